Background: an optimization exercise with open tools, aiming at small area and a short achievable clock period. Do not read the settings as production practice.
RTL that was checked went through simulation tests only; none was proved equivalent to the original.
Order is by start time. A run may have started before the one above it ended, and the first run may already hold edits.
Not every run is shown, and edits may drop behaviour that the tests do not exercise.
For runs 1, 3 and 4, only the layout was checked, not whether the RTL still works.

[design/flow/constraint.sdc]
create_clock -name core_clock -period 14.0 [get_ports {clk_i}]
set_input_delay 2.8000 -clock core_clock [delete_from_list [all_inputs] [get_ports {clk_i}]]
set_output_delay 2.8000 -clock core_clock [all_outputs]
set_load 0.01 [all_outputs]
[design/flow/run.sh]
#!/bin/bash
# synth_recipe.tcl (not shown) runs the flow's synth.tcl, then flattens the netlist and writes it again
# the make line also repeats each setting of config.mk as NAME=value (left out here)
make -C /OpenROAD-flow-scripts/flow DESIGN_CONFIG=/design/flow/config.mk WORK_HOME=/design/flow/orfs CLKGATE_MAP_FILE= SYNTH_SCRIPT=/design/flow/synth_recipe.tcl finish
[design/flow/design.v]
module fir(
    input                clk_i,
    input                rst_n_i,
    input  signed [15:0] data_in,                        
    input signed [15:0] coef1,       
    input signed [15:0] coef2,
    input signed [15:0] coef3,
    input signed [15:0] coef4,
    input signed [15:0] coef5,
    input signed [15:0] coef6,
    input signed [15:0] coef7,
    input signed [15:0] coef8,
    input signed [15:0] coef9,
    output signed [15:0] data_o                    
    );
reg signed [15:0] data_shift1;
reg signed [15:0] data_shift2;
reg signed [15:0] data_shift3;
reg signed [15:0] data_shift4;
reg signed [15:0] data_shift5;
reg signed [15:0] data_shift6;
reg signed [15:0] data_shift7;
reg signed [15:0] data_shift8;
reg signed [15:0] data_shift9;
always @(posedge clk_i or negedge rst_n_i) begin
    if(!rst_n_i)begin
        data_shift1 <= 16'd0;
        data_shift2 <= 16'd0;
        data_shift3 <= 16'd0;
        data_shift4 <= 16'd0;
        data_shift5 <= 16'd0;
        data_shift6 <= 16'd0;
        data_shift7 <= 16'd0;
        data_shift8 <= 16'd0;
        data_shift9 <= 16'd0;
    end
    else begin
        data_shift9 <= data_shift8;
        data_shift8 <= data_shift7;
        data_shift7 <= data_shift6;
        data_shift6 <= data_shift5;
        data_shift5 <= data_shift4;
        data_shift4 <= data_shift3;
        data_shift3 <= data_shift2;
        data_shift2 <= data_shift1;
        data_shift1 <= data_in    ;
    end
end
reg signed [31:0] multi_data1;
reg signed [31:0] multi_data2;
reg signed [31:0] multi_data3;
reg signed [31:0] multi_data4;
reg signed [31:0] multi_data5;
reg signed [31:0] multi_data6;
reg signed [31:0] multi_data7;
reg signed [31:0] multi_data8;
reg signed [31:0] multi_data9;
always @(posedge clk_i or negedge rst_n_i) begin
    if(!rst_n_i)begin
        multi_data1 <= 32'd0;
        multi_data2 <= 32'd0;
        multi_data3 <= 32'd0;
        multi_data4 <= 32'd0;
        multi_data5 <= 32'd0;
        multi_data6 <= 32'd0;
        multi_data7 <= 32'd0;
        multi_data8 <= 32'd0;
        multi_data9 <= 32'd0;
    end
    else begin
        multi_data1 <= data_shift1 * coef1 ;
        multi_data2 <= data_shift2 * coef2 ;
        multi_data3 <= data_shift3 * coef3 ;
        multi_data4 <= data_shift4 * coef4 ;
        multi_data5 <= data_shift5 * coef5 ;
        multi_data6 <= data_shift6 * coef6 ;
        multi_data7 <= data_shift7 * coef7 ;
        multi_data8 <= data_shift8 * coef8 ;
        multi_data9 <= data_shift9 * coef9 ;
    end
end
reg signed [40:0] adder_data_one_1;
reg signed [40:0] adder_data_one_2;
reg signed [40:0] adder_data_one_3;
reg signed [40:0] adder_data_one_4;
reg signed [40:0] adder_data_one_5;
reg signed [40:0] adder_data_two_1;
reg signed [40:0] adder_data_two_2;
reg signed [40:0] adder_data_two_3;
reg signed [40:0] adder_data_three_1;
reg signed [40:0] adder_data_three_2;
reg signed [40:0] adder_data_four;
always @(posedge clk_i or negedge rst_n_i) begin
    if(!rst_n_i)begin
        adder_data_one_1   <= 40'd0;
        adder_data_one_2   <= 40'd0;
        adder_data_one_3   <= 40'd0;
        adder_data_one_4   <= 40'd0;
        adder_data_one_5   <= 40'd0;
        adder_data_two_1   <= 40'd0;
        adder_data_two_2   <= 40'd0;
        adder_data_two_3   <= 40'd0;
        adder_data_three_1 <= 40'd0;
        adder_data_three_2 <= 40'd0;
        adder_data_four    <= 40'd0;
    end
    else begin
        adder_data_one_1   <= multi_data1 + multi_data2;
        adder_data_one_2   <= multi_data3 + multi_data4;
        adder_data_one_3   <= multi_data5 + multi_data6;
        adder_data_one_4   <= multi_data7 + multi_data8;
        adder_data_one_5   <= multi_data9;
        adder_data_two_1   <= adder_data_one_1 + adder_data_one_2;
        adder_data_two_2   <= adder_data_one_3 + adder_data_one_4;
        adder_data_two_3   <= adder_data_one_5;
        adder_data_three_1 <= adder_data_two_1 + adder_data_two_2;
        adder_data_three_2 <= adder_data_two_3;
        adder_data_four    <= adder_data_three_1 + adder_data_three_2;
    end
end
assign data_o = adder_data_four>>24;
endmodule
module error_calcu(
    input                clk_i,
    input                rst_n_i,
    input  signed [15:0] data_in,            
    input  signed [15:0] data_ref,           
    output signed [15:0] error_o             
    );
    wire  signed [15:0] error;
    reg signed [15:0] data_shift1;
    reg signed [15:0] data_shift2;
    reg signed [15:0] data_shift3;
    reg signed [15:0] data_shift4;
    reg signed [15:0] data_shift5;
    reg signed [15:0] data_shift6;
    reg signed [15:0] data_shift7;
    reg signed [15:0] data_shift8;
    reg signed [15:0] data_shift9;
    always @(posedge clk_i or negedge rst_n_i) begin
        if(!rst_n_i)begin
            data_shift1 <= 16'd0;
            data_shift2 <= 16'd0;
            data_shift3 <= 16'd0;
            data_shift4 <= 16'd0;
            data_shift5 <= 16'd0;
            data_shift6 <= 16'd0;
            data_shift7 <= 16'd0;
            data_shift8 <= 16'd0;
            data_shift9 <= 16'd0;
        end
        else begin
            data_shift1 <= data_ref   ;
            data_shift2 <= data_shift1;
            data_shift3 <= data_shift2;
            data_shift4 <= data_shift3;
            data_shift5 <= data_shift4;
            data_shift6 <= data_shift5;
            data_shift7 <= data_shift6;
            data_shift8 <= data_shift7;
            data_shift9 <= data_shift8;
        end
    end
assign error = data_shift9 - data_in;
assign error_o = error;
endmodule
module coef_update(                      
    input               clk_i,
    input               rst_n_i,
    input signed [15:0] error_o,           
    input signed [15:0] data_in,         
    output reg signed [15:0] coef1,
    output reg signed [15:0] coef2,
    output reg signed [15:0] coef3,
    output reg signed [15:0] coef4,
    output reg signed [15:0] coef5,
    output reg signed [15:0] coef6,
    output reg signed [15:0] coef7,
    output reg signed [15:0] coef8,
    output reg signed [15:0] coef9
    );
    reg signed [15:0] mu;            
    reg signed [15:0] data_shift1;
    reg signed [15:0] data_shift2;
    reg signed [15:0] data_shift3;
    reg signed [15:0] data_shift4;
    reg signed [15:0] data_shift5;
    reg signed [15:0] data_shift6;
    reg signed [15:0] data_shift7;
    reg signed [15:0] data_shift8;
    reg signed [15:0] data_shift9;
    always @(posedge clk_i or negedge rst_n_i) begin
        if(!rst_n_i)begin            
            data_shift1 <= 16'b0000_0001_0010_1010;            
            data_shift2 <= 16'b0000_0001_0010_1011;            
            data_shift3 <= 16'b0000_0001_0010_1100;            
            data_shift4 <= 16'b0000_0001_0010_1101;            
            data_shift5 <= 16'b0000_0001_0010_1101;            
            data_shift6 <= 16'b0000_0001_0010_1110;            
            data_shift7 <= 16'b0000_0001_0010_1100;            
            data_shift8 <= 16'b0000_0001_0010_1011;            
            data_shift9 <= 16'b0000_0001_0010_1001;            
            mu          <= 16'd383;              
        end
        else begin
            data_shift1 <= data_in   ;
            data_shift2 <= data_shift1;
            data_shift3 <= data_shift2;
            data_shift4 <= data_shift3;
            data_shift5 <= data_shift4;
            data_shift6 <= data_shift5;
            data_shift7 <= data_shift6;
            data_shift8 <= data_shift7;
            data_shift9 <= data_shift8;
        end
    end    
    reg signed [47:0] coef1_reg;
    reg signed [47:0] coef2_reg;
    reg signed [47:0] coef3_reg;
    reg signed [47:0] coef4_reg;
    reg signed [47:0] coef5_reg;
    reg signed [47:0] coef6_reg;
    reg signed [47:0] coef7_reg;
    reg signed [47:0] coef8_reg;
    reg signed [47:0] coef9_reg;
always @(posedge clk_i or negedge rst_n_i) begin
    if(!rst_n_i)begin
        coef1 <= 16'd0;
        coef2 <= 16'd0;
        coef3 <= 16'd0;
        coef4 <= 16'd0;
        coef5 <= 16'd0;
        coef6 <= 16'd0;
        coef7 <= 16'd0;
        coef8 <= 16'd0;
        coef9 <= 16'd0;
        coef1_reg <= 16'd0;
        coef2_reg <= 16'd0;
        coef3_reg <= 16'd0;
        coef4_reg <= 16'd0;
        coef5_reg <= 16'd0;
        coef6_reg <= 16'd0;
        coef7_reg <= 16'd0;
        coef8_reg <= 16'd0;
        coef9_reg <= 16'd0;
    end
    else begin
        coef1_reg <= (mu * error_o * data_shift1)>>2;
        coef2_reg <= (mu * error_o * data_shift2)>>2;
        coef3_reg <= (mu * error_o * data_shift3)>>2;
        coef4_reg <= (mu * error_o * data_shift4)>>2;
        coef5_reg <= (mu * error_o * data_shift5)>>2;
        coef6_reg <= (mu * error_o * data_shift6)>>2;
        coef7_reg <= (mu * error_o * data_shift7)>>2;
        coef8_reg <= (mu * error_o * data_shift8)>>2;
        coef9_reg <= (mu * error_o * data_shift9)>>2;
        coef1 <= coef1 + coef1_reg;
        coef2 <= coef2 + coef2_reg;
        coef3 <= coef3 + coef3_reg;
        coef4 <= coef4 + coef4_reg;
        coef5 <= coef5 + coef5_reg;
        coef6 <= coef6 + coef6_reg;
        coef7 <= coef7 + coef7_reg;
        coef8 <= coef8 + coef8_reg;
        coef9 <= coef9 + coef9_reg;
    end
end
endmodule
module lsm_top(
    (* io_buffer_type = "none" *)input clk_i,
    (* io_buffer_type = "none" *)input rst_n_i,
    (* io_buffer_type = "none" *)input signed [15:0] data_in,         
    (* io_buffer_type = "none" *)input signed [15:0] data_ref,        
    (* io_buffer_type = "none" *)output signed [15:0] error_o,          
    (* io_buffer_type = "none" *)output signed [15:0] data_o          
    );
    wire signed [15:0] coef1;
    wire signed [15:0] coef2;
    wire signed [15:0] coef3;
    wire signed [15:0] coef4;
    wire signed [15:0] coef5;
    wire signed [15:0] coef6;
    wire signed [15:0] coef7;
    wire signed [15:0] coef8;
    wire signed [15:0] coef9;
    fir 
    fir_dut (
      .clk_i (clk_i ),
      .rst_n_i (rst_n_i ),
      .data_in (data_in ),
      .coef1 (coef1 ),
      .coef2 (coef2 ),
      .coef3 (coef3 ),
      .coef4 (coef4 ),
      .coef5 (coef5 ),
      .coef6 (coef6 ),
      .coef7 (coef7 ),
      .coef8 (coef8 ),
      .coef9 (coef9 ),
      .data_o(data_o)
    );
    error_calcu 
    error_calcu_dut (
      .clk_i (clk_i ),
      .rst_n_i (rst_n_i ),
      .data_in (data_in ),
      .data_ref (data_ref ),
      .error_o  ( error_o)
    );
    coef_update 
    coef_update_dut (
      .clk_i (clk_i ),
      .rst_n_i (rst_n_i ),
      .error_o (error_o ),
      .data_in (data_in ),
      .coef1 (coef1 ),
      .coef2 (coef2 ),
      .coef3 (coef3 ),
      .coef4 (coef4 ),
      .coef5 (coef5 ),
      .coef6 (coef6 ),
      .coef7 (coef7 ),
      .coef8 (coef8 ),
      .coef9 (coef9 )
    );
endmodule
[design/flow/config.mk]
export PLATFORM = sky130hd
export DESIGN_NAME = lsm_top
export DESIGN_NICKNAME = lsm_top
export VERILOG_FILES = /design/flow/design.v
export SDC_FILE = /design/flow/constraint.sdc
export NUM_CORES = 4
export LEC_CHECK = 0
export CAP_MARGIN = 20
export CORE_MARGIN = 2
export CORE_UTILIZATION = 40
export PLACE_DENSITY = 0.6
export SLEW_MARGIN = 20
==> results.json, run 1 <==
{
  "cpMaxStageDelayCell": "fa_1",
  "antenna_found_initial": 28,
  "synth_area_mm2": 0.185,
  "endpoint_kind": "flop",
  "chipWidth_um": 684,
  "synthFlopType": "dfrtp_1",
  "avgSynthCellArea_um2": 9.73,
  "ant_nets": 0,
  "largest_register": "fir_dut.adder_data_three_1",
  "max-cap-violations": 0,
  "syn_to_final_growth_pct": 9.02,
  "worst-path-max-fanout": 4,
  "yosysMostFrequentCell": "inv_1",
  "finalCritPeriodShare_pct": 97.2,
  "ys_warn_count": 3,
  "hold_viol": 0,
  "rsz0062_at_grt": "yes",
  "hold_buffers": 0,
  "clock_latency_ns": 0.89,
  "grt_max_degree": 158,
  "synthTopCellsByArea": "fa_1 37%, dfrtp_1 17%, ha_1 12%",
  "routed_wirelength_mm": 486,
  "reg2reg_to": "coef_update_dut.coef2_reg[15]",
  "drive_gt1_share_pct": 5.21,
  "synth_top_area_share_pct": 36.8,
  "dr_wl_met2_mm": 231,
  "reg_top3": "fir_dut.adder_data_three_1 (40), fir_dut.adder_data_two_1 (34), fir_dut.adder_data_two_2 (34)",
  "cts_buffer_depth": 4,
  "synth-edff-count": 0,
  "slew_viol_final": 0,
  "tritoncts": "done",
  "nets": 24400,
  "rows": 249,
  "grt_pass1_vias": 137000,
  "dieArea_mm2": 0.468,
  "viasPerCell": 4.93,
  "crit_required_ns": 14.73,
  "holdPathStages": 0,
  "crit_path_start_kind": "input port",
  "drc_errors": 0,
  "clkSinkCount": 1267,
  "hold_path_class": "flop to flop",
  "cts_buffers": 157,
  "hold_start": "fir_dut.adder_data_two_3[1]",
  "synth.largest_area_cell": "fa_1",
  "post_drt_wl_per_cell_um": 19.1,
  "worstPathArrival_ns": 14.34,
  "grt_util_all_layers_pct": 21.3,
  "reg2reg_depth": 49,
  "clk_pin_slew_worst_paths_ns": 0.06,
  "worstSetupPathType": "input port to flop",
  "wl_met1_mm": 211,
  "critPathMostFrequentCell": "fa_1",
  "synth.top_cells.by_count": "4255 x inv_1, 3397 x fa_1, 2140 x nand2_1, 1765 x ha_1, 1522 x and2_1",
  "cts-root-buf": "clkbuf_16",
  "die-height_um": 684,
  "grt_pass1_wl_mm": 782,
  "max_stage_delay_ns": 0.57,
  "io_pins": 66,
  "status": "finished clean",
  "grt_overflow": 0,
  "coreArea_mm2": 0.460,
  "finalSetupViolCount": 0,
  "dr.pass1.iters": 6,
  "wl_met3_mm": 26.9,
  "hpwl_mm": 380,
  "ys_seq_area_share_pct": 17.2,
  "relSlewSlack_pct": 22.3,
  "fmaxAchievable_ghz": 0.0735,
  "min_to": "fir_dut.adder_data_three_2[1]",
  "reg2reg_slack_ns": 2.38,
  "portBuffers": 65,
  "synth-async-reset-ratio_pct": 100,
  "fin_skew_ns": 0.0663,
  "r2r-start": "error_calcu_dut.data_shift9[0]",
  "dr.max_layer_used": "met5",
  "netlist_instances": 19000,
  "largest_reg_flops": 40,
  "period_minus_slack_ns": 13.61,
  "finalSetupTns_ns": 0,
  "drt_iter0_markers": 7260,
  "initial_core_util_pct": 40.2,
  "tightest_slew_ns": 1.17,
  "vias": 125000,
  "cts-htree-levels": 4,
  "synthDistinctLibCells": 91,
  "gp_congestion": 0.873,
  "ys_seq_elements": 1267
}
layer usage:
metal / track usage [%] / up-vias
li1: - / 57400
met1: 28.4 / 64300
met2: 35.9 / 3080
met3: 2.89 / 685
met4: 6.74 / 2
met5: 0 / -
kinds of logic after synthesis:
family                   Yosys count  synth area share (%)
XOR/XNOR                         989                  4.87
adder cells (fa/ha/maj)         5162                  48.7
AND/OR/NAND/NOR                 5008                  13.4
AO/OA/AOI/OAI                   1683                  5.83
buffers and inverters           4882                  9.92
multiplexers                       9                0.0494
flip-flops                      1267                  17.2
how the worst max path moves through the flow:
stage,startpoint,to,slack [ns],cells past startpoint
floorplan,data_in[2],coef_update_dut.coef3_reg[15],0.02,47
global placement,data_in[1],coef_update_dut.coef3_reg[15],-1.06,47
detailed placement,data_in[1],coef_update_dut.coef3_reg[15],-1.11,47
CTS,data_in[1],coef_update_dut.coef2_reg[15],0.03,48
global route,data_in[5],coef_update_dut.coef4_reg[15],-0.06,47
finish,data_in[5],coef_update_dut.coef2_reg[15],0.39,47
stage by stage:
step	utilization, %	area, µm²	instances	hold WS, ns	setup WS, ns
2_1_floorplan	-	185000	19000	0.331	0.0180
5_1_grt	43.8	202000	25400	0.329	-0.0566
3_5_place_dp	42.6	196000	25200	0.335	-1.11
4_1_cts	43.7	201000	25400	0.322	0.0270
6_report	43.8	202000	25500	0.318	0.386
3_3_place_gp	42.6	196000	25200	0.331	-1.06
cell type report:
type,count,area (µm²)
Multi-Input combinational cell,12900,135000
Timing Repair Buffer,641,5560
Inverter,4256,16000
Clock buffer,195,4270
Antenna cell,11,27.5
Tap cell,6149,7690
Clock inverter,86,1030
Fill cell,44300,259000
Sequential cell,1267,31800
critical path: cells and delay by family:
kind,cells,cell delay (ns)
AOI/OAI and AO/OA,4,0.85
xor gates and xnor gates,13,2.29
adders and majority gates,13,6.00
buffers and inverters,13,1.78
and+or+nand+nor,4,0.57
cell usage in the layout (no fill, tap or decap), drive strengths merged, types with 198 or more instances in the layout:
master	instances
and2	1522
nand2b	256
buf	575
a21o	276
o21ai	302
nor2	385
nor2b	256
a21oi	543
fa	3397
xnor2	772
dfrtp	1226
nand2	2141
ha	1765
inv	4276
xor2	198
what timing repair did:
item	in CTS	in global routing
pin swaps	0	66
gates cloned	0	2
buffers inserted	0	9
endpoints found under the setup margin	7	9
resized for setup	4	53
Power of run 1 is not shown: default switching activity piles up to over one toggle a cycle in this logic, so the estimate is an artifact.
## Run 2: large edit since run 1, in outline
design/flow/design.v: 326 -> 4852 lines; modules unchanged: 0
  fir: edited, 122 -> 2916 lines, shown in part
  full_add: new, 4 lines
  half_add: new, 4 lines
  error_calcu: edited, 44 -> 23 lines
  coef_update: edited, 102 -> 1856 lines, not shown
  lsm_top: edited, 58 -> 49 lines
==> module fir, changes in run 2, first 56 of 3034 lines <==
@@ -1,122 +1,2916 @@
 module fir(
     input                clk_i,
     input                rst_n_i,
-    input  signed [15:0] data_in,                        
-    input signed [15:0] coef1,       
-    input signed [15:0] coef2,
-    input signed [15:0] coef3,
-    input signed [15:0] coef4,
-    input signed [15:0] coef5,
-    input signed [15:0] coef6,
-    input signed [15:0] coef7,
-    input signed [15:0] coef8,
-    input signed [15:0] coef9,
-    output signed [15:0] data_o                    
+    input        [143:0] taps,      
+    input        [143:0] coefs,     
+    input        [9:1]   valid,     
+    output signed [15:0] data_o
     );
-reg signed [15:0] data_shift1;
-reg signed [15:0] data_shift2;
-reg signed [15:0] data_shift3;
-reg signed [15:0] data_shift4;
-reg signed [15:0] data_shift5;
-reg signed [15:0] data_shift6;
-reg signed [15:0] data_shift7;
-reg signed [15:0] data_shift8;
-reg signed [15:0] data_shift9;
-always @(posedge clk_i or negedge rst_n_i) begin
-    if(!rst_n_i)begin
-        data_shift1 <= 16'd0;
-        data_shift2 <= 16'd0;
-        data_shift3 <= 16'd0;
-        data_shift4 <= 16'd0;
-        data_shift5 <= 16'd0;
-        data_shift6 <= 16'd0;
-        data_shift7 <= 16'd0;
-        data_shift8 <= 16'd0;
-        data_shift9 <= 16'd0;
-    end
-    else begin
-        data_shift9 <= data_shift8;
-        data_shift8 <= data_shift7;
-        data_shift7 <= data_shift6;
-        data_shift6 <= data_shift5;
-        data_shift5 <= data_shift4;
-        data_shift4 <= data_shift3;
-        data_shift3 <= data_shift2;
-        data_shift2 <= data_shift1;
-        data_shift1 <= data_in    ;
-    end
-end
-reg signed [31:0] multi_data1;
-reg signed [31:0] multi_data2;
-reg signed [31:0] multi_data3;
==> module full_add as of run 2 <==
module full_add(input a, input b, input ci, output s, output co);
  assign s  = a ^ b ^ ci;
  assign co = (a & b) | (ci & (a ^ b));
endmodule
==> module half_add as of run 2 <==
module half_add(input a, input b, output s, output co);
  assign s  = a ^ b;
  assign co = a & b;
endmodule
==> module error_calcu as of run 2 <==
module error_calcu(
    input                clk_i,
    input                rst_n_i,
    input  signed [15:0] data_in,
    input  signed [15:0] data_ref,
    input                valid9,     
    output signed [15:0] error_o
    );
  reg [15:0] ref1, ref2, ref3, ref4, ref5, ref6, ref7, ref8, ref9;
  always @(posedge clk_i) begin
    ref1 <= data_ref;
    ref2 <= ref1;
    ref3 <= ref2;
    ref4 <= ref3;
    ref5 <= ref4;
    ref6 <= ref5;
    ref7 <= ref6;
    ref8 <= ref7;
    ref9 <= ref8;
  end
  wire [15:0] ref9m = ref9 & {16{valid9}};
  assign error_o = ref9m - data_in;
endmodule
==> module lsm_top as of run 2 <==
module lsm_top(
    (* io_buffer_type = "none" *)input clk_i,
    (* io_buffer_type = "none" *)input rst_n_i,
    (* io_buffer_type = "none" *)input signed [15:0] data_in,
    (* io_buffer_type = "none" *)input signed [15:0] data_ref,
    (* io_buffer_type = "none" *)output signed [15:0] error_o,
    (* io_buffer_type = "none" *)output signed [15:0] data_o
    );
  reg [10:1] valid;
  reg [143:0] taps9;
  reg [15:0]  tap10;
  always @(posedge clk_i or negedge rst_n_i) begin
    if (!rst_n_i) begin
      valid <= 10'd0;
      taps9 <= {16'h0129, 16'h012B, 16'h012C, 16'h012E, 16'h012D, 16'h012D, 16'h012C, 16'h012B, 16'h012A};
    end else begin
      valid <= {valid[9:1], 1'b1};
      taps9 <= {taps9[127:0], data_in};
    end
  end
  always @(posedge clk_i)
    tap10 <= taps9[143:128];
  wire [159:0] taps = {tap10, taps9};
  wire [143:0] coefs;
  error_calcu error_calcu_dut (
    .clk_i   (clk_i),
    .rst_n_i (rst_n_i),
    .data_in (data_in),
    .data_ref(data_ref),
    .valid9  (valid[9]),
    .error_o (error_o)
  );
  coef_update coef_update_dut (
    .clk_i   (clk_i),
    .rst_n_i (rst_n_i),
    .error_o (error_o),
    .taps    (taps),
    .valid   (valid),
    .coefs   (coefs)
  );
  fir fir_dut (
    .clk_i   (clk_i),
    .rst_n_i (rst_n_i),
    .taps    (taps[143:0]),
    .coefs   (coefs),
    .valid   (valid[9:1]),
    .data_o  (data_o)
  );
endmodule
removed: design/flow/run.sh
==> design/flow/flow/run.sh (new file) <==
#!/bin/bash
set -euo pipefail
MARGIN=7.4
sed -e "s/SETUP_SLACK_MARGIN=[0-9.]*/SETUP_SLACK_MARGIN=$MARGIN/" standard.sh > standard_margin.sh
grep -q "SETUP_SLACK_MARGIN=$MARGIN" standard_margin.sh
bash standard_margin.sh > standard.log 2>&1
==> design/flow/standard.sh (new file) <==
#!/bin/bash
# synth_recipe.tcl (not shown) runs the flow's synth.tcl, then flattens the netlist and writes it again
# the make line also repeats each setting of config.mk as NAME=value (left out here)
make -C /OpenROAD-flow-scripts/flow DESIGN_CONFIG=/design/flow/config.mk WORK_HOME=/design/flow/orfs CLKGATE_MAP_FILE= SYNTH_SCRIPT=/design/flow/synth_recipe.tcl "${@:-finish}"
==> design/flow/config.mk (replaced) <==
export PLATFORM = sky130hd
export DESIGN_NAME = lsm_top
export DESIGN_NICKNAME = lsm_top
export VERILOG_FILES = /design/flow/design.v
export SDC_FILE = /design/flow/constraint.sdc
export NUM_CORES = 4
export LEC_CHECK = 0
export ABC_AREA = 1
export CAP_MARGIN = 20
export CORE_MARGIN = 2
export CORE_UTILIZATION = 55
export PLACE_DENSITY = 0.65
export SETUP_SLACK_MARGIN = 5
export SLEW_MARGIN = 20
export SYNTH_HIERARCHICAL = 1
export SYNTH_MINIMUM_KEEP_SIZE = 0
==> run 2 against run 1 <==
Area after synthesis down 44%. Sequential share of layout area down 3.8 points. Die area down 59%. Worst setup slack better by 6.6 ns. Fmax up 94%. First-iteration DRC count up 83%. Wire length down 4.8%. Utilization up 16 points. Largest cell class unchanged.
==> results.json, run 2 <==
{
  "status": "finished clean",
  "coreArea_mm2": 0.187,
  "routed_wirelength_mm": 462,
  "clk_pin_slew_worst_paths_ns": 0.07,
  "wl_met1_mm": 169,
  "slew_viol_final": 0,
  "dpl.cell_count": 12600,
  "syn_to_final_growth_pct": 9.06,
  "clkSinkCount": 587,
  "worstSetupPathType": "input port to output pin",
  "grt_pass1_vias": 88000,
  "final_common_cell": "xor2_1",
  "rsz0062_at_grt": "yes",
  "hold_path_class": "flop to flop",
  "rows": 159,
  "hold-worst-slack_ns": 0.320,
  "worst-path-max-fanout": 3,
  "seq_area_mm2": 0.0135,
  "fmaxAchievable_ghz": 0.142,
  "antenna_found_initial": 24,
  "finalCritPeriodShare_pct": 50.2,
  "grt_max_degree": 104,
  "crit_path_start_kind": "input port",
  "wl_met3_mm": 71.1,
  "dieArea_mm2": 0.191,
  "portBuffers": 65,
  "relSlewSlack_pct": 18.1,
  "avgSynthCellArea_um2": 9.71,
  "ant_nets": 0,
  "drive_gt1_share_pct": 12.7,
  "reg2reg_to": "fir_dut.sa[27]",
  "holdPathStages": 0,
  "largest_reg_flops": 144,
  "finalSetupViolCount": 0,
  "multiInputGateArea_mm2": 0.0849,
  "post_drt_wl_per_cell_um": 35.5,
  "ys_warn_count": 10,
  "hpwl_mm": 356,
  "period_minus_slack_ns": 7.02,
  "dr.pass1.iters": 8,
  "final_util_pct": 60.2,
  "dr.max_layer_used": "met5",
  "vias": 88500,
  "fin_skew_ns": 0.0594,
  "clock_latency_ns": 0.78,
  "initial_core_util_pct": 55.2,
  "reg2reg_slack_ns": 7.40,
  "gp_congestion": 1.14,
  "viasPerCell": 6.79,
  "cts-htree-levels": 3,
  "crit_required_ns": 11.20,
  "layoutNonFillerInstCount": 13000,
  "netlist_instances": 10600,
  "chipWidth_um": 437,
  "nets": 12800,
  "startpoint": "data_in[0]",
  "die-height_um": 437,
  "tritoncts": "done",
  "cts_buffer_depth": 3,
  "cts_buffers": 78,
  "reg_top3": "taps9 (144), fir_dut.sa (34), fir_dut.sb (34)",
  "drt_iter0_markers": 13300,
  "tightest_slew_ns": 1.22,
  "cts-root-buf": "clkbuf_16",
  "worstPathArrival_ns": 4.22,
  "hold_viol": 0,
  "grt_pass1_wl_mm": 650,
  "drc_errors": 0,
  "endpoint_kind": "output pin",
  "crit_end": "error_o[14]",
  "mostFrequentLayoutCells": "1982 x xor2_1, 1820 x fa_1, 1582 x o22ai_1",
  "synth_area_mm2": 0.103,
  "finalSetupTns_ns": 0,
  "max-cap-violations": 0,
  "dr_wl_met2_mm": 185,
  "grt_util_all_layers_pct": 47.5,
  "r2r-start": "taps9[61]",
  "reg2reg_depth": 15,
  "largest_register": "taps9",
  "io_pins": 66,
  "fillers": 16000,
  "grt_overflow": 0
}
## run 2: cell type report
cell class	instances	share of cell area, %
clock buffer	92	1.82
timing repair inverter	4	0.0222
tap	2495	2.77
inverter	862	3.23
multi-input combinational	8443	75.4
antenna	10	0.0222
timing repair buffer	497	4.17
sequential	587	12.0
clock inverter	51	0.608
## run 2: critical path, cell delays in order
cell	delay, ns
buf_8	0.10
ha_4	0.15
fa_2	0.40
inv_2	0.07
nand4_1	0.09
nand2_2	0.15
nand2_2	0.09
nand2_1	0.07
nand2_1	0.06
nand2_2	0.11
buf_6	0.12
## run 2: metal layers
metal	up-vias	global-route usage, %
li1	35000	-
met1	44600	62.8
met4	30	27.5
met3	1647	19.3
met5	-	0.731
met2	7224	65.5
## run 2: through the flow
step | area, µm² | worst slack [ns]
after floorplan | 103000 | 7.33
after global placement | 105000 | 5.95
after detailed placement | 105000 | 6.02
after CTS | 110000 | 6.92
after global routing | 113000 | 6.91
final | 113000 | 6.98
## run 2: worst min path at each step
stage | startpoint | endpoint | slack, ns
2_1_floorplan | error_calcu_dut.ref1[0] | error_calcu_dut.ref2[0] | 0.31
6_report | error_calcu_dut.ref6[6] | error_calcu_dut.ref7[6] | 0.32
3_5_place_dp | error_calcu_dut.ref1[7] | error_calcu_dut.ref2[7] | 0.31
3_3_place_gp | error_calcu_dut.ref2[13] | error_calcu_dut.ref3[13] | 0.31
5_1_grt | error_calcu_dut.ref1[13] | error_calcu_dut.ref2[13] | 0.33
4_1_cts | error_calcu_dut.ref6[6] | error_calcu_dut.ref7[6] | 0.32
## run 2: repair_timing
item | in CTS | in global routing
buffers inserted | 112 | 153
resized for setup | 466 | 369
cloned | 2 | 8
hold buffers | 0 | 0
setup endpoints to repair | 68 | 84
pin swaps | 65 | 108
Power of run 2 is left out for the same reason.
--- run 3: outline of the changes from run 2 ---
design/flow/design.v: 4852 -> 4916 lines; modules unchanged: 2
  error_calcu: edited, 23 -> 23 lines
  err_sub: new, 257 lines
  g_nand2: new, 3 lines
  g_nor2: new, 3 lines
  g_inv: new, 3 lines
  g_aoi21: new, 3 lines
  g_oai21: new, 3 lines
  g_mux2i: new, 3 lines
  coef_regs: new, 10 lines
  lsm_top: edited, 49 -> 4600 lines, shown in part
  removed: fir, coef_update
==> module error_calcu, changes in run 3 <==
@@ -19,5 +19,5 @@
     ref9 <= ref8;
   end
   wire [15:0] ref9m = ref9 & {16{valid9}};
-  assign error_o = ref9m - data_in;
+  err_sub sub (.a(ref9m), .x(data_in), .d(error_o));
 endmodule
==> module err_sub as of run 3 <==
module err_sub(input [15:0] a, input [15:0] x, output [15:0] d);
  wire [15:0] an = ~a;
  wire [15:0] h = a ^ x;
  wire [15:0] hn = ~h;
  wire s1;
  g_nand2 u_s1 (.a(an[0]), .b(x[0]), .y(s1));
  wire s2;
  g_nor2 u_s2 (.a(an[1]), .b(x[1]), .y(s2));
  wire s3;
  g_nand2 u_s3 (.a(an[1]), .b(x[1]), .y(s3));
  wire s4;
  g_nor2 u_s4 (.a(an[2]), .b(x[2]), .y(s4));
  wire s5;
  g_nand2 u_s5 (.a(an[2]), .b(x[2]), .y(s5));
  wire s6;
  g_nor2 u_s6 (.a(an[3]), .b(x[3]), .y(s6));
  wire s7;
  g_nand2 u_s7 (.a(an[3]), .b(x[3]), .y(s7));
  wire s8;
  g_nor2 u_s8 (.a(an[4]), .b(x[4]), .y(s8));
  wire s9;
  g_nand2 u_s9 (.a(an[4]), .b(x[4]), .y(s9));
  wire s10;
  g_nor2 u_s10 (.a(an[5]), .b(x[5]), .y(s10));
  wire s11;
  g_nand2 u_s11 (.a(an[5]), .b(x[5]), .y(s11));
  wire s12;
  g_nor2 u_s12 (.a(an[6]), .b(x[6]), .y(s12));
  wire s13;
  g_nand2 u_s13 (.a(an[6]), .b(x[6]), .y(s13));
  wire s14;
  g_nor2 u_s14 (.a(an[7]), .b(x[7]), .y(s14));
  wire s15;
  g_nand2 u_s15 (.a(an[7]), .b(x[7]), .y(s15));
  wire s16;
  g_nor2 u_s16 (.a(an[8]), .b(x[8]), .y(s16));
  wire s17;
  g_nand2 u_s17 (.a(an[8]), .b(x[8]), .y(s17));
  wire s18;
  g_nor2 u_s18 (.a(an[9]), .b(x[9]), .y(s18));
  wire s19;
  g_nand2 u_s19 (.a(an[9]), .b(x[9]), .y(s19));
  wire s20;
  g_nor2 u_s20 (.a(an[10]), .b(x[10]), .y(s20));
  wire s21;
  g_nand2 u_s21 (.a(an[10]), .b(x[10]), .y(s21));
  wire s22;
  g_nor2 u_s22 (.a(an[11]), .b(x[11]), .y(s22));
  wire s23;
  g_nand2 u_s23 (.a(an[11]), .b(x[11]), .y(s23));
  wire s24;
  g_nor2 u_s24 (.a(an[12]), .b(x[12]), .y(s24));
  wire s25;
  g_nand2 u_s25 (.a(an[12]), .b(x[12]), .y(s25));
  wire s26;
  g_nor2 u_s26 (.a(an[13]), .b(x[13]), .y(s26));
  wire s27;
  g_nand2 u_s27 (.a(an[13]), .b(x[13]), .y(s27));
  wire s28;
  g_nor2 u_s28 (.a(an[14]), .b(x[14]), .y(s28));
  wire s29;
  g_nand2 u_s29 (.a(an[14]), .b(x[14]), .y(s29));
  wire s30;
  g_nor2 u_s30 (.a(an[15]), .b(x[15]), .y(s30));
  wire s31;
  g_nand2 u_s31 (.a(an[15]), .b(x[15]), .y(s31));
  wire s32;
  g_aoi21 u_s32 (.a(s3), .b(s1), .c(s2), .y(s32));
  wire s33;
  g_aoi21 u_s33 (.a(s5), .b(s2), .c(s4), .y(s33));
  wire s34;
  g_nand2 u_s34 (.a(s5), .b(s3), .y(s34));
  wire s35;
  g_aoi21 u_s35 (.a(s7), .b(s4), .c(s6), .y(s35));
  wire s36;
  g_nand2 u_s36 (.a(s7), .b(s5), .y(s36));
  wire s37;
  g_aoi21 u_s37 (.a(s9), .b(s6), .c(s8), .y(s37));
  wire s38;
  g_nand2 u_s38 (.a(s9), .b(s7), .y(s38));
  wire s39;
  g_aoi21 u_s39 (.a(s11), .b(s8), .c(s10), .y(s39));
  wire s40;
  g_nand2 u_s40 (.a(s11), .b(s9), .y(s40));
  wire s41;
  g_aoi21 u_s41 (.a(s13), .b(s10), .c(s12), .y(s41));
  wire s42;
  g_nand2 u_s42 (.a(s13), .b(s11), .y(s42));
  wire s43;
  g_aoi21 u_s43 (.a(s15), .b(s12), .c(s14), .y(s43));
  wire s44;
  g_nand2 u_s44 (.a(s15), .b(s13), .y(s44));
  wire s45;
  g_aoi21 u_s45 (.a(s17), .b(s14), .c(s16), .y(s45));
  wire s46;
  g_nand2 u_s46 (.a(s17), .b(s15), .y(s46));
  wire s47;
  g_aoi21 u_s47 (.a(s19), .b(s16), .c(s18), .y(s47));
  wire s48;
  g_nand2 u_s48 (.a(s19), .b(s17), .y(s48));
  wire s49;
  g_aoi21 u_s49 (.a(s21), .b(s18), .c(s20), .y(s49));
  wire s50;
  g_nand2 u_s50 (.a(s21), .b(s19), .y(s50));
  wire s51;
  g_aoi21 u_s51 (.a(s23), .b(s20), .c(s22), .y(s51));
  wire s52;
  g_nand2 u_s52 (.a(s23), .b(s21), .y(s52));
  wire s53;
  g_aoi21 u_s53 (.a(s25), .b(s22), .c(s24), .y(s53));
  wire s54;
  g_nand2 u_s54 (.a(s25), .b(s23), .y(s54));
  wire s55;
  g_aoi21 u_s55 (.a(s27), .b(s24), .c(s26), .y(s55));
  wire s56;
  g_nand2 u_s56 (.a(s27), .b(s25), .y(s56));
  wire s57;
  g_aoi21 u_s57 (.a(s29), .b(s26), .c(s28), .y(s57));
  wire s58;
  g_nand2 u_s58 (.a(s29), .b(s27), .y(s58));
  wire s59;
  g_aoi21 u_s59 (.a(s31), .b(s28), .c(s30), .y(s59));
  wire s60;
  g_nand2 u_s60 (.a(s31), .b(s29), .y(s60));
  wire s61;
  g_inv u_s61 (.a(s1), .y(s61));
  wire s62;
  g_oai21 u_s62 (.a(s34), .b(s61), .c(s33), .y(s62));
  wire s63;
  g_oai21 u_s63 (.a(s36), .b(s32), .c(s35), .y(s63));
  wire s64;
  g_oai21 u_s64 (.a(s38), .b(s33), .c(s37), .y(s64));
  wire s65;
  g_nor2 u_s65 (.a(s38), .b(s34), .y(s65));
  wire s66;
  g_oai21 u_s66 (.a(s40), .b(s35), .c(s39), .y(s66));
  wire s67;
  g_nor2 u_s67 (.a(s40), .b(s36), .y(s67));
  wire s68;
  g_oai21 u_s68 (.a(s42), .b(s37), .c(s41), .y(s68));
  wire s69;
  g_nor2 u_s69 (.a(s42), .b(s38), .y(s69));
  wire s70;
  g_oai21 u_s70 (.a(s44), .b(s39), .c(s43), .y(s70));
  wire s71;
  g_nor2 u_s71 (.a(s44), .b(s40), .y(s71));
  wire s72;
  g_oai21 u_s72 (.a(s46), .b(s41), .c(s45), .y(s72));
  wire s73;
  g_nor2 u_s73 (.a(s46), .b(s42), .y(s73));
  wire s74;
  g_oai21 u_s74 (.a(s48), .b(s43), .c(s47), .y(s74));
  wire s75;
  g_nor2 u_s75 (.a(s48), .b(s44), .y(s75));
  wire s76;
  g_oai21 u_s76 (.a(s50), .b(s45), .c(s49), .y(s76));
  wire s77;
  g_nor2 u_s77 (.a(s50), .b(s46), .y(s77));
  wire s78;
  g_oai21 u_s78 (.a(s52), .b(s47), .c(s51), .y(s78));
  wire s79;
  g_nor2 u_s79 (.a(s52), .b(s48), .y(s79));
  wire s80;
  g_oai21 u_s80 (.a(s54), .b(s49), .c(s53), .y(s80));
  wire s81;
  g_nor2 u_s81 (.a(s54), .b(s50), .y(s81));
  wire s82;
  g_oai21 u_s82 (.a(s56), .b(s51), .c(s55), .y(s82));
  wire s83;
  g_nor2 u_s83 (.a(s56), .b(s52), .y(s83));
  wire s84;
  g_oai21 u_s84 (.a(s58), .b(s53), .c(s57), .y(s84));
  wire s85;
  g_nor2 u_s85 (.a(s58), .b(s54), .y(s85));
  wire s86;
  g_oai21 u_s86 (.a(s60), .b(s55), .c(s59), .y(s86));
  wire s87;
  g_nor2 u_s87 (.a(s60), .b(s56), .y(s87));
  wire s88;
  g_aoi21 u_s88 (.a(s65), .b(s1), .c(s64), .y(s88));
  wire s89;
  g_inv u_s89 (.a(s32), .y(s89));
  wire s90;
  g_aoi21 u_s90 (.a(s67), .b(s89), .c(s66), .y(s90));
  wire s91;
  g_aoi21 u_s91 (.a(s69), .b(s62), .c(s68), .y(s91));
  wire s92;
  g_aoi21 u_s92 (.a(s71), .b(s63), .c(s70), .y(s92));
  wire s93;
  g_aoi21 u_s93 (.a(s73), .b(s64), .c(s72), .y(s93));
  wire s94;
  g_nand2 u_s94 (.a(s73), .b(s65), .y(s94));
  wire s95;
  g_aoi21 u_s95 (.a(s75), .b(s66), .c(s74), .y(s95));
  wire s96;
  g_nand2 u_s96 (.a(s75), .b(s67), .y(s96));
  wire s97;
  g_aoi21 u_s97 (.a(s77), .b(s68), .c(s76), .y(s97));
  wire s98;
  g_nand2 u_s98 (.a(s77), .b(s69), .y(s98));
  wire s99;
  g_aoi21 u_s99 (.a(s79), .b(s70), .c(s78), .y(s99));
  wire s100;
  g_nand2 u_s100 (.a(s79), .b(s71), .y(s100));
  wire s101;
  g_aoi21 u_s101 (.a(s81), .b(s72), .c(s80), .y(s101));
  wire s102;
  g_nand2 u_s102 (.a(s81), .b(s73), .y(s102));
  wire s103;
  g_aoi21 u_s103 (.a(s83), .b(s74), .c(s82), .y(s103));
  wire s104;
  g_nand2 u_s104 (.a(s83), .b(s75), .y(s104));
  wire s105;
  g_aoi21 u_s105 (.a(s85), .b(s76), .c(s84), .y(s105));
  wire s106;
  g_nand2 u_s106 (.a(s85), .b(s77), .y(s106));
  wire s107;
  g_aoi21 u_s107 (.a(s87), .b(s78), .c(s86), .y(s107));
  wire s108;
  g_nand2 u_s108 (.a(s87), .b(s79), .y(s108));
  wire s109;
  g_oai21 u_s109 (.a(s94), .b(s61), .c(s93), .y(s109));
  wire s110;
  g_oai21 u_s110 (.a(s96), .b(s32), .c(s95), .y(s110));
  wire s111;
  g_inv u_s111 (.a(s62), .y(s111));
  wire s112;
  g_oai21 u_s112 (.a(s98), .b(s111), .c(s97), .y(s112));
  wire s113;
  g_inv u_s113 (.a(s63), .y(s113));
  wire s114;
  g_oai21 u_s114 (.a(s100), .b(s113), .c(s99), .y(s114));
  wire s115;
  g_oai21 u_s115 (.a(s102), .b(s88), .c(s101), .y(s115));
  wire s116;
  g_oai21 u_s116 (.a(s104), .b(s90), .c(s103), .y(s116));
  wire s117;
  g_oai21 u_s117 (.a(s106), .b(s91), .c(s105), .y(s117));
  wire s118;
  g_oai21 u_s118 (.a(s108), .b(s92), .c(s107), .y(s118));
  assign d[0] = h[0];
  g_mux2i u_d1 (.a(h[1]), .b(hn[1]), .s(s1), .y(d[1]));
  g_mux2i u_d2 (.a(hn[2]), .b(h[2]), .s(s32), .y(d[2]));
  g_mux2i u_d3 (.a(h[3]), .b(hn[3]), .s(s62), .y(d[3]));
  g_mux2i u_d4 (.a(h[4]), .b(hn[4]), .s(s63), .y(d[4]));
  g_mux2i u_d5 (.a(hn[5]), .b(h[5]), .s(s88), .y(d[5]));
  g_mux2i u_d6 (.a(hn[6]), .b(h[6]), .s(s90), .y(d[6]));
  g_mux2i u_d7 (.a(hn[7]), .b(h[7]), .s(s91), .y(d[7]));
  g_mux2i u_d8 (.a(hn[8]), .b(h[8]), .s(s92), .y(d[8]));
  g_mux2i u_d9 (.a(h[9]), .b(hn[9]), .s(s109), .y(d[9]));
  g_mux2i u_d10 (.a(h[10]), .b(hn[10]), .s(s110), .y(d[10]));
  g_mux2i u_d11 (.a(h[11]), .b(hn[11]), .s(s112), .y(d[11]));
  g_mux2i u_d12 (.a(h[12]), .b(hn[12]), .s(s114), .y(d[12]));
  g_mux2i u_d13 (.a(h[13]), .b(hn[13]), .s(s115), .y(d[13]));
  g_mux2i u_d14 (.a(h[14]), .b(hn[14]), .s(s116), .y(d[14]));
  g_mux2i u_d15 (.a(h[15]), .b(hn[15]), .s(s117), .y(d[15]));
endmodule
==> module g_nand2 as of run 3 <==
module g_nand2(input a, input b, output y);
  assign y = ~(a & b);
endmodule
==> module g_nor2 as of run 3 <==
module g_nor2(input a, input b, output y);
  assign y = ~(a | b);
endmodule
==> module g_inv as of run 3 <==
module g_inv(input a, output y);
  assign y = ~a;
endmodule
==> module g_aoi21 as of run 3 <==
module g_aoi21(input a, input b, input c, output y);
  assign y = ~((a & b) | c);
endmodule
==> module g_oai21 as of run 3 <==
module g_oai21(input a, input b, input c, output y);
  assign y = ~((a | b) & c);
endmodule
==> module g_mux2i as of run 3 <==
module g_mux2i(input a, input b, input s, output y);
  assign y = ~(s ? b : a);
endmodule
==> module coef_regs as of run 3 <==
module coef_regs(
    input              clk_i,
    input              rst_n_i,
    input      [143:0] next,
    output reg [143:0] coefs
    );
  always @(posedge clk_i or negedge rst_n_i)
    if (!rst_n_i) coefs <= 144'd0;
    else coefs <= next;
endmodule
==> module lsm_top, changes in run 3, first 50 of 4596 lines <==
@@ -21,7 +21,6 @@
   always @(posedge clk_i)
     tap10 <= taps9[143:128];
   wire [159:0] taps = {tap10, taps9};
-  wire [143:0] coefs;
   error_calcu error_calcu_dut (
     .clk_i   (clk_i),
     .rst_n_i (rst_n_i),
@@ -30,20 +29,4572 @@
     .valid9  (valid[9]),
     .error_o (error_o)
   );
-  coef_update coef_update_dut (
-    .clk_i   (clk_i),
-    .rst_n_i (rst_n_i),
-    .error_o (error_o),
-    .taps    (taps),
-    .valid   (valid),
-    .coefs   (coefs)
-  );
-  fir fir_dut (
-    .clk_i   (clk_i),
-    .rst_n_i (rst_n_i),
-    .taps    (taps[143:0]),
-    .coefs   (coefs),
-    .valid   (valid[9:1]),
-    .data_o  (data_o)
+  wire [143:0] coefs;
+  wire [17:0] es = {{2{error_o[15]}}, error_o};
+  wire [17:0] e383 = (es << 8) + (es << 7) - es;
+  wire en_one0 = e383[0] ^ 1'b0;
+  wire en_two0 = (e383[1] & ~e383[0] & ~1'b0) | (~e383[1] & e383[0] & 1'b0);
+  wire en_neg0 = e383[1];
+  wire en_one1 = e383[2] ^ e383[1];
+  wire en_two1 = (e383[3] & ~e383[2] & ~e383[1]) | (~e383[3] & e383[2] & e383[1]);
+  wire en_neg1 = e383[3];
+  wire en_one2 = e383[4] ^ e383[3];
+  wire en_two2 = (e383[5] & ~e383[4] & ~e383[3]) | (~e383[5] & e383[4] & e383[3]);
+  wire en_neg2 = e383[5];
+  wire en_one3 = e383[6] ^ e383[5];
+  wire en_two3 = (e383[7] & ~e383[6] & ~e383[5]) | (~e383[7] & e383[6] & e383[5]);
+  wire en_neg3 = e383[7];
+  wire en_one4 = e383[8] ^ e383[7];
+  wire en_two4 = (e383[9] & ~e383[8] & ~e383[7]) | (~e383[9] & e383[8] & e383[7]);
+  wire en_neg4 = e383[9];
+  wire en_one5 = e383[10] ^ e383[9];
+  wire en_two5 = (e383[11] & ~e383[10] & ~e383[9]) | (~e383[11] & e383[10] & e383[9]);
+  wire en_neg5 = e383[11];
+  wire en_one6 = e383[12] ^ e383[11];
+  wire en_two6 = (e383[13] & ~e383[12] & ~e383[11]) | (~e383[13] & e383[12] & e383[11]);
==> design/flow/flow/run.sh (replaced) <==
#!/bin/bash
set -euo pipefail
MARGIN=7.5
sed -e "s/SETUP_SLACK_MARGIN=[0-9.]*/SETUP_SLACK_MARGIN=$MARGIN/" standard.sh > standard_margin.sh
grep -q "SETUP_SLACK_MARGIN=$MARGIN" standard_margin.sh
bash standard_margin.sh > standard.log 2>&1
==> run 3 against run 2 <==
Global-route usage grew 3.2 points. Fmax grew 3.6%. Worst setup slack better by 0.24 ns. Register-to-register slack worse by 0.16 ns. Sequential share of layout area shrank 0.23 points. Flip-flop and latch count decreased by 14.
==> results.json, run 3 <==
{
  "yosysMostFrequentCell": "xor2_1",
  "synthTopCellsByArea": "fa_1 37%, xor2_1 17%, o22ai_1 11%",
  "nets": 12900,
  "ant_nets": 0,
  "mostFrequentLayoutCells": "1965 x xor2_1, 1716 x o22ai_1, 1687 x fa_1",
  "dr.pass1.iters": 9,
  "clkSinkCount": 573,
  "fillers": 15500,
  "initial_core_util_pct": 55.4,
  "ys_warn_count": 9,
  "status": "finished clean",
  "relSlewSlack_pct": 22.5,
  "drt_iter0_markers": 14500,
  "grt_overflow": 0,
  "cts-root-buf": "clkbuf_16",
  "worstPathArrival_ns": 3.98,
  "rows": 157,
  "routed_wirelength_mm": 478,
  "reg2reg_depth": 22,
  "clock_latency_ns": 0.80,
  "hpwl_mm": 361,
  "die-height_um": 434,
  "synth-edff-count": 0,
  "dieArea_mm2": 0.188,
  "grt_max_degree": 112,
  "crit_required_ns": 11.20,
  "finalCritPeriodShare_pct": 48.4,
  "hold_start": "error_calcu_dut.ref8[5]",
  "crit_path_start_kind": "input port",
  "crit_chain": "buf_12 > nor2_4 > buf_4 > a21oi_4 > o21ai_4 > a21oi_4 > o21ai_2 > inv_1 > nand2_1 > nand2_2 > buf_6",
  "drive_gt1_share_pct": 14.6,
  "synth.top_cells.by_count": "1986 x xor2_1, 1889 x fa_1, 1760 x o22ai_1, 1360 x nand2_1, 700 x inv_1",
  "reg2reg_slack_ns": 7.24,
  "critPathMostFrequentCell": "a21oi_4",
  "final_common_cell": "xor2_1",
  "viasPerCell": 6.91,
  "cts-htree-levels": 3,
  "fmaxAchievable_ghz": 0.148,
  "cts_buffer_depth": 3,
  "synth-async-reset-ratio_pct": 56.5,
  "synth_top_area_share_pct": 37.3,
  "drc_errors": 0,
  "reg_top3": "coef_update_dut.coefs (144), taps9 (144)",
  "r2r-start": "taps9[5]",
  "portBuffers": 65,
  "netlist_instances": 10700,
  "grt_util_all_layers_pct": 50.8,
  "synth_area_mm2": 0.101,
  "synth.largest_area_cell": "fa_1",
  "coreArea_mm2": 0.183,
  "hold_buffers": 0,
  "ys_seq_elements": 573,
  "hold_viol": 0,
  "worstSetupPathType": "input port to output pin",
  "rsz0062_at_grt": "yes",
  "slew_viol_final": 0,
  "grt_pass1_wl_mm": 673,
  "cpMaxStageDelayCell": "o21ai_4",
  "holdPathStages": 0,
  "synthDistinctLibCells": 53,
  "endpoint_kind": "output pin",
  "max_stage_delay_ns": 0.18,
  "hold_path_class": "flop to flop",
  "gp_congestion": 1.13,
  "vias": 91200,
  "synthFlopType": "dfrtp_1",
  "max-cap-violations": 0,
  "fin_skew_ns": 0.0726,
  "antenna_found_initial": 28,
  "period_minus_slack_ns": 6.78,
  "finalSetupViolCount": 0,
  "grt_pass1_vias": 90100,
  "reg2reg_to": "sc",
  "avgSynthCellArea_um2": 9.49,
  "io_pins": 66,
  "multiInputGateArea_mm2": 0.0842,
  "tritoncts": "done",
  "seq_area_mm2": 0.0133,
  "tightest_slew_ns": 1.16,
  "clk_pin_slew_worst_paths_ns": 0.07,
  "worst-path-max-fanout": 4,
  "min_to": "error_calcu_dut.ref9[5]",
  "cts_buffers": 78,
  "finalSetupTns_ns": 0,
  "chipWidth_um": 434,
  "post_drt_wl_per_cell_um": 36.2,
  "syn_to_final_growth_pct": 11.2,
  "ys_seq_area_share_pct": 13.0
}
-- run 3: cell types whose count changed in the layout (fill, tap and decap cells not counted), moves of 24 or more --
cell,before,now
nand2_1,1052,1241
fa_1,1820,1687
buf_4,337,421
nand3_1,157,185
inv_1,741,635
o22ai_1,1582,1716
o22ai_2,181,40
ha_1,359,283
nand2_4,57,89
o21bai_1,43,19
fa_2,60,202
inv_2,34,73
-- run 3: Yosys stat by module, one instance, submodules excluded, excerpt --
module | flops+latches | times used | cells inside | area [µm²]
g_nor2 | 0 | 25 | 1 | 3.75
g_oai21 | 0 | 20 | 1 | 5.00
coef_regs | 144 | 1 | 144 | 3600
g_inv | 0 | 4 | 1 | 3.75
g_mux2i | 0 | 15 | 6 | 22.5
lsm_top | 285 | 1 | 8058 | 54400
-- run 3: final cells by class --
class	instances	share of cell area (%)
inverters	819	3.20
clock buffers	94	1.90
well taps	2464	2.73
flip-flops and latches	573	11.7
clock inverters	52	0.651
repair inverters	15	0.0854
diodes	26	0.0577
multi-input cells	8564	74.6
repair buffers	592	4.98
-- run 3: worst max-delay path by stage --
stage / endpoint / from / slack, ns / depth (start not counted)
after floorplan: error_o[13] / data_in[1] / 7.51 / 8
after global placement: error_o[15] / data_in[4] / 6.06 / 9
after detailed placement: error_o[15] / data_in[4] / 6.07 / 9
after CTS: error_o[15] / data_in[3] / 7.29 / 10
after global routing: sc / taps9[7] / 7.06 / 23
final: error_o[14] / data_in[3] / 7.22 / 11
-- run 3: layer usage --
layer  vias up  GRT usage (%)  share of wire, %
li1      35400              -                 -
met1     45400           63.0                35
met2      8252           68.9                39
met3      2093           25.6                17
met4        34           33.5               9.1
met5         -           2.11              0.19
-- run 3: what timing repair did --
item / 4_1_cts / 5_1_grt
pin swaps: 166 / 177
buffers inserted: 229 / 89
gates cloned: 20 / 4
endpoints found under the setup margin: 56 / 56
gates resized for setup: 815 / 311
-- run 3: logic make-up after synthesis --
family,after synthesis,synth area share [%]
buf+inv,1570,6.52
flops,573,13.0
other cells,1,0.00369
xor+xnor,2001,17.3
compound gates,2268,13.8
fa+ha+maj,2175,40.8
simple gates,2112,8.65
-- run 3: through the flow --
stage          hold WS [ns]  worst slack (ns)  instance area (µm²)  util, %  instances
2_1_floorplan         0.310              7.51               102000        -      10700
3_3_place_gp          0.310              6.06               103000     56.4      12700
3_5_place_dp          0.312              6.07               103000     56.4      12700
4_1_cts               0.313              7.29               111000     60.5      13100
5_1_grt               0.310              7.06               113000     61.5      13200
6_report              0.319              7.22               113000     61.6      13200
-- run 3: critical path: cells and delay by family --
| family | cells | cell delay, ns |
|---|---|---|
| simple gates | 3 | 0.30 |
| compound gates | 4 | 0.42 |
| buf+inv | 4 | 0.45 |
Power of run 3 is left out for the same reason.
==> run 4: changes to the inputs <==
==> design/flow/flow/run.sh (replaced) <==
#!/bin/bash
set -euo pipefail
MARGIN=7.2
sed -e "s/SETUP_SLACK_MARGIN=[0-9.]*/SETUP_SLACK_MARGIN=$MARGIN/" standard.sh > standard_margin.sh
grep -q "SETUP_SLACK_MARGIN=$MARGIN" standard_margin.sh
bash standard_margin.sh > standard.log 2>&1
==> run 4 against run 3 <==
Highest routed layer unchanged. Via count shrank 0.18%. Critical path depth rose by 3. Clock skew is 0.011 ns lower. Worst setup slack got worse by 0.11 ns. Wire length fell by 0.12%. First-iteration DRC count grew 3.1%. Die area is the same.
==> results.json, run 4 <==
{
  "status": "finished clean",
  "reg_top3": "coef_update_dut.coefs (144), taps9 (144)",
  "initial_core_util_pct": 55.4,
  "viasPerCell": 6.95,
  "clkSinkCount": 573,
  "finalSetupViolCount": 0,
  "wl_met3_mm": 79.6,
  "dr.max_layer_used": "met5",
  "yosysMostFrequentCell": "xor2_1",
  "worst-path-max-fanout": 22,
  "synth-edff-count": 0,
  "hpwl_mm": 364,
  "gp_congestion": 1.14,
  "antenna_found_initial": 27,
  "critPathMostFrequentCell": "fa_1",
  "chipWidth_um": 434,
  "crit_path_start_kind": "flop",
  "worstPathArrival_ns": 7.49,
  "ys_seq_area_share_pct": 13.0,
  "coreArea_mm2": 0.183,
  "rows": 157,
  "dr.pass1.iters": 9,
  "syn_to_final_growth_pct": 9.05,
  "rsz0062_at_grt": "yes",
  "endpoint_kind": "flop",
  "final_cell_area_mm2": 0.111,
  "relSlewSlack_pct": 23.9,
  "synth-async-reset-ratio_pct": 56.5,
  "ys_warn_count": 9,
  "nets": 12800,
  "synth.top_cells.by_count": "1986 x xor2_1, 1889 x fa_1, 1760 x o22ai_1, 1360 x nand2_1, 700 x inv_1",
  "clk_pin_slew_worst_paths_ns": 0.07,
  "crit_required_ns": 14.60,
  "synth_top_area_share_pct": 37.3,
  "path_delay_family": "adder cells",
  "avgSynthCellArea_um2": 9.49,
  "finalSetupTns_ns": 0,
  "ys_seq_elements": 573,
  "fin_skew_ns": 0.0618,
  "slew_viol_final": 0,
  "grt_pass1_vias": 88400,
  "io_pins": 66,
  "synthDistinctLibCells": 53,
  "hold_buffers": 0,
  "max_stage_delay_ns": 0.78,
  "worst-path-buf-inv": 1,
  "mostFrequentLayoutCells": "1967 x xor2_1, 1847 x fa_1, 1743 x o22ai_1",
  "die-height_um": 434,
  "cts-root-buf": "clkbuf_16",
  "placed_area_mm2": 0.103,
  "grt_overflow": 0,
  "cts_buffers": 79,
  "clock_latency_ns": 0.79,
  "wl_met1_mm": 169,
  "drt_iter0_markers": 15000,
  "grt_max_degree": 123,
  "max-cap-violations": 0,
  "ant_nets": 0,
  "synthFlopType": "dfrtp_1",
  "hold_path_class": "flop to flop",
  "drc_errors": 0,
  "dr_wl_met2_mm": 187,
  "grt_pass1_wl_mm": 666,
  "cts_buffer_depth": 3,
  "cpMaxStageDelayCell": "xor2_1",
  "tritoncts": "done",
  "post_drt_wl_per_cell_um": 36.5,
  "dieArea_mm2": 0.188,
  "drive_gt1_share_pct": 11.5,
  "fillers": 15600,
  "final_common_cell": "xor2_1",
  "netlist_instances": 10700,
  "fmaxAchievable_ghz": 0.145,
  "period_minus_slack_ns": 6.89,
  "synth_area_mm2": 0.101,
  "synth.largest_area_cell": "fa_1",
  "routed_wirelength_mm": 478,
  "cts-htree-levels": 3,
  "synthTopCellsByArea": "fa_1 37%, xor2_1 17%, o22ai_1 11%",
  "portBuffers": 65,
  "worstSetupPathType": "flop to flop",
  "crit_chain": "buf_4 > nor2_1 > nor2_1 > nand2_1 > xor2_1 > fa_1 > fa_1 > fa_1 > fa_1 > fa_1 > fa_1 > fa_1 > fa_1 > fa_1",
  "grt_util_all_layers_pct": 50.4,
  "finalCritPeriodShare_pct": 49.2,
  "vias": 91000,
  "tightest_slew_ns": 1.14,
  "hold_viol": 0
}
## run 4: cell count changes in the layout (fill, tap and decap cells not counted), sizes merged, moves of 2 or more
cell      change
inv           -5
diode         +2
nor2          -2
clkbuf        +8
buf          -96
clkinvlp      +7
bufinv        -6
bufbuf        -3
nand2         -2
## run 4: cells by family (layout without fill, tap and decap cells)
logic type | Yosys count | after routing | share of synthesized area [%]
xor gates and xnor gates | 2001 | 2001 | 17.3
DFF | 573 | 573 | 13.0
other | 1 | 32 | 0.00369
and+or+nand+nor | 2112 | 2112 | 8.65
adders and majority gates | 2175 | 2175 | 40.8
buffers and inverters | 1570 | 1479 | 6.52
AOI/OAI and AO/OA | 2268 | 2268 | 13.8
## run 4: path summary, 6_finish.rpt
check                                        start                    endpoint  depth (start not counted)  slack [ns]
max                                      taps9[91]                       sb[2]                         14        7.11
min                        error_calcu_dut.ref8[1]     error_calcu_dut.ref9[1]                          0        0.32
max reg2reg                              taps9[91]                       sb[2]                         14        7.11
min reg2reg                error_calcu_dut.ref8[1]     error_calcu_dut.ref9[1]                          0        0.32
max in group asynchronous                  rst_n_i                   taps9[39]                          3        9.72
min in group asynchronous                  rst_n_i  coef_update_dut.coefs[105]                          1        1.97
## run 4: modules after synthesis (local to each module, per instance), a selection
module | cells | times used | cell area, µm²
g_inv | 1 | 4 | 3.75
g_aoi21 | 1 | 25 | 8.76
err_sub | 126 | 1 | 477
coef_regs | 144 | 1 | 3600
g_oai21 | 1 | 20 | 5.00
lsm_top | 8058 | 1 | 54400
g_nand2 | 1 | 35 | 3.75
g_mux2i | 6 | 15 | 22.5
full_add | 1 | 1880 | 20.0
error_calcu | 178 | 1 | 3050
half_add | 1 | 115 | 12.5
## run 4: area by class of cell
type / instances / area [µm²] / share of cell area [%]
clock buffer: 97 / 2130 / 1.93
multi-input combinational: 8560 / 83300 / 75.2
inverter: 819 / 3540 / 3.20
antenna: 28 / 70.1 / 0.0633
tap: 2464 / 3080 / 2.79
timing repair buffer: 501 / 4560 / 4.12
timing repair inverter: 11 / 65.1 / 0.0588
clock inverter: 51 / 716 / 0.647
sequential: 573 / 13200 / 12.0
## run 4: metrics by stage
stage	cells	utilization [%]	worst slack, ns	hold slack (ns)
final	13100	60.4	7.11	0.325
after global routing	13100	60.4	7.08	0.330
after CTS	13000	59.1	7.15	0.321
after detailed placement	12700	56.5	5.95	0.312
after global placement	12700	56.5	5.97	0.310
after floorplan	10700	-	7.45	0.310
## run 4: metal layers
layer  vias to the layer above  track usage (%)
li1                      35200                -
met1                     45400             63.9
met2                      8338             67.6
met3                      2072             25.2
met4                        31             32.0
met5                         -            0.520
## run 4: what timing repair did
item	in CTS	in global routing
resized for setup	445	327
buffers inserted	100	110
endpoints found under the setup margin	55	46
pin swaps	53	81
cloned	6	9
Power of run 4 is left out for the same reason.
==> run 5: changes to the inputs <==
--- a/design/flow/design.v
+++ b/design/flow/design.v
@@ -574,7 +574,68 @@
   full_add uc1_165 (.a(c1_111), .b(c1_142), .ci(c1_143), .s(c1_165), .co(c1_166));
   wire [17:0] c1_ra = {c1_164, c1_162, c1_160, c1_158, c1_156, c1_154, c1_152, c1_150, c1_148, c1_146, c1_145, c1_120, c1_118, c1_116, c1_114, q1_1[0], q1_0[1], e_neg0};
   wire [17:0] c1_rb = {c1_165, c1_163, c1_161, c1_159, c1_157, c1_155, c1_153, c1_151, c1_149, c1_147, 1'b0, c1_121, c1_119, c1_117, c1_115, c1_113, 1'b0, q1_0[0]};
-  wire [17:0] c1_s = c1_ra + c1_rb;
+  wire [17:0] c1_g = c1_ra & c1_rb;
+  wire [17:0] c1_p = c1_ra ^ c1_rb;
+  wire c1_G1 = c1_g[1] | (c1_p[1] & c1_g[0]);
+  wire c1_G2 = c1_g[3] | (c1_p[3] & c1_g[2]);
+  wire c1_P2 = c1_p[3] & c1_p[2];
+  wire c1_G3 = c1_g[5] | (c1_p[5] & c1_g[4]);
+  wire c1_P3 = c1_p[5] & c1_p[4];
+  wire c1_G4 = c1_g[7] | (c1_p[7] & c1_g[6]);
+  wire c1_P4 = c1_p[7] & c1_p[6];
+  wire c1_G5 = c1_g[9] | (c1_p[9] & c1_g[8]);
+  wire c1_P5 = c1_p[9] & c1_p[8];
+  wire c1_G6 = c1_g[11] | (c1_p[11] & c1_g[10]);
+  wire c1_P6 = c1_p[11] & c1_p[10];
+  wire c1_G7 = c1_g[13] | (c1_p[13] & c1_g[12]);
+  wire c1_P7 = c1_p[13] & c1_p[12];
+  wire c1_G8 = c1_g[15] | (c1_p[15] & c1_g[14]);
+  wire c1_P8 = c1_p[15] & c1_p[14];
+  wire c1_G9 = c1_g[17] | (c1_p[17] & c1_g[16]);
+  wire c1_P9 = c1_p[17] & c1_p[16];
+  wire c1_G10 = c1_G2 | (c1_P2 & c1_G1);
+  wire c1_G11 = c1_G4 | (c1_P4 & c1_G3);
+  wire c1_P11 = c1_P4 & c1_P3;
+  wire c1_G12 = c1_G6 | (c1_P6 & c1_G5);
+  wire c1_P12 = c1_P6 & c1_P5;
+  wire c1_G13 = c1_G8 | (c1_P8 & c1_G7);
+  wire c1_P13 = c1_P8 & c1_P7;
+  wire c1_G14 = c1_G11 | (c1_P11 & c1_G10);
+  wire c1_G15 = c1_G13 | (c1_P13 & c1_G12);
+  wire c1_P15 = c1_P13 & c1_P12;
+  wire c1_G16 = c1_G15 | (c1_P15 & c1_G14);
+  wire c1_G17 = c1_G12 | (c1_P12 & c1_G14);
+  wire c1_G18 = c1_G3 | (c1_P3 & c1_G10);
+  wire c1_G19 = c1_G5 | (c1_P5 & c1_G14);
+  wire c1_G20 = c1_G7 | (c1_P7 & c1_G17);
+  wire c1_G21 = c1_G9 | (c1_P9 & c1_G16);
+  wire c1_G22 = c1_g[2] | (c1_p[2] & c1_G1);
+  wire c1_G23 = c1_g[4] | (c1_p[4] & c1_G10);
+  wire c1_G24 = c1_g[6] | (c1_p[6] & c1_G18);
+  wire c1_G25 = c1_g[8] | (c1_p[8] & c1_G14);
+  wire c1_G26 = c1_g[10] | (c1_p[10] & c1_G19);
+  wire c1_G27 = c1_g[12] | (c1_p[12] & c1_G17);
+  wire c1_G28 = c1_g[14] | (c1_p[14] & c1_G20);
+  wire c1_G29 = c1_g[16] | (c1_p[16] & c1_G16);
+  wire [17:0] c1_s;
+  assign c1_s[0] = c1_p[0];
+  assign c1_s[1] = c1_p[1] ^ c1_g[0];
+  assign c1_s[2] = c1_p[2] ^ c1_G1;
+  assign c1_s[3] = c1_p[3] ^ c1_G22;
+  assign c1_s[4] = c1_p[4] ^ c1_G10;
+  assign c1_s[5] = c1_p[5] ^ c1_G23;
+  assign c1_s[6] = c1_p[6] ^ c1_G18;
+  assign c1_s[7] = c1_p[7] ^ c1_G24;
+  assign c1_s[8] = c1_p[8] ^ c1_G14;
+  assign c1_s[9] = c1_p[9] ^ c1_G25;
+  assign c1_s[10] = c1_p[10] ^ c1_G19;
+  assign c1_s[11] = c1_p[11] ^ c1_G26;
+  assign c1_s[12] = c1_p[12] ^ c1_G17;
+  assign c1_s[13] = c1_p[13] ^ c1_G27;
+  assign c1_s[14] = c1_p[14] ^ c1_G20;
+  assign c1_s[15] = c1_p[15] ^ c1_G28;
+  assign c1_s[16] = c1_p[16] ^ c1_G16;
+  assign c1_s[17] = c1_p[17] ^ c1_G29;
   wire [15:0] u2 = taps[47:32];
   wire [17:0] u2_x = {{2{u2[15]}}, u2};
   wire [17:0] q2_0 = (({18{e_one0}} & u2_x[17:0]) | ({18{e_two0}} & {u2_x[16:0], 1'b0})) ^ {18{e_neg0}};
@@ -754,7 +815,68 @@
   full_add uc2_165 (.a(c2_111), .b(c2_142), .ci(c2_143), .s(c2_165), .co(c2_166));
   wire [17:0] c2_ra = {c2_164, c2_162, c2_160, c2_158, c2_156, c2_154, c2_152, c2_150, c2_148, c2_146, c2_145, c2_120, c2_118, c2_116, c2_114, q2_1[0], q2_0[1], e_neg0};
   wire [17:0] c2_rb = {c2_165, c2_163, c2_161, c2_159, c2_157, c2_155, c2_153, c2_151, c2_149, c2_147, 1'b0, c2_121, c2_119, c2_117, c2_115, c2_113, 1'b0, q2_0[0]};
-  wire [17:0] c2_s = c2_ra + c2_rb;
+  wire [17:0] c2_g = c2_ra & c2_rb;
+  wire [17:0] c2_p = c2_ra ^ c2_rb;
+  wire c2_G1 = c2_g[1] | (c2_p[1] & c2_g[0]);
+  wire c2_G2 = c2_g[3] | (c2_p[3] & c2_g[2]);
+  wire c2_P2 = c2_p[3] & c2_p[2];
+  wire c2_G3 = c2_g[5] | (c2_p[5] & c2_g[4]);
+  wire c2_P3 = c2_p[5] & c2_p[4];
+  wire c2_G4 = c2_g[7] | (c2_p[7] & c2_g[6]);
+  wire c2_P4 = c2_p[7] & c2_p[6];
+  wire c2_G5 = c2_g[9] | (c2_p[9] & c2_g[8]);
+  wire c2_P5 = c2_p[9] & c2_p[8];
+  wire c2_G6 = c2_g[11] | (c2_p[11] & c2_g[10]);
+  wire c2_P6 = c2_p[11] & c2_p[10];
+  wire c2_G7 = c2_g[13] | (c2_p[13] & c2_g[12]);
+  wire c2_P7 = c2_p[13] & c2_p[12];
+  wire c2_G8 = c2_g[15] | (c2_p[15] & c2_g[14]);
+  wire c2_P8 = c2_p[15] & c2_p[14];
+  wire c2_G9 = c2_g[17] | (c2_p[17] & c2_g[16]);
+  wire c2_P9 = c2_p[17] & c2_p[16];
+  wire c2_G10 = c2_G2 | (c2_P2 & c2_G1);
+  wire c2_G11 = c2_G4 | (c2_P4 & c2_G3);
+  wire c2_P11 = c2_P4 & c2_P3;
+  wire c2_G12 = c2_G6 | (c2_P6 & c2_G5);
+  wire c2_P12 = c2_P6 & c2_P5;
+  wire c2_G13 = c2_G8 | (c2_P8 & c2_G7);
+  wire c2_P13 = c2_P8 & c2_P7;
+  wire c2_G14 = c2_G11 | (c2_P11 & c2_G10);
+  wire c2_G15 = c2_G13 | (c2_P13 & c2_G12);
+  wire c2_P15 = c2_P13 & c2_P12;
+  wire c2_G16 = c2_G15 | (c2_P15 & c2_G14);
+  wire c2_G17 = c2_G12 | (c2_P12 & c2_G14);
+  wire c2_G18 = c2_G3 | (c2_P3 & c2_G10);
+  wire c2_G19 = c2_G5 | (c2_P5 & c2_G14);
+  wire c2_G20 = c2_G7 | (c2_P7 & c2_G17);
+  wire c2_G21 = c2_G9 | (c2_P9 & c2_G16);
+  wire c2_G22 = c2_g[2] | (c2_p[2] & c2_G1);
+  wire c2_G23 = c2_g[4] | (c2_p[4] & c2_G10);
+  wire c2_G24 = c2_g[6] | (c2_p[6] & c2_G18);
+  wire c2_G25 = c2_g[8] | (c2_p[8] & c2_G14);
+  wire c2_G26 = c2_g[10] | (c2_p[10] & c2_G19);
+  wire c2_G27 = c2_g[12] | (c2_p[12] & c2_G17);
+  wire c2_G28 = c2_g[14] | (c2_p[14] & c2_G20);
+  wire c2_G29 = c2_g[16] | (c2_p[16] & c2_G16);
+  wire [17:0] c2_s;
+  assign c2_s[0] = c2_p[0];
+  assign c2_s[1] = c2_p[1] ^ c2_g[0];
+  assign c2_s[2] = c2_p[2] ^ c2_G1;
+  assign c2_s[3] = c2_p[3] ^ c2_G22;
+  assign c2_s[4] = c2_p[4] ^ c2_G10;
+  assign c2_s[5] = c2_p[5] ^ c2_G23;
+  assign c2_s[6] = c2_p[6] ^ c2_G18;
+  assign c2_s[7] = c2_p[7] ^ c2_G24;
+  assign c2_s[8] = c2_p[8] ^ c2_G14;
+  assign c2_s[9] = c2_p[9] ^ c2_G25;
+  assign c2_s[10] = c2_p[10] ^ c2_G19;
+  assign c2_s[11] = c2_p[11] ^ c2_G26;
+  assign c2_s[12] = c2_p[12] ^ c2_G17;
+  assign c2_s[13] = c2_p[13] ^ c2_G27;
+  assign c2_s[14] = c2_p[14] ^ c2_G20;
+  assign c2_s[15] = c2_p[15] ^ c2_G28;
+  assign c2_s[16] = c2_p[16] ^ c2_G16;
+  assign c2_s[17] = c2_p[17] ^ c2_G29;
   wire [15:0] u3 = taps[63:48];
   wire [17:0] u3_x = {{2{u3[15]}}, u3};
   wire [17:0] q3_0 = (({18{e_one0}} & u3_x[17:0]) | ({18{e_two0}} & {u3_x[16:0], 1'b0})) ^ {18{e_neg0}};
@@ -934,7 +1056,68 @@
   full_add uc3_165 (.a(c3_111), .b(c3_142), .ci(c3_143), .s(c3_165), .co(c3_166));
   wire [17:0] c3_ra = {c3_164, c3_162, c3_160, c3_158, c3_156, c3_154, c3_152, c3_150, c3_148, c3_146, c3_145, c3_120, c3_118, c3_116, c3_114, q3_1[0], q3_0[1], e_neg0};
   wire [17:0] c3_rb = {c3_165, c3_163, c3_161, c3_159, c3_157, c3_155, c3_153, c3_151, c3_149, c3_147, 1'b0, c3_121, c3_119, c3_117, c3_115, c3_113, 1'b0, q3_0[0]};
-  wire [17:0] c3_s = c3_ra + c3_rb;
+  wire [17:0] c3_g = c3_ra & c3_rb;
+  wire [17:0] c3_p = c3_ra ^ c3_rb;
+  wire c3_G1 = c3_g[1] | (c3_p[1] & c3_g[0]);
+  wire c3_G2 = c3_g[3] | (c3_p[3] & c3_g[2]);
+  wire c3_P2 = c3_p[3] & c3_p[2];
+  wire c3_G3 = c3_g[5] | (c3_p[5] & c3_g[4]);
+  wire c3_P3 = c3_p[5] & c3_p[4];
+  wire c3_G4 = c3_g[7] | (c3_p[7] & c3_g[6]);
+  wire c3_P4 = c3_p[7] & c3_p[6];
+  wire c3_G5 = c3_g[9] | (c3_p[9] & c3_g[8]);
+  wire c3_P5 = c3_p[9] & c3_p[8];
+  wire c3_G6 = c3_g[11] | (c3_p[11] & c3_g[10]);
+  wire c3_P6 = c3_p[11] & c3_p[10];
+  wire c3_G7 = c3_g[13] | (c3_p[13] & c3_g[12]);
+  wire c3_P7 = c3_p[13] & c3_p[12];
+  wire c3_G8 = c3_g[15] | (c3_p[15] & c3_g[14]);
+  wire c3_P8 = c3_p[15] & c3_p[14];
+  wire c3_G9 = c3_g[17] | (c3_p[17] & c3_g[16]);
+  wire c3_P9 = c3_p[17] & c3_p[16];
+  wire c3_G10 = c3_G2 | (c3_P2 & c3_G1);
+  wire c3_G11 = c3_G4 | (c3_P4 & c3_G3);
+  wire c3_P11 = c3_P4 & c3_P3;
+  wire c3_G12 = c3_G6 | (c3_P6 & c3_G5);
+  wire c3_P12 = c3_P6 & c3_P5;
+  wire c3_G13 = c3_G8 | (c3_P8 & c3_G7);
+  wire c3_P13 = c3_P8 & c3_P7;
+  wire c3_G14 = c3_G11 | (c3_P11 & c3_G10);
+  wire c3_G15 = c3_G13 | (c3_P13 & c3_G12);
+  wire c3_P15 = c3_P13 & c3_P12;
+  wire c3_G16 = c3_G15 | (c3_P15 & c3_G14);
+  wire c3_G17 = c3_G12 | (c3_P12 & c3_G14);
+  wire c3_G18 = c3_G3 | (c3_P3 & c3_G10);
+  wire c3_G19 = c3_G5 | (c3_P5 & c3_G14);
+  wire c3_G20 = c3_G7 | (c3_P7 & c3_G17);
+  wire c3_G21 = c3_G9 | (c3_P9 & c3_G16);
+  wire c3_G22 = c3_g[2] | (c3_p[2] & c3_G1);
+  wire c3_G23 = c3_g[4] | (c3_p[4] & c3_G10);
+  wire c3_G24 = c3_g[6] | (c3_p[6] & c3_G18);
+  wire c3_G25 = c3_g[8] | (c3_p[8] & c3_G14);
+  wire c3_G26 = c3_g[10] | (c3_p[10] & c3_G19);
+  wire c3_G27 = c3_g[12] | (c3_p[12] & c3_G17);
+  wire c3_G28 = c3_g[14] | (c3_p[14] & c3_G20);
+  wire c3_G29 = c3_g[16] | (c3_p[16] & c3_G16);
+  wire [17:0] c3_s;
+  assign c3_s[0] = c3_p[0];
+  assign c3_s[1] = c3_p[1] ^ c3_g[0];
+  assign c3_s[2] = c3_p[2] ^ c3_G1;
+  assign c3_s[3] = c3_p[3] ^ c3_G22;
+  assign c3_s[4] = c3_p[4] ^ c3_G10;
+  assign c3_s[5] = c3_p[5] ^ c3_G23;
+  assign c3_s[6] = c3_p[6] ^ c3_G18;
+  assign c3_s[7] = c3_p[7] ^ c3_G24;
+  assign c3_s[8] = c3_p[8] ^ c3_G14;
+  assign c3_s[9] = c3_p[9] ^ c3_G25;
+  assign c3_s[10] = c3_p[10] ^ c3_G19;
+  assign c3_s[11] = c3_p[11] ^ c3_G26;
+  assign c3_s[12] = c3_p[12] ^ c3_G17;
+  assign c3_s[13] = c3_p[13] ^ c3_G27;
+  assign c3_s[14] = c3_p[14] ^ c3_G20;
+  assign c3_s[15] = c3_p[15] ^ c3_G28;
+  assign c3_s[16] = c3_p[16] ^ c3_G16;
+  assign c3_s[17] = c3_p[17] ^ c3_G29;
   wire [15:0] u4 = taps[79:64];
   wire [17:0] u4_x = {{2{u4[15]}}, u4};
   wire [17:0] q4_0 = (({18{e_one0}} & u4_x[17:0]) | ({18{e_two0}} & {u4_x[16:0], 1'b0})) ^ {18{e_neg0}};
@@ -1114,7 +1297,68 @@
   full_add uc4_165 (.a(c4_111), .b(c4_142), .ci(c4_143), .s(c4_165), .co(c4_166));
   wire [17:0] c4_ra = {c4_164, c4_162, c4_160, c4_158, c4_156, c4_154, c4_152, c4_150, c4_148, c4_146, c4_145, c4_120, c4_118, c4_116, c4_114, q4_1[0], q4_0[1], e_neg0};
   wire [17:0] c4_rb = {c4_165, c4_163, c4_161, c4_159, c4_157, c4_155, c4_153, c4_151, c4_149, c4_147, 1'b0, c4_121, c4_119, c4_117, c4_115, c4_113, 1'b0, q4_0[0]};
-  wire [17:0] c4_s = c4_ra + c4_rb;
+  wire [17:0] c4_g = c4_ra & c4_rb;
+  wire [17:0] c4_p = c4_ra ^ c4_rb;
+  wire c4_G1 = c4_g[1] | (c4_p[1] & c4_g[0]);
+  wire c4_G2 = c4_g[3] | (c4_p[3] & c4_g[2]);
+  wire c4_P2 = c4_p[3] & c4_p[2];
+  wire c4_G3 = c4_g[5] | (c4_p[5] & c4_g[4]);
+  wire c4_P3 = c4_p[5] & c4_p[4];
+  wire c4_G4 = c4_g[7] | (c4_p[7] & c4_g[6]);
+  wire c4_P4 = c4_p[7] & c4_p[6];
+  wire c4_G5 = c4_g[9] | (c4_p[9] & c4_g[8]);
+  wire c4_P5 = c4_p[9] & c4_p[8];
+  wire c4_G6 = c4_g[11] | (c4_p[11] & c4_g[10]);
+  wire c4_P6 = c4_p[11] & c4_p[10];
+  wire c4_G7 = c4_g[13] | (c4_p[13] & c4_g[12]);
+  wire c4_P7 = c4_p[13] & c4_p[12];
+  wire c4_G8 = c4_g[15] | (c4_p[15] & c4_g[14]);
+  wire c4_P8 = c4_p[15] & c4_p[14];
+  wire c4_G9 = c4_g[17] | (c4_p[17] & c4_g[16]);
+  wire c4_P9 = c4_p[17] & c4_p[16];
+  wire c4_G10 = c4_G2 | (c4_P2 & c4_G1);
+  wire c4_G11 = c4_G4 | (c4_P4 & c4_G3);
+  wire c4_P11 = c4_P4 & c4_P3;
+  wire c4_G12 = c4_G6 | (c4_P6 & c4_G5);
+  wire c4_P12 = c4_P6 & c4_P5;
+  wire c4_G13 = c4_G8 | (c4_P8 & c4_G7);
+  wire c4_P13 = c4_P8 & c4_P7;
+  wire c4_G14 = c4_G11 | (c4_P11 & c4_G10);
+  wire c4_G15 = c4_G13 | (c4_P13 & c4_G12);
+  wire c4_P15 = c4_P13 & c4_P12;
+  wire c4_G16 = c4_G15 | (c4_P15 & c4_G14);
+  wire c4_G17 = c4_G12 | (c4_P12 & c4_G14);
+  wire c4_G18 = c4_G3 | (c4_P3 & c4_G10);
+  wire c4_G19 = c4_G5 | (c4_P5 & c4_G14);
+  wire c4_G20 = c4_G7 | (c4_P7 & c4_G17);
+  wire c4_G21 = c4_G9 | (c4_P9 & c4_G16);
+  wire c4_G22 = c4_g[2] | (c4_p[2] & c4_G1);
+  wire c4_G23 = c4_g[4] | (c4_p[4] & c4_G10);
+  wire c4_G24 = c4_g[6] | (c4_p[6] & c4_G18);
+  wire c4_G25 = c4_g[8] | (c4_p[8] & c4_G14);
+  wire c4_G26 = c4_g[10] | (c4_p[10] & c4_G19);
+  wire c4_G27 = c4_g[12] | (c4_p[12] & c4_G17);
+  wire c4_G28 = c4_g[14] | (c4_p[14] & c4_G20);
+  wire c4_G29 = c4_g[16] | (c4_p[16] & c4_G16);
+  wire [17:0] c4_s;
+  assign c4_s[0] = c4_p[0];
+  assign c4_s[1] = c4_p[1] ^ c4_g[0];
+  assign c4_s[2] = c4_p[2] ^ c4_G1;
+  assign c4_s[3] = c4_p[3] ^ c4_G22;
+  assign c4_s[4] = c4_p[4] ^ c4_G10;
+  assign c4_s[5] = c4_p[5] ^ c4_G23;
+  assign c4_s[6] = c4_p[6] ^ c4_G18;
+  assign c4_s[7] = c4_p[7] ^ c4_G24;
+  assign c4_s[8] = c4_p[8] ^ c4_G14;
+  assign c4_s[9] = c4_p[9] ^ c4_G25;
+  assign c4_s[10] = c4_p[10] ^ c4_G19;
+  assign c4_s[11] = c4_p[11] ^ c4_G26;
+  assign c4_s[12] = c4_p[12] ^ c4_G17;
+  assign c4_s[13] = c4_p[13] ^ c4_G27;
+  assign c4_s[14] = c4_p[14] ^ c4_G20;
+  assign c4_s[15] = c4_p[15] ^ c4_G28;
+  assign c4_s[16] = c4_p[16] ^ c4_G16;
+  assign c4_s[17] = c4_p[17] ^ c4_G29;
   wire [15:0] u5 = taps[95:80];
   wire [17:0] u5_x = {{2{u5[15]}}, u5};
   wire [17:0] q5_0 = (({18{e_one0}} & u5_x[17:0]) | ({18{e_two0}} & {u5_x[16:0], 1'b0})) ^ {18{e_neg0}};
@@ -1294,7 +1538,68 @@
   full_add uc5_165 (.a(c5_111), .b(c5_142), .ci(c5_143), .s(c5_165), .co(c5_166));
   wire [17:0] c5_ra = {c5_164, c5_162, c5_160, c5_158, c5_156, c5_154, c5_152, c5_150, c5_148, c5_146, c5_145, c5_120, c5_118, c5_116, c5_114, q5_1[0], q5_0[1], e_neg0};
   wire [17:0] c5_rb = {c5_165, c5_163, c5_161, c5_159, c5_157, c5_155, c5_153, c5_151, c5_149, c5_147, 1'b0, c5_121, c5_119, c5_117, c5_115, c5_113, 1'b0, q5_0[0]};
-  wire [17:0] c5_s = c5_ra + c5_rb;
+  wire [17:0] c5_g = c5_ra & c5_rb;
+  wire [17:0] c5_p = c5_ra ^ c5_rb;
+  wire c5_G1 = c5_g[1] | (c5_p[1] & c5_g[0]);
+  wire c5_G2 = c5_g[3] | (c5_p[3] & c5_g[2]);
+  wire c5_P2 = c5_p[3] & c5_p[2];
+  wire c5_G3 = c5_g[5] | (c5_p[5] & c5_g[4]);
+  wire c5_P3 = c5_p[5] & c5_p[4];
+  wire c5_G4 = c5_g[7] | (c5_p[7] & c5_g[6]);
+  wire c5_P4 = c5_p[7] & c5_p[6];
+  wire c5_G5 = c5_g[9] | (c5_p[9] & c5_g[8]);
+  wire c5_P5 = c5_p[9] & c5_p[8];
+  wire c5_G6 = c5_g[11] | (c5_p[11] & c5_g[10]);
+  wire c5_P6 = c5_p[11] & c5_p[10];
+  wire c5_G7 = c5_g[13] | (c5_p[13] & c5_g[12]);
+  wire c5_P7 = c5_p[13] & c5_p[12];
+  wire c5_G8 = c5_g[15] | (c5_p[15] & c5_g[14]);
+  wire c5_P8 = c5_p[15] & c5_p[14];
+  wire c5_G9 = c5_g[17] | (c5_p[17] & c5_g[16]);
+  wire c5_P9 = c5_p[17] & c5_p[16];
+  wire c5_G10 = c5_G2 | (c5_P2 & c5_G1);
+  wire c5_G11 = c5_G4 | (c5_P4 & c5_G3);
+  wire c5_P11 = c5_P4 & c5_P3;
+  wire c5_G12 = c5_G6 | (c5_P6 & c5_G5);
+  wire c5_P12 = c5_P6 & c5_P5;
+  wire c5_G13 = c5_G8 | (c5_P8 & c5_G7);
+  wire c5_P13 = c5_P8 & c5_P7;
+  wire c5_G14 = c5_G11 | (c5_P11 & c5_G10);
+  wire c5_G15 = c5_G13 | (c5_P13 & c5_G12);
+  wire c5_P15 = c5_P13 & c5_P12;
+  wire c5_G16 = c5_G15 | (c5_P15 & c5_G14);
+  wire c5_G17 = c5_G12 | (c5_P12 & c5_G14);
+  wire c5_G18 = c5_G3 | (c5_P3 & c5_G10);
+  wire c5_G19 = c5_G5 | (c5_P5 & c5_G14);
+  wire c5_G20 = c5_G7 | (c5_P7 & c5_G17);
+  wire c5_G21 = c5_G9 | (c5_P9 & c5_G16);
+  wire c5_G22 = c5_g[2] | (c5_p[2] & c5_G1);
+  wire c5_G23 = c5_g[4] | (c5_p[4] & c5_G10);
+  wire c5_G24 = c5_g[6] | (c5_p[6] & c5_G18);
+  wire c5_G25 = c5_g[8] | (c5_p[8] & c5_G14);
+  wire c5_G26 = c5_g[10] | (c5_p[10] & c5_G19);
+  wire c5_G27 = c5_g[12] | (c5_p[12] & c5_G17);
+  wire c5_G28 = c5_g[14] | (c5_p[14] & c5_G20);
+  wire c5_G29 = c5_g[16] | (c5_p[16] & c5_G16);
+  wire [17:0] c5_s;
+  assign c5_s[0] = c5_p[0];
+  assign c5_s[1] = c5_p[1] ^ c5_g[0];
+  assign c5_s[2] = c5_p[2] ^ c5_G1;
+  assign c5_s[3] = c5_p[3] ^ c5_G22;
+  assign c5_s[4] = c5_p[4] ^ c5_G10;
+  assign c5_s[5] = c5_p[5] ^ c5_G23;
+  assign c5_s[6] = c5_p[6] ^ c5_G18;
+  assign c5_s[7] = c5_p[7] ^ c5_G24;
+  assign c5_s[8] = c5_p[8] ^ c5_G14;
+  assign c5_s[9] = c5_p[9] ^ c5_G25;
+  assign c5_s[10] = c5_p[10] ^ c5_G19;
+  assign c5_s[11] = c5_p[11] ^ c5_G26;
+  assign c5_s[12] = c5_p[12] ^ c5_G17;
+  assign c5_s[13] = c5_p[13] ^ c5_G27;
+  assign c5_s[14] = c5_p[14] ^ c5_G20;
+  assign c5_s[15] = c5_p[15] ^ c5_G28;
+  assign c5_s[16] = c5_p[16] ^ c5_G16;
+  assign c5_s[17] = c5_p[17] ^ c5_G29;
   wire [15:0] u6 = taps[111:96];
   wire [17:0] u6_x = {{2{u6[15]}}, u6};
   wire [17:0] q6_0 = (({18{e_one0}} & u6_x[17:0]) | ({18{e_two0}} & {u6_x[16:0], 1'b0})) ^ {18{e_neg0}};
@@ -1474,7 +1779,68 @@
   full_add uc6_165 (.a(c6_111), .b(c6_142), .ci(c6_143), .s(c6_165), .co(c6_166));
   wire [17:0] c6_ra = {c6_164, c6_162, c6_160, c6_158, c6_156, c6_154, c6_152, c6_150, c6_148, c6_146, c6_145, c6_120, c6_118, c6_116, c6_114, q6_1[0], q6_0[1], e_neg0};
   wire [17:0] c6_rb = {c6_165, c6_163, c6_161, c6_159, c6_157, c6_155, c6_153, c6_151, c6_149, c6_147, 1'b0, c6_121, c6_119, c6_117, c6_115, c6_113, 1'b0, q6_0[0]};
-  wire [17:0] c6_s = c6_ra + c6_rb;
+  wire [17:0] c6_g = c6_ra & c6_rb;
+  wire [17:0] c6_p = c6_ra ^ c6_rb;
+  wire c6_G1 = c6_g[1] | (c6_p[1] & c6_g[0]);
+  wire c6_G2 = c6_g[3] | (c6_p[3] & c6_g[2]);
+  wire c6_P2 = c6_p[3] & c6_p[2];
+  wire c6_G3 = c6_g[5] | (c6_p[5] & c6_g[4]);
+  wire c6_P3 = c6_p[5] & c6_p[4];
+  wire c6_G4 = c6_g[7] | (c6_p[7] & c6_g[6]);
+  wire c6_P4 = c6_p[7] & c6_p[6];
+  wire c6_G5 = c6_g[9] | (c6_p[9] & c6_g[8]);
+  wire c6_P5 = c6_p[9] & c6_p[8];
+  wire c6_G6 = c6_g[11] | (c6_p[11] & c6_g[10]);
+  wire c6_P6 = c6_p[11] & c6_p[10];
+  wire c6_G7 = c6_g[13] | (c6_p[13] & c6_g[12]);
+  wire c6_P7 = c6_p[13] & c6_p[12];
+  wire c6_G8 = c6_g[15] | (c6_p[15] & c6_g[14]);
+  wire c6_P8 = c6_p[15] & c6_p[14];
+  wire c6_G9 = c6_g[17] | (c6_p[17] & c6_g[16]);
+  wire c6_P9 = c6_p[17] & c6_p[16];
+  wire c6_G10 = c6_G2 | (c6_P2 & c6_G1);
+  wire c6_G11 = c6_G4 | (c6_P4 & c6_G3);
+  wire c6_P11 = c6_P4 & c6_P3;
+  wire c6_G12 = c6_G6 | (c6_P6 & c6_G5);
+  wire c6_P12 = c6_P6 & c6_P5;
+  wire c6_G13 = c6_G8 | (c6_P8 & c6_G7);
+  wire c6_P13 = c6_P8 & c6_P7;
+  wire c6_G14 = c6_G11 | (c6_P11 & c6_G10);
+  wire c6_G15 = c6_G13 | (c6_P13 & c6_G12);
+  wire c6_P15 = c6_P13 & c6_P12;
+  wire c6_G16 = c6_G15 | (c6_P15 & c6_G14);
+  wire c6_G17 = c6_G12 | (c6_P12 & c6_G14);
+  wire c6_G18 = c6_G3 | (c6_P3 & c6_G10);
+  wire c6_G19 = c6_G5 | (c6_P5 & c6_G14);
+  wire c6_G20 = c6_G7 | (c6_P7 & c6_G17);
+  wire c6_G21 = c6_G9 | (c6_P9 & c6_G16);
+  wire c6_G22 = c6_g[2] | (c6_p[2] & c6_G1);
+  wire c6_G23 = c6_g[4] | (c6_p[4] & c6_G10);
+  wire c6_G24 = c6_g[6] | (c6_p[6] & c6_G18);
+  wire c6_G25 = c6_g[8] | (c6_p[8] & c6_G14);
+  wire c6_G26 = c6_g[10] | (c6_p[10] & c6_G19);
+  wire c6_G27 = c6_g[12] | (c6_p[12] & c6_G17);
+  wire c6_G28 = c6_g[14] | (c6_p[14] & c6_G20);
+  wire c6_G29 = c6_g[16] | (c6_p[16] & c6_G16);
+  wire [17:0] c6_s;
+  assign c6_s[0] = c6_p[0];
+  assign c6_s[1] = c6_p[1] ^ c6_g[0];
+  assign c6_s[2] = c6_p[2] ^ c6_G1;
+  assign c6_s[3] = c6_p[3] ^ c6_G22;
+  assign c6_s[4] = c6_p[4] ^ c6_G10;
+  assign c6_s[5] = c6_p[5] ^ c6_G23;
+  assign c6_s[6] = c6_p[6] ^ c6_G18;
+  assign c6_s[7] = c6_p[7] ^ c6_G24;
+  assign c6_s[8] = c6_p[8] ^ c6_G14;
+  assign c6_s[9] = c6_p[9] ^ c6_G25;
+  assign c6_s[10] = c6_p[10] ^ c6_G19;
+  assign c6_s[11] = c6_p[11] ^ c6_G26;
+  assign c6_s[12] = c6_p[12] ^ c6_G17;
+  assign c6_s[13] = c6_p[13] ^ c6_G27;
+  assign c6_s[14] = c6_p[14] ^ c6_G20;
+  assign c6_s[15] = c6_p[15] ^ c6_G28;
+  assign c6_s[16] = c6_p[16] ^ c6_G16;
+  assign c6_s[17] = c6_p[17] ^ c6_G29;
   wire [15:0] u7 = taps[127:112];
   wire [17:0] u7_x = {{2{u7[15]}}, u7};
   wire [17:0] q7_0 = (({18{e_one0}} & u7_x[17:0]) | ({18{e_two0}} & {u7_x[16:0], 1'b0})) ^ {18{e_neg0}};
@@ -1654,7 +2020,68 @@
   full_add uc7_165 (.a(c7_111), .b(c7_142), .ci(c7_143), .s(c7_165), .co(c7_166));
   wire [17:0] c7_ra = {c7_164, c7_162, c7_160, c7_158, c7_156, c7_154, c7_152, c7_150, c7_148, c7_146, c7_145, c7_120, c7_118, c7_116, c7_114, q7_1[0], q7_0[1], e_neg0};
   wire [17:0] c7_rb = {c7_165, c7_163, c7_161, c7_159, c7_157, c7_155, c7_153, c7_151, c7_149, c7_147, 1'b0, c7_121, c7_119, c7_117, c7_115, c7_113, 1'b0, q7_0[0]};
-  wire [17:0] c7_s = c7_ra + c7_rb;
+  wire [17:0] c7_g = c7_ra & c7_rb;
+  wire [17:0] c7_p = c7_ra ^ c7_rb;
+  wire c7_G1 = c7_g[1] | (c7_p[1] & c7_g[0]);
+  wire c7_G2 = c7_g[3] | (c7_p[3] & c7_g[2]);
+  wire c7_P2 = c7_p[3] & c7_p[2];
+  wire c7_G3 = c7_g[5] | (c7_p[5] & c7_g[4]);
+  wire c7_P3 = c7_p[5] & c7_p[4];
+  wire c7_G4 = c7_g[7] | (c7_p[7] & c7_g[6]);
+  wire c7_P4 = c7_p[7] & c7_p[6];
+  wire c7_G5 = c7_g[9] | (c7_p[9] & c7_g[8]);
+  wire c7_P5 = c7_p[9] & c7_p[8];
+  wire c7_G6 = c7_g[11] | (c7_p[11] & c7_g[10]);
+  wire c7_P6 = c7_p[11] & c7_p[10];
+  wire c7_G7 = c7_g[13] | (c7_p[13] & c7_g[12]);
+  wire c7_P7 = c7_p[13] & c7_p[12];
+  wire c7_G8 = c7_g[15] | (c7_p[15] & c7_g[14]);
+  wire c7_P8 = c7_p[15] & c7_p[14];
+  wire c7_G9 = c7_g[17] | (c7_p[17] & c7_g[16]);
+  wire c7_P9 = c7_p[17] & c7_p[16];
+  wire c7_G10 = c7_G2 | (c7_P2 & c7_G1);
+  wire c7_G11 = c7_G4 | (c7_P4 & c7_G3);
+  wire c7_P11 = c7_P4 & c7_P3;
+  wire c7_G12 = c7_G6 | (c7_P6 & c7_G5);
+  wire c7_P12 = c7_P6 & c7_P5;
+  wire c7_G13 = c7_G8 | (c7_P8 & c7_G7);
+  wire c7_P13 = c7_P8 & c7_P7;
+  wire c7_G14 = c7_G11 | (c7_P11 & c7_G10);
+  wire c7_G15 = c7_G13 | (c7_P13 & c7_G12);
+  wire c7_P15 = c7_P13 & c7_P12;
+  wire c7_G16 = c7_G15 | (c7_P15 & c7_G14);
+  wire c7_G17 = c7_G12 | (c7_P12 & c7_G14);
+  wire c7_G18 = c7_G3 | (c7_P3 & c7_G10);
+  wire c7_G19 = c7_G5 | (c7_P5 & c7_G14);
+  wire c7_G20 = c7_G7 | (c7_P7 & c7_G17);
+  wire c7_G21 = c7_G9 | (c7_P9 & c7_G16);
+  wire c7_G22 = c7_g[2] | (c7_p[2] & c7_G1);
+  wire c7_G23 = c7_g[4] | (c7_p[4] & c7_G10);
+  wire c7_G24 = c7_g[6] | (c7_p[6] & c7_G18);
+  wire c7_G25 = c7_g[8] | (c7_p[8] & c7_G14);
+  wire c7_G26 = c7_g[10] | (c7_p[10] & c7_G19);
+  wire c7_G27 = c7_g[12] | (c7_p[12] & c7_G17);
+  wire c7_G28 = c7_g[14] | (c7_p[14] & c7_G20);
+  wire c7_G29 = c7_g[16] | (c7_p[16] & c7_G16);
+  wire [17:0] c7_s;
+  assign c7_s[0] = c7_p[0];
+  assign c7_s[1] = c7_p[1] ^ c7_g[0];
+  assign c7_s[2] = c7_p[2] ^ c7_G1;
+  assign c7_s[3] = c7_p[3] ^ c7_G22;
+  assign c7_s[4] = c7_p[4] ^ c7_G10;
+  assign c7_s[5] = c7_p[5] ^ c7_G23;
+  assign c7_s[6] = c7_p[6] ^ c7_G18;
+  assign c7_s[7] = c7_p[7] ^ c7_G24;
+  assign c7_s[8] = c7_p[8] ^ c7_G14;
+  assign c7_s[9] = c7_p[9] ^ c7_G25;
+  assign c7_s[10] = c7_p[10] ^ c7_G19;
+  assign c7_s[11] = c7_p[11] ^ c7_G26;
+  assign c7_s[12] = c7_p[12] ^ c7_G17;
+  assign c7_s[13] = c7_p[13] ^ c7_G27;
+  assign c7_s[14] = c7_p[14] ^ c7_G20;
+  assign c7_s[15] = c7_p[15] ^ c7_G28;
+  assign c7_s[16] = c7_p[16] ^ c7_G16;
+  assign c7_s[17] = c7_p[17] ^ c7_G29;
   wire [15:0] u8 = taps[143:128];
   wire [17:0] u8_x = {{2{u8[15]}}, u8};
   wire [17:0] q8_0 = (({18{e_one0}} & u8_x[17:0]) | ({18{e_two0}} & {u8_x[16:0], 1'b0})) ^ {18{e_neg0}};
@@ -1834,7 +2261,68 @@
   full_add uc8_165 (.a(c8_111), .b(c8_142), .ci(c8_143), .s(c8_165), .co(c8_166));
   wire [17:0] c8_ra = {c8_164, c8_162, c8_160, c8_158, c8_156, c8_154, c8_152, c8_150, c8_148, c8_146, c8_145, c8_120, c8_118, c8_116, c8_114, q8_1[0], q8_0[1], e_neg0};
   wire [17:0] c8_rb = {c8_165, c8_163, c8_161, c8_159, c8_157, c8_155, c8_153, c8_151, c8_149, c8_147, 1'b0, c8_121, c8_119, c8_117, c8_115, c8_113, 1'b0, q8_0[0]};
-  wire [17:0] c8_s = c8_ra + c8_rb;
+  wire [17:0] c8_g = c8_ra & c8_rb;
+  wire [17:0] c8_p = c8_ra ^ c8_rb;
+  wire c8_G1 = c8_g[1] | (c8_p[1] & c8_g[0]);
+  wire c8_G2 = c8_g[3] | (c8_p[3] & c8_g[2]);
+  wire c8_P2 = c8_p[3] & c8_p[2];
+  wire c8_G3 = c8_g[5] | (c8_p[5] & c8_g[4]);
+  wire c8_P3 = c8_p[5] & c8_p[4];
+  wire c8_G4 = c8_g[7] | (c8_p[7] & c8_g[6]);
+  wire c8_P4 = c8_p[7] & c8_p[6];
+  wire c8_G5 = c8_g[9] | (c8_p[9] & c8_g[8]);
+  wire c8_P5 = c8_p[9] & c8_p[8];
+  wire c8_G6 = c8_g[11] | (c8_p[11] & c8_g[10]);
+  wire c8_P6 = c8_p[11] & c8_p[10];
+  wire c8_G7 = c8_g[13] | (c8_p[13] & c8_g[12]);
+  wire c8_P7 = c8_p[13] & c8_p[12];
+  wire c8_G8 = c8_g[15] | (c8_p[15] & c8_g[14]);
+  wire c8_P8 = c8_p[15] & c8_p[14];
+  wire c8_G9 = c8_g[17] | (c8_p[17] & c8_g[16]);
+  wire c8_P9 = c8_p[17] & c8_p[16];
+  wire c8_G10 = c8_G2 | (c8_P2 & c8_G1);
+  wire c8_G11 = c8_G4 | (c8_P4 & c8_G3);
+  wire c8_P11 = c8_P4 & c8_P3;
+  wire c8_G12 = c8_G6 | (c8_P6 & c8_G5);
+  wire c8_P12 = c8_P6 & c8_P5;
+  wire c8_G13 = c8_G8 | (c8_P8 & c8_G7);
+  wire c8_P13 = c8_P8 & c8_P7;
+  wire c8_G14 = c8_G11 | (c8_P11 & c8_G10);
+  wire c8_G15 = c8_G13 | (c8_P13 & c8_G12);
+  wire c8_P15 = c8_P13 & c8_P12;
+  wire c8_G16 = c8_G15 | (c8_P15 & c8_G14);
+  wire c8_G17 = c8_G12 | (c8_P12 & c8_G14);
+  wire c8_G18 = c8_G3 | (c8_P3 & c8_G10);
+  wire c8_G19 = c8_G5 | (c8_P5 & c8_G14);
+  wire c8_G20 = c8_G7 | (c8_P7 & c8_G17);
+  wire c8_G21 = c8_G9 | (c8_P9 & c8_G16);
+  wire c8_G22 = c8_g[2] | (c8_p[2] & c8_G1);
+  wire c8_G23 = c8_g[4] | (c8_p[4] & c8_G10);
+  wire c8_G24 = c8_g[6] | (c8_p[6] & c8_G18);
+  wire c8_G25 = c8_g[8] | (c8_p[8] & c8_G14);
+  wire c8_G26 = c8_g[10] | (c8_p[10] & c8_G19);
+  wire c8_G27 = c8_g[12] | (c8_p[12] & c8_G17);
+  wire c8_G28 = c8_g[14] | (c8_p[14] & c8_G20);
+  wire c8_G29 = c8_g[16] | (c8_p[16] & c8_G16);
+  wire [17:0] c8_s;
+  assign c8_s[0] = c8_p[0];
+  assign c8_s[1] = c8_p[1] ^ c8_g[0];
+  assign c8_s[2] = c8_p[2] ^ c8_G1;
+  assign c8_s[3] = c8_p[3] ^ c8_G22;
+  assign c8_s[4] = c8_p[4] ^ c8_G10;
+  assign c8_s[5] = c8_p[5] ^ c8_G23;
+  assign c8_s[6] = c8_p[6] ^ c8_G18;
+  assign c8_s[7] = c8_p[7] ^ c8_G24;
+  assign c8_s[8] = c8_p[8] ^ c8_G14;
+  assign c8_s[9] = c8_p[9] ^ c8_G25;
+  assign c8_s[10] = c8_p[10] ^ c8_G19;
+  assign c8_s[11] = c8_p[11] ^ c8_G26;
+  assign c8_s[12] = c8_p[12] ^ c8_G17;
+  assign c8_s[13] = c8_p[13] ^ c8_G27;
+  assign c8_s[14] = c8_p[14] ^ c8_G20;
+  assign c8_s[15] = c8_p[15] ^ c8_G28;
+  assign c8_s[16] = c8_p[16] ^ c8_G16;
+  assign c8_s[17] = c8_p[17] ^ c8_G29;
   wire [15:0] u9 = taps[159:144];
   wire [17:0] u9_x = {{2{u9[15]}}, u9};
   wire [17:0] q9_0 = (({18{e_one0}} & u9_x[17:0]) | ({18{e_two0}} & {u9_x[16:0], 1'b0})) ^ {18{e_neg0}};
@@ -2014,7 +2502,68 @@
   full_add uc9_165 (.a(c9_111), .b(c9_142), .ci(c9_143), .s(c9_165), .co(c9_166));
   wire [17:0] c9_ra = {c9_164, c9_162, c9_160, c9_158, c9_156, c9_154, c9_152, c9_150, c9_148, c9_146, c9_145, c9_120, c9_118, c9_116, c9_114, q9_1[0], q9_0[1], e_neg0};
   wire [17:0] c9_rb = {c9_165, c9_163, c9_161, c9_159, c9_157, c9_155, c9_153, c9_151, c9_149, c9_147, 1'b0, c9_121, c9_119, c9_117, c9_115, c9_113, 1'b0, q9_0[0]};
-  wire [17:0] c9_s = c9_ra + c9_rb;
+  wire [17:0] c9_g = c9_ra & c9_rb;
+  wire [17:0] c9_p = c9_ra ^ c9_rb;
+  wire c9_G1 = c9_g[1] | (c9_p[1] & c9_g[0]);
+  wire c9_G2 = c9_g[3] | (c9_p[3] & c9_g[2]);
+  wire c9_P2 = c9_p[3] & c9_p[2];
+  wire c9_G3 = c9_g[5] | (c9_p[5] & c9_g[4]);
+  wire c9_P3 = c9_p[5] & c9_p[4];
+  wire c9_G4 = c9_g[7] | (c9_p[7] & c9_g[6]);
+  wire c9_P4 = c9_p[7] & c9_p[6];
+  wire c9_G5 = c9_g[9] | (c9_p[9] & c9_g[8]);
+  wire c9_P5 = c9_p[9] & c9_p[8];
+  wire c9_G6 = c9_g[11] | (c9_p[11] & c9_g[10]);
+  wire c9_P6 = c9_p[11] & c9_p[10];
+  wire c9_G7 = c9_g[13] | (c9_p[13] & c9_g[12]);
+  wire c9_P7 = c9_p[13] & c9_p[12];
+  wire c9_G8 = c9_g[15] | (c9_p[15] & c9_g[14]);
+  wire c9_P8 = c9_p[15] & c9_p[14];
+  wire c9_G9 = c9_g[17] | (c9_p[17] & c9_g[16]);
+  wire c9_P9 = c9_p[17] & c9_p[16];
+  wire c9_G10 = c9_G2 | (c9_P2 & c9_G1);
+  wire c9_G11 = c9_G4 | (c9_P4 & c9_G3);
+  wire c9_P11 = c9_P4 & c9_P3;
+  wire c9_G12 = c9_G6 | (c9_P6 & c9_G5);
+  wire c9_P12 = c9_P6 & c9_P5;
+  wire c9_G13 = c9_G8 | (c9_P8 & c9_G7);
+  wire c9_P13 = c9_P8 & c9_P7;
+  wire c9_G14 = c9_G11 | (c9_P11 & c9_G10);
+  wire c9_G15 = c9_G13 | (c9_P13 & c9_G12);
+  wire c9_P15 = c9_P13 & c9_P12;
+  wire c9_G16 = c9_G15 | (c9_P15 & c9_G14);
+  wire c9_G17 = c9_G12 | (c9_P12 & c9_G14);
+  wire c9_G18 = c9_G3 | (c9_P3 & c9_G10);
+  wire c9_G19 = c9_G5 | (c9_P5 & c9_G14);
+  wire c9_G20 = c9_G7 | (c9_P7 & c9_G17);
+  wire c9_G21 = c9_G9 | (c9_P9 & c9_G16);
+  wire c9_G22 = c9_g[2] | (c9_p[2] & c9_G1);
+  wire c9_G23 = c9_g[4] | (c9_p[4] & c9_G10);
+  wire c9_G24 = c9_g[6] | (c9_p[6] & c9_G18);
+  wire c9_G25 = c9_g[8] | (c9_p[8] & c9_G14);
+  wire c9_G26 = c9_g[10] | (c9_p[10] & c9_G19);
+  wire c9_G27 = c9_g[12] | (c9_p[12] & c9_G17);
+  wire c9_G28 = c9_g[14] | (c9_p[14] & c9_G20);
+  wire c9_G29 = c9_g[16] | (c9_p[16] & c9_G16);
+  wire [17:0] c9_s;
+  assign c9_s[0] = c9_p[0];
+  assign c9_s[1] = c9_p[1] ^ c9_g[0];
+  assign c9_s[2] = c9_p[2] ^ c9_G1;
+  assign c9_s[3] = c9_p[3] ^ c9_G22;
+  assign c9_s[4] = c9_p[4] ^ c9_G10;
+  assign c9_s[5] = c9_p[5] ^ c9_G23;
+  assign c9_s[6] = c9_p[6] ^ c9_G18;
+  assign c9_s[7] = c9_p[7] ^ c9_G24;
+  assign c9_s[8] = c9_p[8] ^ c9_G14;
+  assign c9_s[9] = c9_p[9] ^ c9_G25;
+  assign c9_s[10] = c9_p[10] ^ c9_G19;
+  assign c9_s[11] = c9_p[11] ^ c9_G26;
+  assign c9_s[12] = c9_p[12] ^ c9_G17;
+  assign c9_s[13] = c9_p[13] ^ c9_G27;
+  assign c9_s[14] = c9_p[14] ^ c9_G20;
+  assign c9_s[15] = c9_p[15] ^ c9_G28;
+  assign c9_s[16] = c9_p[16] ^ c9_G16;
+  assign c9_s[17] = c9_p[17] ^ c9_G29;
   coef_regs coef_update_dut (
     .clk_i  (clk_i),
     .rst_n_i(rst_n_i),
@@ -4900,7 +5449,95 @@
   wire [12:0] flow = {1'b0, fa_row[11:0]} + {1'b0, fb_row[11:0]};
   reg         sc;
   reg  [22:0] sa, sb;
-  wire [22:0] fsum = sa + sb + {22'd0, sc};
+  wire [23:0] fs_a = {sa, sc};
+  wire [23:0] fs_b = {sb, sc};
+  wire [23:0] fs_g = fs_a & fs_b;
+  wire [23:0] fs_p = fs_a ^ fs_b;
+  wire fs_G1 = fs_g[1] | (fs_p[1] & fs_g[0]);
+  wire fs_G2 = fs_g[3] | (fs_p[3] & fs_g[2]);
+  wire fs_P2 = fs_p[3] & fs_p[2];
+  wire fs_G3 = fs_g[5] | (fs_p[5] & fs_g[4]);
+  wire fs_P3 = fs_p[5] & fs_p[4];
+  wire fs_G4 = fs_g[7] | (fs_p[7] & fs_g[6]);
+  wire fs_P4 = fs_p[7] & fs_p[6];
+  wire fs_G5 = fs_g[9] | (fs_p[9] & fs_g[8]);
+  wire fs_P5 = fs_p[9] & fs_p[8];
+  wire fs_G6 = fs_g[11] | (fs_p[11] & fs_g[10]);
+  wire fs_P6 = fs_p[11] & fs_p[10];
+  wire fs_G7 = fs_g[13] | (fs_p[13] & fs_g[12]);
+  wire fs_P7 = fs_p[13] & fs_p[12];
+  wire fs_G8 = fs_g[15] | (fs_p[15] & fs_g[14]);
+  wire fs_P8 = fs_p[15] & fs_p[14];
+  wire fs_G9 = fs_g[17] | (fs_p[17] & fs_g[16]);
+  wire fs_P9 = fs_p[17] & fs_p[16];
+  wire fs_G10 = fs_g[19] | (fs_p[19] & fs_g[18]);
+  wire fs_P10 = fs_p[19] & fs_p[18];
+  wire fs_G11 = fs_g[21] | (fs_p[21] & fs_g[20]);
+  wire fs_P11 = fs_p[21] & fs_p[20];
+  wire fs_G12 = fs_g[23] | (fs_p[23] & fs_g[22]);
+  wire fs_P12 = fs_p[23] & fs_p[22];
+  wire fs_G13 = fs_G2 | (fs_P2 & fs_G1);
+  wire fs_G14 = fs_G4 | (fs_P4 & fs_G3);
+  wire fs_P14 = fs_P4 & fs_P3;
+  wire fs_G15 = fs_G6 | (fs_P6 & fs_G5);
+  wire fs_P15 = fs_P6 & fs_P5;
+  wire fs_G16 = fs_G8 | (fs_P8 & fs_G7);
+  wire fs_P16 = fs_P8 & fs_P7;
+  wire fs_G17 = fs_G10 | (fs_P10 & fs_G9);
+  wire fs_P17 = fs_P10 & fs_P9;
+  wire fs_G18 = fs_G12 | (fs_P12 & fs_G11);
+  wire fs_P18 = fs_P12 & fs_P11;
+  wire fs_G19 = fs_G14 | (fs_P14 & fs_G13);
+  wire fs_G20 = fs_G16 | (fs_P16 & fs_G15);
+  wire fs_P20 = fs_P16 & fs_P15;
+  wire fs_G21 = fs_G18 | (fs_P18 & fs_G17);
+  wire fs_P21 = fs_P18 & fs_P17;
+  wire fs_G22 = fs_G20 | (fs_P20 & fs_G19);
+  wire fs_G23 = fs_G21 | (fs_P21 & fs_G22);
+  wire fs_G24 = fs_G15 | (fs_P15 & fs_G19);
+  wire fs_G25 = fs_G17 | (fs_P17 & fs_G22);
+  wire fs_G26 = fs_G3 | (fs_P3 & fs_G13);
+  wire fs_G27 = fs_G5 | (fs_P5 & fs_G19);
+  wire fs_G28 = fs_G7 | (fs_P7 & fs_G24);
+  wire fs_G29 = fs_G9 | (fs_P9 & fs_G22);
+  wire fs_G30 = fs_G11 | (fs_P11 & fs_G25);
+  wire fs_G31 = fs_g[2] | (fs_p[2] & fs_G1);
+  wire fs_G32 = fs_g[4] | (fs_p[4] & fs_G13);
+  wire fs_G33 = fs_g[6] | (fs_p[6] & fs_G26);
+  wire fs_G34 = fs_g[8] | (fs_p[8] & fs_G19);
+  wire fs_G35 = fs_g[10] | (fs_p[10] & fs_G27);
+  wire fs_G36 = fs_g[12] | (fs_p[12] & fs_G24);
+  wire fs_G37 = fs_g[14] | (fs_p[14] & fs_G28);
+  wire fs_G38 = fs_g[16] | (fs_p[16] & fs_G22);
+  wire fs_G39 = fs_g[18] | (fs_p[18] & fs_G29);
+  wire fs_G40 = fs_g[20] | (fs_p[20] & fs_G25);
+  wire fs_G41 = fs_g[22] | (fs_p[22] & fs_G30);
+  wire [23:0] fs_s;
+  assign fs_s[0] = fs_p[0];
+  assign fs_s[1] = fs_p[1] ^ fs_g[0];
+  assign fs_s[2] = fs_p[2] ^ fs_G1;
+  assign fs_s[3] = fs_p[3] ^ fs_G31;
+  assign fs_s[4] = fs_p[4] ^ fs_G13;
+  assign fs_s[5] = fs_p[5] ^ fs_G32;
+  assign fs_s[6] = fs_p[6] ^ fs_G26;
+  assign fs_s[7] = fs_p[7] ^ fs_G33;
+  assign fs_s[8] = fs_p[8] ^ fs_G19;
+  assign fs_s[9] = fs_p[9] ^ fs_G34;
+  assign fs_s[10] = fs_p[10] ^ fs_G27;
+  assign fs_s[11] = fs_p[11] ^ fs_G35;
+  assign fs_s[12] = fs_p[12] ^ fs_G24;
+  assign fs_s[13] = fs_p[13] ^ fs_G36;
+  assign fs_s[14] = fs_p[14] ^ fs_G28;
+  assign fs_s[15] = fs_p[15] ^ fs_G37;
+  assign fs_s[16] = fs_p[16] ^ fs_G22;
+  assign fs_s[17] = fs_p[17] ^ fs_G38;
+  assign fs_s[18] = fs_p[18] ^ fs_G29;
+  assign fs_s[19] = fs_p[19] ^ fs_G39;
+  assign fs_s[20] = fs_p[20] ^ fs_G25;
+  assign fs_s[21] = fs_p[21] ^ fs_G40;
+  assign fs_s[22] = fs_p[22] ^ fs_G30;
+  assign fs_s[23] = fs_p[23] ^ fs_G41;
+  wire [22:0] fsum = fs_s[23:1];
   reg  [10:0] d2, d3, d4, d5;
   always @(posedge clk_i) begin
     sc <= flow[12];
==> design/flow/flow/run.sh (replaced) <==
#!/bin/bash
set -euo pipefail
MARGIN=7.2
CTS="-sink_clustering_enable -repair_clock_nets -dont_use_dummy_load"
sed -e "s/SETUP_SLACK_MARGIN=[0-9.]*/SETUP_SLACK_MARGIN=$MARGIN/" \
    -e "s/\"\${@:-finish}\"/REMOVE_ABC_BUFFERS=1 CTS_ARGS='$CTS' \"\${@:-finish}\"/" standard.sh > standard_custom.sh
grep -q "SETUP_SLACK_MARGIN=$MARGIN" standard_custom.sh
grep -q "REMOVE_ABC_BUFFERS=1" standard_custom.sh
bash standard_custom.sh > standard.log 2>&1
==> run 5 against run 4 <==
Still clean. Utilization shrank 1.5 points. Fmax rose by 0.83%. Register-to-register slack better by 0.06 ns. Flip-flop and latch count stayed put. Die area fell by 1.7%. Critical path type unchanged.
==> results.json, run 5 <==
{
  "seq_area_mm2": 0.0132,
  "final_cell_area_mm2": 0.106,
  "clk_pin_slew_worst_paths_ns": 0.07,
  "ys_warn_count": 9,
  "hold_viol": 0,
  "netlist_instances": 9607,
  "multiInputGateArea_mm2": 0.0812,
  "synth-edff-count": 0,
  "die-height_um": 430,
  "fillers": 15300,
  "ys_seq_area_share_pct": 13.2,
  "synth-async-reset-ratio_pct": 56.5,
  "hold_path_class": "flop to flop",
  "rows": 156,
  "gp_congestion": 1.11,
  "finalSetupViolCount": 0,
  "worstPathArrival_ns": 7.46,
  "antenna_found_initial": 11,
  "synth_top_area_share_pct": 39.5,
  "cts_buffers": 77,
  "finalCritPeriodShare_pct": 48.8,
  "cts-root-buf": "clkbuf_16",
  "rsz0062_at_grt": "yes",
  "mostFrequentLayoutCells": "1986 x xor2_1, 1950 x fa_1, 1591 x o22ai_1",
  "viasPerCell": 6.93,
  "grt_util_all_layers_pct": 45.6,
  "yosysMostFrequentCell": "xor2_1",
  "ant_nets": 0,
  "cpMaxStageDelayCell": "fa_1",
  "io_pins": 66,
  "worstSetupPathType": "flop to flop",
  "cts-htree-levels": 3,
  "grt_max_degree": 136,
  "grt_overflow": 0,
  "initial_core_util_pct": 55.2,
  "clkSinkCount": 573,
  "period_minus_slack_ns": 6.83,
  "max-cap-violations": 0,
  "crit_required_ns": 14.63,
  "post_drt_wl_per_cell_um": 35.7,
  "nets": 11700,
  "avgSynthCellArea_um2": 10.4,
  "fmaxAchievable_ghz": 0.146,
  "hpwl_mm": 320,
  "synthDistinctLibCells": 46,
  "routed_wirelength_mm": 422,
  "drive_gt1_share_pct": 13.2,
  "max_stage_delay_ns": 0.64,
  "clock_latency_ns": 0.76,
  "fin_skew_ns": 0.0983,
  "drc_errors": 0,
  "cts_buffer_depth": 3,
  "synth.largest_area_cell": "fa_1",
  "slew_viol_final": 0,
  "grt_pass1_wl_mm": 602,
  "portBuffers": 65,
  "finalSetupTns_ns": 0,
  "tritoncts": "done",
  "final_common_cell": "xor2_1",
  "critPathMostFrequentCell": "fa_1",
  "crit_path_start_kind": "flop",
  "endpoint_kind": "flop",
  "relSlewSlack_pct": 24.1,
  "synth.top_cells.by_count": "1996 x xor2_1, 1966 x fa_1, 1596 x o22ai_1, 818 x nand2_1, 538 x inv_1",
  "ys_seq_elements": 573,
  "placed_area_mm2": 0.101,
  "crit_chain": "inv_2 > nand2_2 > nand2_2 > o22ai_1 > xor2_1 > fa_1 > fa_1 > fa_1 > fa_1 > fa_1 > fa_1 > fa_1 > fa_1 > ha_1 > nand2_1 > inv_1 > nand3_1 > nor3_2 > nand2_1 > o2111ai_1",
  "synthTopCellsByArea": "fa_1 39%, xor2_1 18%, o22ai_1 10%",
  "synth_area_mm2": 0.0997,
  "drt_iter0_markers": 11900,
  "synthFlopType": "dfrtp_1",
  "hold_buffers": 0,
  "status": "finished clean",
  "tightest_slew_ns": 1.14,
  "grt_pass1_vias": 82700,
  "reg_top3": "coef_update_dut.coefs (144), taps9 (144)",
  "chipWidth_um": 430,
  "dr.pass1.iters": 8,
  "coreArea_mm2": 0.181,
  "vias": 81700,
  "worst-path-max-fanout": 16,
  "syn_to_final_growth_pct": 6.69,
  "dieArea_mm2": 0.185
}
[run 5: changes by cell type after synthesis, sizes merged, moves of 20 or more]
cell    delta
a21oi     -94
buf       +47
clkbuf    -51
fa        +77
inv      -130
nand2    -527
nand3    -141
nor2     -155
nor3      -43
o21ai     -39
o21bai    -20
xnor2     +20
[run 5: final timing paths]
kind	from	endpoint	slack, ns	cells past startpoint
worst max-delay path	taps9[100]	sc	7.17	20
worst min-delay path	error_calcu_dut.ref2[4]	error_calcu_dut.ref3[4]	0.26	0
worst max register to register	taps9[100]	sc	7.17	20
worst min register to register	error_calcu_dut.ref2[4]	error_calcu_dut.ref3[4]	0.26	0
max in group asynchronous	rst_n_i	coef_update_dut.coefs[24]	9.50	3
min in group asynchronous	rst_n_i	coef_update_dut.coefs[122]	2.12	1
[run 5: logic make-up after synthesis]
group | synth area share, %
buf+inv | 6.48
fa+ha+maj | 42.9
flops | 13.2
other cells | 0.00376
simple gates | 5.26
xor+xnor | 17.8
compound gates | 14.3
[run 5: metal layers]
metal  routed length (µm)  up-vias  share of wire, %  GRT usage [%]
met5                   27        -            0.0064              0
met4                41000        4               9.7           33.8
met3                61600     1674                15           16.8
met2               173000     7088                41           64.1
met1               146000    41400                35           57.4
li1                     -    31500                 -              -
[run 5: final cells by class]
| class | count | area share [%] |
|---|---|---|
| Timing Repair Buffer | 472 | 3.90 |
| Timing Repair inverter | 2 | 0.0141 |
| Clock buffer | 77 | 1.81 |
| Tap cell | 2370 | 2.79 |
| Sequential cell | 573 | 12.4 |
| Antenna cell | 9 | 0.0212 |
| Inverter | 679 | 2.70 |
| Multi-Input combinational cell | 7611 | 76.3 |
[run 5: per-module statistics from Yosys (local to each module, per instance), excerpt]
module    times used  cells inside  flip-flops and latches
g_nand2           35             1                       0
lsm_top            1          6965                     285
g_nor2            25             1                       0
full_add        1880             1                       0
err_sub            1           126                       0
g_mux2i           15             6                       0
g_oai21           20             1                       0
[run 5: repair_timing]
action,4_1_cts,5_1_grt
cloned,2,1
resized for setup,388,157
pin swaps,45,54
setup endpoints to repair,47,48
setup buffers,94,89
[run 5: through the flow]
stage	hold WS, ns	utilization, %	setup WS [ns]	std cells
floorplan	0.310	-	5.65	8863
global placement	0.310	56.1	6.05	11500
detailed placement	0.312	56.1	6.07	11500
CTS	0.260	58.1	7.11	11700
global route	0.269	58.9	7.00	11800
finish	0.260	58.9	7.17	11800
[run 5: worst max-delay path: cells and delay by family, from the launching register on]
family / cells / cell delay, ns
xor gates and xnor gates: 1 / 0.22
adders and majority gates: 9 / 4.36
buffers and inverters: 2 / 0.36
DFF: 1 / 0.59
AOI/OAI and AO/OA: 2 / 0.40
and+or+nand+nor: 6 / 0.84
Power of run 5 is left out for the same reason.
==> run 6: changes to the inputs <==
--- a/design/flow/config.mk
+++ b/design/flow/config.mk
@@ -14,3 +14,4 @@
 export SLEW_MARGIN = 20
 export SYNTH_HIERARCHICAL = 1
 export SYNTH_MINIMUM_KEEP_SIZE = 0
+export TNS_END_PERCENT = 20
==> run 6 against run 5 <==
Still clean on timing, DRC and antenna. First-iteration DRC count increased by 4.4%. Global-route usage down 0.36 points. Synthesized cell count stayed put. Register-to-register slack worse by 0.15 ns. Flip-flop and latch count unchanged. Cell count about the same. Non-clock buffer count up 3. Largest cell class unchanged.
==> results.json, run 6 <==
{
  "status": "finished clean",
  "cts-root-buf": "clkbuf_16",
  "final_cell_area_mm2": 0.106,
  "crit_path_start_kind": "flop",
  "synth.top_cells.by_count": "1996 x xor2_1, 1966 x fa_1, 1596 x o22ai_1, 818 x nand2_1, 538 x inv_1",
  "routed_wirelength_mm": 420,
  "grt_max_degree": 136,
  "hold_buffers": 0,
  "slew_viol_final": 0,
  "clk_pin_slew_worst_paths_ns": 0.07,
  "synth_area_mm2": 0.0997,
  "fin_skew_ns": 0.107,
  "seq_area_mm2": 0.0132,
  "worstPathArrival_ns": 7.57,
  "synth-async-reset-ratio_pct": 56.5,
  "portBuffers": 65,
  "vias": 81200,
  "yosysMostFrequentCell": "xor2_1",
  "initial_core_util_pct": 55.2,
  "ys_warn_count": 9,
  "worstSetupPathType": "flop to flop",
  "placed_area_mm2": 0.101,
  "coreArea_mm2": 0.181,
  "max-cap-violations": 0,
  "mostFrequentLayoutCells": "1986 x xor2_1, 1950 x fa_1, 1590 x o22ai_1",
  "ant_nets": 0,
  "period_minus_slack_ns": 6.98,
  "ys_seq_elements": 573,
  "grt_pass1_wl_mm": 598,
  "cts_buffer_depth": 3,
  "max_stage_delay_ns": 0.78,
  "path_delay_family": "adder cells",
  "grt_overflow": 0,
  "hpwl_mm": 320,
  "clock_latency_ns": 0.76,
  "hold_viol": 0,
  "synth_top_area_share_pct": 39.5,
  "drt_iter0_markers": 12400,
  "io_pins": 66,
  "post_drt_wl_per_cell_um": 35.6,
  "dpl_worst_slack_ns": 6.07,
  "worst-path-max-fanout": 22,
  "hold_path_class": "flop to flop",
  "crit_required_ns": 14.59,
  "finalSetupTns_ns": 0,
  "synthFlopType": "dfrtp_1",
  "synthDistinctLibCells": 46,
  "grt_pass1_vias": 82300,
  "crit_chain": "buf_4 > inv_2 > nand2_1 > o21ai_2 > buf_4 > o22ai_1 > xor2_1 > fa_1 > fa_1 > fa_1 > fa_1 > fa_1 > fa_1 > fa_1 > fa_1",
  "dr.pass1.iters": 7,
  "tightest_slew_ns": 1.14,
  "critPathMostFrequentCell": "fa_1",
  "netlist_instances": 9607,
  "fin_ws_ns": 7.02,
  "antenna_found_initial": 8,
  "cts_buffers": 77,
  "avgSynthCellArea_um2": 10.4,
  "rows": 156,
  "synth.largest_area_cell": "fa_1",
  "nets": 11700,
  "finalSetupViolCount": 0,
  "tritoncts": "done",
  "die-height_um": 430,
  "synthTopCellsByArea": "fa_1 39%, xor2_1 18%, o22ai_1 10%",
  "worst-path-buf-inv": 3,
  "cpMaxStageDelayCell": "fa_1",
  "fmaxAchievable_ghz": 0.143,
  "grt_util_all_layers_pct": 45.2,
  "finalCritPeriodShare_pct": 49.9,
  "chipWidth_um": 430,
  "multiInputGateArea_mm2": 0.0811,
  "ys_seq_area_share_pct": 13.2,
  "rsz0062_at_grt": "yes",
  "dpl.cell_count": 11500,
  "endpoint_kind": "flop",
  "dieArea_mm2": 0.185,
  "viasPerCell": 6.89,
  "clkSinkCount": 573,
  "synth-edff-count": 0,
  "syn_to_final_growth_pct": 6.69,
  "fillers": 15300,
  "gp_congestion": 1.11,
  "final_common_cell": "xor2_1",
  "relSlewSlack_pct": 23.8,
  "reg_top3": "coef_update_dut.coefs (144), taps9 (144)",
  "cts-htree-levels": 3,
  "drive_gt1_share_pct": 13.2,
  "drc_errors": 0,
  "layoutNonFillerInstCount": 11800
}
run 6: final timing paths:
path	slack (ns)	cells past startpoint	endpoint	from
worst min register to register	0.26	0	error_calcu_dut.ref3[4]	error_calcu_dut.ref2[4]
worst max-delay path	7.02	15	sb[1]	taps9[141]
min in group asynchronous	2.12	1	coef_update_dut.coefs[122]	rst_n_i
max in group asynchronous	9.51	3	coef_update_dut.coefs[24]	rst_n_i
worst max register to register	7.02	15	sb[1]	taps9[141]
worst min-delay path	0.26	0	error_calcu_dut.ref3[4]	error_calcu_dut.ref2[4]
run 6: logic make-up (layout without fill, tap and decap cells):
group | after synthesis | in the layout | share of synthesized area, %
DFF | 573 | 573 | 13.2
other | 1 | 14 | 0.00376
and+or+nand+nor | 1230 | 1230 | 5.26
buffers and inverters | 1426 | 1232 | 6.48
adders and majority gates | 2242 | 2242 | 42.9
AOI/OAI and AO/OA | 2105 | 2105 | 14.3
xor gates and xnor gates | 2030 | 2030 | 17.8
run 6: per-layer routing:
| metal | GRT usage [%] | wire length [µm] | vias to the layer above |
|---|---|---|---|
| li1 | - | - | 31500 |
| met1 | 57.6 | 146000 | 41100 |
| met2 | 63.7 | 173000 | 6967 |
| met3 | 15.2 | 59900 | 1631 |
| met4 | 33.8 | 40600 | 4 |
| met5 | 0.911 | 252 | - |
run 6: what timing repair did:
item                                    in CTS  in global routing
pin swaps                                   40                 29
setup buffers                               60                126
gates resized for setup                    323                187
gates cloned                                 0                  2
endpoints found under the setup margin      47                 49
run 6: through the flow:
| step | util [%] | hold WS [ns] |
|---|---|---|
| after floorplan | - | 0.310 |
| after global placement | 56.1 | 0.310 |
| after detailed placement | 56.1 | 0.312 |
| after CTS | 57.8 | 0.260 |
| after global routing | 58.9 | 0.269 |
| final | 58.9 | 0.256 |
run 6: cell type report:
| cell class | count | area share (%) |
|---|---|---|
| inverter | 679 | 2.73 |
| tap | 2370 | 2.79 |
| timing repair buffer | 475 | 3.94 |
| timing repair inverter | 1 | 0.00823 |
| multi-input combinational | 7611 | 76.3 |
| clock buffer | 77 | 1.81 |
| sequential | 573 | 12.4 |
| antenna | 10 | 0.0235 |
run 6: worst register-to-register path, cell delays in order (launching register included):
cell and delay, ns:
dfrtp_1 0.32, buf_4 0.39, inv_2 0.24, nand2_1 0.13, o21ai_2 0.05, buf_4 0.21, o22ai_1 0.22, xor2_1 0.59
fa_1 0.71, fa_1 0.79, fa_1 0.50, fa_1 0.49, fa_1 0.74, fa_1 0.51, fa_1 0.55, fa_1 0.46
run 6: Yosys stat by module (local to each module, per instance), excerpt:
module       copies in the design  area, µm²  cells inside
coef_regs                       1       3600           144
error_calcu                     1       3050           178
g_mux2i                        15       22.5             6
g_inv                           4       3.75             1
g_nor2                         25       3.75             1
half_add                      115       12.5             1
err_sub                         1        477           126
Power of run 6 is left out for the same reason.
==> run 7: changes to the inputs <==
==> design/flow/flow/run.sh (replaced) <==
#!/bin/bash
set -euo pipefail
MARGIN=7.2
CTS="-sink_clustering_enable -repair_clock_nets -dont_use_dummy_load -sink_clustering_size 24 -sink_clustering_max_diameter 80"
sed -e "s/SETUP_SLACK_MARGIN=[0-9.]*/SETUP_SLACK_MARGIN=$MARGIN/" \
    -e "s/\"\${@:-finish}\"/REMOVE_ABC_BUFFERS=1 CTS_ARGS='$CTS' \"\${@:-finish}\"/" standard.sh > standard_custom.sh
grep -q "SETUP_SLACK_MARGIN=$MARGIN" standard_custom.sh
grep -q "REMOVE_ABC_BUFFERS=1" standard_custom.sh
bash standard_custom.sh > standard.log 2>&1
--- a/design/flow/config.mk
+++ b/design/flow/config.mk
@@ -14,4 +14,3 @@
 export SLEW_MARGIN = 20
 export SYNTH_HIERARCHICAL = 1
 export SYNTH_MINIMUM_KEEP_SIZE = 0
-export TNS_END_PERCENT = 20
==> run 7 against run 6 <==
Non-clock buffer count increased by 40. Global-route usage increased by 0.38 points. Design area increased by 0.63%. Sequential share of layout area decreased by 0.082 points. Count of clock-buffer cells in the layout decreased by 6. Die area unchanged. Worst setup slack improved by 0.038 ns. Still clean. First-iteration DRC count increased by 0.70%. Register-to-register slack improved by 0.04 ns.
==> results.json, run 7 <==
{
  "placed_area_mm2": 0.101,
  "drt_iter0_markers": 12500,
  "dieArea_mm2": 0.185,
  "cts_buffers": 71,
  "antenna_found_initial": 14,
  "hpwl_mm": 320,
  "slew_viol_final": 0,
  "ant_nets": 0,
  "synthTopCellsByArea": "fa_1 39%, xor2_1 18%, o22ai_1 10%",
  "synth-async-reset-ratio_pct": 56.5,
  "critPathMostFrequentCell": "fa_1",
  "synth_area_mm2": 0.0997,
  "synthFlopType": "dfrtp_1",
  "cts-root-buf": "clkbuf_16",
  "post_drt_wl_per_cell_um": 35.8,
  "final_cell_area_mm2": 0.107,
  "rows": 156,
  "cpMaxStageDelayCell": "dfrtp_1",
  "die-height_um": 430,
  "initial_core_util_pct": 55.2,
  "yosysMostFrequentCell": "xor2_1",
  "hold_path_class": "flop to flop",
  "r2r-start": "taps9[89]",
  "period_minus_slack_ns": 6.94,
  "fmaxAchievable_ghz": 0.144,
  "synth.top_cells.by_count": "1996 x xor2_1, 1966 x fa_1, 1596 x o22ai_1, 818 x nand2_1, 538 x inv_1",
  "routed_wirelength_mm": 424,
  "cts-htree-levels": 3,
  "max_stage_delay_ns": 0.72,
  "crit_path_start_kind": "flop",
  "startpoint": "taps9[89]",
  "mostFrequentLayoutCells": "1983 x xor2_1, 1942 x fa_1, 1590 x o22ai_1",
  "hold_buffers": 0,
  "worst-path-max-fanout": 15,
  "reg_top3": "coef_update_dut.coefs (144), taps9 (144)",
  "synth-edff-count": 0,
  "drive_gt1_share_pct": 13.9,
  "grt_pass1_wl_mm": 603,
  "rsz0062_at_grt": "yes",
  "tightest_slew_ns": 1.15,
  "endpoint_kind": "flop",
  "dr.pass1.iters": 8,
  "synth.largest_area_cell": "fa_1",
  "avgSynthCellArea_um2": 10.4,
  "hold_viol": 0,
  "coreArea_mm2": 0.181,
  "crit_required_ns": 14.59,
  "vias": 82100,
  "worstSetupPathType": "flop to flop",
  "clkSinkCount": 573,
  "netlist_instances": 9607,
  "grt_util_all_layers_pct": 45.6,
  "fin_skew_ns": 0.0962,
  "status": "finished clean",
  "finalSetupViolCount": 0,
  "synth_top_area_share_pct": 39.5,
  "tritoncts": "done",
  "chipWidth_um": 430,
  "gp_congestion": 1.11,
  "ys_warn_count": 9,
  "viasPerCell": 6.94,
  "finalCritPeriodShare_pct": 49.6,
  "crit_chain": "nand2_1 > inv_1 > nor2_1 > inv_1 > o22ai_1 > xor2_1 > fa_1 > fa_1 > fa_1 > fa_1 > fa_1 > fa_1 > fa_1 > fa_1 > fa_1",
  "io_pins": 66,
  "portBuffers": 65,
  "grt_max_degree": 136,
  "ys_seq_elements": 573,
  "cts_buffer_depth": 3,
  "drc_errors": 0,
  "grt_pass1_vias": 82800,
  "finalSetupTns_ns": 0,
  "synthDistinctLibCells": 46,
  "syn_to_final_growth_pct": 7.36,
  "nets": 11700,
  "ys_seq_area_share_pct": 13.2,
  "final_common_cell": "xor2_1",
  "worstPathArrival_ns": 7.53,
  "relSlewSlack_pct": 23.3,
  "clk_pin_slew_worst_paths_ns": 0.08,
  "max-cap-violations": 0,
  "grt_overflow": 0,
  "hold_start": "error_calcu_dut.ref2[4]",
  "clock_latency_ns": 0.77
}
run 7: layout make-up:
type | count | area [µm²]
antenna | 13 | 32.5
clock buffer | 71 | 1780
fill | 15200 | 73500
inverter | 679 | 2940
multi-input combinational | 7612 | 81400
sequential | 573 | 13200
tap | 2370 | 2970
timing repair buffer | 515 | 4650
timing repair inverter | 5 | 37.5
run 7: modules after synthesis (local to each module, per instance), excerpt:
module	cells	area, µm²
g_nand2	1	3.75
g_inv	1	3.75
g_nor2	1	3.75
half_add	1	12.5
g_mux2i	6	22.5
coef_regs	144	3600
run 7: kinds of logic after synthesis:
family	synth area share (%)
AO/OA/AOI/OAI	14.3
XOR/XNOR	17.8
adder cells (fa/ha/maj)	42.9
buffers and inverters	6.48
flip-flops	13.2
other	0.00376
AND/OR/NAND/NOR	5.26
run 7: worst paths after layout:
check | cells after the start | end | slack (ns)
worst max-delay path | 15 | sb[7] | 7.06
worst min-delay path | 0 | error_calcu_dut.ref3[4] | 0.28
worst max register to register | 15 | sb[7] | 7.06
worst min register to register | 0 | error_calcu_dut.ref3[4] | 0.28
max in group asynchronous | 3 | taps9[12] | 9.50
min in group asynchronous | 1 | coef_update_dut.coefs[122] | 2.11
run 7: what timing repair did:
action,in CTS,in global routing
gates cloned,2,9
setup endpoints to repair,48,50
setup buffers,105,116
resized for setup,416,238
pin swaps,45,85
run 7: through the flow:
stage / utilization (%) / hold slack (ns) / std cells / worst slack (ns)
after global routing: 59.3 / 0.278 / 11800 / 7.04
after detailed placement: 56.1 / 0.312 / 11500 / 6.07
after CTS: 58.2 / 0.269 / 11700 / 7.11
final: 59.3 / 0.276 / 11800 / 7.06
after floorplan: - / 0.310 / 8863 / 5.65
after global placement: 56.1 / 0.310 / 11500 / 6.05
run 7: routing by layer:
metal	share of wire [%]	track usage [%]	vias to the layer above	routed length [µm]
li1	-	-	31600	-
met1	35	57.5	41500	147000
met2	41	63.8	7199	173000
met3	15	16.8	1792	62400
met4	9.8	34.3	4	41600
met5	0.063	0.911	-	266
run 7: critical path, delay by kind of cell, from the launching register on:
kind            cells  cell delay (ns)
fa+ha+maj           9             4.79
flops               1             0.72
buf+inv             2             0.65
simple gates        2             0.25
xor+xnor            1             0.22
compound gates      1             0.20
Power of run 7 is left out for the same reason.
==> run 8: changes to the inputs <==
==> design/flow/flow/run.sh (replaced) <==
#!/bin/bash
set -euo pipefail
MARGIN=7.4
CTS="-sink_clustering_enable -repair_clock_nets -dont_use_dummy_load"
sed -e "s/SETUP_SLACK_MARGIN=[0-9.]*/SETUP_SLACK_MARGIN=$MARGIN/" \
    -e "s/\"\${@:-finish}\"/REMOVE_ABC_BUFFERS=1 CTS_ARGS='$CTS' \"\${@:-finish}\"/" standard.sh > standard_custom.sh
grep -q "SETUP_SLACK_MARGIN=$MARGIN" standard_custom.sh
grep -q "REMOVE_ABC_BUFFERS=1" standard_custom.sh
bash standard_custom.sh > standard.log 2>&1
==> run 8 against run 7 <==
First-iteration DRC count is essentially flat. Global-route usage grew 0.60 points. Largest cell class unchanged. Area after synthesis is the same. Register-to-register slack gained 0.17 ns. Worst hold slack lost 0.021 ns. Design area grew 1.8%. Clock skew grew 0.0050 ns. Count of clock-buffer cells in the layout grew 6. Utilization grew 1.0 points. Cell count grew 0.69%.
==> results.json, run 8 <==
{
  "grt_pass1_wl_mm": 609,
  "slew_viol_final": 0,
  "grt_pass1_vias": 83400,
  "cts_buffer_depth": 3,
  "chipWidth_um": 430,
  "drt_iter0_markers": 12500,
  "tightest_slew_ns": 1.15,
  "io_pins": 66,
  "cts-htree-levels": 3,
  "syn_to_final_growth_pct": 9.26,
  "die-height_um": 430,
  "relSlewSlack_pct": 23.1,
  "reg2reg_slack_ns": 7.23,
  "synth.top_cells.by_count": "1996 x xor2_1, 1966 x fa_1, 1596 x o22ai_1, 818 x nand2_1, 538 x inv_1",
  "fin_skew_ns": 0.101,
  "hold-worst-slack_ns": 0.256,
  "final_common_cell": "xor2_1",
  "worstSetupPathType": "flop to flop",
  "mostFrequentLayoutCells": "1969 x xor2_1, 1881 x fa_1, 1572 x o22ai_1",
  "synth_area_mm2": 0.0997,
  "synthDistinctLibCells": 46,
  "synthFlopType": "dfrtp_1",
  "portBuffers": 65,
  "grt_overflow": 0,
  "ys_seq_elements": 573,
  "ant_nets": 0,
  "status": "finished clean",
  "dr.pass1.iters": 8,
  "dr.max_layer_used": "met5",
  "initial_core_util_pct": 55.2,
  "post_drt_wl_per_cell_um": 36.1,
  "hpwl_mm": 320,
  "finalSetupViolCount": 0,
  "drive_gt1_share_pct": 16.0,
  "clock_latency_ns": 0.76,
  "tritoncts": "done",
  "clk_pin_slew_worst_paths_ns": 0.07,
  "wl_met3_mm": 65.3,
  "dr_wl_met2_mm": 175,
  "wl_met1_mm": 147,
  "synth-async-reset-ratio_pct": 56.5,
  "fmaxAchievable_ghz": 0.148,
  "dpl_worst_slack_ns": 6.07,
  "vias": 82800,
  "rsz0062_at_grt": "yes",
  "dieArea_mm2": 0.185,
  "antenna_found_initial": 15,
  "grt_max_degree": 136,
  "worst-path-max-fanout": 15,
  "hold_viol": 0,
  "crit_path_start_kind": "flop",
  "finalSetupTns_ns": 0,
  "period_minus_slack_ns": 6.77,
  "cts_buffers": 77,
  "avgSynthCellArea_um2": 10.4,
  "gp_congestion": 1.11,
  "fin_ws_ns": 7.23,
  "hold_path_class": "flop to flop",
  "grt_util_all_layers_pct": 46.2,
  "ys_warn_count": 9,
  "yosysMostFrequentCell": "xor2_1",
  "finalCritPeriodShare_pct": 48.4,
  "cts-root-buf": "clkbuf_16",
  "synth.largest_area_cell": "fa_1",
  "viasPerCell": 6.95,
  "worstPathArrival_ns": 7.39,
  "synth-edff-count": 0,
  "netlist_instances": 9607,
  "synth_top_area_share_pct": 39.5,
  "rows": 156,
  "reg_top3": "coef_update_dut.coefs (144), taps9 (144)",
  "synthTopCellsByArea": "fa_1 39%, xor2_1 18%, o22ai_1 10%",
  "drc_errors": 0,
  "crit_required_ns": 14.62,
  "nets": 11800,
  "max-cap-violations": 0,
  "ys_seq_area_share_pct": 13.2,
  "routed_wirelength_mm": 430,
  "endpoint_kind": "flop",
  "coreArea_mm2": 0.181,
  "clkSinkCount": 573
}
==> run 8: cells by family (layout without fill, tap and decap cells) <==
| group | after synthesis | count (layout) | share of synthesized area (%) |
|---|---|---|---|
| AO/OA/AOI/OAI | 2105 | 2105 | 14.3 |
| XOR/XNOR | 2030 | 2030 | 17.8 |
| adder cells (fa/ha/maj) | 2242 | 2242 | 42.9 |
| buffers and inverters | 1426 | 1351 | 6.48 |
| flip-flops | 573 | 573 | 13.2 |
| other | 1 | 19 | 0.00376 |
| AND/OR/NAND/NOR | 1230 | 1230 | 5.26 |
==> run 8: repair_timing <==
| item | 4_1_cts | 5_1_grt |
|---|---|---|
| pin swaps | 106 | 118 |
| cloned | 12 | 6 |
| resized for setup | 616 | 285 |
| hold buffers | 0 | 0 |
| buffers inserted | 177 | 112 |
| endpoints found under the setup margin | 55 | 55 |
==> run 8: routing by layer <==
metal  global-route usage [%]  up-vias
li1                         -    31800
met1                     58.2    41800
met2                     64.6     7431
met3                     17.4     1771
met4                     34.4       14
met5                        0        -
==> run 8: area by class of cell <==
type / count / area, µm²
Multi-Input combinational cell: 7611 / 82100
Fill cell: 15100 / 71600
Sequential cell: 573 / 13300
Timing Repair Buffer: 585 / 5590
Inverter: 679 / 3000
Tap cell: 2370 / 2970
Clock buffer: 77 / 1930
Timing Repair inverter: 10 / 67.6
Antenna cell: 15 / 37.5
==> run 8: worst paths after layout <==
kind	end	from	cells after the start
max in group asynchronous	e_neg[0]	rst_n_i	3
hold reg to reg	error_calcu_dut.ref3[4]	error_calcu_dut.ref2[4]	0
setup reg to reg	sc	taps9[132]	22
hold / removal	error_calcu_dut.ref3[4]	error_calcu_dut.ref2[4]	0
setup / recovery	sc	taps9[132]	22
min in group asynchronous	coef_update_dut.coefs[122]	rst_n_i	1
==> run 8: per-module statistics from Yosys, one instance, submodules excluded, a selection <==
module | cell area, µm² | cells | copies in the design | flip-flops and latches
coef_regs | 3600 | 144 | 1 | 144
error_calcu | 3050 | 178 | 1 | 144
g_mux2i | 22.5 | 6 | 15 | 0
full_add | 20.0 | 1 | 1880 | 0
half_add | 12.5 | 1 | 115 | 0
g_aoi21 | 8.76 | 1 | 25 | 0
g_inv | 3.75 | 1 | 4 | 0
g_nor2 | 3.75 | 1 | 25 | 0
g_nand2 | 3.75 | 1 | 35 | 0
==> run 8: critical path, cell delays in order, from the launching register on <==
cell and delay (ns):
dfrtp_1 0.59, clkinvlp_4 0.18, nand2_2 0.18, nor2_2 0.07, nor2_4 0.11, buf_8 0.23, o22ai_1 0.13, xor2_1 0.19
fa_1 0.53, fa_2 0.79, fa_2 0.50, fa_1 0.40, fa_1 0.44, fa_2 0.57, fa_2 0.45, fa_1 0.45
ha_1 0.31, nand2_2 0.08, inv_1 0.07, nand3_1 0.07, nor3_2 0.12, nand2_1 0.09, o2111ai_2 0.11
==> run 8: through the flow <==
| step | area [µm²] | cells | utilization, % |
|---|---|---|---|
| after floorplan | 95900 | 8863 | - |
| after global placement | 101000 | 11500 | 56.1 |
| after global routing | 109000 | 11900 | 60.3 |
| after detailed placement | 101000 | 11500 | 56.1 |
| after CTS | 107000 | 11800 | 59.1 |
| final | 109000 | 11900 | 60.4 |
Power of run 8 is left out for the same reason.
==> run 9: changes to the inputs <==
--- a/design/flow/design.v
+++ b/design/flow/design.v
@@ -347,7 +347,92 @@
   );
   wire [143:0] coefs;
   wire [17:0] es = {{2{error_o[15]}}, error_o};
-  wire [17:0] e383 = (es << 8) + (es << 7) - es;
+  wire [17:0] esn = ~es;
+  wire m_1, m_2;
+  full_add um_1 (.a(es[0]), .b(es[1]), .ci(esn[8]), .s(m_1), .co(m_2));
+  wire m_3, m_4;
+  full_add um_3 (.a(es[1]), .b(es[2]), .ci(esn[9]), .s(m_3), .co(m_4));
+  wire m_5, m_6;
+  full_add um_5 (.a(es[2]), .b(es[3]), .ci(esn[10]), .s(m_5), .co(m_6));
+  wire m_7, m_8;
+  full_add um_7 (.a(es[3]), .b(es[4]), .ci(esn[11]), .s(m_7), .co(m_8));
+  wire m_9, m_10;
+  full_add um_9 (.a(es[4]), .b(es[5]), .ci(esn[12]), .s(m_9), .co(m_10));
+  wire m_11, m_12;
+  full_add um_11 (.a(es[5]), .b(es[6]), .ci(esn[13]), .s(m_11), .co(m_12));
+  wire m_13, m_14;
+  full_add um_13 (.a(es[6]), .b(es[7]), .ci(esn[14]), .s(m_13), .co(m_14));
+  wire m_15, m_16;
+  full_add um_15 (.a(es[7]), .b(es[8]), .ci(esn[15]), .s(m_15), .co(m_16));
+  wire m_17, m_18;
+  full_add um_17 (.a(es[8]), .b(es[9]), .ci(esn[16]), .s(m_17), .co(m_18));
+  wire m_19, m_20;
+  full_add um_19 (.a(es[9]), .b(es[10]), .ci(esn[17]), .s(m_19), .co(m_20));
+  wire [17:0] m_ra = {m_18, m_16, m_14, m_12, m_10, m_8, m_6, m_4, m_2, m_1, es[0], esn[6], esn[5], esn[4], esn[3], esn[2], esn[1], esn[0]};
+  wire [17:0] m_rb = {m_19, m_17, m_15, m_13, m_11, m_9, m_7, m_5, m_3, 1'b0, esn[7], 1'b0, 1'b0, 1'b0, 1'b0, 1'b0, 1'b0, 1'b1};
+  wire [17:0] m_g = m_ra & m_rb;
+  wire [17:0] m_p = m_ra ^ m_rb;
+  wire m_G1 = m_g[1] | (m_p[1] & m_g[0]);
+  wire m_G2 = m_g[3] | (m_p[3] & m_g[2]);
+  wire m_P2 = m_p[3] & m_p[2];
+  wire m_G3 = m_g[5] | (m_p[5] & m_g[4]);
+  wire m_P3 = m_p[5] & m_p[4];
+  wire m_G4 = m_g[7] | (m_p[7] & m_g[6]);
+  wire m_P4 = m_p[7] & m_p[6];
+  wire m_G5 = m_g[9] | (m_p[9] & m_g[8]);
+  wire m_P5 = m_p[9] & m_p[8];
+  wire m_G6 = m_g[11] | (m_p[11] & m_g[10]);
+  wire m_P6 = m_p[11] & m_p[10];
+  wire m_G7 = m_g[13] | (m_p[13] & m_g[12]);
+  wire m_P7 = m_p[13] & m_p[12];
+  wire m_G8 = m_g[15] | (m_p[15] & m_g[14]);
+  wire m_P8 = m_p[15] & m_p[14];
+  wire m_G9 = m_g[17] | (m_p[17] & m_g[16]);
+  wire m_P9 = m_p[17] & m_p[16];
+  wire m_G10 = m_G2 | (m_P2 & m_G1);
+  wire m_G11 = m_G4 | (m_P4 & m_G3);
+  wire m_P11 = m_P4 & m_P3;
+  wire m_G12 = m_G6 | (m_P6 & m_G5);
+  wire m_P12 = m_P6 & m_P5;
+  wire m_G13 = m_G8 | (m_P8 & m_G7);
+  wire m_P13 = m_P8 & m_P7;
+  wire m_G14 = m_G11 | (m_P11 & m_G10);
+  wire m_G15 = m_G13 | (m_P13 & m_G12);
+  wire m_P15 = m_P13 & m_P12;
+  wire m_G16 = m_G15 | (m_P15 & m_G14);
+  wire m_G17 = m_G12 | (m_P12 & m_G14);
+  wire m_G18 = m_G3 | (m_P3 & m_G10);
+  wire m_G19 = m_G5 | (m_P5 & m_G14);
+  wire m_G20 = m_G7 | (m_P7 & m_G17);
+  wire m_G21 = m_G9 | (m_P9 & m_G16);
+  wire m_G22 = m_g[2] | (m_p[2] & m_G1);
+  wire m_G23 = m_g[4] | (m_p[4] & m_G10);
+  wire m_G24 = m_g[6] | (m_p[6] & m_G18);
+  wire m_G25 = m_g[8] | (m_p[8] & m_G14);
+  wire m_G26 = m_g[10] | (m_p[10] & m_G19);
+  wire m_G27 = m_g[12] | (m_p[12] & m_G17);
+  wire m_G28 = m_g[14] | (m_p[14] & m_G20);
+  wire m_G29 = m_g[16] | (m_p[16] & m_G16);
+  wire [17:0] m_s;
+  assign m_s[0] = m_p[0];
+  assign m_s[1] = m_p[1] ^ m_g[0];
+  assign m_s[2] = m_p[2] ^ m_G1;
+  assign m_s[3] = m_p[3] ^ m_G22;
+  assign m_s[4] = m_p[4] ^ m_G10;
+  assign m_s[5] = m_p[5] ^ m_G23;
+  assign m_s[6] = m_p[6] ^ m_G18;
+  assign m_s[7] = m_p[7] ^ m_G24;
+  assign m_s[8] = m_p[8] ^ m_G14;
+  assign m_s[9] = m_p[9] ^ m_G25;
+  assign m_s[10] = m_p[10] ^ m_G19;
+  assign m_s[11] = m_p[11] ^ m_G26;
+  assign m_s[12] = m_p[12] ^ m_G17;
+  assign m_s[13] = m_p[13] ^ m_G27;
+  assign m_s[14] = m_p[14] ^ m_G20;
+  assign m_s[15] = m_p[15] ^ m_G28;
+  assign m_s[16] = m_p[16] ^ m_G16;
+  assign m_s[17] = m_p[17] ^ m_G29;
+  wire [17:0] e383 = m_s;
   wire en_one0 = e383[0] ^ 1'b0;
   wire en_two0 = (e383[1] & ~e383[0] & ~1'b0) | (~e383[1] & e383[0] & 1'b0);
   wire en_neg0 = e383[1];
--- a/design/flow/flow/run.sh
+++ b/design/flow/flow/run.sh
@@ -1,6 +1,6 @@
 #!/bin/bash
 set -euo pipefail
-MARGIN=7.4
+MARGIN=7.2
 CTS="-sink_clustering_enable -repair_clock_nets -dont_use_dummy_load"
 sed -e "s/SETUP_SLACK_MARGIN=[0-9.]*/SETUP_SLACK_MARGIN=$MARGIN/" \
     -e "s/\"\${@:-finish}\"/REMOVE_ABC_BUFFERS=1 CTS_ARGS='$CTS' \"\${@:-finish}\"/" standard.sh > standard_custom.sh
==> run 9 against run 8 <==
Worst setup slack got worse by 0.095 ns. Wire length rose by 0.51%. Register-to-register slack got worse by 0.09 ns. Via count fell by 1.0%. Count of clock-buffer cells in the layout fell by 1. Worst hold slack improved by 0.064 ns. Cell count fell by 2.6%. Die area fell by 1.4%. Area after synthesis fell by 1.4%. Design area fell by 2.8%. Critical endpoint is now sb[7]. Largest cell class unchanged.
==> results.json, run 9 <==
{
  "netlist_instances": 9407,
  "grt_overflow": 0,
  "io_pins": 66,
  "seq_area_mm2": 0.0132,
  "final_common_cell": "xor2_1",
  "portBuffers": 65,
  "hold_viol": 0,
  "fillers": 15000,
  "cts_buffer_depth": 3,
  "cts-htree-levels": 3,
  "viasPerCell": 7.06,
  "drive_gt1_share_pct": 12.5,
  "routed_wirelength_mm": 432,
  "grt_pass1_wl_mm": 611,
  "synth.top_cells.by_count": "2001 x xor2_1, 1971 x fa_1, 1677 x o22ai_1, 717 x nand2_1, 493 x inv_1",
  "ant_nets": 0,
  "nets": 11500,
  "worst-path-max-fanout": 16,
  "drc_errors": 0,
  "synthTopCellsByArea": "fa_1 40%, xor2_1 18%, o22ai_1 11%",
  "cts_buffers": 76,
  "drt_iter0_markers": 12800,
  "yosysMostFrequentCell": "xor2_1",
  "ys_warn_count": 9,
  "hpwl_mm": 316,
  "clock_latency_ns": 0.74,
  "syn_to_final_growth_pct": 7.73,
  "worstPathArrival_ns": 7.41,
  "antenna_found_initial": 13,
  "endpoint_kind": "flop",
  "hold_path_class": "flop to flop",
  "hold_buffers": 0,
  "reg_top3": "coef_update_dut.coefs (144), taps9 (144)",
  "worstSetupPathType": "flop to flop",
  "finalSetupTns_ns": 0,
  "fmaxAchievable_ghz": 0.146,
  "initial_core_util_pct": 55.2,
  "post_drt_wl_per_cell_um": 37.2,
  "finalSetupViolCount": 0,
  "cts-root-buf": "clkbuf_16",
  "crit_required_ns": 14.55,
  "clkSinkCount": 573,
  "rows": 155,
  "vias": 82000,
  "clk_pin_slew_worst_paths_ns": 0.07,
  "synthDistinctLibCells": 49,
  "synth_top_area_share_pct": 40.1,
  "ys_seq_area_share_pct": 13.4,
  "ys_seq_elements": 573,
  "coreArea_mm2": 0.178,
  "finalCritPeriodShare_pct": 49.0,
  "tritoncts": "done",
  "synth-async-reset-ratio_pct": 56.5,
  "grt_max_degree": 138,
  "dr.pass1.iters": 10,
  "die-height_um": 427,
  "avgSynthCellArea_um2": 10.5,
  "period_minus_slack_ns": 6.86,
  "synth.largest_area_cell": "fa_1",
  "chipWidth_um": 427,
  "gp_congestion": 1.07,
  "tightest_slew_ns": 1.31,
  "grt_util_all_layers_pct": 47.4,
  "mostFrequentLayoutCells": "1992 x xor2_1, 1951 x fa_1, 1664 x o22ai_1",
  "fin_skew_ns": 0.0617,
  "grt_pass1_vias": 83000,
  "crit_path_start_kind": "flop",
  "slew_viol_final": 0,
  "dieArea_mm2": 0.182,
  "synth-edff-count": 0,
  "max-cap-violations": 0,
  "hold-worst-slack_ns": 0.320,
  "multiInputGateArea_mm2": 0.0807,
  "relSlewSlack_pct": 11.8,
  "synth_area_mm2": 0.0983,
  "synthFlopType": "dfrtp_1",
  "status": "finished clean",
  "rsz0062_at_grt": "yes"
}
-- run 9: cell count changes after synthesis, sizes merged, moves of 6 or more --
| cell | change |
|---|---|
| nand4 | -14 |
| nand3 | -17 |
| inv | -83 |
| nand2 | -101 |
| buf | -44 |
| o21ai | -14 |
| a21oi | +10 |
| and2 | +7 |
| and3 | -9 |
| clkbuf | +42 |
| nor2 | -9 |
| nand3b | +6 |
-- run 9: metal layers --
layer / share of wire (%) / vias to the layer above / track usage [%]
li1: - / 31100 / -
met1: 35 / 41700 / 59.6
met2: 41 / 7445 / 65.4
met3: 15 / 1774 / 19.5
met4: 9.3 / 14 / 34.5
met5: 0.056 / - / 0.926
-- run 9: path summary, 6_finish.rpt --
| kind | from | to | slack (ns) | depth (start not counted) |
|---|---|---|---|---|
| max in group asynchronous | rst_n_i | taps9[49] | 9.88 | 3 |
| max | taps9[81] | sb[7] | 7.14 | 16 |
| min in group asynchronous | rst_n_i | coef_update_dut.coefs[109] | 1.95 | 1 |
| max reg2reg | taps9[81] | sb[7] | 7.14 | 16 |
| min | d3[10] | d4[10] | 0.32 | 0 |
| min reg2reg | d3[10] | d4[10] | 0.32 | 0 |
-- run 9: cells by family (layout without fill, tap and decap cells) --
| kind of cell | after synthesis | after routing | synth area share (%) |
|---|---|---|---|
| other cells | 1 | 20 | 0.00381 |
| flops | 573 | 573 | 13.4 |
| mux | 2 | 2 | 0.0204 |
| compound gates | 2115 | 2116 | 14.1 |
| simple gates | 1094 | 1094 | 4.67 |
| xor+xnor | 2034 | 2034 | 18.1 |
| fa+ha+maj | 2248 | 2248 | 43.7 |
| buf+inv | 1340 | 1167 | 6.08 |
-- run 9: stage by stage --
step | util, % | instances | setup WS, ns | cell area [µm²]
detailed placement | 56.1 | 11300 | 5.91 | 99900
CTS | 58.3 | 11500 | 7.09 | 104000
finish | 59.5 | 11600 | 7.14 | 106000
global route | 59.5 | 11600 | 7.04 | 106000
global placement | 56.1 | 11300 | 5.92 | 99900
floorplan | - | 8665 | 5.65 | 94600
-- run 9: repair_timing --
| item | in CTS | in global routing |
|---|---|---|
| setup endpoints to repair | 49 | 42 |
| pin swaps | 47 | 74 |
| setup buffers | 104 | 100 |
| gates cloned | 4 | 6 |
| resized for setup | 426 | 263 |
| hold endpoints to repair | 0 | 0 |
-- run 9: final cells by class --
cell class | instances | share of cell area, %
Tap cell | 2355 | 2.78
Inverter | 595 | 2.47
Multi-Input combinational cell | 7498 | 76.2
Sequential cell | 573 | 12.5
Antenna cell | 16 | 0.0378
Timing Repair inverter | 7 | 0.0484
Clock buffer | 76 | 1.80
Timing Repair Buffer | 489 | 4.21
-- run 9: per-module statistics from Yosys, one instance, submodules excluded, a selection --
module	cell area, µm²	cells inside	flip-flops and latches	times used
lsm_top	51000	6755	285	1
error_calcu	3050	178	144	1
err_sub	477	126	0	1
full_add	20.0	1	0	1890
half_add	12.5	1	0	115
g_aoi21	8.76	1	0	25
g_oai21	5.00	1	0	20
g_nor2	3.75	1	0	25
-- run 9: worst max-delay path, cell delays in order (launching register included) --
cell and delay [ns]:
dfstp_2 0.60, nand2_4 0.12, bufinv_16 0.27, nand2_1 0.11
nand2_1 0.12, nand2_4 0.15, a21oi_1 0.20, xor2_1 0.53
fa_1 0.56, fa_1 0.55, fa_1 0.47, fa_1 0.55
fa_1 0.52, fa_1 0.56, fa_1 0.43, fa_1 0.51
fa_1 0.42
Power of run 9 is left out for the same reason.
==> run 10: changes to the inputs <==
--- a/design/flow/config.mk
+++ b/design/flow/config.mk
@@ -6,11 +6,11 @@
 export NUM_CORES = 4
 export LEC_CHECK = 0
 export ABC_AREA = 1
-export CAP_MARGIN = 20
+export CAP_MARGIN = 5
 export CORE_MARGIN = 2
 export CORE_UTILIZATION = 55
 export PLACE_DENSITY = 0.65
 export SETUP_SLACK_MARGIN = 5
-export SLEW_MARGIN = 20
+export SLEW_MARGIN = 5
 export SYNTH_HIERARCHICAL = 1
 export SYNTH_MINIMUM_KEEP_SIZE = 0
==> run 10 against run 9 <==
Count of clock-buffer cells in the layout did not move. Critical path type unchanged. Clock skew fell by 0.0011 ns. Flip-flop and latch count did not move. Non-clock buffer count fell by 1. Utilization barely moved. Critical endpoint unchanged. Die area did not move. Global-route usage did not move.
==> results.json, run 10 <==
{
  "status": "finished clean",
  "slew_viol_final": 0,
  "ys_seq_area_share_pct": 13.4,
  "post_drt_wl_per_cell_um": 37.2,
  "synthFlopType": "dfrtp_1",
  "synth-edff-count": 0,
  "hold_path_class": "flop to flop",
  "chipWidth_um": 427,
  "synth.largest_area_cell": "fa_1",
  "path_delay_family": "adder cells",
  "crit_required_ns": 14.54,
  "worstPathArrival_ns": 7.41,
  "coreArea_mm2": 0.178,
  "fin_skew_ns": 0.0606,
  "nets": 11500,
  "endpoint_kind": "flop",
  "grt_overflow": 0,
  "syn_to_final_growth_pct": 7.72,
  "synth-async-reset-ratio_pct": 56.5,
  "crit_chain": "nand2_4 > bufinv_16 > nand2_1 > nand2_1 > nand2_4 > a21oi_1 > xor2_1 > fa_1 > fa_1 > fa_1 > fa_1 > fa_1 > fa_1 > fa_1 > fa_1 > fa_1",
  "period_minus_slack_ns": 6.87,
  "cts-root-buf": "clkbuf_16",
  "finalSetupViolCount": 0,
  "grt_max_degree": 138,
  "avgSynthCellArea_um2": 10.5,
  "grt_pass1_vias": 83000,
  "clock_latency_ns": 0.73,
  "yosysMostFrequentCell": "xor2_1",
  "drt_iter0_markers": 12600,
  "clkSinkCount": 573,
  "synth_top_area_share_pct": 40.1,
  "grt_util_all_layers_pct": 47.4,
  "drc_errors": 0,
  "rsz0062_at_grt": "yes",
  "startpoint": "taps9[81]",
  "synth_area_mm2": 0.0983,
  "ys_seq_elements": 573,
  "io_pins": 66,
  "routed_wirelength_mm": 432,
  "cts_buffers": 76,
  "cpMaxStageDelayCell": "dfstp_2",
  "relSlewSlack_pct": 13.2,
  "gp_congestion": 1.07,
  "viasPerCell": 7.07,
  "mostFrequentLayoutCells": "1992 x xor2_1, 1951 x fa_1, 1664 x o22ai_1",
  "dr.pass1.iters": 10,
  "cts_buffer_depth": 3,
  "crit_path_start_kind": "flop",
  "fillers": 15000,
  "synthDistinctLibCells": 49,
  "tritoncts": "done",
  "final_common_cell": "xor2_1",
  "hold_start": "d3[10]",
  "portBuffers": 65,
  "initial_core_util_pct": 55.2,
  "max_stage_delay_ns": 0.60,
  "synthTopCellsByArea": "fa_1 40%, xor2_1 18%, o22ai_1 11%",
  "dieArea_mm2": 0.182,
  "grt_pass1_wl_mm": 611,
  "rows": 155,
  "r2r-start": "taps9[81]",
  "synth.top_cells.by_count": "2001 x xor2_1, 1971 x fa_1, 1677 x o22ai_1, 717 x nand2_1, 493 x inv_1",
  "reg_top3": "coef_update_dut.coefs (144), taps9 (144)",
  "worst-path-buf-inv": 1,
  "ys_warn_count": 9,
  "tightest_slew_ns": 1.29,
  "drive_gt1_share_pct": 12.5,
  "die-height_um": 427,
  "hpwl_mm": 316,
  "fmaxAchievable_ghz": 0.146,
  "finalSetupTns_ns": 0,
  "worstSetupPathType": "flop to flop",
  "cts-htree-levels": 3,
  "clk_pin_slew_worst_paths_ns": 0.07,
  "critPathMostFrequentCell": "fa_1",
  "netlist_instances": 9407,
  "hold_viol": 0,
  "max-cap-violations": 0,
  "finalCritPeriodShare_pct": 49.0,
  "worst-path-max-fanout": 16,
  "antenna_found_initial": 14,
  "vias": 82100,
  "ant_nets": 0
}
run 10: cell counts after synthesis:
No cell type changed its count.
run 10: final timing paths:
path | end | slack, ns | cells past startpoint
worst min-delay path | d4[10] | 0.32 | 0
min in group asynchronous | coef_update_dut.coefs[109] | 2.14 | 1
worst max-delay path | sb[7] | 7.13 | 16
worst min register to register | d4[10] | 0.32 | 0
max in group asynchronous | taps9[49] | 9.39 | 3
worst max register to register | sb[7] | 7.13 | 16
run 10: per-stage QoR:
step | hold WS, ns | cell area (µm²) | utilization, % | setup slack (ns) | std cells
global placement | 0.310 | 99900 | 56.1 | 5.92 | 11300
CTS | 0.323 | 104000 | 58.3 | 7.09 | 11500
floorplan | 0.310 | 94600 | - | 5.65 | 8665
detailed placement | 0.312 | 99900 | 56.1 | 5.91 | 11300
global route | 0.324 | 106000 | 59.5 | 7.04 | 11600
finish | 0.320 | 106000 | 59.5 | 7.13 | 11600
run 10: cells by family after synthesis:
logic type | after synthesis | synth area share (%)
compound gates | 2115 | 14.1
xor+xnor | 2034 | 18.1
fa+ha+maj | 2248 | 43.7
buf+inv | 1340 | 6.08
flops | 573 | 13.4
mux | 2 | 0.0204
other cells | 1 | 0.00381
simple gates | 1094 | 4.67
run 10: repair_timing:
item,CTS,global route
setup endpoints to repair,49,42
gates cloned,4,6
hold buffers,0,0
hold endpoints to repair,0,0
resized for setup,426,264
pin swaps,47,74
buffers inserted,104,101
run 10: layer usage:
layer	vias up	share of wire, %	global-route usage, %
met5	-	0.080	0.926
met4	12	9.4	34.5
met3	1815	15	19.5
met2	7625	41	65.4
met1	41600	35	59.6
li1	31100	-	-
run 10: worst reg2reg max path, cell delays in order, from the launching register on:
cell,delay [ns]
dfstp_2,0.60
nand2_4,0.12
bufinv_16,0.27
nand2_1,0.12
nand2_1,0.13
nand2_4,0.16
a21oi_1,0.20
xor2_1,0.54
fa_1,0.56
fa_1,0.54
fa_1,0.47
fa_1,0.55
fa_1,0.53
fa_1,0.56
fa_1,0.43
fa_1,0.51
fa_1,0.42
run 10: Yosys stat by module, one instance, submodules excluded, excerpt:
module       area, µm²  copies in the design
lsm_top          51000                     1
coef_regs         3600                     1
error_calcu       3050                     1
err_sub            477                     1
g_mux2i           22.5                    15
full_add          20.0                  1890
half_add          12.5                   115
g_oai21           5.00                    20
g_nor2            3.75                    25
g_inv             3.75                     4
g_nand2           3.75                    35
run 10: final cells by class:
type | count | area [µm²] | area share (%)
inverter | 595 | 2620 | 2.47
multi-input combinational | 7498 | 80700 | 76.2
tap | 2355 | 2950 | 2.78
timing repair inverter | 7 | 51.3 | 0.0484
timing repair buffer | 488 | 4430 | 4.18
sequential | 573 | 13200 | 12.5
clock buffer | 76 | 1900 | 1.80
antenna | 23 | 57.6 | 0.0543
Power of run 10 is left out for the same reason.
==> run 11: changes to the inputs <==
--- a/design/flow/flow/run.sh
+++ b/design/flow/flow/run.sh
@@ -1,6 +1,6 @@
 #!/bin/bash
 set -euo pipefail
-MARGIN=7.2
+MARGIN=7.1
 CTS="-sink_clustering_enable -repair_clock_nets -dont_use_dummy_load"
 sed -e "s/SETUP_SLACK_MARGIN=[0-9.]*/SETUP_SLACK_MARGIN=$MARGIN/" \
     -e "s/\"\${@:-finish}\"/REMOVE_ABC_BUFFERS=1 CTS_ARGS='$CTS' \"\${@:-finish}\"/" standard.sh > standard_custom.sh
--- a/design/flow/config.mk
+++ b/design/flow/config.mk
@@ -6,11 +6,11 @@
 export NUM_CORES = 4
 export LEC_CHECK = 0
 export ABC_AREA = 1
-export CAP_MARGIN = 5
+export CAP_MARGIN = 20
 export CORE_MARGIN = 2
 export CORE_UTILIZATION = 55
 export PLACE_DENSITY = 0.65
 export SETUP_SLACK_MARGIN = 5
-export SLEW_MARGIN = 5
+export SLEW_MARGIN = 20
 export SYNTH_HIERARCHICAL = 1
 export SYNTH_MINIMUM_KEEP_SIZE = 0
==> run 11 against run 10 <==
Highest routed layer unchanged. Cell count decreased by 0.46%. Synthesized cell count unchanged. Register-to-register slack got worse by 0.08 ns. Clock skew decreased by 0.0047 ns. Fmax decreased by 1.2%.
==> results.json, run 11 <==
{
  "ys_seq_elements": 573,
  "clkSinkCount": 573,
  "crit_path_start_kind": "flop",
  "grt_overflow": 0,
  "syn_to_final_growth_pct": 6.56,
  "hold_path_class": "flop to flop",
  "vias": 81600,
  "cts_buffer_depth": 3,
  "coreArea_mm2": 0.178,
  "die-height_um": 427,
  "ys_warn_count": 9,
  "synthTopCellsByArea": "fa_1 40%, xor2_1 18%, o22ai_1 11%",
  "post_drt_wl_per_cell_um": 37.2,
  "avgSynthCellArea_um2": 10.5,
  "fillers": 15200,
  "rsz0062_at_grt": "yes",
  "gp_congestion": 1.07,
  "synthFlopType": "dfrtp_1",
  "synth.top_cells.by_count": "2001 x xor2_1, 1971 x fa_1, 1677 x o22ai_1, 717 x nand2_1, 493 x inv_1",
  "status": "finished clean",
  "grt_util_all_layers_pct": 47.3,
  "synth-async-reset-ratio_pct": 56.5,
  "grt_pass1_wl_mm": 609,
  "nets": 11500,
  "ant_nets": 0,
  "dr.pass1.iters": 8,
  "initial_core_util_pct": 55.2,
  "ys_seq_area_share_pct": 13.4,
  "synthDistinctLibCells": 49,
  "chipWidth_um": 427,
  "max-cap-violations": 0,
  "synth_area_mm2": 0.0983,
  "cts_buffers": 76,
  "endpoint_kind": "flop",
  "tritoncts": "done",
  "slew_viol_final": 0,
  "clk_pin_slew_worst_paths_ns": 0.06,
  "viasPerCell": 7.06,
  "tightest_slew_ns": 1.32,
  "netlist_instances": 9407,
  "rows": 155,
  "clock_latency_ns": 0.73,
  "portBuffers": 65,
  "yosysMostFrequentCell": "xor2_1",
  "synth.largest_area_cell": "fa_1",
  "fmaxAchievable_ghz": 0.144,
  "drt_iter0_markers": 12700,
  "finalSetupViolCount": 0,
  "worstPathArrival_ns": 7.49,
  "io_pins": 66,
  "cts-root-buf": "clkbuf_16",
  "relSlewSlack_pct": 11.3,
  "grt_pass1_vias": 82700,
  "hold_viol": 0,
  "hpwl_mm": 316,
  "synth-edff-count": 0,
  "antenna_found_initial": 14,
  "crit_required_ns": 14.54,
  "routed_wirelength_mm": 430,
  "grt_max_degree": 138,
  "finalCritPeriodShare_pct": 49.6,
  "worst-path-max-fanout": 18,
  "finalSetupTns_ns": 0,
  "final_common_cell": "xor2_1",
  "drive_gt1_share_pct": 11.4,
  "synth_top_area_share_pct": 40.1,
  "reg_top3": "coef_update_dut.coefs (144), taps9 (144)",
  "drc_errors": 0,
  "cts-htree-levels": 3,
  "fin_skew_ns": 0.0560,
  "worstSetupPathType": "flop to flop",
  "mostFrequentLayoutCells": "1997 x xor2_1, 1960 x fa_1, 1671 x o22ai_1",
  "period_minus_slack_ns": 6.95,
  "dieArea_mm2": 0.182
}
## run 11: cell counts after synthesis
No cell type changed its count.
## run 11: per-layer routing
layer / up-vias / part of all wire [%] / track usage [%]
li1: 30900 / - / -
met1: 41400 / 34 / 59.4
met2: 7488 / 41 / 65.2
met3: 1771 / 15 / 19.4
met4: 14 / 9.5 / 34.7
met5: - / 0.064 / 0.952
## run 11: cell families (layout without fill, tap and decap cells)
logic type,after synthesis,after routing,synth area share (%)
adder cells (fa/ha/maj),2248,2248,43.7
buffers and inverters,1340,1120,6.08
XOR/XNOR,2034,2034,18.1
AO/OA/AOI/OAI,2115,2115,14.1
other,1,21,0.00381
multiplexers,2,2,0.0204
flip-flops,573,573,13.4
AND/OR/NAND/NOR,1094,1094,4.67
## run 11: layout make-up
type                       count  area (µm²)  share of cell area [%]
multi-input combinational   7497       80200                    76.6
antenna                       17        42.5                  0.0406
inverter                     595        2540                    2.42
tap                         2355        2950                    2.81
clock buffer                  76        1900                    1.82
timing repair inverter         5        32.5                  0.0311
timing repair buffer         444        3860                    3.69
sequential                   573       13200                    12.6
## run 11: per-module statistics from Yosys, one instance, submodules excluded, excerpt
module | cell area, µm² | copies in the design | flip-flops and latches | cells
err_sub | 477 | 1 | 0 | 126
g_inv | 3.75 | 4 | 0 | 1
g_mux2i | 22.5 | 15 | 0 | 6
g_nor2 | 3.75 | 25 | 0 | 1
half_add | 12.5 | 115 | 0 | 1
lsm_top | 51000 | 1 | 285 | 6755
## run 11: timing repair
action,4_1_cts,5_1_grt
gates cloned,3,2
pin swaps,36,28
hold buffers,0,0
buffers inserted,82,79
setup endpoints to repair,46,34
gates resized for setup,331,183
## run 11: worst max-delay path, stage by stage (launching register included)
cell        delay [ns]
dfrtp_1           0.73
clkinvlp_4        0.62
o22ai_2           0.32
xor2_1            0.34
fa_1              0.50
fa_1              0.63
fa_1              0.70
fa_1              0.49
fa_1              0.59
fa_1              0.43
fa_1              0.47
fa_1              0.51
fa_1              0.42
## run 11: worst paths after layout
path                                           start                         end  slack [ns]  cells after the start
min                                           d3[10]                      d4[10]        0.32                      0
max                        coef_update_dut.coefs[95]                       sb[7]        7.05                     12
max in group asynchronous                    rst_n_i                   taps9[49]        9.88                      3
min reg2reg                                   d3[10]                      d4[10]        0.32                      0
min in group asynchronous                    rst_n_i  coef_update_dut.coefs[109]        1.97                      1
max reg2reg                coef_update_dut.coefs[95]                       sb[7]        7.05                     12
## run 11: stage by stage
stage | util [%] | setup WS [ns] | cells | hold slack (ns) | instance area, µm²
global placement | 56.1 | 5.92 | 11300 | 0.310 | 99900
finish | 58.8 | 7.05 | 11600 | 0.321 | 105000
global route | 58.8 | 6.99 | 11500 | 0.324 | 105000
floorplan | - | 5.65 | 8665 | 0.310 | 94600
detailed placement | 56.1 | 5.91 | 11300 | 0.312 | 99900
CTS | 58.0 | 7.08 | 11500 | 0.323 | 103000
Power of run 11 is left out for the same reason.

==> afterwards: timing with drivers on the ports <==
How much do the figures lean on ideal ports? The routed layouts below were timed once more, with nothing changed but the port constraints. Step 1 (the two cells are an assumption about what drives the block):
set clk [get_ports {clk_i}]
set_driving_cell -lib_cell sky130_fd_sc_hd__clkbuf_16 $clk
set_driving_cell -lib_cell sky130_fd_sc_hd__buf_2 [delete_from_list [all_inputs] $clk]
Step 2, shift: input delay + t, output delay - t, t = (earliest + latest rising clock arrival at the registers) / 2. This alone moves slack from input paths to output paths. a / b / c = ideal ports / drivers / drivers and shift; a / b = the first two.
run | shift t [ns] | setup slack, ns | slew at the worst register clock pin (ns) | worst data-port slew with drivers (ns) | pins driven straight from the clock port
run 1 | 0.963 | 0.386 / 0.438 / -0.525 | 0.08 / 0.08 | 0.11 | 1
run 2 | 0.841 | 6.978 / 6.936 / 6.936 | 0.07 / 0.07 | 0.09 | 1
run 3 | 0.857 | 7.222 / 7.127 / 7.127 | 0.09 / 0.09 | 0.10 | 1
run 4 | 0.846 | 7.114 / 7.114 / 7.114 | 0.08 / 0.08 | 0.07 | 1
run 5 | 0.798 | 7.171 / 7.158 / 7.158 | 0.07 / 0.07 | 0.10 | 1
run 6 | 0.802 | 7.019 / 7.019 / 7.019 | 0.07 / 0.07 | 0.08 | 1
run 7 | 0.807 | 7.057 / 7.057 / 7.057 | 0.09 / 0.09 | 0.08 | 1
run 8 | 0.802 | 7.231 / 7.222 / 7.222 | 0.07 / 0.07 | 0.09 | 1
run 9 | 0.795 | 7.136 / 7.061 / 7.061 | 0.07 / 0.07 | 0.11 | 1
run 10 | 0.791 | 7.135 / 7.053 / 7.053 | 0.07 / 0.07 | 0.11 | 1
run 11 | 0.792 | 7.055 / 7.054 / 7.054 | 0.07 / 0.07 | 0.11 | 1
Met with ideal ports but missed after step 2: setup timing in run 1. For run 1, which loses most, drivers alone change the setup slack by +0.052 ns; drivers and shift together by -0.911 ns.
